Source: an optimization exercise on an open RTL-to-GDS flow (aim: small area). Production flows keep margins and buffers that such runs may drop.
At most, simulation tests tie the RTL to the original design; equivalence was not proved.
Order is by start time. A run may have started before the one above it ended, and the first run may already hold edits.
Not every run is shown, and edits may drop behaviour that the tests do not exercise.
For run 12, only the layout was checked, not whether the RTL still works.
No driver is modelled on the clock port, so clocking that relies on it looks cheaper here than on a real chip.
Power figures rest on the tool's default switching activity, not on a simulated workload.

**flow/run.sh**
```bash
#!/bin/bash
# synth_recipe.tcl (not shown) runs the flow's synth.tcl, then flattens the netlist and writes it again
# the make line also repeats each setting of config.mk as NAME=value (left out here)
make -C /OpenROAD-flow-scripts/flow DESIGN_CONFIG=/design/flow/config.mk WORK_HOME=/design/flow/orfs CLKGATE_MAP_FILE= SYNTH_SCRIPT=/design/flow/synth_recipe.tcl finish
```
**flow/config.mk**
```make
export PLATFORM = sky130hd
export DESIGN_NAME = top
export DESIGN_NICKNAME = top
export VERILOG_FILES = /design/flow/design.v
export SDC_FILE = /design/flow/constraint.sdc
export NUM_CORES = 4
export LEC_CHECK = 0
export CAP_MARGIN = 20
export CORE_MARGIN = 2
export CORE_UTILIZATION = 40
export SLEW_MARGIN = 20
```
**flow/constraint.sdc**
```tcl
create_clock -name core_clock -period 10.0 [get_ports {clk}]
set_input_delay 2.0000 -clock core_clock [delete_from_list [all_inputs] [get_ports {clk}]]
set_output_delay 2.0000 -clock core_clock [all_outputs]
set_load 0.01 [all_outputs]
```
**flow/design.v**
```verilog
module stability_detector (  
    input   logic   clk,
    input   logic   data_in,
    output  logic   data_out
);
    logic[2:0] data_buffer;
    always_ff @ (posedge clk) begin
        data_buffer <= {data_buffer[1:0], data_in};
    end
    always_ff @ (posedge clk) begin
        if (data_buffer == 3'b111) begin
            data_out <= 1'b1;
        end else if (data_buffer == 3'b000) begin
            data_out <= 1'b0;
        end
    end
endmodule
module params (
    input   logic       clk,
    input   logic       reset_n,
    input   logic       write_en,
    input   logic       address,
    input   logic[7:0]  param,
    output  logic[7:0]  p,
    output  logic[7:0]  setpoint
);  
    always_ff @ (posedge clk) begin
        if (~reset_n) begin
            p        <= 16;
            setpoint <= 127;
        end else begin
            if (write_en) begin
                case (address)
                    0: p        <= param;
                    1: setpoint <= param;
                endcase
            end
        end
    end
endmodule
module spi_mcp3202_interface (
    input   logic       sys_clk,
    input   logic       sys_reset_n,
    output  logic       spi_clk,
    input   logic       spi_miso,
    output  logic       spi_mosi,
    output  logic       spi_cs_n,
    output  logic[11:0] sensor_reading,
    output  logic       reading_valid
);
    typedef enum {IDLE, START, SGL, SIGN, MSBF, NULL,
                  DATA11, DATA10, DATA9, DATA8, DATA7, DATA6, DATA5, DATA4, DATA3, DATA2, DATA1, DATA0,
                  DONENC, DONE, DONEW} controller_state;     
    controller_state state;
    controller_state next_state;
    logic[4:0] counter;
    logic[8:0] done_counter;
    always_ff @ (posedge sys_clk) begin
        if (~sys_reset_n) begin
            counter <= '0;
            done_counter <= '0;
            state <= IDLE;
        end else begin
            counter <= counter + 1;
            if (state == DONE) begin
                done_counter <= '0;
            end else begin
                done_counter <= done_counter + 1;
            end
            state <= next_state;
        end
    end
    always_ff @ (posedge sys_clk) begin
        spi_clk <= (next_state == IDLE || next_state == DONEW) ? 1'b0 : counter[4];
        spi_cs_n <= (next_state == IDLE || next_state == DONEW);
    end
    always_ff @ (posedge sys_clk) begin
        if (next_state == START) begin
            spi_mosi <= 1'b1;
        end else if (next_state == SGL) begin
            spi_mosi <= 1'b1;
        end else if (next_state == SIGN) begin
            spi_mosi <= 1'b0;
        end else if (next_state == MSBF) begin
            spi_mosi <= 1'b1;
        end else begin
            spi_mosi <= 1'b0;
        end
    end
    always_ff @ (posedge sys_clk) begin
        if (counter == 5'b10000) begin
            if (next_state == DATA11) begin
                sensor_reading[11] <= spi_miso;
            end else if (next_state == DATA10) begin
                sensor_reading[10] <= spi_miso;
            end else if (next_state == DATA9) begin
                sensor_reading[9] <= spi_miso;
            end else if (next_state == DATA8) begin
                sensor_reading[8] <= spi_miso;
            end else if (next_state == DATA7) begin
                sensor_reading[7] <= spi_miso;
            end else if (next_state == DATA6) begin
                sensor_reading[6] <= spi_miso;
            end else if (next_state == DATA5) begin
                sensor_reading[5] <= spi_miso;
            end else if (next_state == DATA4) begin
                sensor_reading[4] <= spi_miso;
            end else if (next_state == DATA3) begin
                sensor_reading[3] <= spi_miso;
            end else if (next_state == DATA2) begin
                sensor_reading[2] <= spi_miso;
            end else if (next_state == DATA1) begin
                sensor_reading[1] <= spi_miso;
            end else if (next_state == DATA0) begin
                sensor_reading[0] <= spi_miso;
            end else if (next_state == DONENC) begin
                reading_valid <= 1'b1;
            end
        end else begin
            reading_valid <= 1'b0;
        end
    end
    always_comb begin
        next_state = state;
        if (counter == 5'b00000) begin
            case (state)
                IDLE:   next_state = START;
                START:  next_state = SGL;
                SGL:    next_state = SIGN;
                SIGN:   next_state = MSBF;
                MSBF:   next_state = NULL;
                NULL:   next_state = DATA11;
                DATA11: next_state = DATA10;
                DATA10: next_state = DATA9;
                DATA9:  next_state = DATA8;
                DATA8:  next_state = DATA7;
                DATA7:  next_state = DATA6;
                DATA6:  next_state = DATA5;
                DATA5:  next_state = DATA4;
                DATA4:  next_state = DATA3;
                DATA3:  next_state = DATA2;
                DATA2:  next_state = DATA1;
                DATA1:  next_state = DATA0;
                DATA0:  next_state = DONENC;
                DONENC: next_state = DONE;
                DONE:   next_state = DONEW;
                DONEW:  next_state = (&done_counter) ? IDLE : DONEW;
            endcase 
        end
    end
endmodule
module p_controller (
    input   logic               clk,
    input   logic               reset_n,
    input   logic[11:0]         sensor_reading,
    input   logic[7:0]          setpoint,
    input   logic[7:0]          p,
    output  logic signed[7:0]   output_setpoint
);
    logic[7:0]          round_reading;
    logic signed[8:0]   error;
    logic signed[17:0]  internal_output_setpoint;
    always_ff @ (posedge clk) begin
        if (sensor_reading[3] == 1'b1 && sensor_reading[11:4] != '1) begin
            round_reading <= sensor_reading[11:4] + 1;
        end else begin
            round_reading <= sensor_reading[11:4];
        end
    end
    always_ff @ (posedge clk) begin
        error <= $signed(setpoint) - $signed(round_reading);
    end
    always_ff @ (posedge clk) begin
        internal_output_setpoint <= error * $signed({1'b0, p});
    end
    always_ff @ (posedge clk) begin
        output_setpoint <= (internal_output_setpoint >>> 10);
    end
endmodule
module pwm (
    input   logic       clk,
    input   logic       reset_n,
    input   logic[7:0]  duty_cycle,
    output  logic       pwm_out
);
    logic[9:0] counter;
    logic[9:0] switch_threshold;
    assign switch_threshold = {duty_cycle, 2'b00};
    always_ff @ (posedge clk) begin
        if (~reset_n) begin
            counter <= '0;
        end else begin
            counter <= counter + 1;
        end
    end
    always_ff @ (posedge clk) begin
        if (counter > switch_threshold) begin
            pwm_out <= 1'b0;
        end else begin
            pwm_out <= 1'b1;
        end
    end
endmodule
`default_nettype none
module motor_driver (
    input   logic               clk,
    input   logic               reset_n,
    input   logic signed[7:0]   setpoint,
    output  logic               pwm_a,
    output  logic               pwm_b
);
    logic[7:0] motor_a_duty_cycle;
    logic[7:0] motor_b_duty_cycle;
    always_ff @ (posedge clk) begin
        if (~reset_n) begin
            motor_a_duty_cycle <= 8'd127;
            motor_b_duty_cycle <= 8'd127;
        end else begin
            motor_a_duty_cycle <= $signed(8'd127) + setpoint;
            motor_b_duty_cycle <= $signed(8'd127) - setpoint;
        end
    end
    pwm a (
        .clk        (clk),
        .reset_n    (reset_n),
        .duty_cycle (motor_a_duty_cycle),
        .pwm_out    (pwm_a)
    );
    pwm b (
        .clk        (clk),
        .reset_n    (reset_n),
        .duty_cycle (motor_b_duty_cycle),
        .pwm_out    (pwm_b)
    );
endmodule
module spi_mosi_interface # (
    parameter WIDTH = 16
) (
    input   logic                   sys_clk,
    input   logic                   sys_reset_n,
    input   logic                   spi_clk,
    input   logic                   spi_mosi,
    input   logic                   spi_cs_n,
    output  logic[WIDTH-1:0]        mosi_buffer,
    output  logic                   mosi_buffer_valid
);
    logic sync_spi_clk;
    logic sync_spi_mosi;
    logic sync_spi_cs_n;
    logic sync_spi_cs_n_del;
    logic internal_reset_n;
    logic[$clog2(WIDTH):0] mosi_buffer_counter;
    always_ff @ (posedge sys_clk) begin
        if (~sys_reset_n) begin
            internal_reset_n <= 1'b0;
            sync_spi_cs_n_del <= 1'b1;
        end else begin
            if (sync_spi_cs_n == 1'b0 && sync_spi_cs_n_del == 1'b1) begin
                internal_reset_n <= 1'b0;
            end else begin
                internal_reset_n <= 1'b1;
            end
            sync_spi_cs_n_del <= sync_spi_cs_n;
        end
    end
    logic sync_spi_clk_del;
    always_ff @ (posedge sys_clk) begin
        sync_spi_clk_del <= sync_spi_clk;
    end
    always_ff @ (posedge sys_clk) begin
        if (~sys_reset_n || ~internal_reset_n) begin
            mosi_buffer_counter <= '0;
            mosi_buffer <= '0;
        end else if (sync_spi_clk && ~sync_spi_clk_del) begin
            mosi_buffer <= {mosi_buffer[WIDTH-2:0], sync_spi_mosi};
            mosi_buffer_counter <= mosi_buffer_counter + 1'b1;
        end
    end
    assign mosi_buffer_valid = (mosi_buffer_counter == WIDTH);
    stability_detector clk (sys_clk, spi_clk, sync_spi_clk);
    stability_detector mosi (sys_clk, spi_mosi, sync_spi_mosi);
    stability_detector cs_n (sys_clk, spi_cs_n, sync_spi_cs_n);
endmodule
`default_nettype none
module top (
    input   logic       clk,
    input   logic       reset_n,
    input   logic       input_spi_clk,
    input   logic       input_spi_mosi,
    input   logic       input_spi_cs_n,
    output  logic       adc_spi_clk,
    input   logic       adc_spi_miso,
    output  logic       adc_spi_mosi,
    output  logic       adc_spi_cs_n,
    output  logic       pwm_a,
    output  logic       pwm_b
);
    logic[15:0] input_mosi_buffer;
    logic       input_mosi_buffer_valid;
    logic       param_address;
    logic[7:0]  param_value;
    logic[7:0]  p;
    logic[7:0]  setpoint;
    logic[11:0] sensor_reading;
    logic[11:0] sensor_reading_captured;
    logic       sensor_reading_valid;
    logic signed[7:0] motor_setpoint;
    assign param_address = input_mosi_buffer[8];
    assign param_value = input_mosi_buffer[7:0];
    always_ff @ (posedge clk) begin
        if (sensor_reading_valid) begin
            sensor_reading_captured <= sensor_reading;
        end
    end
    spi_mosi_interface # (16) input_spi_interface (
        .sys_clk            (clk),
        .sys_reset_n        (reset_n),
        .spi_clk            (input_spi_clk),
        .spi_mosi           (input_spi_mosi),
        .spi_cs_n           (input_spi_cs_n),
        .mosi_buffer        (input_mosi_buffer),
        .mosi_buffer_valid  (input_mosi_buffer_valid)
    );
    params p_setpoint_storage (
        .clk                (clk),
        .reset_n            (reset_n),
        .write_en           (input_mosi_buffer_valid),
        .address            (param_address),
        .param              (param_value),
        .p                  (p),
        .setpoint           (setpoint)
    );
    spi_mcp3202_interface mcp3202 (
        .sys_clk            (clk),
        .sys_reset_n        (reset_n),
        .spi_clk            (adc_spi_clk),
        .spi_miso           (adc_spi_miso),
        .spi_mosi           (adc_spi_mosi),
        .spi_cs_n           (adc_spi_cs_n),
        .sensor_reading     (sensor_reading),
        .reading_valid      (sensor_reading_valid)
    );
    p_controller p_cont (
        .clk                (clk),
        .reset_n            (reset_n),
        .sensor_reading     (sensor_reading_captured),
        .setpoint           (setpoint),
        .p                  (p),
        .output_setpoint    (motor_setpoint)  
    );
    motor_driver driver (
        .clk                (clk),
        .reset_n            (reset_n),
        .setpoint           (motor_setpoint),
        .pwm_a              (pwm_a),
        .pwm_b              (pwm_b)
    );
endmodule
```
==> metrics.cfg, run 1 <==
[outcome]
status = finished clean

[timing]
slew_headroom = 0.4005
fmax_mhz = 200.9
rsz0062_at_grt = false
hold_viol = 0
min_period_ns = 4.977
final.setup.tns_ns = 0
setup_violations = 0
finalCritPeriodShare = 0.4977
maxSlewViolCount = 0
fin_worst_skew_ns = 0.02574
worstMarginPinSlew_ns = 0.8974

[job]
drv_cap = 0

[synthesis]
yosysSeqAreaShare = 0.4110
synth_enable_flop_cells = 18
synth_top_area_share = 0.3532
synth_area_leader_cell = dfxtp_1
synth_area_leaders = dfxtp_1, fa_1, ha_1, edfxtp_1, inv_1
ys_seq_elements = 183
synthArstFlopShare = 0
synthDistinctLibCells = 48
syn_inst = 961
ys_warn_count = 8
avgSynthCellArea_um2 = 9.731
synth_area_um2 = 9351
syn-num-nets = 1095
synth_ff_type = dfxtp_1

[critical_path]
rrSetupSlack_ns = 5.02
cpMaxStageDelayCell = dfxtp_1
critPathLaunchType = flip-flop
rr_worst_depth = 15
crit_fanout = 10
critPathArrivalTime_ns = 5.28
r2r-start = p_setpoint_storage.p[1]
critPathKind = reg -> reg
critPathMaxStageDelay_ns = 0.56
crit_path_end_kind = flip-flop
r2r_end = p_cont.internal_output_setpoint[17]
required_ns = 10.30
crit_chain = and2_1 > fa_1 > fa_1 > fa_1 > inv_1 > fa_1 > inv_1 > ha_1 > and3_1 > a221o_1 > a221oi_2 > o21ai_1 > o41ai_2 > o21bai_1 > xnor2_1
worst_path_most_repeated_cell = fa_1

[cells_and_area]
nFillCells = 2135
fin_util = 0.4564
antennaDiodeCount = 0
syn_to_final_growth_pct = 11.16
fin_area_um2 = 10400
drive_gt1_frac = 0.04281
nets = 1102

[worst_hold_path]
min_path_type = reg -> reg
min_to = p_cont.output_setpoint[6]
whs_path_depth = 0
min_from = p_cont.internal_output_setpoint[16]

[clock_network]
cts_tree = built
path_clk_slew_ns = 0.08
postCtsSetupBuffers = 0
clockBufferDepth = 2
cts-resized-gates = 0
clkLatencyLatePin_ns = 0.44
cts-root-buf = clkbuf_16
numCtsBuffers = 17
cts_sinks = 183
htreeDepth = 4
postCtsHoldBufs = 0

[power]
swShare = 0.2647
p_leak_uw = 0.004775
power_switching_uw = 409.2
powerDensity_nw_per_um2 = 148.7
p_clk_frac = 0.461
p_int_uw = 1137
seqPwrFrac = 0.496
combPwrFrac = 0.043
peakVddDrop_v = 0.00009753

[grt]
antenna_found_initial = 0
grt_max_degree = 60
grt_overflow = 0
grt_pass1_wl_um = 27920
grt_pass1_vias = 5967
grt_usage = 0.1422

[placed_design]
gp_congestion = 0.8179
io_buffers = 10
dp_hpwl_um = 11510
placed_area_um2 = 9752

[detailed_routing]
num_vias = 5908
drc_errors = 0
dr.pass1.iters = 4
drtIter0Drc = 258
routedWlPerCell_um = 12.10
routed_wl_um = 15650
vias_per_cell = 4.566
drtAntennaViolNets = 0

[die]
ios = 11
die-area_um2 = 24620
die_h_um = 156.9
rows = 55
initial_core_util = 0.4105
die_w_um = 156.9
core_area_um2 = 22780

## layout by cell type, fill, tap and decap left out, types with 15 or more instances in the layout
cell / instances
dfxtp_1: 165
inv_1: 139
nand2_1: 93
nor2_1: 70
ha_1: 68
and2_1: 65
fa_1: 60
xnor2_1: 32
xor2_1: 31
nand3_1: 30
a21oi_1: 26
edfxtp_1: 18
o21ai_0: 17
clkbuf_16: 17
nand4_1: 16
mux2i_1: 16
and3_1: 15
## sequential cells by signal, summed over array words and instances (netlist names), 9 cells and up
register                         count
driver.a.counter                    10
mcp3202.sensor_reading               9
p_cont.error                         9
driver.b.counter                    10
mcp3202.state                       32
mcp3202.done_counter                 9
input_spi_interface.mosi_buffer      9
sensor_reading_captured              9
## stage by stage
step	hold WS, ns	instances	setup WS (ns)	total power [uW]
floorplan	0.3096	961	5.292	829.6
CTS	0.3209	1294	5.013	1570
detailed placement	0.3121	1262	5.049	850.7
finish	0.3162	1294	5.023	1546
global placement	0.3102	1262	5.091	850.4
global route	0.3411	1294	4.720	1611
## worst max-delay path by stage
stage | startpoint | end | slack (ns) | cells after the start
floorplan | p_setpoint_storage.p[5] | p_cont.internal_output_setpoint[17] | 5.29 | 17
CTS | p_setpoint_storage.p[1] | p_cont.internal_output_setpoint[17] | 5.01 | 15
global placement | p_setpoint_storage.p[1] | p_cont.internal_output_setpoint[17] | 5.09 | 15
global route | p_setpoint_storage.p[1] | p_cont.internal_output_setpoint[17] | 4.72 | 17
detailed placement | p_setpoint_storage.p[1] | p_cont.internal_output_setpoint[17] | 5.05 | 15
finish | p_setpoint_storage.p[1] | p_cont.internal_output_setpoint[17] | 5.02 | 15
## kinds of logic after synthesis
kind of cell / share of synthesized area
and+or+nand+nor: 0.1806
DFF: 0.4110
buffers and inverters: 0.06623
adders and majority gates: 0.2194
AOI/OAI and AO/OA: 0.04536
xor gates and xnor gates: 0.05900
muxes: 0.01833
## routing by layer
metal / wire length [um] / global-route usage / vias to the layer above
met5: 0 / 0 / -
li1: - / - / 3090
met1: 7793 / 0.1860 / 2766
met3: 282 / 0.02368 / 11
met2: 7391 / 0.2400 / 41
met4: 185 / 0.04631 / 0
## final cells by class
type	instances	area [um2]	area share
inverter	140	525.5	0.05055
timing repair buffer	11	102.6	0.009870
clock inverter	15	217.7	0.02094
clock buffer	17	425.4	0.04092
multi-input combinational	615	4888	0.4703
sequential	183	3844	0.3698
tap	313	391.6	0.03767
## power groups by stage
stage	Clock [uW]	Combinational [uW]	Sequential, uW
5_1_grt	765	76.8	769
2_1_floorplan	0	48.6	781
6_report	713	66.9	766
3_5_place_dp	0	67.5	783
4_1_cts	736	68.2	766
3_3_place_gp	0	67.3	783
## critical path: cells and delay by family (launching register included)
family,cells,cell delay (ns)
buffers and inverters,2,0.09
DFF,1,0.56
xor gates and xnor gates,1,0.13
adders and majority gates,5,2.21
and+or+nand+nor,2,0.46
AOI/OAI and AO/OA,5,1.37
## Yosys cell counts (all sizes together) (17+ instances only)
library cell  count
nor2             70
edfxtp           18
nand2            93
nand3            30
a21oi            26
ha               68
fa               60
xor2             31
xnor2            32
and2             65
clkbuf           17
inv             140
o21ai            19
dfxtp           165
==> run 2: changes to the inputs <==
==> flow/design.v (replaced) <==
`default_nettype none
module top (
    input   logic       clk,
    input   logic       reset_n,
    input   logic       input_spi_clk,
    input   logic       input_spi_mosi,
    input   logic       input_spi_cs_n,
    output  logic       adc_spi_clk,
    input   logic       adc_spi_miso,
    output  logic       adc_spi_mosi,
    output  logic       adc_spi_cs_n,
    output  logic       pwm_a,
    output  logic       pwm_b
);
    logic [9:0] n;
    logic [5:0] s;
    always_ff @(posedge clk) begin
        if (~reset_n) begin
            n <= '1;
            s <= 6'd35;
        end else begin
            n <= n + 1'b1;
            if (&n[4:0])
                s <= (s == 6'd35) ? 6'd0 : s + 1'b1;
        end
    end
    assign adc_spi_cs_n = (s >= 6'd19);
    assign adc_spi_clk  = ~adc_spi_cs_n & n[4];
    assign adc_spi_mosi = (s == 6'd0) | (s == 6'd1) | (s == 6'd3);
    logic [8:0] sr;
    always_ff @(posedge clk) begin
        if (n[4:0] == 5'd15 && s >= 6'd5 && s <= 6'd13)
            sr <= {sr[7:0], adc_spi_miso};
    end
    logic [7:0] r8;
    logic       rx, rf;
    always_ff @(posedge clk) begin
        if (s == 6'd17 && n[4:0] == 5'd21) begin
            r8 <= sr[8:1];
            rf <= sr[0] & ~(&sr[8:1]);
            rx <= sr[8] | (sr[0] & (&sr[7:1]));
        end
    end
    logic       clk_q;
    logic [3:0] since;
    logic [4:0] bitcnt;
    logic [8:0] buffer;
    logic [7:0] p, setpoint;
    wire rise  = input_spi_clk & ~clk_q;
    wire shift = (since == 4'd1);
    wire valid = (bitcnt == 5'd16);
    always_ff @(posedge clk) begin
        clk_q <= input_spi_clk;
        if (rise)
            since <= 4'd0;
        else if (~since[3])
            since <= since + 1'b1;
        if (shift)
            buffer <= {buffer[7:0], input_spi_mosi};
    end
    always_ff @(posedge clk) begin
        if (~reset_n || input_spi_cs_n)
            bitcnt <= '0;
        else if (shift)
            bitcnt <= bitcnt + 1'b1;
    end
    always_ff @(posedge clk) begin
        if (~reset_n) begin
            p        <= 8'd16;
            setpoint <= 8'd127;
        end else if (valid) begin
            if (~buffer[8] && since == 4'd7)
                p <= buffer[7:0];
            if (buffer[8] && since[3])
                setpoint <= buffer[7:0];
        end
    end
    wire signed [8:0]  err  = $signed({setpoint[7], setpoint}) - $signed({rx, r8}) - $signed({8'd0, rf});
    wire signed [17:0] prod = err * $signed({1'b0, p});
    wire signed [7:0]  cmd  = prod[17:10];
    wire [7:0] duty_a = 8'd127 + cmd;
    wire [7:0] duty_b = 8'd127 - cmd;
    always_ff @(posedge clk) begin
        pwm_a <= (&n) | (n[9:2] < duty_a);
        pwm_b <= (&n) | (n[9:2] < duty_b);
    end
endmodule
==> run 2 against run 1 <==
  * Still clean on timing, DRC and antenna
  * Non-clock buffer count grew 2
  * Combinational power grew 150%
  * Clock skew shrank 0.021 ns
  * Global-route usage grew 1.4 points
  * Die area shrank 30%
  * Worst setup slack lost 3.4 ns
  * Synthesized cell count shrank 30%
  * Design area shrank 32%
  * Count of clock-buffer cells in the layout shrank 6
  * Flip-flop and latch count shrank 111
  * Largest cell class unchanged
  * Largest power group unchanged
==> metrics.cfg, run 2 <==
[synthesis]
synth_mux_area_frac = 0.01588  ; -0.002454
yosysSeqAreaShare = 0.2664  ; -0.1446
synthDistinctLibCells = 55  ; +15%
synth_ff_type = dfxtp_1
synth_compound_area_frac = 0.07764  ; +0.03228
synth_most_common_cell = inv_1
yosys.area_share.simple = 0.1621  ; -0.01857
avgSynthCellArea_um2 = 9.560  ; -1.8%
syn-num-nets = 816  ; -25%
synth_area_leaders = fa_1, ha_1, dfxtp_1, edfxtp_1, inv_1
synthAdderAreaFrac = 0.3303  ; +0.1109
ys_seq_elements = 72  ; -61%
synth_enable_flop_cells = 28  ; +10
synth_top_area_share = 0.1890  ; -0.1643
ys_top_cells_by_count = inv_1, ha_1, nand2_1
synth_area_um2 = 6462  ; -31%
ys_warn_count = 1  ; -7
synth_area_leader_cell = fa_1
syn_inst = 676  ; -30%
synth_top_family_by_area = adder cells
synth_xor_area_frac = 0.06312  ; +0.004113
synthArstFlopShare = 0  ; unchanged

[grt]
grt_max_degree = 34  ; -43%
antenna_found_initial = 0  ; unchanged
grt_overflow = 0  ; unchanged
grt_pass1_vias = 4722  ; -21%
grt_pass1_wl_um = 22310  ; -20%
grt_usage = 0.1557  ; +0.01354

[detailed_routing]
routedWlPerCell_um = 13.71  ; +13%
num_vias = 4385  ; -26%
drtAntennaViolNets = 0  ; unchanged
routed_wl_um = 12380  ; -21%
vias_per_cell = 4.856  ; +6.4%
dr.pass1.iters = 4  ; unchanged
drc_errors = 0  ; unchanged
drtIter0Drc = 173  ; -33%

[die]
ios = 11  ; unchanged
die_w_um = 131.1  ; -16%
core_area_um2 = 15830  ; -31%
initial_core_util = 0.4083  ; -0.002246
die_h_um = 131.1  ; -16%
die-area_um2 = 17190  ; -30%
rows = 46  ; -16%

[cells_and_area]
fin_util = 0.4454  ; -0.01098
antennaDiodeCount = 0  ; unchanged
drive_gt1_frac = 0.04221  ; -0.0006009
largest_reg_flops = 10  ; -69%
final_common_cell = inv_1
regMostFlops = n
final_cell_mix = inv_1, nand2_1, ha_1
syn_to_final_growth_pct = 9.080
nFillCells = 1497  ; -30%
largestRegisters = n (10), buffer (9), sr (9)
nets = 822  ; -25%

[timing]
worstMarginPinSlew_ns = 0.9527  ; +0.05527 ns
fin_worst_skew_ns = 0.005217  ; -0.02053 ns
final.setup.tns_ns = 0  ; unchanged
slew_headroom = 0.3603  ; -0.04018
fmax_mhz = 118.8  ; -41%
hold_viol = 0  ; unchanged
maxSlewViolCount = 0  ; unchanged
min_period_ns = 8.416  ; +3.439 ns
rsz0062_at_grt = false
setup_violations = 0  ; unchanged
finalCritPeriodShare = 0.8416  ; +0.3439

[critical_path]
rr_worst_depth = 32  ; +17
r2r_end = pwm_a
cpMaxStageDelayCell = xnor2_1
required_ns = 10.25  ; -0.05 ns
crit_end = pwm_a
crit_fanout = 12  ; +2
crit_path_end_kind = flip-flop
critPathKind = reg -> reg
critPathArrivalTime_ns = 8.67  ; +3.39 ns
rrSetupSlack_ns = 1.58  ; -3.44 ns
worst_path_most_repeated_cell = fa_1
critical_path.startpoint = r8[0]
r2r-start = r8[0]
critPathMaxStageDelay_ns = 0.69  ; +0.13 ns
critPathLaunchType = flip-flop

[power]
combPwrFrac = 0.193  ; +0.150
p_leak_uw = 0.003341  ; -30%
peakVddDrop_v = 0.0001072  ; +9.9%
swShare = 0.2922  ; +0.02749
power_switching_uw = 248.4  ; -39%
p_clk_frac = 0.334  ; -0.127
powerDensity_nw_per_um2 = 120.6  ; -19%
seqPwrFrac = 0.473  ; -0.023
p_int_uw = 601.8  ; -47%

[worst_hold_path]
min_from = n[0]
min_path_type = reg -> reg

[clock_network]
clkLatencyLatePin_ns = 0.32  ; -0.12 ns
cts-resized-gates = 0  ; unchanged
cts_sinks = 72  ; -61%
postCtsHoldBufs = 0  ; unchanged
cts_tree = built
numCtsBuffers = 9  ; -8
clockBufferDepth = 2  ; unchanged
path_clk_slew_ns = 0.05  ; -0.03 ns
postCtsSetupBuffers = 0  ; unchanged
cts-root-buf = clkbuf_16
htreeDepth = 3  ; -1

[outcome]
status = finished clean

[job]
drv_cap = 0  ; unchanged

[placed_design]
dp_hpwl_um = 9786  ; -15%
gp_congestion = 0.8349  ; +2.1%
io_buffers = 10  ; unchanged

==> run 2: cell count changes after synthesis, moves of 11 or more <==
cell     change
and2_1      -35
nand4_1     -11
xor2_1      -16
dfxtp_1    -121
inv_1       -12
nor2_1      -45
nand3_1     -18
nand2_1     -20
o21ai_0     -11
==> run 2: worst max-delay path: cells and delay by family (launching register included) <==
| family | cells | cell delay [ns] |
|---|---|---|
| and+or+nand+nor | 8 | 1.71 |
| adders and majority gates | 8 | 3.32 |
| DFF | 1 | 0.36 |
| xor gates and xnor gates | 1 | 0.69 |
| buffers and inverters | 5 | 0.28 |
| AOI/OAI and AO/OA | 10 | 1.97 |
==> run 2: how the worst min path moves through the flow <==
stage                       to  cells past startpoint
after floorplan           n[0]                      1
after global placement    n[0]                      1
after detailed placement  n[0]                      1
after CTS                 n[0]                      1
after global routing      n[0]                      1
final                     n[0]                      1
==> run 2: logic make-up after synthesis <==
family                     Yosys count
adders and majority gates          134
xor gates and xnor gates            45
AOI/OAI and AO/OA                   69
DFF                                 72
buffers and inverters              145
muxes                                9
and+or+nand+nor                    202
==> run 2: cell type report <==
class	count	area, um2	area share
inverter	127	476.7	0.06763
clock buffer	11	232.7	0.03301
clock inverter	5	31.28	0.004437
multi-input combinational	459	4199	0.5957
sequential	72	1722	0.2442
timing repair buffer	13	117.6	0.01668
tap	216	270.3	0.03834
==> run 2: metrics by stage <==
step	std cells	hold WS, ns	cell area, um2	setup slack (ns)	power, uW
detailed placement	887	0.4332	6785	1.575	572.9
floorplan	676	0.4126	6462	2.255	511.2
global placement	887	0.4291	6790	1.872	563.6
global route	903	0.4819	7049	1.035	903.5
CTS	903	0.4479	7049	1.550	860.0
finish	903	0.4470	7049	1.584	850.2
==> run 2: power by group through the flow <==
| stage | logic (uW) | clock network [uW] | registers [uW] |
|---|---|---|---|
| 2_1_floorplan | 120 | 0 | 391 |
| 3_3_place_gp | 157 | 0 | 406 |
| 3_5_place_dp | 164 | 0 | 409 |
| 4_1_cts | 166 | 291 | 403 |
| 5_1_grt | 190 | 303 | 410 |
| 6_report | 164 | 284 | 403 |
==> run 2: metal layers <==
metal | share of wire | vias to the layer above | global-route usage | routed length, um
met4 | 0.019 | 0 | 0.05133 | 233
li1 | - | 2191 | - | -
met3 | 0.024 | 24 | 0.02315 | 300
met5 | 0 | - | 0 | 0
met1 | 0.47 | 2111 | 0.2000 | 5840
met2 | 0.49 | 59 | 0.2699 | 6005
==> run 3: changes to the inputs <==
--- a/flow/config.mk
+++ b/flow/config.mk
@@ -5,6 +5,7 @@
 export SDC_FILE = /design/flow/constraint.sdc
 export NUM_CORES = 4
 export LEC_CHECK = 0
+export ABC_AREA = 1
 export CAP_MARGIN = 20
 export CORE_MARGIN = 2
 export CORE_UTILIZATION = 40
==> run 3 against run 2 <==
  * Highest routed layer unchanged
  * Largest cell class unchanged
  * Power fell by 3.0%
  * First-iteration DRC count rose by 55%
  * Global-route usage rose by 0.30 points
==> metrics.cfg, run 3 <==
[timing]
setup_violations = 0  ; unchanged
rsz0062_at_grt = false
worstMarginPinSlew_ns = 0.7409  ; -0.2118 ns
hold_slack_ns = 0.4360  ; -0.01109 ns
finalCritPeriodShare = 0.7163  ; -0.1252
maxSlewViolCount = 0  ; unchanged
fin_worst_skew_ns = 0.01034  ; +0.005125 ns
fmax_mhz = 139.6  ; +17%
final.setup.tns_ns = 0  ; unchanged
min_period_ns = 7.163  ; -1.252 ns
hold_viol = 0  ; unchanged
slew_headroom = 0.5042  ; +0.1439

[critical_path]
critPathMaxStageDelay_ns = 0.58  ; -0.11 ns
required_ns = 10.29  ; +0.04 ns
r2r-start = r8[0]
crit_path_end_kind = flip-flop
crit_fanout = 7  ; -5
critPathKind = reg -> reg
critPathLaunchType = flip-flop
critical_path.startpoint = r8[0]
critPathArrivalTime_ns = 7.45  ; -1.22 ns
cpMaxStageDelayCell = fa_1
worst_path_most_repeated_cell = nand2_1

[grt]
grt_max_degree = 21  ; -38%
grt_pass1_vias = 4848  ; +2.7%
grt_overflow = 0  ; unchanged
grt_pass1_wl_um = 22750  ; +1.9%
antenna_found_initial = 0  ; unchanged
grt_usage = 0.1587  ; +0.002970

[clock_network]
cts_sinks = 72  ; unchanged
cts-resized-gates = 0  ; unchanged
clockBufferDepth = 2  ; unchanged
cts_tree = built
cts-root-buf = clkbuf_16
postCtsSetupBuffers = 0  ; unchanged
clkLatencyLatePin_ns = 0.34  ; +0.02 ns
numCtsBuffers = 9  ; unchanged
htreeDepth = 3  ; unchanged
path_clk_slew_ns = 0.07  ; +0.02 ns
postCtsHoldBufs = 0  ; unchanged

[synthesis]
ys_top_cells_by_count = inv_1, nand2_1, ha_1
avgSynthCellArea_um2 = 8.223  ; -14%
synth_area_leader_cell = fa_1
synthArstFlopShare = 0  ; unchanged
synth_top_area_share = 0.1854  ; -0.003554
yosysSeqAreaShare = 0.2614  ; -0.005010
synthDistinctLibCells = 45  ; -18%
synth_most_common_cell = inv_1
synth_area_um2 = 6586  ; +1.9%
ys_seq_elements = 72  ; unchanged
synth_enable_flop_cells = 28  ; unchanged
synth_area_leaders = fa_1, ha_1, dfxtp_1, edfxtp_1, inv_1
syn-num-nets = 941  ; +15%
syn_inst = 801  ; +18%
synth_ff_type = dfxtp_1
ys_warn_count = 1  ; unchanged

[power]
p_leak_uw = 0.003631  ; +8.7%
peakVddDrop_v = 0.0001436  ; +34%
power_uw = 824.7  ; -3.0%
powerDensity_nw_per_um2 = 114.2  ; -5.3%

[detailed_routing]
drc_errors = 0  ; unchanged
dr.pass1.iters = 4  ; unchanged
drtAntennaViolNets = 0  ; unchanged
num_vias = 4885  ; +11%
vias_per_cell = 4.711  ; -3.0%
routedWlPerCell_um = 12.18  ; -11%
drtIter0Drc = 269  ; +55%
routed_wl_um = 12630  ; +2.1%

[cells_and_area]
nets = 956  ; +16%
finalNonFillerCells = 1037  ; +15%
largest_reg_flops = 10  ; unchanged
largestRegisters = n (10), buffer (9), sr (9)
final_cell_mix = inv_1, nand2_1, ha_1
nFillCells = 1618  ; +8.1%
drive_gt1_frac = 0.06090  ; +0.01869
fin_util = 0.4512  ; +0.005829
final_common_cell = inv_1
syn_to_final_growth_pct = 9.612
antennaDiodeCount = 0  ; unchanged
regMostFlops = n

[job]
drv_cap = 0  ; unchanged

[die]
die_h_um = 132.3  ; +0.93%
initial_core_util = 0.4116  ; +0.003336
rows = 46  ; unchanged
core_area_um2 = 16000  ; +1.1%
die_w_um = 132.3  ; +0.93%
ios = 11  ; unchanged
die-area_um2 = 17510  ; +1.9%

[outcome]
status = finished clean

[placed_design]
gp_congestion = 0.8357  ; about the same
io_buffers = 10  ; unchanged
dp_hpwl_um = 10540  ; +7.7%
dp.cells = 1021  ; +15%

[worst_hold_path]
min_from = n[0]
min_path_type = reg -> reg

[run 3: cell count changes after synthesis, sizes merged, moves of 8 or more]
| cell | change |
|---|---|
| nand2 | +82 |
| inv | +62 |
| nor2 | +41 |
| a21oi | +32 |
| and2 | -29 |
| o21ai | +26 |
| xnor2 | -20 |
| a21o | -12 |
| nor2b | -12 |
| clkbuf | -11 |
| nand3 | +11 |
| mux2i | -8 |
| nand2b | -8 |
[run 3: metal layers]
layer	wire length (um)	global-route usage	share of wire	vias up
met5	0	0	0	-
met4	181	0.04241	0.014	0
met3	341	0.02461	0.027	12
met2	5503	0.2504	0.44	59
met1	6607	0.2271	0.52	2297
li1	-	-	-	2517
[run 3: logic make-up after synthesis]
logic type / count (synthesis) / share of synthesized area
xor gates and xnor gates: 19 / 0.02641
buffers and inverters: 199 / 0.1159
and+or+nand+nor: 279 / 0.1886
AOI/OAI and AO/OA: 98 / 0.08359
adders and majority gates: 134 / 0.3241
DFF: 72 / 0.2614
[run 3: where the power goes]
part / switching (uW) / internal (uW) / total (uW) / leakage [uW]
clock network: 138 / 176 / 315 / 0.000147
logic: 75.5 / 53.3 / 129 / 0.00287
registers: 35.0 / 346 / 381 / 0.000614
total: 249 / 576 / 825 / 0.00363
[run 3: through the flow]
step | worst slack (ns) | instance area [um2]
finish | 2.837 | 7219
CTS | 2.799 | 7219
global route | 2.236 | 7219
detailed placement | 2.849 | 6925
floorplan | 3.453 | 6586
global placement | 2.905 | 6925
[run 3: critical path, delay by kind of cell (launching register included)]
family	cells	cell delay, ns
AO/OA/AOI/OAI	6	0.86
XOR/XNOR	1	0.32
adder cells (fa/ha/maj)	9	3.63
buffers and inverters	6	0.38
flip-flops	1	0.37
AND/OR/NAND/NOR	17	1.57
[run 3: layout make-up]
class	count	area, um2	share of cell area
clock buffers	9	225.2	0.03120
clock inverters	7	68.82	0.009532
inverters	191	716.9	0.09931
multi-input cells	530	4101	0.5681
flip-flops and latches	72	1722	0.2385
well taps	216	270.3	0.03744
repair buffers	12	115.1	0.01594
[run 3: worst paths after layout]
path | endpoint | slack [ns] | depth (start not counted)
max | pwm_a | 2.84 | 39
min | n[0] | 0.44 | 1
max reg2reg | pwm_a | 2.84 | 39
min reg2reg | n[0] | 0.44 | 1
==> run 4: changes to the inputs <==
--- a/flow/design.v
+++ b/flow/design.v
@@ -1,3 +1,218 @@
+module p_mul (
+    input  logic [8:0] en,
+    input  logic [7:0] pn,
+    output logic [6:0] cmd
+);
+    wire e8 = ~en[8];
+    wire pp1 = ~(en[0] | pn[0]);
+    wire pp2 = ~(en[0] | pn[1]);
+    wire pp3 = ~(en[0] | pn[2]);
+    wire pp4 = ~(en[0] | pn[3]);
+    wire pp5 = ~(en[0] | pn[4]);
+    wire pp6 = ~(en[0] | pn[5]);
+    wire pp7 = ~(en[0] | pn[6]);
+    wire pp8 = ~(en[0] | pn[7]);
+    wire pp9 = ~(en[1] | pn[0]);
+    wire pp10 = ~(en[1] | pn[1]);
+    wire pp11 = ~(en[1] | pn[2]);
+    wire pp12 = ~(en[1] | pn[3]);
+    wire pp13 = ~(en[1] | pn[4]);
+    wire pp14 = ~(en[1] | pn[5]);
+    wire pp15 = ~(en[1] | pn[6]);
+    wire pp16 = ~(en[1] | pn[7]);
+    wire pp17 = ~(en[2] | pn[0]);
+    wire pp18 = ~(en[2] | pn[1]);
+    wire pp19 = ~(en[2] | pn[2]);
+    wire pp20 = ~(en[2] | pn[3]);
+    wire pp21 = ~(en[2] | pn[4]);
+    wire pp22 = ~(en[2] | pn[5]);
+    wire pp23 = ~(en[2] | pn[6]);
+    wire pp24 = ~(en[2] | pn[7]);
+    wire pp25 = ~(en[3] | pn[0]);
+    wire pp26 = ~(en[3] | pn[1]);
+    wire pp27 = ~(en[3] | pn[2]);
+    wire pp28 = ~(en[3] | pn[3]);
+    wire pp29 = ~(en[3] | pn[4]);
+    wire pp30 = ~(en[3] | pn[5]);
+    wire pp31 = ~(en[3] | pn[6]);
+    wire pp32 = ~(en[3] | pn[7]);
+    wire pp33 = ~(en[4] | pn[0]);
+    wire pp34 = ~(en[4] | pn[1]);
+    wire pp35 = ~(en[4] | pn[2]);
+    wire pp36 = ~(en[4] | pn[3]);
+    wire pp37 = ~(en[4] | pn[4]);
+    wire pp38 = ~(en[4] | pn[5]);
+    wire pp39 = ~(en[4] | pn[6]);
+    wire pp40 = ~(en[4] | pn[7]);
+    wire pp41 = ~(en[5] | pn[0]);
+    wire pp42 = ~(en[5] | pn[1]);
+    wire pp43 = ~(en[5] | pn[2]);
+    wire pp44 = ~(en[5] | pn[3]);
+    wire pp45 = ~(en[5] | pn[4]);
+    wire pp46 = ~(en[5] | pn[5]);
+    wire pp47 = ~(en[5] | pn[6]);
+    wire pp48 = ~(en[5] | pn[7]);
+    wire pp49 = ~(en[6] | pn[0]);
+    wire pp50 = ~(en[6] | pn[1]);
+    wire pp51 = ~(en[6] | pn[2]);
+    wire pp52 = ~(en[6] | pn[3]);
+    wire pp53 = ~(en[6] | pn[4]);
+    wire pp54 = ~(en[6] | pn[5]);
+    wire pp55 = ~(en[6] | pn[6]);
+    wire pp56 = ~(en[6] | pn[7]);
+    wire pp57 = ~(en[7] | pn[0]);
+    wire pp58 = ~(en[7] | pn[1]);
+    wire pp59 = ~(en[7] | pn[2]);
+    wire pp60 = ~(en[7] | pn[3]);
+    wire pp61 = ~(en[7] | pn[4]);
+    wire pp62 = ~(en[7] | pn[5]);
+    wire pp63 = ~(en[7] | pn[6]);
+    wire pp64 = ~(en[7] | pn[7]);
+    wire pp65 = e8 & pn[0];
+    wire pp66 = e8 & pn[1];
+    wire pp67 = e8 & pn[2];
+    wire pp68 = e8 & pn[3];
+    wire pp69 = e8 & pn[4];
+    wire pp70 = e8 & pn[5];
+    wire pp71 = e8 & pn[6];
+    wire pp72 = e8 & pn[7];
+    wire s73, c74;
+    p_ha us73 (.a(pp7), .b(pp14), .s(s73), .co(c74));
+    wire s75, c76;
+    p_fa us75 (.a(pp8), .b(pp15), .c(pp22), .s(s75), .co(c76));
+    wire s77, c78;
+    p_ha us77 (.a(pp29), .b(pp36), .s(s77), .co(c78));
+    wire s79, c80;
+    p_fa us79 (.a(pp16), .b(pp23), .c(pp30), .s(s79), .co(c80));
+    wire s81, c82;
+    p_fa us81 (.a(pp37), .b(pp44), .c(pp51), .s(s81), .co(c82));
+    wire s83, c84;
+    p_ha us83 (.a(pp58), .b(pp65), .s(s83), .co(c84));
+    wire s85, c86;
+    p_fa us85 (.a(pp24), .b(pp31), .c(pp38), .s(s85), .co(c86));
+    wire s87, c88;
+    p_fa us87 (.a(pp45), .b(pp52), .c(pp59), .s(s87), .co(c88));
+    wire s89, c90;
+    p_fa us89 (.a(pp32), .b(pp39), .c(pp46), .s(s89), .co(c90));
+    wire s91, c92;
+    p_ha us91 (.a(pp5), .b(pp12), .s(s91), .co(c92));
+    wire s93, c94;
+    p_fa us93 (.a(pp6), .b(pp13), .c(pp20), .s(s93), .co(c94));
+    wire s95, c96;
+    p_ha us95 (.a(pp27), .b(pp34), .s(s95), .co(c96));
+    wire s97, c98;
+    p_fa us97 (.a(s73), .b(pp21), .c(pp28), .s(s97), .co(c98));
+    wire s99, c100;
+    p_fa us99 (.a(pp35), .b(pp42), .c(pp49), .s(s99), .co(c100));
+    wire s101, c102;
+    p_fa us101 (.a(s75), .b(s77), .c(pp43), .s(s101), .co(c102));
+    wire s103, c104;
+    p_fa us103 (.a(pp50), .b(pp57), .c(c74), .s(s103), .co(c104));
+    wire s105, c106;
+    p_fa us105 (.a(s79), .b(s81), .c(s83), .s(s105), .co(c106));
+    wire s107, c108;
+    p_fa us107 (.a(e8), .b(c76), .c(c78), .s(s107), .co(c108));
+    wire s109, c110;
+    p_fa us109 (.a(s85), .b(s87), .c(pp66), .s(s109), .co(c110));
+    wire s111, c112;
+    p_fa us111 (.a(c80), .b(c82), .c(c84), .s(s111), .co(c112));
+    wire s113, c114;
+    p_fa us113 (.a(s89), .b(pp53), .c(pp60), .s(s113), .co(c114));
+    wire s115, c116;
+    p_fa us115 (.a(pp67), .b(c86), .c(c88), .s(s115), .co(c116));
+    wire s117, c118;
+    p_fa us117 (.a(pp40), .b(pp47), .c(pp54), .s(s117), .co(c118));
+    wire s119, c120;
+    p_fa us119 (.a(pp61), .b(pp68), .c(c90), .s(s119), .co(c120));
+    wire s121, c122;
+    p_fa us121 (.a(pp48), .b(pp55), .c(pp62), .s(s121), .co(c122));
+    wire s123, c124;
+    p_ha us123 (.a(pp4), .b(pp11), .s(s123), .co(c124));
+    wire s125, c126;
+    p_fa us125 (.a(s91), .b(pp19), .c(pp26), .s(s125), .co(c126));
+    wire s127, c128;
+    p_fa us127 (.a(s93), .b(s95), .c(pp41), .s(s127), .co(c128));
+    wire s129, c130;
+    p_fa us129 (.a(s97), .b(s99), .c(c94), .s(s129), .co(c130));
+    wire s131, c132;
+    p_fa us131 (.a(s101), .b(s103), .c(c98), .s(s131), .co(c132));
+    wire s133, c134;
+    p_fa us133 (.a(s105), .b(s107), .c(c102), .s(s133), .co(c134));
+    wire s135, c136;
+    p_fa us135 (.a(s109), .b(s111), .c(c106), .s(s135), .co(c136));
+    wire s137, c138;
+    p_fa us137 (.a(s113), .b(s115), .c(c110), .s(s137), .co(c138));
+    wire s139, c140;
+    p_fa us139 (.a(s117), .b(s119), .c(c114), .s(s139), .co(c140));
+    wire s141, c142;
+    p_fa us141 (.a(s121), .b(pp69), .c(c118), .s(s141), .co(c142));
+    wire s143, c144;
+    p_fa us143 (.a(pp56), .b(pp63), .c(pp70), .s(s143), .co(c144));
+    wire s145, c146;
+    p_ha us145 (.a(pp3), .b(pp10), .s(s145), .co(c146));
+    wire s147, c148;
+    p_fa us147 (.a(s123), .b(pp18), .c(pp25), .s(s147), .co(c148));
+    wire s149, c150;
+    p_fa us149 (.a(s125), .b(pp33), .c(c124), .s(s149), .co(c150));
+    wire s151, c152;
+    p_fa us151 (.a(s127), .b(c92), .c(c126), .s(s151), .co(c152));
+    wire s153, c154;
+    p_fa us153 (.a(s129), .b(c96), .c(c128), .s(s153), .co(c154));
+    wire s155, c156;
+    p_fa us155 (.a(s131), .b(c100), .c(c130), .s(s155), .co(c156));
+    wire s157, c158;
+    p_fa us157 (.a(s133), .b(c104), .c(c132), .s(s157), .co(c158));
+    wire s159, c160;
+    p_fa us159 (.a(s135), .b(c108), .c(c134), .s(s159), .co(c160));
+    wire s161, c162;
+    p_fa us161 (.a(s137), .b(c112), .c(c136), .s(s161), .co(c162));
+    wire s163, c164;
+    p_fa us163 (.a(s139), .b(c116), .c(c138), .s(s163), .co(c164));
+    wire s165, c166;
+    p_fa us165 (.a(s141), .b(c120), .c(c140), .s(s165), .co(c166));
+    wire s167, c168;
+    p_fa us167 (.a(s143), .b(c122), .c(c142), .s(s167), .co(c168));
+    wire s169, c170;
+    p_fa us169 (.a(pp64), .b(pp71), .c(c144), .s(s169), .co(c170));
+    wire c171 = pp2 & pp9;
+    wire c172 = (s145 & pp17) | (s145 & c171) | (pp17 & c171);
+    wire c173 = (s147 & c146) | (s147 & c172) | (c146 & c172);
+    wire c174 = (s149 & c148) | (s149 & c173) | (c148 & c173);
+    wire c175 = (s151 & c150) | (s151 & c174) | (c150 & c174);
+    wire c176 = (s153 & c152) | (s153 & c175) | (c152 & c175);
+    wire c177 = (s155 & c154) | (s155 & c176) | (c154 & c176);
+    wire c178 = (s157 & c156) | (s157 & c177) | (c156 & c177);
+    wire c179 = (s159 & c158) | (s159 & c178) | (c158 & c178);
+    wire s180, c181;
+    p_fa us180 (.a(s161), .b(c160), .c(c179), .s(s180), .co(c181));
+    assign cmd[0] = s180;
+    wire s182, c183;
+    p_fa us182 (.a(s163), .b(c162), .c(c181), .s(s182), .co(c183));
+    assign cmd[1] = s182;
+    wire s184, c185;
+    p_fa us184 (.a(s165), .b(c164), .c(c183), .s(s184), .co(c185));
+    assign cmd[2] = s184;
+    wire s186, c187;
+    p_fa us186 (.a(s167), .b(c166), .c(c185), .s(s186), .co(c187));
+    assign cmd[3] = s186;
+    wire s188, c189;
+    p_fa us188 (.a(s169), .b(c168), .c(c187), .s(s188), .co(c189));
+    assign cmd[4] = s188;
+    wire s190, c191;
+    p_fa us190 (.a(pp72), .b(c170), .c(c189), .s(s190), .co(c191));
+    assign cmd[5] = s190;
+    wire s192, c193;
+    p_ha us192 (.a(e8), .b(c191), .s(s192), .co(c193));
+    assign cmd[6] = s192;
+endmodule
+module p_fa (input logic a, input logic b, input logic c, output logic s, output logic co);
+    assign s  = a ^ b ^ c;
+    assign co = (a & b) | (a & c) | (b & c);
+endmodule
+module p_ha (input logic a, input logic b, output logic s, output logic co);
+    assign s  = a ^ b;
+    assign co = a & b;
+endmodule
 `default_nettype none
 module top (
     input   logic       clk,
@@ -42,21 +257,20 @@
         end
     end
     logic       clk_q;
-    logic [3:0] since;
+    logic [3:0] since;       
     logic [4:0] bitcnt;
-    logic [8:0] buffer;
-    logic [7:0] p, setpoint;
-    wire rise  = input_spi_clk & ~clk_q;
+    logic [8:0] bufn;        
+    logic [7:0] pn, spn;     
     wire shift = (since == 4'd1);
     wire valid = (bitcnt == 5'd16);
     always_ff @(posedge clk) begin
         clk_q <= input_spi_clk;
-        if (rise)
+        if (input_spi_clk & ~clk_q)
             since <= 4'd0;
         else if (~since[3])
             since <= since + 1'b1;
         if (shift)
-            buffer <= {buffer[7:0], input_spi_mosi};
+            bufn <= {bufn[7:0], ~input_spi_mosi};
     end
     always_ff @(posedge clk) begin
         if (~reset_n || input_spi_cs_n)
@@ -66,22 +280,44 @@
     end
     always_ff @(posedge clk) begin
         if (~reset_n) begin
-            p        <= 8'd16;
-            setpoint <= 8'd127;
+            pn  <= ~8'd16;
+            spn <= ~8'd127;
         end else if (valid) begin
-            if (~buffer[8] && since == 4'd7)
-                p <= buffer[7:0];
-            if (buffer[8] && since[3])
-                setpoint <= buffer[7:0];
+            if (bufn[8] && since == 4'd7)
+                pn <= bufn[7:0];
+            if (~bufn[8] && since[3])
+                spn <= bufn[7:0];
         end
     end
-    wire signed [8:0]  err  = $signed({setpoint[7], setpoint}) - $signed({rx, r8}) - $signed({8'd0, rf});
-    wire signed [17:0] prod = err * $signed({1'b0, p});
-    wire signed [7:0]  cmd  = prod[17:10];
-    wire [7:0] duty_a = 8'd127 + cmd;
-    wire [7:0] duty_b = 8'd127 - cmd;
-    always_ff @(posedge clk) begin
-        pwm_a <= (&n) | (n[9:2] < duty_a);
-        pwm_b <= (&n) | (n[9:2] < duty_b);
+    logic [8:0] en;
+    logic [8:0] ec;
+    assign ec[0] = rf;
+    genvar gi;
+    generate for (gi = 0; gi < 8; gi = gi + 1) begin : g_en
+        p_fa fa_en (.a(r8[gi]), .b(spn[gi]), .c(ec[gi]), .s(en[gi]), .co(ec[gi+1]));
+    end endgenerate
+    assign en[8] = rx ^ spn[7] ^ ec[8];
+    logic [6:0] cmd;
+    p_mul mul (.en(en), .pn(pn), .cmd(cmd));
+    logic [6:0] bz;          
+    logic [7:0] duty_a, duty_b;
+    assign bz[0] = 1'b1;
+    generate for (gi = 0; gi < 6; gi = gi + 1) begin : g_dec
+        assign duty_a[gi] = cmd[gi] ^ bz[gi];
+        assign bz[gi+1]   = bz[gi] & ~cmd[gi];
+    end endgenerate
+    assign duty_a[6] = cmd[6] ^ bz[6];
+    assign duty_a[7] = ~cmd[6] & ~bz[6];
+    assign duty_b    = {cmd[6], ~cmd[6], ~cmd[5:0]};
+    logic [8:0] lta, ltb;
+    assign lta[0] = 1'b0;
+    assign ltb[0] = 1'b0;
+    generate for (gi = 0; gi < 8; gi = gi + 1) begin : g_cmp
+        assign lta[gi+1] = (~n[gi+2] & duty_a[gi]) | (~(n[gi+2] ^ duty_a[gi]) & lta[gi]);
+        assign ltb[gi+1] = (~n[gi+2] & duty_b[gi]) | (~(n[gi+2] ^ duty_b[gi]) & ltb[gi]);
+    end endgenerate
+    always_ff @(posedge clk) begin
+        pwm_a <= (&n) | lta[8];
+        pwm_b <= (&n) | ltb[8];
     end
 endmodule
--- a/flow/config.mk
+++ b/flow/config.mk
@@ -5,8 +5,9 @@
 export SDC_FILE = /design/flow/constraint.sdc
 export NUM_CORES = 4
 export LEC_CHECK = 0
-export ABC_AREA = 1
 export CAP_MARGIN = 20
 export CORE_MARGIN = 2
 export CORE_UTILIZATION = 40
 export SLEW_MARGIN = 20
+export SYNTH_HIERARCHICAL = 1
+export SYNTH_MINIMUM_KEEP_SIZE = 0
==> run 4 against run 3 <==
  * Wire length is 29% lower
  * Still clean
  * Highest routed layer unchanged
  * Area after synthesis is 25% lower
  * Clock power is 8.6% higher
==> metrics.cfg, run 4 <==
[outcome]
status = finished clean

[timing]
finalCritPeriodShare = 0.9618  ; +0.2455
maxSlewViolCount = 0  ; unchanged
worstMarginPinSlew_ns = 0.7190  ; -0.02186 ns
slew_headroom = 0.5201  ; +0.01588
fmax_mhz = 104.0  ; -26%
fin_worst_skew_ns = 0.004167  ; -0.006174 ns
setup_violations = 0  ; unchanged
hold_viol = 0  ; unchanged
hold_slack_ns = 0.4310  ; -0.004993 ns
min_period_ns = 9.618  ; +2.455 ns
rsz0062_at_grt = false

[power]
p_int_uw = 647.5  ; +12%
p_clk_frac = 0.382  ; about the same
powerDensity_nw_per_um2 = 162.8  ; +43%
combPwrFrac = 0.179  ; +0.023
seqPwrFrac = 0.439  ; -0.023
power_uw = 895.3  ; +8.6%
power_switching_uw = 247.8  ; -0.50%
swShare = 0.2767  ; -0.02519
p_leak_uw = 0.002406  ; -34%
peakVddDrop_v = 0.0001053  ; -27%

[synthesis]
avgSynthCellArea_um2 = 10.76  ; +31%
synthDistinctLibCells = 49  ; +8.9%
synth_area_um2 = 4959  ; -25%
synth_area_leader_cell = fa_1
synth_ff_type = dfxtp_1
synth_area_leaders = fa_1, dfxtp_1, edfxtp_1, ha_1, nor2_1
synth_most_common_cell = nor2_1
synth_top_area_share = 0.2261  ; +0.04068
ys_seq_elements = 72  ; unchanged
ys_warn_count = 7  ; +6
syn-num-nets = 562  ; -40%
yosysSeqAreaShare = 0.3472  ; +0.08581
syn_inst = 461  ; -42%
synthArstFlopShare = 0  ; unchanged
ys_top_cells_by_count = nor2_1, fa_1, dfxtp_1
synth_enable_flop_cells = 28  ; unchanged

[critical_path]
rr_worst_depth = 31  ; -21%
rrSetupSlack_ns = 0.38  ; -2.45 ns
critPathKind = reg -> reg
required_ns = 10.22  ; -0.07 ns
worst_path_most_repeated_cell = fa_1
critPathMaxStageDelay_ns = 0.55  ; -0.03 ns
crit_fanout = 3  ; -4
cpMaxStageDelayCell = fa_1
crit_path_end_kind = flip-flop
critPathArrivalTime_ns = 9.84  ; +2.39 ns
critPathLaunchType = flip-flop
r2r-start = r8[0]
r2r_end = pwm_a

[cells_and_area]
fin_area_um2 = 5498  ; -24%
drive_gt1_frac = 0.08639  ; +0.02549
antennaDiodeCount = 0  ; unchanged
final_cell_mix = nor2_1, fa_1, dfxtp_1
nets = 559  ; -42%
final_common_cell = nor2_1
largest_reg_flops = 10  ; unchanged
syn_to_final_growth_pct = 10.88
largestRegisters = n (10), bufn (9), sr (9)
regMostFlops = n

[detailed_routing]
routedWlPerCell_um = 14.22  ; +17%
drc_errors = 0  ; unchanged
drtAntennaViolNets = 0  ; unchanged
wl_met2_um = 4427  ; -20%
drtIter0Drc = 118  ; -56%
dr.pass1.iters = 4  ; unchanged
route.top_layer_used = met4
drt-met1-wl_um = 4128  ; -38%
vias_per_cell = 4.899  ; +4.0%
route.met3.wl_um = 269  ; -21%
num_vias = 3091  ; -37%
routed_wl_um = 8970  ; -29%

[grt]
grt_max_degree = 34  ; +62%
antenna_found_initial = 0  ; unchanged
grt_overflow = 0  ; unchanged
grt_pass1_wl_um = 15740  ; -31%
grt_usage = 0.1506  ; -0.008062
grt_pass1_vias = 3296  ; -32%

[clock_network]
numCtsBuffers = 9  ; unchanged
cts_tree = built
clkLatencyLatePin_ns = 0.33  ; about the same
cts_sinks = 72  ; unchanged
htreeDepth = 3  ; unchanged
path_clk_slew_ns = 0.06  ; about the same
clockBufferDepth = 2  ; unchanged
cts-root-buf = clkbuf_16

[job]
drv_cap = 0  ; unchanged

[worst_hold_path]
min_path_type = reg -> reg
min_to = n[0]
whs_path_depth = 1  ; unchanged
min_from = n[0]

[die]
die_w_um = 115.3  ; -13%
die-area_um2 = 13300  ; -24%
rows = 40  ; -13%
core_area_um2 = 12060  ; -25%
ios = 11  ; unchanged
die_h_um = 115.3  ; -13%
initial_core_util = 0.4111  ; -0.0005363

[placed_design]
dp_hpwl_um = 6879  ; -35%
placed_area_um2 = 5129  ; -26%
gp_congestion = 0.8251  ; -1.3%
io_buffers = 10  ; unchanged

==> run 4: Yosys stat by module (local to each module, per instance) <==
module	flip-flops and latches	cells inside	area (um2)	times used
top	72	286	3224	1
p_ha	0	1	12.51	8
p_fa	0	1	20.02	56
p_mul	0	111	513.0	1
==> run 4: worst max path at each step <==
stage               startpoint    end  cells after the start
detailed placement       r8[0]  pwm_a                     33
finish                   r8[0]  pwm_a                     31
global route             r8[0]  pwm_a                     33
CTS                      r8[0]  pwm_a                     33
global placement         r8[0]  pwm_a                     33
floorplan                r8[0]  pwm_a                     34
==> run 4: area by class of cell <==
cell class | count | area, um2
Tap cell | 168 | 210.2
Fill cell | 1125 | 6564
Clock buffer | 10 | 229.0
Multi-Input combinational cell | 330 | 2995
Inverter | 30 | 112.6
Sequential cell | 72 | 1722
Timing Repair Buffer | 15 | 136.4
Clock inverter | 6 | 92.59
==> run 4: power groups by stage <==
| stage | Combinational [uW] | Sequential (uW) | Clock [uW] |
|---|---|---|---|
| finish | 160 | 393 | 342 |
| CTS | 161 | 393 | 351 |
| global route | 186 | 399 | 363 |
| detailed placement | 159 | 399 | 0 |
| global placement | 155 | 398 | 0 |
| floorplan | 124 | 384 | 0 |
==> run 4: stage by stage <==
step                  util  setup slack [ns]  TNS [ns]  std cells
floorplan                -            0.1026         0        461
global placement    0.4252           0.06095         0        613
global route        0.4558          0.001812         0        631
CTS                 0.4538           0.04118         0        630
finish              0.4558            0.3819         0        631
detailed placement  0.4252           -0.1618   -0.1618        613
==> run 4: layer usage <==
metal | up-vias | track usage
met3 | 10 | 0.02056
met4 | 0 | 0.06506
met2 | 53 | 0.2538
met5 | - | 0
li1 | 1510 | -
met1 | 1518 | 0.1944
==> run 4: logic make-up after synthesis <==
kind of cell | after synthesis | synth area share
AO/OA/AOI/OAI | 35 | 0.04517
XOR/XNOR | 19 | 0.03356
buffers and inverters | 59 | 0.05703
multiplexers | 16 | 0.03230
adder cells (fa/ha/maj) | 96 | 0.3268
flip-flops | 72 | 0.3472
AND/OR/NAND/NOR | 164 | 0.1580
==> run 4: what timing repair did <==
item                       in CTS  in global routing
gates resized for setup         5                  8
setup buffers                   1                  1
pin swaps                       6                 10
hold buffers                    0                  0
setup endpoints to repair       1                  2
==> run 4: worst max-delay path: cells and delay by family, from the launching register on <==
kind / cells / cell delay [ns]
compound gates: 5 / 0.75
simple gates: 2 / 0.14
buf+inv: 1 / 0.06
flops: 1 / 0.41
fa+ha+maj: 21 / 7.80
xor+xnor: 2 / 0.34
==> run 5: changes to the inputs <==
--- a/flow/config.mk
+++ b/flow/config.mk
@@ -8,6 +8,8 @@
 export CAP_MARGIN = 20
 export CORE_MARGIN = 2
 export CORE_UTILIZATION = 40
+export CTS_BUF_LIST = sky130_fd_sc_hd__clkbuf_4 sky130_fd_sc_hd__clkbuf_8
+export CTS_CLUSTER_SIZE = 30
 export SLEW_MARGIN = 20
 export SYNTH_HIERARCHICAL = 1
 export SYNTH_MINIMUM_KEEP_SIZE = 0
==> run 5 against run 4 <==
  * Still clean on timing, DRC and antenna
  * Non-clock buffer count stayed put
  * Worst hold slack improved by 0.0035 ns
  * Area after synthesis stayed put
  * Clock skew rose by 0.0025 ns
  * Critical path depth did not move
  * Largest cell class unchanged
  * Largest power group unchanged
==> metrics.cfg, run 5 <==
[detailed_routing]
dr.pass1.iters = 4  ; unchanged
drtAntennaViolNets = 0  ; unchanged
routed_wl_um = 8913  ; -0.64%
routedWlPerCell_um = 14.13  ; -0.64%
num_vias = 3098  ; +0.23%
drtIter0Drc = 112  ; -5.1%
vias_per_cell = 4.910  ; +0.23%
drc_errors = 0  ; unchanged

[critical_path]
critPathKind = reg -> reg
worst_path_most_repeated_cell = fa_1
critPathLaunchType = flip-flop
cpLargestDelayFamily = adder cells
crit_path_end_kind = flip-flop
cpMaxStageDelayCell = fa_1
critPathArrivalTime_ns = 9.84  ; about the same
rrSetupSlack_ns = 0.40  ; +0.02 ns
required_ns = 10.24  ; +0.02 ns
crit_fanout = 3  ; unchanged
critPathMaxStageDelay_ns = 0.55  ; about the same
cp_num_buf_inv = 1  ; unchanged

[cells_and_area]
final_cell_mix = nor2_1, fa_1, dfxtp_1
nets = 559  ; unchanged
syn_to_final_growth_pct = 8.958
regMostFlops = n
final_common_cell = nor2_1
fin_util = 0.4479  ; -0.007884
largest_reg_flops = 10  ; unchanged
drive_gt1_frac = 0.09071  ; +0.004320
fin_area_um2 = 5403  ; -1.7%
antennaDiodeCount = 0  ; unchanged
largestRegisters = n (10), bufn (9), sr (9)

[clock_network]
clkLatencyLatePin_ns = 0.35  ; +0.02 ns
cts_sinks = 72  ; unchanged
cts_tree = built
clockBufferDepth = 2  ; unchanged
numCtsBuffers = 9  ; unchanged
cts-root-buf = clkbuf_8
path_clk_slew_ns = 0.08  ; +0.02 ns
htreeDepth = 3  ; unchanged
postCtsHoldBufs = 0  ; unchanged

[synthesis]
synth_area_leaders = fa_1, dfxtp_1, edfxtp_1, ha_1, nor2_1
syn-num-nets = 562  ; unchanged
ys_seq_elements = 72  ; unchanged
avgSynthCellArea_um2 = 10.76  ; unchanged
ys_top_cells_by_count = nor2_1, fa_1, dfxtp_1
synthDistinctLibCells = 49  ; unchanged
synth_area_leader_cell = fa_1
yosysSeqAreaShare = 0.3472  ; unchanged
synthArstFlopShare = 0  ; unchanged
synth_area_um2 = 4959  ; unchanged
syn_inst = 461  ; unchanged
synth_most_common_cell = nor2_1
ys_warn_count = 7  ; unchanged
synth_ff_type = dfxtp_1
synth_enable_flop_cells = 28  ; unchanged
synth_top_area_share = 0.2261  ; unchanged

[placed_design]
dp_slack_ns = -0.1618  ; unchanged
placed_area_um2 = 5129  ; unchanged
io_buffers = 10  ; unchanged
gp_congestion = 0.8251  ; unchanged
dp_hpwl_um = 6879  ; unchanged

[job]
drv_cap = 0  ; unchanged

[die]
die_w_um = 115.3  ; unchanged
initial_core_util = 0.4111  ; unchanged
rows = 40  ; unchanged
core_area_um2 = 12060  ; unchanged
die_h_um = 115.3  ; unchanged
die-area_um2 = 13300  ; unchanged
ios = 11  ; unchanged

[grt]
grt_overflow = 0  ; unchanged
grt_usage = 0.1489  ; -0.001680
busiest_layer = met2
use_met3 = 0.02319  ; +0.002636
grt_pass1_vias = 3298  ; +0.061%
met2_usage = 0.2511  ; -0.002729
antenna_found_initial = 0  ; unchanged
grt_pass1_wl_um = 15650  ; -0.57%
grt_max_degree = 34  ; unchanged
use_met1 = 0.1940  ; -0.0003386

[power]
power_uw = 808.6  ; -9.7%
p_leak_uw = 0.002362  ; -1.8%
powerDensity_nw_per_um2 = 149.7  ; -8.1%
peakVddDrop_v = 0.0001028  ; -2.3%

[timing]
hold_viol = 0  ; unchanged
worstMarginPinSlew_ns = 0.6953  ; -0.02377 ns
slew_headroom = 0.5360  ; +0.01586
final.setup.worst_slack_ns = 0.4042  ; +0.02231 ns
rsz0062_at_grt = false
setup_violations = 0  ; unchanged
min_period_ns = 9.596  ; -0.02231 ns
fmax_mhz = 104.2  ; +0.23%
finalCritPeriodShare = 0.9596  ; -0.002231
maxSlewViolCount = 0  ; unchanged
fin_worst_skew_ns = 0.006679  ; +0.002512 ns

[worst_hold_path]
min_path_type = reg -> reg

[outcome]
status = finished clean

-- run 5: cell types whose count changed in the layout (fill, tap and decap cells not counted) --
cell	change
fa_2	+1
clkbuf_8	+9
fa_1	-1
clkbuf_1	-1
clkbuf_16	-9
clkbuf_4	+1
-- run 5: report_power, final --
group          total, uW  switching [uW]  internal, uW
Clock                256             111           145
Sequential           393            42.0           351
Combinational        160            83.6          76.4
Total                809             237           572
-- run 5: per-stage QoR --
| stage | TNS, ns | hold slack [ns] | instances |
|---|---|---|---|
| after floorplan | 0 | 0.4039 | 461 |
| after global placement | 0 | 0.4168 | 613 |
| after detailed placement | -0.1618 | 0.4235 | 613 |
| after CTS | 0 | 0.4416 | 630 |
| after global routing | 0 | 0.4646 | 631 |
| final | 0 | 0.4344 | 631 |
-- run 5: final timing paths --
path	startpoint	end	cells after the start
worst max register to register	r8[0]	pwm_a	31
worst max-delay path	r8[0]	pwm_a	31
worst min register to register	n[0]	n[0]	1
worst min-delay path	n[0]	n[0]	1
-- run 5: cells by family (layout without fill, tap and decap cells) --
logic type               after synthesis  after routing  share of synthesized area
multiplexers                          16             16                    0.03230
AO/OA/AOI/OAI                         35             35                    0.04517
flip-flops                            72             72                     0.3472
buffers and inverters                 59             61                    0.05703
adder cells (fa/ha/maj)               96             96                     0.3268
AND/OR/NAND/NOR                      164            164                     0.1580
XOR/XNOR                              19             19                    0.03356
-- run 5: cell type report --
type | instances | area, um2
well taps | 168 | 210.2
multi-input cells | 330 | 2998
flip-flops and latches | 72 | 1722
clock buffers | 10 | 131.4
fillers | 1142 | 6659
inverters | 30 | 112.6
clock inverters | 6 | 92.59
repair buffers | 15 | 136.4
-- run 5: what timing repair did --
item	4_1_cts	5_1_grt
gates resized for setup	5	9
endpoints found under the setup margin	1	2
setup buffers	1	1
pin swaps	6	11
-- run 5: per-module statistics from Yosys (local to each module, per instance) --
module  cells inside  times used
top              286           1
p_mul            111           1
p_fa               1          56
p_ha               1           8
-- run 5: metal layers --
metal	vias up	wire length [um]
li1	1508	-
met1	1532	4098
met2	46	4376
met3	12	290
met4	0	148
met5	-	0
==> run 6: changes to the inputs <==
--- a/flow/design.v
+++ b/flow/design.v
@@ -227,15 +227,23 @@
     output  logic       pwm_a,
     output  logic       pwm_b
 );
-    logic [9:0] n;
-    logic [5:0] s;
+    logic [9:0]  n;
+    logic [5:0]  s;
+    logic [9:0]  n_inc;      
+    logic [10:0] t;          
+    assign t[0] = 1'b1;
+    genvar gi;
+    generate for (gi = 0; gi < 10; gi = gi + 1) begin : g_n
+        assign n_inc[gi] = n[gi] ^ t[gi];
+        assign t[gi+1]   = n[gi] & t[gi];
+    end endgenerate
     always_ff @(posedge clk) begin
         if (~reset_n) begin
             n <= '1;
             s <= 6'd35;
         end else begin
-            n <= n + 1'b1;
-            if (&n[4:0])
+            n <= n_inc;
+            if (t[5])
                 s <= (s == 6'd35) ? 6'd0 : s + 1'b1;
         end
     end
@@ -292,7 +300,6 @@
     logic [8:0] en;
     logic [8:0] ec;
     assign ec[0] = rf;
-    genvar gi;
     generate for (gi = 0; gi < 8; gi = gi + 1) begin : g_en
         p_fa fa_en (.a(r8[gi]), .b(spn[gi]), .c(ec[gi]), .s(en[gi]), .co(ec[gi+1]));
     end endgenerate
@@ -310,14 +317,14 @@
     assign duty_a[7] = ~cmd[6] & ~bz[6];
     assign duty_b    = {cmd[6], ~cmd[6], ~cmd[5:0]};
     logic [8:0] lta, ltb;
-    assign lta[0] = 1'b0;
-    assign ltb[0] = 1'b0;
+    assign lta[0] = t[2];    
+    assign ltb[0] = t[2];
     generate for (gi = 0; gi < 8; gi = gi + 1) begin : g_cmp
-        assign lta[gi+1] = (~n[gi+2] & duty_a[gi]) | (~(n[gi+2] ^ duty_a[gi]) & lta[gi]);
-        assign ltb[gi+1] = (~n[gi+2] & duty_b[gi]) | (~(n[gi+2] ^ duty_b[gi]) & ltb[gi]);
+        assign lta[gi+1] = (~n_inc[gi+2] & duty_a[gi]) | (~n_inc[gi+2] & lta[gi]) | (duty_a[gi] & lta[gi]);
+        assign ltb[gi+1] = (~n_inc[gi+2] & duty_b[gi]) | (~n_inc[gi+2] & ltb[gi]) | (duty_b[gi] & ltb[gi]);
     end endgenerate
     always_ff @(posedge clk) begin
-        pwm_a <= (&n) | lta[8];
-        pwm_b <= (&n) | ltb[8];
+        pwm_a <= lta[8];
+        pwm_b <= ltb[8];
     end
 endmodule
--- a/flow/config.mk
+++ b/flow/config.mk
@@ -8,8 +8,9 @@
 export CAP_MARGIN = 20
 export CORE_MARGIN = 2
 export CORE_UTILIZATION = 40
-export CTS_BUF_LIST = sky130_fd_sc_hd__clkbuf_4 sky130_fd_sc_hd__clkbuf_8
-export CTS_CLUSTER_SIZE = 30
+export CTS_BUF_LIST = sky130_fd_sc_hd__clkbuf_8
+export CTS_CLUSTER_DIAMETER = 200
+export CTS_CLUSTER_SIZE = 40
 export SLEW_MARGIN = 20
 export SYNTH_HIERARCHICAL = 1
 export SYNTH_MINIMUM_KEEP_SIZE = 0
==> run 6 against run 5 <==
  * Still clean
  * First-iteration DRC count is 17% higher
  * Sequential share of layout area is 1.1 points higher
  * Clock skew is 0.0016 ns higher
  * Largest cell class unchanged
==> metrics.cfg, run 6 <==
[outcome]
status = finished clean

[worst_hold_path]
min_path_type = reg -> reg

[power]
p_int_uw = 541.7  ; -5.3%
p_leak_uw = 0.002177  ; -7.8%
p_clk_frac = 0.279  ; -0.038
combPwrFrac = 0.226  ; +0.028
power_uw = 781.9  ; -3.3%
seqPwrFrac = 0.495  ; +0.009
powerDensity_nw_per_um2 = 149.9  ; +0.13%
peakVddDrop_v = 0.00009125  ; -11%
swShare = 0.3072  ; +0.01442
power_switching_uw = 240.2  ; +1.5%

[detailed_routing]
routedWlPerCell_um = 14.47  ; +2.4%
num_vias = 2959  ; -4.5%
drtIter0Drc = 131  ; +17%
vias_per_cell = 5.084  ; +3.6%
drc_errors = 0  ; unchanged
dr.pass1.iters = 6  ; +2
drtAntennaViolNets = 0  ; unchanged
routed_wl_um = 8421  ; -5.5%

[timing]
finalCritPeriodShare = 0.9596  ; about the same
final.setup.tns_ns = 0  ; unchanged
worstMarginPinSlew_ns = 0.9960  ; +0.3007 ns
hold_slack_ns = 0.4093  ; -0.02515 ns
maxSlewViolCount = 0  ; unchanged
min_period_ns = 9.596  ; +0.0001330 ns
slew_headroom = 0.3305  ; -0.2055
fin_worst_skew_ns = 0.008259  ; +0.001580 ns
fmax_mhz = 104.2  ; about the same
rsz0062_at_grt = false
setup_violations = 0  ; unchanged
hold_viol = 0  ; unchanged

[cells_and_area]
largestRegisters = n (10), bufn (9), sr (9)
antennaDiodeCount = 0  ; unchanged
multiInputGateArea_um2 = 2887  ; -3.7%
nFillCells = 1083  ; -5.2%
fin_util = 0.4531  ; +0.005139
nets = 526  ; -5.9%
fin_area_um2 = 5218  ; -3.4%
final_common_cell = nor2_1
final_cell_mix = nor2_1, dfxtp_1, fa_1
regMostFlops = n
largest_reg_flops = 10  ; unchanged
drive_gt1_frac = 0.1253  ; +0.03457
seq_area_um2 = 1722  ; unchanged
syn_to_final_growth_pct = 9.679

[critical_path]
critPathLaunchType = flip-flop
required_ns = 10.24  ; about the same
worst_path_most_repeated_cell = fa_2
crit_end = pwm_a
rr_worst_depth = 31  ; unchanged
critPathArrivalTime_ns = 9.83  ; about the same
crit_fanout = 3  ; unchanged
r2r-start = rf
critical_path.startpoint = rf
cpMaxStageDelayCell = fa_2
rrSetupSlack_ns = 0.40  ; about the same
cp_num_buf_inv = 2  ; +1
critPathKind = reg -> reg
crit_path_end_kind = flip-flop
critPathMaxStageDelay_ns = 0.57  ; +0.02 ns
r2r_end = pwm_a
cp.depth = 31  ; unchanged
cpLargestDelayFamily = adder cells

[synthesis]
synth_area_leaders = fa_1, dfxtp_1, edfxtp_1, ha_1, nor2_1
yosysSeqAreaShare = 0.3619  ; +0.01470
synth_top_area_share = 0.2357  ; +0.009574
syn-num-nets = 524  ; -6.8%
avgSynthCellArea_um2 = 11.01  ; +2.4%
ys_top_cells_by_count = nor2_1, fa_1, dfxtp_1
ys_warn_count = 7  ; unchanged
synthArstFlopShare = 0  ; unchanged
ys_seq_elements = 72  ; unchanged
synthDistinctLibCells = 47  ; -4.1%
synth_area_leader_cell = fa_1
synth_most_common_cell = nor2_1
syn_inst = 432  ; -6.3%
synth_enable_flop_cells = 28  ; unchanged
synth_area_um2 = 4757  ; -4.1%
synth_ff_type = dfxtp_1

[clock_network]
htreeDepth = 3  ; unchanged
cts_sinks = 72  ; unchanged
clkLatencyLatePin_ns = 0.35  ; about the same
postCtsHoldBufs = 0  ; unchanged
clockBufferDepth = 2  ; unchanged
numCtsBuffers = 9  ; unchanged
path_clk_slew_ns = 0.08  ; about the same
cts-root-buf = clkbuf_8
cts_tree = built

[grt]
grt_overflow = 0  ; unchanged
grt_usage = 0.1485  ; -0.0004100
grt_pass1_vias = 3151  ; -4.5%
grt_pass1_wl_um = 15080  ; -3.7%
antenna_found_initial = 0  ; unchanged
grt_max_degree = 33  ; -2.9%

[die]
ios = 11  ; unchanged
core_area_um2 = 11520  ; -4.5%
die_w_um = 113.1  ; -2.0%
die_h_um = 113.1  ; -2.0%
rows = 39  ; -2.5%
die-area_um2 = 12780  ; -3.9%
initial_core_util = 0.4131  ; +0.001982

[placed_design]
dp_hpwl_um = 6251  ; -9.1%
gp_congestion = 0.7907  ; -4.2%
placed_area_um2 = 4959  ; -3.3%
io_buffers = 10  ; unchanged

[job]
drv_cap = 0  ; unchanged

==> run 6: cell types whose count changed after synthesis, sizes merged, moves of 5 or more <==
cell    delta
inv       -11
ha         -9
nand2      -8
nand2b     +7
xnor2      -7
maj3       +5
==> run 6: timing repair <==
item | in CTS | in global routing
setup endpoints to repair | 1 | 1
resized for setup | 7 | 8
buffers inserted | 2 | 0
hold endpoints to repair | 0 | 0
pin swaps | 6 | 8
==> run 6: per-layer routing <==
layer	wire length (um)	global-route usage	vias to the layer above
met3	299	0.03107	11
met2	4046	0.2403	38
met5	0	0	-
li1	-	-	1435
met4	145	0.05528	0
met1	3929	0.1981	1475
==> run 6: worst reg2reg max path, delay by kind of cell (launching register included) <==
family          cells  cell delay [ns]
simple gates        2             0.10
compound gates      6             0.81
flops               1             0.40
fa+ha+maj          21             8.01
buf+inv             2             0.17
==> run 6: layout make-up <==
class,count,share of cell area
flip-flops and latches,72,0.3300
inverters,19,0.01367
clock buffers,11,0.02902
multi-input cells,313,0.5532
well taps,143,0.03429
clock inverters,5,0.007674
repair buffers,19,0.03213
==> run 6: worst min-delay path by stage <==
| stage | from | to | slack, ns | cells past startpoint |
|---|---|---|---|---|
| 2_1_floorplan | n[0] | n[0] | 0.38 | 1 |
| 3_3_place_gp | n[0] | n[0] | 0.39 | 1 |
| 3_5_place_dp | n[0] | n[0] | 0.39 | 1 |
| 4_1_cts | n[0] | n[0] | 0.41 | 1 |
| 5_1_grt | n[0] | n[0] | 0.45 | 1 |
| 6_report | n[0] | n[0] | 0.41 | 1 |
==> run 6: cell families (layout without fill, tap and decap cells) <==
family	count (synthesis)	count (layout)	synth area share
simple gates	154	154	0.1528
fa+ha+maj	92	92	0.3288
flops	72	72	0.3619
buf+inv	47	54	0.04524
compound gates	37	37	0.05181
mux	16	16	0.03367
xor+xnor	14	14	0.02578
==> run 6: Yosys stat by module (local to each module, per instance) <==
module  cells inside  copies in the design  cell area (um2)
p_mul            111                     1            513.0
p_fa               1                    56            20.02
p_ha               1                     8            12.51
top              257                     1             3023
==> run 6: stage by stage <==
stage / std cells / setup WS (ns)
detailed placement: 564 / -0.1823
finish: 582 / 0.4041
CTS: 582 / 0.008544
floorplan: 432 / 0.02483
global route: 582 / 0.02139
global placement: 564 / -0.03292
==> run 6: power groups by stage <==
stage / logic (uW) / clock network [uW] / registers (uW)
after floorplan: 134 / 0 / 381
after global placement: 169 / 0 / 391
after detailed placement: 173 / 0 / 393
after CTS: 175 / 224 / 386
after global routing: 202 / 239 / 392
final: 176 / 218 / 387
==> run 7: changes to the inputs <==
==> flow/config.mk (replaced) <==
export PLATFORM = sky130hd
export DESIGN_NAME = top
export DESIGN_NICKNAME = top
export VERILOG_FILES = /design/flow/design.v
export SDC_FILE = /design/flow/constraint.sdc
export NUM_CORES = 4
export LEC_CHECK = 0
export CAP_MARGIN = 20
export CORE_MARGIN = 2
export CORE_UTILIZATION = 60
export CTS_BUF_LIST = sky130_fd_sc_hd__clkbuf_4 sky130_fd_sc_hd__clkbuf_8
export CTS_CLUSTER_SIZE = 30
export SLEW_MARGIN = 20
export SYNTH_HIERARCHICAL = 1
export SYNTH_MINIMUM_KEEP_SIZE = 0
==> run 7 against run 6 <==
  * Still clean
  * Global-route usage increased by 6.7 points
  * Design area is 0.46% lower
  * Flip-flop and latch count is the same
  * Wire length shrank 1.5%
  * Clock skew is 0.0051 ns higher
  * Maximum frequency fell by 2.3%
==> metrics.cfg, run 7 <==
[die]
die_h_um = 93.04  ; -18%
die-area_um2 = 8656  ; -32%
core_area_um2 = 7687  ; -33%
die_w_um = 93.04  ; -18%
rows = 32  ; -18%
ios = 11  ; unchanged
initial_core_util = 0.6188  ; +0.2057

[clock_network]
cts_sinks = 72  ; unchanged
clockBufferDepth = 2  ; unchanged
path_clk_slew_ns = 0.09  ; about the same
clkLatencyLatePin_ns = 0.34  ; about the same
cts_tree = built
postCtsHoldBufs = 0  ; unchanged
numCtsBuffers = 9  ; unchanged
htreeDepth = 3  ; unchanged
cts-root-buf = clkbuf_8

[synthesis]
ys_warn_count = 7  ; unchanged
synth_area_leader_cell = fa_1
synth_ff_type = dfxtp_1
synth_top_area_share = 0.2357  ; unchanged
syn-num-nets = 524  ; unchanged
synth_enable_flop_cells = 28  ; unchanged
ys_seq_elements = 72  ; unchanged
synth_most_common_cell = nor2_1
yosysSeqAreaShare = 0.3619  ; unchanged
syn_inst = 432  ; unchanged
ys_top_cells_by_count = nor2_1, fa_1, dfxtp_1
avgSynthCellArea_um2 = 11.01  ; unchanged
synthDistinctLibCells = 47  ; unchanged
synthArstFlopShare = 0  ; unchanged
synth_area_leaders = fa_1, dfxtp_1, edfxtp_1, ha_1, nor2_1
synth_area_um2 = 4757  ; unchanged

[grt]
grt_usage = 0.2155  ; +0.06695
grt_overflow = 0  ; unchanged
grt_pass1_vias = 3043  ; -3.4%
grt_pass1_wl_um = 14390  ; -4.5%
antenna_found_initial = 0  ; unchanged
grt_max_degree = 33  ; unchanged

[cells_and_area]
nets = 524  ; -0.38%
drive_gt1_frac = 0.1213  ; -0.004003
antennaDiodeCount = 0  ; unchanged
final_cell_mix = nor2_1, fa_1, dfxtp_1
largestRegisters = n (10), bufn (9), sr (9)
nFillCells = 618  ; -43%
largest_reg_flops = 10  ; unchanged
final_common_cell = nor2_1
syn_to_final_growth_pct = 9.179
regMostFlops = n

[worst_hold_path]
min_to = n[0]
min_from = n[0]
min_path_type = reg -> reg
whs_path_depth = 1  ; unchanged

[detailed_routing]
drc_errors = 0  ; unchanged
num_vias = 2958  ; -0.034%
routed_wl_um = 8292  ; -1.5%
dr.pass1.iters = 4  ; -2
drtAntennaViolNets = 0  ; unchanged
vias_per_cell = 5.488  ; +7.9%
drtIter0Drc = 149  ; +14%
routedWlPerCell_um = 15.38  ; +6.3%

[critical_path]
rr_worst_depth = 30  ; -3.2%
rrSetupSlack_ns = 0.18  ; -0.22 ns
r2r-start = r8[0]
critPathMaxStageDelay_ns = 0.61  ; +0.04 ns
crit_path_end_kind = flip-flop
worst_path_most_repeated_cell = fa_2
required_ns = 10.22  ; -0.02 ns
r2r_end = pwm_a
crit_fanout = 3  ; unchanged
critPathKind = reg -> reg
cpMaxStageDelayCell = fa_2
critPathLaunchType = flip-flop
critPathArrivalTime_ns = 10.05  ; +0.22 ns

[timing]
finalCritPeriodShare = 0.9821  ; +0.02250
fmax_mhz = 101.8  ; -2.3%
fin_worst_skew_ns = 0.01339  ; +0.005130 ns
slew_headroom = 0.2802  ; -0.05030
hold_slack_ns = 0.4111  ; +0.001759 ns
setup_violations = 0  ; unchanged
min_period_ns = 9.821  ; +0.2250 ns
hold_viol = 0  ; unchanged
maxSlewViolCount = 0  ; unchanged
worstMarginPinSlew_ns = 1.075  ; +0.07903 ns
rsz0062_at_grt = true

[power]
power_uw = 815.2  ; +4.3%
peakVddDrop_v = 0.0001513  ; +66%
p_leak_uw = 0.002188  ; +0.50%
powerDensity_nw_per_um2 = 157.0  ; +4.7%

[placed_design]
gp_congestion = 0.8244  ; +4.3%
io_buffers = 10  ; unchanged
dp_hpwl_um = 6256  ; about the same

[outcome]
status = finished clean

[job]
drv_cap = 0  ; unchanged

## run 7: what timing repair did
action | in CTS | in global routing
resized for setup | 7 | 9
setup endpoints to repair | 1 | 1
buffers inserted | 0 | 1
pin swaps | 3 | 9
## run 7: cells by family (layout without fill, tap and decap cells)
group	after synthesis	in the layout	share of synthesized area
AOI/OAI and AO/OA	37	37	0.05181
xor gates and xnor gates	14	14	0.02578
adders and majority gates	92	92	0.3288
buffers and inverters	47	52	0.04524
DFF	72	72	0.3619
muxes	16	16	0.03367
and+or+nand+nor	154	154	0.1528
## run 7: per-stage QoR
| stage | utilization | worst slack [ns] | setup TNS (ns) | std cells | area, um2 |
|---|---|---|---|---|---|
| after global routing | 0.6756 | -0.2089 | -0.2089 | 539 | 5194 |
| after global placement | 0.6374 | 0.02545 | 0 | 522 | 4900 |
| after CTS | 0.6691 | 0.001263 | 0 | 538 | 5144 |
| after floorplan | - | 0.02483 | 0 | 432 | 4765 |
| after detailed placement | 0.6374 | -0.2080 | -0.2080 | 522 | 4900 |
| final | 0.6756 | 0.1791 | 0 | 539 | 5194 |
## run 7: worst max path at each step
stage	from	end	slack, ns	cells past startpoint
2_1_floorplan	r8[0]	pwm_a	0.02	33
3_3_place_gp	r8[0]	pwm_a	0.03	32
3_5_place_dp	r8[0]	pwm_a	-0.21	32
4_1_cts	r8[0]	pwm_a	0.001	32
5_1_grt	r8[0]	pwm_a	-0.21	32
6_report	r8[0]	pwm_a	0.18	30
## run 7: final cells by class
type | count | area [um2] | share of cell area
Sequential cell | 72 | 1722 | 0.3315
Clock inverter | 6 | 90.09 | 0.01735
Timing Repair Buffer | 17 | 152.6 | 0.02939
Inverter | 19 | 71.32 | 0.01373
Tap cell | 102 | 127.6 | 0.02457
Clock buffer | 10 | 131.4 | 0.02530
Multi-Input combinational cell | 313 | 2899 | 0.5582
## run 7: critical path, delay by kind of cell (launching register included)
family	cells	cell delay, ns
AO/OA/AOI/OAI	4	0.46
adder cells (fa/ha/maj)	21	8.39
buffers and inverters	1	0.05
flip-flops	1	0.41
AND/OR/NAND/NOR	4	0.37
## run 7: modules after synthesis, one instance, submodules excluded
module  cells inside  copies in the design
p_fa               1                    56
p_ha               1                     8
p_mul            111                     1
top              257                     1
## run 7: metal layers
layer,part of all wire,global-route usage,up-vias
met2,0.48,0.3599,40
met5,0,0,-
li1,-,-,1426
met1,0.47,0.2842,1479
met3,0.030,0.04432,13
met4,0.022,0.06985,0
## run 7: report_power, final
part | internal [uW] | leakage (uW) | switching (uW)
registers | 351 | 0.000615 | 33.8
clock network | 145 | 0.000111 | 112
logic | 83.6 | 0.00146 | 90.4
total | 579 | 0.00219 | 236
==> run 8: changes to the inputs <==
--- a/flow/design.v
+++ b/flow/design.v
@@ -227,38 +227,38 @@
     output  logic       pwm_a,
     output  logic       pwm_b
 );
-    logic [9:0]  n;
+    logic [9:0]  m;
     logic [5:0]  s;
-    logic [9:0]  n_inc;      
+    logic [9:0]  m_inc;      
     logic [10:0] t;          
     assign t[0] = 1'b1;
     genvar gi;
-    generate for (gi = 0; gi < 10; gi = gi + 1) begin : g_n
-        assign n_inc[gi] = n[gi] ^ t[gi];
-        assign t[gi+1]   = n[gi] & t[gi];
+    generate for (gi = 0; gi < 10; gi = gi + 1) begin : g_m
+        assign m_inc[gi] = m[gi] ^ t[gi];
+        assign t[gi+1]   = m[gi] & t[gi];
     end endgenerate
     always_ff @(posedge clk) begin
         if (~reset_n) begin
-            n <= '1;
+            m <= 10'd2;
             s <= 6'd35;
         end else begin
-            n <= n_inc;
-            if (t[5])
+            m <= m_inc;
+            if (m[4:0] == 5'd2)
                 s <= (s == 6'd35) ? 6'd0 : s + 1'b1;
         end
     end
     assign adc_spi_cs_n = (s >= 6'd19);
-    assign adc_spi_clk  = ~adc_spi_cs_n & n[4];
+    assign adc_spi_clk  = ~adc_spi_cs_n & ((m[4:0] >= 5'd19) | (m[4:0] <= 5'd2));
     assign adc_spi_mosi = (s == 6'd0) | (s == 6'd1) | (s == 6'd3);
     logic [8:0] sr;
     always_ff @(posedge clk) begin
-        if (n[4:0] == 5'd15 && s >= 6'd5 && s <= 6'd13)
+        if (m[4:0] == 5'd18 && s >= 6'd5 && s <= 6'd13)
             sr <= {sr[7:0], adc_spi_miso};
     end
     logic [7:0] r8;
     logic       rx, rf;
     always_ff @(posedge clk) begin
-        if (s == 6'd17 && n[4:0] == 5'd21) begin
+        if (s == 6'd17 && m[4:0] == 5'd24) begin
             r8 <= sr[8:1];
             rf <= sr[0] & ~(&sr[8:1]);
             rx <= sr[8] | (sr[0] & (&sr[7:1]));
@@ -306,25 +306,19 @@
     assign en[8] = rx ^ spn[7] ^ ec[8];
     logic [6:0] cmd;
     p_mul mul (.en(en), .pn(pn), .cmd(cmd));
-    logic [6:0] bz;          
-    logic [7:0] duty_a, duty_b;
-    assign bz[0] = 1'b1;
-    generate for (gi = 0; gi < 6; gi = gi + 1) begin : g_dec
-        assign duty_a[gi] = cmd[gi] ^ bz[gi];
-        assign bz[gi+1]   = bz[gi] & ~cmd[gi];
-    end endgenerate
-    assign duty_a[6] = cmd[6] ^ bz[6];
-    assign duty_a[7] = ~cmd[6] & ~bz[6];
-    assign duty_b    = {cmd[6], ~cmd[6], ~cmd[5:0]};
+    logic [7:0] ya, yb;
+    assign ya = {~cmd[6], cmd[6], cmd[5:0]};
+    assign yb = ~ya;
+    wire ok = (|m_inc[9:2]) | (m_inc[1] & m_inc[0]);
     logic [8:0] lta, ltb;
-    assign lta[0] = t[2];    
-    assign ltb[0] = t[2];
+    assign lta[0] = 1'b0;
+    assign ltb[0] = 1'b1;
     generate for (gi = 0; gi < 8; gi = gi + 1) begin : g_cmp
-        assign lta[gi+1] = (~n_inc[gi+2] & duty_a[gi]) | (~n_inc[gi+2] & lta[gi]) | (duty_a[gi] & lta[gi]);
-        assign ltb[gi+1] = (~n_inc[gi+2] & duty_b[gi]) | (~n_inc[gi+2] & ltb[gi]) | (duty_b[gi] & ltb[gi]);
+        assign lta[gi+1] = (~m_inc[gi+2] & ya[gi]) | (~m_inc[gi+2] & lta[gi]) | (ya[gi] & lta[gi]);
+        assign ltb[gi+1] = (~m_inc[gi+2] & yb[gi]) | (~m_inc[gi+2] & ltb[gi]) | (yb[gi] & ltb[gi]);
     end endgenerate
     always_ff @(posedge clk) begin
-        pwm_a <= lta[8];
-        pwm_b <= ltb[8];
+        pwm_a <= ok & lta[8];
+        pwm_b <= ok & ltb[8];
     end
 endmodule
==> flow/flow/run.sh (new file) <==
#!/bin/bash
# The standard layout, with clock tree synthesis run without dummy loads
# and with clkbuf_4 buffers. Each tool's output is in orfs/logs; the make
# output is in flow_make.log.
set -euo pipefail
export CTS_ARGS="-sink_clustering_enable -repair_clock_nets -dont_use_dummy_load -buf_list sky130_fd_sc_hd__clkbuf_4"
bash standard.sh > flow_make.log 2>&1
==> flow/standard.sh (new file) <==
#!/bin/bash
# synth_recipe.tcl (not shown) runs the flow's synth.tcl, then flattens the netlist and writes it again
# the make line also repeats each setting of config.mk as NAME=value (left out here)
make -C /OpenROAD-flow-scripts/flow DESIGN_CONFIG=/design/flow/config.mk WORK_HOME=/design/flow/orfs CLKGATE_MAP_FILE= SYNTH_SCRIPT=/design/flow/synth_recipe.tcl "${@:-finish}"
==> flow/config.mk (replaced) <==
export PLATFORM = sky130hd
export DESIGN_NAME = top
export DESIGN_NICKNAME = top
export VERILOG_FILES = /design/flow/design.v
export SDC_FILE = /design/flow/constraint.sdc
export NUM_CORES = 4
export LEC_CHECK = 0
export CAP_MARGIN = 20
export CORE_MARGIN = 2
export CORE_UTILIZATION = 40
export SLEW_MARGIN = 20
export SYNTH_HIERARCHICAL = 1
export SYNTH_MINIMUM_KEEP_SIZE = 0
removed: flow/run.sh
==> run 8 against run 7 <==
  * Design area decreased by 3.5%
  * Non-clock buffer count decreased by 5
  * Worst setup slack improved by 0.17 ns
  * Critical path type unchanged
==> metrics.cfg, run 8 <==
[worst_hold_path]
whs_path_depth = 0  ; -1
min_from = sr[6]
min_path_type = reg -> reg
min_to = sr[7]

[placed_design]
dp_slack_ns = 0.3499  ; +0.5579 ns
io_buffers = 10  ; unchanged
dp_hpwl_um = 6308  ; +0.84%
dp.cells = 573  ; +9.8%
gp_congestion = 0.8250  ; about the same
placed_area_um2 = 4931  ; +0.64%

[grt]
grt_pass1_vias = 2990  ; -1.7%
antenna_found_initial = 0  ; unchanged
grt_pass1_wl_um = 14300  ; -0.67%
grt_max_degree = 34  ; +3.0%
grt_overflow = 0  ; unchanged
grt_usage = 0.1400  ; -0.07543

[cells_and_area]
regMostFlops = m
syn_to_final_growth_pct = 5.005
finalNonFillerCells = 582  ; +8.0%
final_cell_mix = nor2_1, fa_1, dfxtp_1
multiInputGateArea_um2 = 2872  ; -0.95%
largestRegisters = m (10), bufn (9), sr (9)
antennaDiodeCount = 0  ; unchanged
nFillCells = 1102  ; +78%
final_common_cell = nor2_1
drive_gt1_frac = 0.05239  ; -0.06889
seq_area_um2 = 1722  ; unchanged
nets = 529  ; +0.95%
fin_area_um2 = 5014  ; -3.5%
largest_reg_flops = 10  ; unchanged

[timing]
fmax_mhz = 103.6  ; +1.8%
worstMarginPinSlew_ns = 0.7118  ; -0.3632 ns
min_period_ns = 9.649  ; -0.1719 ns
fin_worst_skew_ns = 0.03724  ; +0.02385 ns
finalCritPeriodShare = 0.9649  ; -0.01719
slew_headroom = 0.5249  ; +0.2447
final.setup.worst_slack_ns = 0.3510  ; +0.1719 ns
setup_violations = 0  ; unchanged
hold_slack_ns = 0.4929  ; +0.08186 ns
hold_viol = 0  ; unchanged
maxSlewViolCount = 0  ; unchanged

[critical_path]
rr_worst_depth = 28  ; -6.7%
r2r_end = pwm_a
crit_path_end_kind = flip-flop
rrSetupSlack_ns = 0.35  ; +0.17 ns
r2r-start = r8[0]
required_ns = 10.27  ; +0.05 ns
critPathLaunchType = flip-flop
worst_path_most_repeated_cell = fa_1
critPathArrivalTime_ns = 9.92  ; -0.13 ns
cpMaxStageDelayCell = fa_1
crit_fanout = 8  ; +5
critPathKind = reg -> reg
cp_num_buf_inv = 0  ; -1
cpLargestDelayFamily = adder cells
critPathMaxStageDelay_ns = 0.66  ; +0.05 ns

[power]
peakVddDrop_v = 0.00008428  ; -44%
powerDensity_nw_per_um2 = 117.0  ; -25%
p_leak_uw = 0.002100  ; -4.0%
power_uw = 586.6  ; -28%

[die]
die-area_um2 = 12830  ; +48%
core_area_um2 = 11520  ; +50%
rows = 39  ; +22%
die_w_um = 113.3  ; +22%
ios = 11  ; unchanged
initial_core_util = 0.4146  ; -0.2042
die_h_um = 113.3  ; +22%

[job]
drv_cap = 0  ; unchanged

[detailed_routing]
drtIter0Drc = 99  ; -34%
routed_wl_um = 8307  ; +0.18%
drc_errors = 0  ; unchanged
vias_per_cell = 5.137  ; -6.4%
num_vias = 2990  ; +1.1%
routedWlPerCell_um = 14.27  ; -7.2%
dr.pass1.iters = 4  ; unchanged
drtAntennaViolNets = 0  ; unchanged

[synthesis]
yosysSeqAreaShare = 0.3606  ; -0.001328
synthArstFlopShare = 0  ; unchanged
synth_enable_flop_cells = 28  ; unchanged
synthDistinctLibCells = 49  ; +4.3%
synth_top_area_share = 0.2348  ; -0.0008646
synth_most_common_cell = nor2_1
synth_ff_type = dfxtp_1
synth_area_leaders = fa_1, dfxtp_1, edfxtp_1, ha_1, nor2_1
synth_area_leader_cell = fa_1
syn_inst = 445  ; +3.0%
syn-num-nets = 533  ; +1.7%
ys_top_cells_by_count = nor2_1, fa_1, dfxtp_1
avgSynthCellArea_um2 = 10.73  ; -2.6%
ys_seq_elements = 72  ; unchanged
synth_area_um2 = 4775  ; +0.37%
ys_warn_count = 7  ; unchanged

[clock_network]
htreeDepth = 3  ; unchanged
cts-root-buf = clkbuf_4
clockBufferDepth = 2  ; unchanged
cts_sinks = 72  ; unchanged
numCtsBuffers = 9  ; unchanged
path_clk_slew_ns = 0.11  ; +0.02 ns
clkLatencyLatePin_ns = 0.41  ; +0.07 ns
cts_tree = built

[outcome]
status = finished clean

-- run 8: changes by cell type after synthesis, sizes merged, moves of 3 or more --
| cell | before | now |
|---|---|---|
| maj3 | 6 | 2 |
| nand2b | 9 | 6 |
| xnor2 | 8 | 5 |
| ha | 30 | 26 |
| nor4 | 2 | 6 |
| nor3 | 3 | 9 |
| nand2 | 20 | 25 |
| a21oi | 8 | 12 |
| and2 | 1 | 10 |
| nand3 | 1 | 4 |
-- run 8: worst max path at each step --
stage,startpoint,endpoint,slack [ns],cells after the start
floorplan,r8[0],pwm_a,0.38,30
global placement,r8[0],pwm_a,0.50,29
detailed placement,r8[0],pwm_a,0.35,27
CTS,r8[0],pwm_a,0.30,27
global route,r8[0],pwm_a,-0.004,29
finish,r8[0],pwm_a,0.35,28
-- run 8: final cells by class --
| cell class | count | area share |
|---|---|---|
| clock buffers | 9 | 0.01348 |
| inverters | 17 | 0.01273 |
| multi-input cells | 329 | 0.5727 |
| flip-flops and latches | 72 | 0.3434 |
| well taps | 143 | 0.03569 |
| repair buffers | 12 | 0.02196 |
-- run 8: through the flow --
stage | utilization | TNS (ns)
5_1_grt | 0.4354 | -0.004150
4_1_cts | 0.4341 | 0
6_report | 0.4354 | 0
3_5_place_dp | 0.4282 | 0
2_1_floorplan | - | 0
3_3_place_gp | 0.4277 | 0
-- run 8: routing by layer --
layer	global-route usage	vias to the layer above	part of all wire
met1	0.1911	1486	0.48
li1	-	1469	-
met3	0.02892	10	0.021
met5	0	-	0
met2	0.2267	25	0.49
met4	0.04146	0	0.012
-- run 8: kinds of logic after synthesis --
| family | Yosys count | share of synthesized area |
|---|---|---|
| xor gates and xnor gates | 10 | 0.01834 |
| AOI/OAI and AO/OA | 44 | 0.05870 |
| buffers and inverters | 44 | 0.04324 |
| DFF | 72 | 0.3606 |
| and+or+nand+nor | 175 | 0.1782 |
| muxes | 16 | 0.03354 |
| adders and majority gates | 84 | 0.3074 |
-- run 8: repair_timing --
item,in CTS,in global routing
setup buffers,0,0
hold buffers,0,0
resized for setup,0,2
setup endpoints to repair,0,1
-- run 8: per-module statistics from Yosys, one instance, submodules excluded --
module,flops+latches,cells,times used,area [um2]
top,72,270,1,3040
p_mul,0,111,1,513.0
p_fa,0,1,56,20.02
p_ha,0,1,8,12.51
-- run 8: where the power goes --
group / switching (uW) / internal [uW]
Combinational: 49.4 / 43.9
Sequential: 27.8 / 338
Clock: 85.4 / 41.8
Total: 163 / 424
==> run 9: changes to the inputs <==
--- a/flow/design.v
+++ b/flow/design.v
@@ -237,28 +237,28 @@
         assign m_inc[gi] = m[gi] ^ t[gi];
         assign t[gi+1]   = m[gi] & t[gi];
     end endgenerate
+    wire [6:0] s_inc = {1'b0, s} + {6'd0, m[4:0] == 5'd2};
     always_ff @(posedge clk) begin
         if (~reset_n) begin
             m <= 10'd2;
-            s <= 6'd35;
+            s <= 6'd63;
         end else begin
             m <= m_inc;
-            if (m[4:0] == 5'd2)
-                s <= (s == 6'd35) ? 6'd0 : s + 1'b1;
+            s <= s_inc[5:0] | {1'b0, {3{s_inc[6]}}, 2'b00};
         end
     end
-    assign adc_spi_cs_n = (s >= 6'd19);
+    assign adc_spi_cs_n = (s >= 6'd47);
     assign adc_spi_clk  = ~adc_spi_cs_n & ((m[4:0] >= 5'd19) | (m[4:0] <= 5'd2));
-    assign adc_spi_mosi = (s == 6'd0) | (s == 6'd1) | (s == 6'd3);
+    assign adc_spi_mosi = (s == 6'd28) | (s == 6'd29) | (s == 6'd31);
     logic [8:0] sr;
     always_ff @(posedge clk) begin
-        if (m[4:0] == 5'd18 && s >= 6'd5 && s <= 6'd13)
+        if (m[4:0] == 5'd18 && s >= 6'd33 && s <= 6'd41)
             sr <= {sr[7:0], adc_spi_miso};
     end
     logic [7:0] r8;
     logic       rx, rf;
     always_ff @(posedge clk) begin
-        if (s == 6'd17 && m[4:0] == 5'd24) begin
+        if (s == 6'd45 && m[4:0] == 5'd24) begin
             r8 <= sr[8:1];
             rf <= sr[0] & ~(&sr[8:1]);
             rx <= sr[8] | (sr[0] & (&sr[7:1]));
==> run 9 against run 8 <==
  * Global-route usage up 1.0 points
  * Sequential share of layout area rose by 0.29 points
  * Worst setup slack gained 0.11 ns
  * Maximum frequency is 1.2% higher
  * Combinational power rose by 8%
  * Clock power hardly changed
  * Design area fell by 0.85%
  * Cell count down 1.7%
  * Non-clock buffer count is the same
  * Area after synthesis fell by 0.50%
  * Register-to-register slack gained 0.11 ns
  * Synthesized cell count decreased by 1.8%
  * Critical path type unchanged
  * Largest power group unchanged
==> metrics.cfg, run 9 <==
[cells_and_area]
final_common_cell = nor2_1
finalNonFillerCells = 572  ; -1.7%
syn_to_final_growth_pct = 4.635
nets = 518  ; -2.1%
antennaDiodeCount = 0  ; unchanged
regMostFlops = m
drive_gt1_frac = 0.05128  ; -0.001110
largestRegisters = m (10), bufn (9), sr (9)
final_cell_mix = nor2_1, fa_1, dfxtp_1
largest_reg_flops = 10  ; unchanged
nFillCells = 1102  ; unchanged
fin_area_um2 = 4971  ; -0.85%

[critical_path]
crit_path_end_kind = flip-flop
critPathMaxStageDelay_ns = 0.64  ; -0.02 ns
rrSetupSlack_ns = 0.46  ; +0.11 ns
crit_fanout = 8  ; unchanged
required_ns = 10.29  ; +0.02 ns
cpMaxStageDelayCell = fa_2
critPathKind = reg -> reg
cpLargestDelayFamily = adder cells
cp_num_buf_inv = 0  ; unchanged
critPathArrivalTime_ns = 9.83  ; -0.09 ns
critPathLaunchType = flip-flop
worst_path_most_repeated_cell = fa_1

[grt]
antenna_found_initial = 0  ; unchanged
grt_pass1_wl_um = 14990  ; +4.9%
grt_usage = 0.1501  ; +0.01001
grt_max_degree = 34  ; unchanged
grt_overflow = 0  ; unchanged
grt_pass1_vias = 3106  ; +3.9%

[clock_network]
numCtsBuffers = 9  ; unchanged
clkLatencyLatePin_ns = 0.42  ; about the same
cts_tree = built
path_clk_slew_ns = 0.10  ; about the same
postCtsSetupBuffers = 0  ; unchanged
postCtsHoldBufs = 0  ; unchanged
clockBufferDepth = 2  ; unchanged
htreeDepth = 3  ; unchanged
cts-root-buf = clkbuf_4
cts_sinks = 72  ; unchanged

[timing]
slew_headroom = 0.5246  ; about the same
hold_viol = 0  ; unchanged
hold_slack_ns = 0.4901  ; -0.002850 ns
rsz0062_at_grt = false
worstMarginPinSlew_ns = 0.7123  ; +0.0004488 ns
finalCritPeriodShare = 0.9538  ; -0.01107
maxSlewViolCount = 0  ; unchanged
fin_worst_skew_ns = 0.03855  ; +0.001311 ns
setup_violations = 0  ; unchanged
final.setup.tns_ns = 0  ; unchanged
min_period_ns = 9.538  ; -0.1107 ns
fmax_mhz = 104.8  ; +1.2%

[synthesis]
synth_top_area_share = 0.2360  ; +0.001175
synth_ff_type = dfxtp_1
ys_seq_elements = 72  ; unchanged
synth_area_leaders = fa_1, dfxtp_1, edfxtp_1, nor2_1, ha_1
synthDistinctLibCells = 51  ; +4.1%
avgSynthCellArea_um2 = 10.87  ; +1.3%
synth_enable_flop_cells = 28  ; unchanged
synth_most_common_cell = nor2_1
syn_inst = 437  ; -1.8%
yosysSeqAreaShare = 0.3624  ; +0.001804
synth_area_um2 = 4751  ; -0.50%
ys_warn_count = 7  ; unchanged
syn-num-nets = 524  ; -1.7%
synthArstFlopShare = 0  ; unchanged
synth_area_leader_cell = fa_1
ys_top_cells_by_count = nor2_1, fa_1, dfxtp_1

[detailed_routing]
num_vias = 2946  ; -1.5%
drtAntennaViolNets = 0  ; unchanged
routedWlPerCell_um = 15.03  ; +5.3%
dr.pass1.iters = 4  ; unchanged
vias_per_cell = 5.150  ; +0.25%
drtIter0Drc = 153  ; +55%
routed_wl_um = 8596  ; +3.5%
drc_errors = 0  ; unchanged

[placed_design]
dp.cells = 563  ; -1.7%
io_buffers = 10  ; unchanged
dp_hpwl_um = 6435  ; +2.0%
gp_congestion = 0.7936  ; -3.8%
placed_area_um2 = 4891  ; -0.81%

[power]
powerDensity_nw_per_um2 = 122.4  ; +4.6%
p_leak_uw = 0.002066  ; -1.6%
power_uw = 608.3  ; +3.7%
peakVddDrop_v = 0.00009573  ; +14%

[die]
die_h_um = 113.0  ; -0.24%
rows = 39  ; unchanged
ios = 11  ; unchanged
initial_core_util = 0.4125  ; -0.002064
die-area_um2 = 12760  ; -0.48%
die_w_um = 113.0  ; -0.24%
core_area_um2 = 11520  ; unchanged

[worst_hold_path]
min_path_type = reg -> reg

[outcome]
status = finished clean

[job]
drv_cap = 0  ; unchanged

-- run 9: changes by cell type in the layout (fill, tap and decap cells not counted), moves of 2 or more --
cell      change
a31oi_1       +3
nand2_1       -2
nand2b_1      +2
nor4_1        -2
inv_1         -4
nor2_1        +2
nand3_1       +4
nor3_1        -5
a21o_1        -2
nor2b_1       +2
a21oi_1       -5
-- run 9: repair_timing --
action	CTS	global route
endpoints found under the setup margin	0	1
resized for setup	0	1
hold endpoints to repair	0	0
-- run 9: layer usage --
metal / global-route usage / routed length [um]
met5: 0 / 0
met4: 0.04878 / 117
met3: 0.03214 / 178
met2: 0.2538 / 4264
met1: 0.1935 / 4035
-- run 9: logic make-up (layout without fill, tap and decap cells) --
kind of cell	after synthesis	after routing	share of synthesized area
flip-flops	72	72	0.3624
multiplexers	16	16	0.03371
XOR/XNOR	10	10	0.01843
AO/OA/AOI/OAI	40	40	0.05610
buffers and inverters	42	34	0.04398
adder cells (fa/ha/maj)	85	85	0.3108
AND/OR/NAND/NOR	172	172	0.1746
-- run 9: cell type report --
class | instances | area (um2) | area share
well taps | 143 | 178.9 | 0.03599
inverters | 13 | 48.80 | 0.009816
flip-flops and latches | 72 | 1722 | 0.3463
repair buffers | 12 | 110.1 | 0.02215
clock buffers | 9 | 67.56 | 0.01359
multi-input cells | 323 | 2844 | 0.5721
-- run 9: modules after synthesis (local to each module, per instance) --
module / cells inside / cell area (um2) / flip-flops and latches / copies in the design
p_ha: 1 / 12.51 / 0 / 8
p_mul: 111 / 513.0 / 0 / 1
p_fa: 1 / 20.02 / 0 / 56
top: 262 / 3017 / 72 / 1
-- run 9: stage by stage --
step | utilization | setup slack, ns
floorplan | - | 0.5754
global placement | 0.4247 | 0.6556
detailed placement | 0.4247 | 0.3788
CTS | 0.4306 | 0.3601
global route | 0.4317 | 0.05284
finish | 0.4317 | 0.4617
-- run 9: worst paths after layout --
check | start | end | cells after the start
min reg2reg | sr[7] | sr[8] | 0
max | r8[0] | pwm_a | 27
min | sr[7] | sr[8] | 0
max reg2reg | r8[0] | pwm_a | 27
-- run 9: report_power, final --
part           switching [uW]  total (uW)  internal, uW
sequential               37.1         378           341
clock                    87.4         129          41.8
combinational            52.4         101          48.9
total                     177         608           431
==> run 10: changes to the inputs <==
==> flow/flow/run.sh (replaced) <==
#!/bin/bash
# The standard layout with two changes: the port buffers are buf_1
# cells, and clock tree synthesis uses clkbuf_4 buffers without dummy loads.
# Each tool's output is in orfs/logs; the make output is in flow_make.log.
set -euo pipefail
export BUFFER_PORTS_ARGS="-buffer_cell sky130_fd_sc_hd__buf_1"
export CTS_ARGS="-sink_clustering_enable -repair_clock_nets -dont_use_dummy_load -buf_list sky130_fd_sc_hd__clkbuf_4"
bash standard.sh > flow_make.log 2>&1
==> run 10 against run 9 <==
  * Still clean
  * First-iteration DRC count increased by 22%
  * Non-clock buffer count increased by 1
  * Synthesized cell count unchanged
  * Clock skew increased by 0.0011 ns
  * Area after synthesis unchanged
  * Sequential power about the same
  * Worst hold slack got worse by 0.0060 ns
  * Power decreased by 1.6%
  * Worst setup slack got worse by 0.022 ns
  * Count of clock-buffer cells in the layout unchanged
  * Cell count increased by 0.17%
  * Combinational power decreased by 7%
  * Critical endpoint unchanged
==> metrics.cfg, run 10 <==
[die]
die_w_um = 113.0  ; unchanged
die_h_um = 113.0  ; unchanged
initial_core_util = 0.4125  ; unchanged
ios = 11  ; unchanged
rows = 39  ; unchanged
core_area_um2 = 11520  ; unchanged
die-area_um2 = 12760  ; unchanged

[critical_path]
critPathMaxStageDelay_ns = 0.64  ; about the same
critPathKind = reg -> reg
critPathArrivalTime_ns = 9.84  ; about the same
cpLargestDelayFamily = adder cells
critPathLaunchType = flip-flop
required_ns = 10.28  ; about the same
crit_path_end_kind = flip-flop
cpMaxStageDelayCell = fa_2
cp_num_buf_inv = 0  ; unchanged
worst_path_most_repeated_cell = fa_1
crit_fanout = 8  ; unchanged

[clock_network]
clkLatencyLatePin_ns = 0.42  ; about the same
cts_tree = built
numCtsBuffers = 9  ; unchanged
clockBufferDepth = 2  ; unchanged
cts-root-buf = clkbuf_4
htreeDepth = 3  ; unchanged
cts_sinks = 72  ; unchanged
path_clk_slew_ns = 0.12  ; +0.02 ns
postCtsSetupBuffers = 0  ; unchanged

[synthesis]
synth_area_um2 = 4751  ; unchanged
synthAdderAreaFrac = 0.3108  ; unchanged
syn-num-nets = 524  ; unchanged
synth_enable_flop_cells = 28  ; unchanged
yosysSeqAreaShare = 0.3624  ; unchanged
synth_compound_area_frac = 0.05610  ; unchanged
synth_area_leaders = fa_1, dfxtp_1, edfxtp_1, nor2_1, ha_1
synth_top_area_share = 0.2360  ; unchanged
synth_top_family_by_area = adder cells
yosys.area_share.simple = 0.1746  ; unchanged
avgSynthCellArea_um2 = 10.87  ; unchanged
synthDistinctLibCells = 51  ; unchanged
synth_most_common_cell = nor2_1
ys_seq_elements = 72  ; unchanged
ys_top_cells_by_count = nor2_1, fa_1, dfxtp_1
ys_warn_count = 7  ; unchanged
synth_ff_type = dfxtp_1
syn_inst = 437  ; unchanged
synth_area_leader_cell = fa_1
synth_xor_area_frac = 0.01844  ; unchanged
synthArstFlopShare = 0  ; unchanged
synth_mux_area_frac = 0.03371  ; unchanged

[grt]
antenna_found_initial = 0  ; unchanged
grt_max_degree = 23  ; -32%
grt_overflow = 0  ; unchanged
busiest_layer = met2
use_met3 = 0.02464  ; -0.007499
grt_usage = 0.1472  ; -0.002870
grt_pass1_vias = 3164  ; +1.9%
use_met1 = 0.1960  ; +0.002441
grt_pass1_wl_um = 14970  ; -0.18%
met2_usage = 0.2430  ; -0.01084

[detailed_routing]
dr.pass1.iters = 4  ; unchanged
drc_errors = 0  ; unchanged
routedWlPerCell_um = 14.66  ; -2.4%
vias_per_cell = 5.223  ; +1.4%
drtIter0Drc = 187  ; +22%
drtAntennaViolNets = 0  ; unchanged
num_vias = 2993  ; +1.6%
routed_wl_um = 8403  ; -2.2%

[cells_and_area]
largest_reg_flops = 10  ; unchanged
final_common_cell = nor2_1
antennaDiodeCount = 0  ; unchanged
drive_gt1_frac = 0.05116  ; -0.0001193
syn_to_final_growth_pct = 3.582
largestRegisters = m (10), bufn (9), sr (9)
finalNonFillerCells = 573  ; +0.17%
regMostFlops = m
final_cell_mix = nor2_1, fa_1, dfxtp_1
fin_area_um2 = 4921  ; -1.0%
nFillCells = 1116  ; +1.3%
nets = 519  ; +0.19%

[timing]
worstMarginPinSlew_ns = 0.7019  ; -0.01043 ns
fmax_mhz = 104.6  ; -0.23%
min_period_ns = 9.561  ; +0.02239 ns
maxSlewViolCount = 0  ; unchanged
setup_violations = 0  ; unchanged
final.setup.tns_ns = 0  ; unchanged
rsz0062_at_grt = false
hold_viol = 0  ; unchanged
slew_headroom = 0.5286  ; +0.003948
finalCritPeriodShare = 0.9561  ; +0.002239
fin_worst_skew_ns = 0.03964  ; +0.001087 ns

[placed_design]
gp_congestion = 0.7880  ; -0.71%
dp.cells = 564  ; +0.18%
io_buffers = 10  ; unchanged
dp_hpwl_um = 6446  ; +0.17%
placed_area_um2 = 4836  ; -1.1%

[outcome]
status = finished clean

[worst_hold_path]
min_path_type = reg -> reg

[power]
p_leak_uw = 0.002043  ; -1.1%
powerDensity_nw_per_um2 = 121.7  ; -0.55%
peakVddDrop_v = 0.00009971  ; +4.1%

[job]
drv_cap = 0  ; unchanged

[run 10: worst paths after layout]
check | from | endpoint | slack [ns] | cells after the start
min | bufn[3] | bufn[4] | 0.48 | 0
min reg2reg | bufn[3] | bufn[4] | 0.48 | 0
max | r8[0] | pwm_a | 0.44 | 27
max reg2reg | r8[0] | pwm_a | 0.44 | 27
[run 10: cells by family after synthesis]
family	count (synthesis)
AND/OR/NAND/NOR	172
adder cells (fa/ha/maj)	85
flip-flops	72
buffers and inverters	42
AO/OA/AOI/OAI	40
multiplexers	16
XOR/XNOR	10
[run 10: per-module statistics from Yosys (local to each module, per instance)]
| module | flops+latches | area [um2] | times used | cells |
|---|---|---|---|---|
| p_ha | 0 | 12.51 | 8 | 1 |
| p_fa | 0 | 20.02 | 56 | 1 |
| top | 72 | 3017 | 1 | 262 |
| p_mul | 0 | 513.0 | 1 | 111 |
[run 10: layout make-up]
| cell class | instances | area [um2] | area share |
|---|---|---|---|
| flip-flops and latches | 72 | 1722 | 0.3499 |
| clock buffers | 9 | 67.56 | 0.01373 |
| repair buffers | 13 | 60.06 | 0.01220 |
| multi-input cells | 323 | 2844 | 0.5779 |
| well taps | 143 | 178.9 | 0.03636 |
| inverters | 13 | 48.80 | 0.009916 |
[run 10: routing by layer]
metal,wire (um),vias up
met2,4066,30
li1,-,1447
met1,4013,1504
met4,121,0
met5,0,-
met3,202,12
[run 10: report_power, final]
part | total (uW) | internal, uW | switching, uW
Clock | 129 | 41.8 | 87.0
Sequential | 376 | 340 | 35.1
Combinational | 94.4 | 42.7 | 51.7
[run 10: worst register-to-register path: stages (launching register included)]
cell and delay [ns]:
edfxtp_1 0.42, fa_1 0.44, fa_1 0.39, fa_1 0.39, fa_1 0.39, fa_1 0.40, fa_1 0.39, fa_1 0.40
fa_2 0.64, nor2_1 0.09, fa_1 0.53, fa_1 0.46, fa_1 0.53, fa_1 0.51, nor2_1 0.15, nor3_1 0.07
nand2_1 0.07, o22ai_1 0.09, fa_1 0.39, fa_1 0.38, fa_1 0.38, fa_1 0.38, fa_1 0.38, fa_1 0.38
ha_1 0.40, nor2_1 0.08, a32oi_1 0.21, o22ai_1 0.09
[run 10: repair_timing]
action	4_1_cts	5_1_grt
resized for setup	0	1
hold buffers	0	0
setup endpoints to repair	0	2
[run 10: metrics by stage]
step	hold WS (ns)	setup WS [ns]	total power, uW	utilization
2_1_floorplan	0.4395	0.5754	445.8	-
3_3_place_gp	0.4698	0.6603	469.4	0.4199
3_5_place_dp	0.4715	0.3704	473.3	0.4199
4_1_cts	0.4838	0.3404	604.8	0.4258
5_1_grt	0.5103	0.05669	639.9	0.4273
6_report	0.4841	0.4393	598.8	0.4273
==> run 11: changes to the inputs <==
--- a/flow/design.v
+++ b/flow/design.v
@@ -256,14 +256,14 @@
             sr <= {sr[7:0], adc_spi_miso};
     end
     logic [7:0] r8;
-    logic       rx, rf;
+    logic       rf;
     always_ff @(posedge clk) begin
         if (s == 6'd45 && m[4:0] == 5'd24) begin
             r8 <= sr[8:1];
             rf <= sr[0] & ~(&sr[8:1]);
-            rx <= sr[8] | (sr[0] & (&sr[7:1]));
         end
     end
+    wire rx = r8[7] | (rf & (&r8[6:0]));
     logic       clk_q;
     logic [3:0] since;       
     logic [4:0] bitcnt;
==> flow/flow/run.sh (replaced) <==
#!/bin/bash
# The standard layout with three changes: the port buffers are buf_1
# cells; clock tree synthesis uses clkbuf_4 buffers without dummy loads; and
# after clock tree synthesis, flow/post_cts.tcl upsizes to clkbuf_8 each
# clock buffer whose flip-flops' clock slew is estimated over 100 ps.
# Each tool's output is in orfs/logs; the make output is in flow_make.log.
set -euo pipefail
here=$(cd "$(dirname "$0")" && pwd)
export BUFFER_PORTS_ARGS="-buffer_cell sky130_fd_sc_hd__buf_1"
export CTS_ARGS="-sink_clustering_enable -repair_clock_nets -dont_use_dummy_load -buf_list sky130_fd_sc_hd__clkbuf_4"
export POST_CTS_TCL="$here/post_cts.tcl"
bash standard.sh > flow_make.log 2>&1
==> flow/flow/post_cts.tcl (new file) <==
estimate_parasitics -placement
set weak {}
foreach pin [all_registers -clock_pins -edge_triggered] {
  set worst 0
  foreach edge {rise fall} {
    foreach a {min max} {
      set s [get_property $pin slew_${a}_$edge]
      if {$s > $worst} { set worst $s }
    }
  }
  if {$worst > 0.100} {
    set net [get_nets -of_objects $pin]
    foreach drv [get_pins -of_objects $net -filter "direction==output"] {
      lappend weak [get_cells -of_objects $drv]
    }
  }
}
set done {}
foreach c $weak {
  set name [get_property $c full_name]
  if {[lsearch -exact $done $name] >= 0} { continue }
  lappend done $name
  if {[get_property [get_lib_cells -of_objects $c] name] eq "sky130_fd_sc_hd__clkbuf_4"} {
    puts "upsizing clock buffer $name"
    replace_cell $c sky130_fd_sc_hd__clkbuf_8
  }
}
if {[llength $done] > 0} {
  detailed_placement
  check_placement -verbose
  estimate_parasitics -placement
}
==> run 11 against run 10 <==
  * Still clean on timing, DRC and antenna
  * Critical path depth grew 2
  * Worst hold slack worse by 0.019 ns
  * Count of clock-buffer cells in the layout is the same
  * Sequential power shrank 1%
  * Wire length grew 0.49%
  * Sequential share of layout area shrank 0.64 points
  * First-iteration DRC count decreased by 24%
  * Area after synthesis decreased by 0.63%
  * Cell count increased by 0.70%
  * Register-to-register slack better by 0.05 ns
  * Non-clock buffer count is 1 higher
  * Synthesized cell count rose by 0.69%
  * Critical endpoint unchanged
  * Largest power group unchanged
==> metrics.cfg, run 11 <==
[outcome]
status = finished clean

[critical_path]
crit_fanout = 6  ; -2
r2r-start = r8[0]
worst_path_most_repeated_cell = fa_1
critPathArrivalTime_ns = 9.82  ; -0.02 ns
required_ns = 10.31  ; +0.03 ns
cp_num_buf_inv = 0  ; unchanged
rrSetupSlack_ns = 0.49  ; +0.05 ns
rr_worst_depth = 29  ; +7.4%
critPathMaxStageDelay_ns = 0.53  ; -0.11 ns
crit_path_end_kind = flip-flop
r2r_end = pwm_a
cpLargestDelayFamily = adder cells
cpMaxStageDelayCell = fa_1
critPathKind = reg -> reg
critPathLaunchType = flip-flop

[synthesis]
syn-num-nets = 527  ; +0.57%
yosysSeqAreaShare = 0.3583  ; -0.004056
synth_ff_type = dfxtp_1
syn_inst = 440  ; +0.69%
synth_area_leaders = fa_1, dfxtp_1, edfxtp_1, nor2_1, ha_1
ys_top_cells_by_count = nor2_1, fa_1, dfxtp_1
synth_top_area_share = 0.2375  ; +0.001501
ys_warn_count = 7  ; unchanged
synth_enable_flop_cells = 27  ; -3.6%
synth_area_um2 = 4721  ; -0.63%
synthArstFlopShare = 0  ; unchanged
ys_seq_elements = 71  ; -1.4%
synth_area_leader_cell = fa_1
synthDistinctLibCells = 47  ; -7.8%
synth_most_common_cell = nor2_1
avgSynthCellArea_um2 = 10.73  ; -1.3%

[timing]
maxSlewViolCount = 0  ; unchanged
finalCritPeriodShare = 0.9507  ; -0.005335
setup_violations = 0  ; unchanged
worstMarginPinSlew_ns = 0.7046  ; +0.002755 ns
fin_worst_skew_ns = 0.02413  ; -0.01551 ns
final.setup.worst_slack_ns = 0.4927  ; +0.05335 ns
hold_viol = 0  ; unchanged
fmax_mhz = 105.2  ; +0.56%
slew_headroom = 0.5298  ; +0.001174
min_period_ns = 9.507  ; -0.05335 ns

[cells_and_area]
final_common_cell = nor2_1
drive_gt1_frac = 0.05300  ; +0.001833
nets = 523  ; +0.77%
fin_util = 0.4295  ; +0.002146
largestRegisters = m (10), bufn (9), sr (9)
syn_to_final_growth_pct = 4.320
nFillCells = 1088  ; -2.5%
largest_reg_flops = 10  ; unchanged
regMostFlops = m
fin_area_um2 = 4925  ; about the same
final_cell_mix = nor2_1, fa_1, dfxtp_1
antennaDiodeCount = 0  ; unchanged

[die]
rows = 39  ; unchanged
core_area_um2 = 11470  ; -0.42%
die_w_um = 112.6  ; -0.31%
die_h_um = 112.6  ; -0.31%
ios = 11  ; unchanged
initial_core_util = 0.4117  ; -0.0008631
die-area_um2 = 12690  ; -0.61%

[job]
drv_cap = 0  ; unchanged

[detailed_routing]
drc_errors = 0  ; unchanged
routed_wl_um = 8444  ; +0.49%
vias_per_cell = 5.109  ; -2.2%
routedWlPerCell_um = 14.63  ; -0.21%
drtAntennaViolNets = 0  ; unchanged
dr.pass1.iters = 4  ; unchanged
num_vias = 2948  ; -1.5%
drtIter0Drc = 142  ; -24%

[clock_network]
clkLatencyLatePin_ns = 0.41  ; about the same
cts_sinks = 71  ; -1.4%
path_clk_slew_ns = 0.09  ; -0.03 ns
cts_tree = built

[placed_design]
placed_area_um2 = 4817  ; -0.39%
dp_slack_ns = 0.3706  ; +0.0001630 ns
dp_hpwl_um = 6482  ; +0.57%
gp_congestion = 0.8244  ; +4.6%
io_buffers = 10  ; unchanged

[power]
p_leak_uw = 0.002057  ; +0.69%
powerDensity_nw_per_um2 = 122.8  ; +0.91%
power_uw = 604.8  ; +0.99%
peakVddDrop_v = 0.00009622  ; -3.5%

[grt]
antenna_found_initial = 0  ; unchanged
grt_overflow = 0  ; unchanged
grt_usage = 0.1498  ; +0.002571
grt_pass1_vias = 3134  ; -0.95%
grt_max_degree = 19  ; -17%
grt_pass1_wl_um = 15170  ; +1.4%

[worst_hold_path]
min_to = sr[1]
whs_path_depth = 0  ; unchanged
min_from = sr[0]
min_path_type = reg -> reg

[run 11: cell types whose count changed in the layout (fill, tap and decap cells not counted), moves of 2 or more]
cell	previous run	this run
nand4_1	3	6
clkbuf_4	9	6
a31oi_1	6	4
a21oi_1	6	11
clkbuf_8	0	3
[run 11: power by group]
| part | switching [uW] | leakage, uW | internal (uW) | total [uW] |
|---|---|---|---|---|
| Combinational | 51.1 | 0.00140 | 42.2 | 93.3 |
| Sequential | 34.2 | 0.000604 | 336 | 371 |
| Clock | 86.4 | 0.0000492 | 54.4 | 141 |
| Total | 172 | 0.00206 | 433 | 605 |
[run 11: metal layers]
layer | wire, um | GRT usage | part of all wire | vias to the layer above
li1 | - | - | - | 1454
met1 | 4086 | 0.1988 | 0.48 | 1452
met2 | 4032 | 0.2467 | 0.48 | 30
met3 | 160 | 0.02862 | 0.019 | 12
met4 | 164 | 0.05203 | 0.019 | 0
met5 | 0 | 0 | 0 | -
[run 11: worst max path at each step]
stage,slack [ns],start,endpoint,depth (start not counted)
after floorplan,0.51,r8[0],pwm_b,31
after detailed placement,0.37,r8[0],pwm_a,29
final,0.49,r8[0],pwm_a,29
after global placement,0.57,r8[0],pwm_a,29
after global routing,-0.03,r8[0],pwm_a,29
[run 11: area by class of cell]
| class | instances | area, um2 | share of cell area |
|---|---|---|---|
| timing repair buffer | 14 | 67.56 | 0.01372 |
| inverter | 13 | 48.80 | 0.009909 |
| multi-input combinational | 327 | 2851 | 0.5790 |
| sequential | 71 | 1692 | 0.3435 |
| tap | 143 | 178.9 | 0.03633 |
| clock buffer | 9 | 86.33 | 0.01753 |
[run 11: modules after synthesis (local to each module, per instance)]
module	flops+latches	cells	area, um2
top	71	265	2987
p_mul	0	111	513.0
p_fa	0	1	20.02
p_ha	0	1	12.51
[run 11: cells by family (layout without fill, tap and decap cells)]
family,count (synthesis),in the layout,synth area share
and+or+nand+nor,175,175,0.1776
adders and majority gates,85,85,0.3130
DFF,71,71,0.3583
buffers and inverters,42,36,0.04214
AOI/OAI and AO/OA,41,41,0.05645
muxes,16,16,0.03392
xor gates and xnor gates,10,10,0.01855
[run 11: through the flow]
stage	TNS, ns	std cells	hold WS (ns)
floorplan	0	440	0.4268
global placement	0	568	0.4404
detailed placement	0	568	0.4514
global route	-0.02633	577	0.4858
finish	0	577	0.4649
==> run 12: changes to the inputs <==
--- a/flow/design.v
+++ b/flow/design.v
@@ -77,126 +77,126 @@
     wire pp71 = e8 & pn[6];
     wire pp72 = e8 & pn[7];
     wire s73, c74;
-    p_ha us73 (.a(pp7), .b(pp14), .s(s73), .co(c74));
+    p_fa us73 (.a(pp3), .b(pp10), .c(pp17), .s(s73), .co(c74));
     wire s75, c76;
-    p_fa us75 (.a(pp8), .b(pp15), .c(pp22), .s(s75), .co(c76));
+    p_fa us75 (.a(pp4), .b(pp11), .c(pp18), .s(s75), .co(c76));
     wire s77, c78;
-    p_ha us77 (.a(pp29), .b(pp36), .s(s77), .co(c78));
+    p_fa us77 (.a(c74), .b(s75), .c(pp25), .s(s77), .co(c78));
     wire s79, c80;
-    p_fa us79 (.a(pp16), .b(pp23), .c(pp30), .s(s79), .co(c80));
+    p_fa us79 (.a(pp5), .b(pp12), .c(pp19), .s(s79), .co(c80));
     wire s81, c82;
-    p_fa us81 (.a(pp37), .b(pp44), .c(pp51), .s(s81), .co(c82));
+    p_fa us81 (.a(c76), .b(s79), .c(pp26), .s(s81), .co(c82));
     wire s83, c84;
-    p_ha us83 (.a(pp58), .b(pp65), .s(s83), .co(c84));
+    p_fa us83 (.a(c78), .b(pp33), .c(s81), .s(s83), .co(c84));
     wire s85, c86;
-    p_fa us85 (.a(pp24), .b(pp31), .c(pp38), .s(s85), .co(c86));
+    p_fa us85 (.a(pp6), .b(pp13), .c(pp20), .s(s85), .co(c86));
     wire s87, c88;
-    p_fa us87 (.a(pp45), .b(pp52), .c(pp59), .s(s87), .co(c88));
+    p_fa us87 (.a(c80), .b(s85), .c(pp27), .s(s87), .co(c88));
     wire s89, c90;
-    p_fa us89 (.a(pp32), .b(pp39), .c(pp46), .s(s89), .co(c90));
+    p_fa us89 (.a(c82), .b(pp34), .c(s87), .s(s89), .co(c90));
     wire s91, c92;
-    p_ha us91 (.a(pp5), .b(pp12), .s(s91), .co(c92));
+    p_fa us91 (.a(pp41), .b(c84), .c(s89), .s(s91), .co(c92));
     wire s93, c94;
-    p_fa us93 (.a(pp6), .b(pp13), .c(pp20), .s(s93), .co(c94));
+    p_fa us93 (.a(pp7), .b(pp14), .c(pp21), .s(s93), .co(c94));
     wire s95, c96;
-    p_ha us95 (.a(pp27), .b(pp34), .s(s95), .co(c96));
+    p_fa us95 (.a(c86), .b(s93), .c(pp28), .s(s95), .co(c96));
     wire s97, c98;
-    p_fa us97 (.a(s73), .b(pp21), .c(pp28), .s(s97), .co(c98));
+    p_fa us97 (.a(c88), .b(pp35), .c(s95), .s(s97), .co(c98));
     wire s99, c100;
-    p_fa us99 (.a(pp35), .b(pp42), .c(pp49), .s(s99), .co(c100));
+    p_fa us99 (.a(pp42), .b(c90), .c(s97), .s(s99), .co(c100));
     wire s101, c102;
-    p_fa us101 (.a(s75), .b(s77), .c(pp43), .s(s101), .co(c102));
+    p_fa us101 (.a(pp49), .b(c92), .c(s99), .s(s101), .co(c102));
     wire s103, c104;
-    p_fa us103 (.a(pp50), .b(pp57), .c(c74), .s(s103), .co(c104));
+    p_fa us103 (.a(pp8), .b(pp15), .c(pp22), .s(s103), .co(c104));
     wire s105, c106;
-    p_fa us105 (.a(s79), .b(s81), .c(s83), .s(s105), .co(c106));
+    p_fa us105 (.a(c94), .b(s103), .c(pp29), .s(s105), .co(c106));
     wire s107, c108;
-    p_fa us107 (.a(e8), .b(c76), .c(c78), .s(s107), .co(c108));
+    p_fa us107 (.a(c96), .b(pp36), .c(s105), .s(s107), .co(c108));
     wire s109, c110;
-    p_fa us109 (.a(s85), .b(s87), .c(pp66), .s(s109), .co(c110));
+    p_fa us109 (.a(pp43), .b(c98), .c(s107), .s(s109), .co(c110));
     wire s111, c112;
-    p_fa us111 (.a(c80), .b(c82), .c(c84), .s(s111), .co(c112));
+    p_fa us111 (.a(pp50), .b(c100), .c(s109), .s(s111), .co(c112));
     wire s113, c114;
-    p_fa us113 (.a(s89), .b(pp53), .c(pp60), .s(s113), .co(c114));
+    p_fa us113 (.a(pp57), .b(c102), .c(s111), .s(s113), .co(c114));
     wire s115, c116;
-    p_fa us115 (.a(pp67), .b(c86), .c(c88), .s(s115), .co(c116));
+    p_fa us115 (.a(pp16), .b(pp23), .c(c104), .s(s115), .co(c116));
     wire s117, c118;
-    p_fa us117 (.a(pp40), .b(pp47), .c(pp54), .s(s117), .co(c118));
+    p_fa us117 (.a(pp30), .b(s115), .c(c106), .s(s117), .co(c118));
     wire s119, c120;
-    p_fa us119 (.a(pp61), .b(pp68), .c(c90), .s(s119), .co(c120));
+    p_fa us119 (.a(pp37), .b(s117), .c(pp44), .s(s119), .co(c120));
     wire s121, c122;
-    p_fa us121 (.a(pp48), .b(pp55), .c(pp62), .s(s121), .co(c122));
+    p_fa us121 (.a(c108), .b(pp51), .c(s119), .s(s121), .co(c122));
     wire s123, c124;
-    p_ha us123 (.a(pp4), .b(pp11), .s(s123), .co(c124));
+    p_fa us123 (.a(c110), .b(pp58), .c(c112), .s(s123), .co(c124));
     wire s125, c126;
-    p_fa us125 (.a(s91), .b(pp19), .c(pp26), .s(s125), .co(c126));
+    p_fa us125 (.a(s121), .b(s123), .c(c114), .s(s125), .co(c126));
     wire s127, c128;
-    p_fa us127 (.a(s93), .b(s95), .c(pp41), .s(s127), .co(c128));
+    p_fa us127 (.a(e8), .b(pp65), .c(s125), .s(s127), .co(c128));
     wire s129, c130;
-    p_fa us129 (.a(s97), .b(s99), .c(c94), .s(s129), .co(c130));
+    p_fa us129 (.a(pp24), .b(pp31), .c(c116), .s(s129), .co(c130));
     wire s131, c132;
-    p_fa us131 (.a(s101), .b(s103), .c(c98), .s(s131), .co(c132));
+    p_fa us131 (.a(pp38), .b(s129), .c(c118), .s(s131), .co(c132));
     wire s133, c134;
-    p_fa us133 (.a(s105), .b(s107), .c(c102), .s(s133), .co(c134));
+    p_fa us133 (.a(pp45), .b(s131), .c(c120), .s(s133), .co(c134));
     wire s135, c136;
-    p_fa us135 (.a(s109), .b(s111), .c(c106), .s(s135), .co(c136));
+    p_fa us135 (.a(pp52), .b(s133), .c(pp59), .s(s135), .co(c136));
     wire s137, c138;
-    p_fa us137 (.a(s113), .b(s115), .c(c110), .s(s137), .co(c138));
+    p_fa us137 (.a(c122), .b(s135), .c(c124), .s(s137), .co(c138));
     wire s139, c140;
-    p_fa us139 (.a(s117), .b(s119), .c(c114), .s(s139), .co(c140));
+    p_fa us139 (.a(pp66), .b(s137), .c(c126), .s(s139), .co(c140));
     wire s141, c142;
-    p_fa us141 (.a(s121), .b(pp69), .c(c118), .s(s141), .co(c142));
+    p_fa us141 (.a(pp32), .b(pp39), .c(c130), .s(s141), .co(c142));
     wire s143, c144;
-    p_fa us143 (.a(pp56), .b(pp63), .c(pp70), .s(s143), .co(c144));
+    p_fa us143 (.a(pp46), .b(s141), .c(c132), .s(s143), .co(c144));
     wire s145, c146;
-    p_ha us145 (.a(pp3), .b(pp10), .s(s145), .co(c146));
+    p_fa us145 (.a(pp53), .b(s143), .c(c134), .s(s145), .co(c146));
     wire s147, c148;
-    p_fa us147 (.a(s123), .b(pp18), .c(pp25), .s(s147), .co(c148));
+    p_fa us147 (.a(pp60), .b(s145), .c(c136), .s(s147), .co(c148));
     wire s149, c150;
-    p_fa us149 (.a(s125), .b(pp33), .c(c124), .s(s149), .co(c150));
+    p_fa us149 (.a(s147), .b(pp67), .c(c138), .s(s149), .co(c150));
     wire s151, c152;
-    p_fa us151 (.a(s127), .b(c92), .c(c126), .s(s151), .co(c152));
+    p_fa us151 (.a(pp40), .b(pp47), .c(c142), .s(s151), .co(c152));
     wire s153, c154;
-    p_fa us153 (.a(s129), .b(c96), .c(c128), .s(s153), .co(c154));
+    p_fa us153 (.a(pp54), .b(s151), .c(c144), .s(s153), .co(c154));
     wire s155, c156;
-    p_fa us155 (.a(s131), .b(c100), .c(c130), .s(s155), .co(c156));
+    p_fa us155 (.a(pp61), .b(s153), .c(c146), .s(s155), .co(c156));
     wire s157, c158;
-    p_fa us157 (.a(s133), .b(c104), .c(c132), .s(s157), .co(c158));
+    p_fa us157 (.a(s155), .b(c148), .c(pp68), .s(s157), .co(c158));
     wire s159, c160;
-    p_fa us159 (.a(s135), .b(c108), .c(c134), .s(s159), .co(c160));
+    p_fa us159 (.a(pp48), .b(pp55), .c(c152), .s(s159), .co(c160));
     wire s161, c162;
-    p_fa us161 (.a(s137), .b(c112), .c(c136), .s(s161), .co(c162));
+    p_fa us161 (.a(pp62), .b(s159), .c(c154), .s(s161), .co(c162));
     wire s163, c164;
-    p_fa us163 (.a(s139), .b(c116), .c(c138), .s(s163), .co(c164));
+    p_fa us163 (.a(s161), .b(c156), .c(pp69), .s(s163), .co(c164));
     wire s165, c166;
-    p_fa us165 (.a(s141), .b(c120), .c(c140), .s(s165), .co(c166));
+    p_fa us165 (.a(pp56), .b(pp63), .c(c160), .s(s165), .co(c166));
     wire s167, c168;
-    p_fa us167 (.a(s143), .b(c122), .c(c142), .s(s167), .co(c168));
+    p_fa us167 (.a(s165), .b(c162), .c(pp70), .s(s167), .co(c168));
     wire s169, c170;
-    p_fa us169 (.a(pp64), .b(pp71), .c(c144), .s(s169), .co(c170));
+    p_fa us169 (.a(pp64), .b(c166), .c(pp71), .s(s169), .co(c170));
     wire c171 = pp2 & pp9;
-    wire c172 = (s145 & pp17) | (s145 & c171) | (pp17 & c171);
-    wire c173 = (s147 & c146) | (s147 & c172) | (c146 & c172);
-    wire c174 = (s149 & c148) | (s149 & c173) | (c148 & c173);
-    wire c175 = (s151 & c150) | (s151 & c174) | (c150 & c174);
-    wire c176 = (s153 & c152) | (s153 & c175) | (c152 & c175);
-    wire c177 = (s155 & c154) | (s155 & c176) | (c154 & c176);
-    wire c178 = (s157 & c156) | (s157 & c177) | (c156 & c177);
-    wire c179 = (s159 & c158) | (s159 & c178) | (c158 & c178);
+    wire c172 = c171 & s73;
+    wire c173 = c172 & s77;
+    wire c174 = c173 & s83;
+    wire c175 = c174 & s91;
+    wire c176 = c175 & s101;
+    wire c177 = c176 & s113;
+    wire c178 = c177 & s127;
+    wire c179 = (c128 & s139) | (c128 & c178) | (s139 & c178);
     wire s180, c181;
-    p_fa us180 (.a(s161), .b(c160), .c(c179), .s(s180), .co(c181));
+    p_fa us180 (.a(s149), .b(c140), .c(c179), .s(s180), .co(c181));
     assign cmd[0] = s180;
     wire s182, c183;
-    p_fa us182 (.a(s163), .b(c162), .c(c181), .s(s182), .co(c183));
+    p_fa us182 (.a(s157), .b(c150), .c(c181), .s(s182), .co(c183));
     assign cmd[1] = s182;
     wire s184, c185;
-    p_fa us184 (.a(s165), .b(c164), .c(c183), .s(s184), .co(c185));
+    p_fa us184 (.a(c158), .b(s163), .c(c183), .s(s184), .co(c185));
     assign cmd[2] = s184;
     wire s186, c187;
-    p_fa us186 (.a(s167), .b(c166), .c(c185), .s(s186), .co(c187));
+    p_fa us186 (.a(c164), .b(s167), .c(c185), .s(s186), .co(c187));
     assign cmd[3] = s186;
     wire s188, c189;
-    p_fa us188 (.a(s169), .b(c168), .c(c187), .s(s188), .co(c189));
+    p_fa us188 (.a(c168), .b(s169), .c(c187), .s(s188), .co(c189));
     assign cmd[4] = s188;
     wire s190, c191;
     p_fa us190 (.a(pp72), .b(c170), .c(c189), .s(s190), .co(c191));
==> flow/flow/run.sh (replaced) <==
#!/bin/bash
# The standard layout with four changes: after floorplanning,
# flow/downsize.tcl puts every logic cell at its smallest drive strength
# (the later repair steps size up where needed); the port buffers are buf_1
# cells; clock tree synthesis uses clkbuf_4 buffers without dummy loads; and
# after clock tree synthesis, flow/post_cts.tcl upsizes to clkbuf_8 each
# clock buffer whose flip-flops' clock slew is estimated over 100 ps.
# Each tool's output is in orfs/logs; the make output is in flow_make.log.
set -euo pipefail
here=$(cd "$(dirname "$0")" && pwd)
export BUFFER_PORTS_ARGS="-buffer_cell sky130_fd_sc_hd__buf_1"
export CTS_ARGS="-sink_clustering_enable -repair_clock_nets -dont_use_dummy_load -buf_list sky130_fd_sc_hd__clkbuf_4"
export POST_CTS_TCL="$here/post_cts.tcl"
export POST_FLOORPLAN_TCL="$here/downsize.tcl"
bash standard.sh > flow_make.log 2>&1
==> flow/flow/downsize.tcl (new file) <==
# Start placement from the smallest drive strength of every logic cell that
# synthesis sized up (not the flip-flops or clock buffers); the resizer's
# later repair steps size up again only where slew, load or timing needs it.
foreach inst [get_cells *] {
  set master [get_property [get_lib_cells -of_objects $inst] name]
  if {![regexp {^(sky130_fd_sc_hd__[a-z0-9]+)_([0-9]+)$} $master -> base drive]} { continue }
  if {$drive <= 1 || [string match *clk* $base] || [string match *df* $base]} { continue }
  foreach alt [list ${base}_1 ${base}_0] {
    if {[llength [get_lib_cells -quiet $alt]] > 0} {
      replace_cell $inst $alt
      break
    }
  }
}
==> run 12 against run 11 <==
  * Worst setup slack worse by 0.031 ns
  * Core utilization is 0.12 points lower
  * Clock skew hardly changed
  * Non-clock buffer count is 1 higher
  * Critical path type unchanged
  * Critical endpoint is now pwm_b
==> metrics.cfg, run 12 <==
[grt]
grt_max_degree = 34  ; +15
grt_usage = 0.1409  ; -0.008863
antenna_found_initial = 0  ; unchanged
grt_pass1_wl_um = 14150  ; -6.8%
grt_pass1_vias = 3060  ; -2.4%
grt_overflow = 0  ; unchanged

[power]
power_switching_uw = 173.3  ; +0.94%
p_leak_uw = 0.002015  ; -2.0%
seqPwrFrac = 0.607  ; -0.006
powerDensity_nw_per_um2 = 124.9  ; +1.7%
p_clk_frac = 0.243  ; +0.010
combPwrFrac = 0.150  ; -0.004
p_int_uw = 440.2  ; +1.6%
peakVddDrop_v = 0.0001040  ; +8.1%
swShare = 0.2825  ; -0.001412

[synthesis]
ys_warn_count = 7  ; unchanged
synth_area_um2 = 4711  ; -0.21%
syn_inst = 425  ; -3.4%
synth_most_common_cell = nor2_1
ys_seq_elements = 71  ; unchanged
synth_enable_flop_cells = 27  ; unchanged
synthArstFlopShare = 0  ; unchanged
synth_area_leaders = fa_1, dfxtp_1, edfxtp_1, nor2_1, ha_1
ys_top_cells_by_count = nor2_1, fa_1, dfxtp_1
avgSynthCellArea_um2 = 11.08  ; +3.3%
synthDistinctLibCells = 49  ; +4.3%
yosysSeqAreaShare = 0.3591  ; +0.0007614
syn-num-nets = 512  ; -2.8%
synth_area_leader_cell = fa_1
synth_top_area_share = 0.2677  ; +0.03025
synth_ff_type = dfxtp_1

[critical_path]
crit_end = pwm_b
critical_path.startpoint = r8[0]
critPathKind = reg -> reg
crit_fanout = 8  ; +2
critPathLaunchType = flip-flop
crit_path_end_kind = flip-flop
critPathArrivalTime_ns = 9.88  ; +0.06 ns
rr_worst_depth = 26  ; -10%
r2r-start = r8[0]
rrSetupSlack_ns = 0.46  ; -0.03 ns
required_ns = 10.34  ; +0.03 ns
r2r_end = pwm_b

[die]
rows = 39  ; unchanged
die_h_um = 112.5  ; -0.10%
ios = 11  ; unchanged
core_area_um2 = 11470  ; unchanged
die-area_um2 = 12660  ; -0.20%
die_w_um = 112.5  ; -0.10%
initial_core_util = 0.4108  ; -0.0008729

[detailed_routing]
routed_wl_um = 7883  ; -6.6%
num_vias = 2917  ; -1.1%
drtIter0Drc = 145  ; +2.1%
routedWlPerCell_um = 14.03  ; -4.2%
dr.pass1.iters = 4  ; unchanged
vias_per_cell = 5.190  ; +1.6%
drc_errors = 0  ; unchanged
drtAntennaViolNets = 0  ; unchanged

[cells_and_area]
multiInputGateArea_um2 = 2818  ; -1.2%
syn_to_final_growth_pct = 4.250  ; about the same
largestRegisters = m (10), bufn (9), sr (9)
drive_gt1_frac = 0.04535  ; -0.007649
regMostFlops = m
nets = 508  ; -2.9%
fin_area_um2 = 4911  ; -0.28%
largest_reg_flops = 10  ; unchanged
final_common_cell = nor2_1
seq_area_um2 = 1692  ; unchanged
fin_util = 0.4283  ; -0.001200
antennaDiodeCount = 0  ; unchanged
final_cell_mix = nor2_1, fa_1, dfxtp_1
nFillCells = 1050  ; -3.5%

[outcome]
status = finished clean

[job]
drv_cap = 0  ; unchanged

[timing]
slew_headroom = 0.5335  ; +0.003736
final.setup.tns_ns = 0  ; unchanged
fmax_mhz = 104.8  ; -0.33%
finalCritPeriodShare = 0.9538  ; +0.003103
maxSlewViolCount = 0  ; unchanged
worstMarginPinSlew_ns = 0.6960  ; -0.008641 ns
rsz0062_at_grt = false
hold_viol = 0  ; unchanged
min_period_ns = 9.538  ; +0.03103 ns
fin_worst_skew_ns = 0.02409  ; -0.00004030 ns
setup_violations = 0  ; unchanged

[clock_network]
clkLatencyLatePin_ns = 0.43  ; +0.02 ns
cts_tree = built
cts_sinks = 71  ; unchanged
path_clk_slew_ns = 0.09  ; about the same

[placed_design]
gp_congestion = 0.7694  ; -6.7%
placed_area_um2 = 4773  ; -0.91%
dp_hpwl_um = 5978  ; -7.8%
io_buffers = 10  ; unchanged

[worst_hold_path]
min_path_type = reg -> reg

[run 12: cell types whose count changed in the layout (fill, tap and decap cells not counted), sizes merged, moves of 3 or more]
cell,previous run,this run
fa,56,63
ha,25,18
nor2,85,78
a22oi,3,0
nand2,21,18
o22ai,6,3
[run 12: per-layer routing]
metal | GRT usage | part of all wire | vias to the layer above | wire [um]
li1 | - | - | 1395 | -
met1 | 0.1835 | 0.47 | 1476 | 3744
met2 | 0.2317 | 0.48 | 35 | 3774
met3 | 0.03186 | 0.029 | 11 | 232
met4 | 0.05203 | 0.017 | 0 | 131
met5 | 0 | 0 | - | 0
[run 12: per-module statistics from Yosys (local to each module, per instance)]
| module | area (um2) | cells | flops+latches |
|---|---|---|---|
| p_fa | 20.02 | 1 | 0 |
| p_mul | 441.7 | 97 | 0 |
| top | 2995 | 264 | 71 |
| p_ha | 12.51 | 1 | 0 |
[run 12: cells by family (layout without fill, tap and decap cells)]
family                     after synthesis  in the layout  synth area share
and+or+nand+nor                        170            170            0.1809
buffers and inverters                   43             37           0.04250
xor gates and xnor gates                10             10           0.01859
adders and majority gates               83             83            0.3201
AOI/OAI and AO/OA                       32             32           0.04488
DFF                                     71             71            0.3591
muxes                                   16             16           0.03400
[run 12: worst min-delay path by stage]
| stage | cells after the start | from | slack, ns | to |
|---|---|---|---|---|
| after floorplan | 0 | sr[8] | 0.43 | r8[7] |
| after global placement | 0 | sr[8] | 0.45 | r8[7] |
| after detailed placement | 0 | sr[0] | 0.45 | sr[1] |
| final | 0 | sr[0] | 0.44 | sr[1] |
| after global routing | 0 | sr[0] | 0.46 | sr[1] |
[run 12: per-stage QoR]
stage	setup WS, ns	cells	power (uW)	hold slack (ns)
5_1_grt	0.02024	562	653.7	0.4624
6_report	0.4617	562	613.5	0.4392
2_1_floorplan	0.6652	425	439.7	0.4268
3_5_place_dp	0.3565	551	468.5	0.4491
3_3_place_gp	0.5686	551	462.5	0.4480
[run 12: cell type report]
type,instances,share of cell area
clock buffers,9,0.02013
inverters,13,0.009936
multi-input cells,311,0.5738
flip-flops and latches,71,0.3445
well taps,143,0.03643
repair buffers,15,0.01529
[run 12: power groups by stage]
stage	combinational, uW	clock, uW	sequential [uW]
floorplan	77.6	0	362
global placement	86.8	0	376
detailed placement	90.9	0	378
global route	106	170	377
finish	91.8	149	372
[run 12: worst max-delay path, cell delays in order, from the launching register on]
cell      delay (ns)
edfxtp_1        0.42
fa_1            0.45
fa_1            0.40
fa_2            0.64
nor2_1          0.07
fa_1            0.46
fa_1            0.43
fa_1            0.57
fa_1            0.44
fa_1            0.40
fa_1            0.47
fa_1            0.53
fa_1            0.41
or4b_1          0.17
nor4_1          0.05
maj3_1          0.39
fa_1            0.38
fa_1            0.38
fa_1            0.39
fa_1            0.39
fa_1            0.41
fa_2            0.38
ha_4            0.30
inv_1           0.07
nor3_1          0.18
a21oi_1         0.09
o211ai_1        0.19
==> run 13: changes to the inputs <==
==> flow/design.v: back to that of run 11 <==
==> run 13 against run 12 <==
  * Worst hold slack improved by 0.023 ns
  * Clock skew rose by 0.0072 ns
  * Sequential power barely moved
  * Largest power group unchanged
  * Critical path depth rose by 2
  * Critical path type unchanged
  * Still clean
  * Largest cell class unchanged
  * Die area rose by 0.20%
  * Core utilization fell by 0.055 points
  * Highest routed layer unchanged
  * Synthesized cell count rose by 3.5%
  * Area after synthesis rose by 0.21%
  * Maximum frequency rose by 0.14%
==> metrics.cfg, run 13 <==
[cells_and_area]
final_common_cell = nor2_1
drive_gt1_frac = 0.03687  ; -0.008480
multiInputGateArea_um2 = 2825  ; +0.27%
nFillCells = 1082  ; +3.0%
regMostFlops = m
syn_to_final_growth_pct = 3.896
largest_reg_flops = 10  ; unchanged
antennaDiodeCount = 0  ; unchanged
largestRegisters = m (10), bufn (9), sr (9)
fin_area_um2 = 4905  ; -0.13%
final_cell_mix = nor2_1, fa_1, dfxtp_1
finalNonFillerCells = 577  ; +2.7%
nets = 523  ; +3.0%
seq_area_um2 = 1692  ; unchanged

[critical_path]
r2r_end = pwm_b
crit_fanout = 8  ; unchanged
rrSetupSlack_ns = 0.48  ; about the same
critical_path.startpoint = r8[0]
crit_end = pwm_b
cp.depth = 28  ; +7.7%
rr_worst_depth = 28  ; +7.7%
cp_num_buf_inv = 0  ; -1
required_ns = 10.31  ; -0.03 ns
r2r-start = r8[0]
cpLargestDelayFamily = adder cells
worst_path_most_repeated_cell = fa_1
critPathKind = reg -> reg
critPathArrivalTime_ns = 9.83  ; -0.05 ns
critPathLaunchType = flip-flop
crit_path_end_kind = flip-flop
critPathMaxStageDelay_ns = 0.68  ; +0.04 ns
cpMaxStageDelayCell = fa_1

[timing]
fmax_mhz = 105.0  ; +0.14%
rsz0062_at_grt = false
finalCritPeriodShare = 0.9525  ; -0.001338
hold_slack_ns = 0.4621  ; +0.02294 ns
final.setup.worst_slack_ns = 0.4750  ; +0.01338 ns
min_period_ns = 9.525  ; -0.01338 ns
slew_headroom = 0.5334  ; about the same
setup_violations = 0  ; unchanged
maxSlewViolCount = 0  ; unchanged
final.setup.tns_ns = 0  ; unchanged
worstMarginPinSlew_ns = 0.6991  ; +0.003135 ns
hold_viol = 0  ; unchanged
fin_worst_skew_ns = 0.03131  ; +0.007221 ns

[die]
die_w_um = 112.6  ; +0.10%
core_area_um2 = 11470  ; unchanged
die_h_um = 112.6  ; +0.10%
ios = 11  ; unchanged
rows = 39  ; unchanged
initial_core_util = 0.4117  ; +0.0008729
die-area_um2 = 12690  ; +0.20%

[synthesis]
synth_top_family_by_area = adder cells
ys_top_cells_by_count = nor2_1, fa_1, dfxtp_1
synth_enable_flop_cells = 27  ; unchanged
synth_compound_area_frac = 0.05645  ; +0.01157
ys_seq_elements = 71  ; unchanged
avgSynthCellArea_um2 = 10.73  ; -3.2%
synth_ff_type = dfxtp_1
synthDistinctLibCells = 47  ; -4.1%
synth_area_leaders = fa_1, dfxtp_1, edfxtp_1, nor2_1, ha_1
synthArstFlopShare = 0  ; unchanged
yosysSeqAreaShare = 0.3583  ; -0.0007614
ys_warn_count = 7  ; unchanged
synth_mux_area_frac = 0.03393  ; -0.00007209
syn-num-nets = 527  ; +2.9%
synth_top_area_share = 0.2375  ; -0.03025
synth_area_um2 = 4721  ; +0.21%
synth_most_common_cell = nor2_1
synth_xor_area_frac = 0.01855  ; -0.00003942
synthAdderAreaFrac = 0.3130  ; -0.007040
yosys.area_share.simple = 0.1776  ; -0.003299
syn_inst = 440  ; +3.5%
synth_area_leader_cell = fa_1

[clock_network]
clkLatencyLatePin_ns = 0.41  ; -0.02 ns
cts_sinks = 71  ; unchanged
path_clk_slew_ns = 0.09  ; about the same
cts_tree = built

[detailed_routing]
drtIter0Drc = 142  ; -2.1%
route.top_layer_used = met4
routed_wl_um = 8327  ; +5.6%
dr.pass1.iters = 6  ; +2
wl_met2_um = 4071  ; +7.9%
vias_per_cell = 5.182  ; -0.16%
num_vias = 2990  ; +2.5%
drt-met1-wl_um = 3898  ; +4.1%
route.met3.wl_um = 210  ; -9.5%
drtAntennaViolNets = 0  ; unchanged
drc_errors = 0  ; unchanged
routedWlPerCell_um = 14.43  ; +2.9%

[power]
p_leak_uw = 0.002047  ; +1.6%
power_switching_uw = 171.5  ; -1.0%
p_clk_frac = 0.238  ; -0.005
peakVddDrop_v = 0.00008683  ; -16%
seqPwrFrac = 0.610  ; +0.003
combPwrFrac = 0.152  ; +0.002
powerDensity_nw_per_um2 = 124.1  ; -0.69%
swShare = 0.2818  ; -0.0006423
p_int_uw = 437.0  ; -0.73%

[placed_design]
io_buffers = 10  ; unchanged
dp.cells = 568  ; +3.1%
placed_area_um2 = 4797  ; +0.50%
dp_hpwl_um = 6307  ; +5.5%
dp_slack_ns = 0.3608  ; +0.004275 ns
gp_congestion = 0.8407  ; +9.3%

[job]
drv_cap = 0  ; unchanged

[grt]
grt_pass1_wl_um = 15370  ; +8.6%
grt_pass1_vias = 3265  ; +6.7%
grt_usage = 0.1501  ; +0.009219
grt_max_degree = 24  ; -29%
antenna_found_initial = 0  ; unchanged
grt_overflow = 0  ; unchanged

[outcome]
status = finished clean

[worst_hold_path]
min_path_type = reg -> reg

==> run 13: power by group through the flow <==
stage	Sequential, uW	Combinational, uW	Clock, uW
floorplan	362	79.7	0
global placement	376	88.7	0
detailed placement	376	91.4	0
global route	377	111	164
finish	371	92.6	145
==> run 13: worst min-delay path by stage <==
stage,slack (ns),start,to,cells after the start
after global routing,0.50,sr[8],r8[7],0
after global placement,0.44,sr[0],sr[1],0
after detailed placement,0.45,sr[8],r8[7],0
final,0.46,sr[0],sr[1],0
after floorplan,0.43,sr[8],r8[7],0
==> run 13: layout make-up <==
cell class | instances | share of cell area
multi-input cells | 327 | 0.5760
clock buffers | 9 | 0.01888
repair buffers | 14 | 0.01378
well taps | 143 | 0.03648
flip-flops and latches | 71 | 0.3449
inverters | 13 | 0.009949
==> run 13: cell families after synthesis <==
family / Yosys count
flip-flops: 71
multiplexers: 16
adder cells (fa/ha/maj): 85
AO/OA/AOI/OAI: 41
XOR/XNOR: 10
buffers and inverters: 42
AND/OR/NAND/NOR: 175
==> run 13: Yosys stat by module (local to each module, per instance) <==
module | copies in the design | cells inside
p_mul | 1 | 111
p_fa | 56 | 1
p_ha | 8 | 1
top | 1 | 265
==> run 13: worst register-to-register path: cells and delay by family (launching register included) <==
| family | cells | cell delay, ns |
|---|---|---|
| AO/OA/AOI/OAI | 4 | 0.44 |
| adder cells (fa/ha/maj) | 19 | 8.08 |
| flip-flops | 1 | 0.43 |
| AND/OR/NAND/NOR | 5 | 0.48 |
==> run 13: metrics by stage <==
stage | power, uW | util
finish | 608.5 | 0.4277
global route | 652.0 | 0.4277
detailed placement | 467.7 | 0.4183
global placement | 464.5 | 0.4183
floorplan | 441.4 | -
==> run 13: layer usage <==
layer / GRT usage / vias up
met5: 0 / -
met4: 0.05041 / 0
met1: 0.2043 / 1487
met3: 0.02970 / 12
met2: 0.2415 / 34
li1: - / 1457
==> run 14: changes to the inputs <==
--- a/flow/config.mk
+++ b/flow/config.mk
@@ -7,7 +7,7 @@
 export LEC_CHECK = 0
 export CAP_MARGIN = 20
 export CORE_MARGIN = 2
-export CORE_UTILIZATION = 40
+export CORE_UTILIZATION = 55
 export SLEW_MARGIN = 20
 export SYNTH_HIERARCHICAL = 1
 export SYNTH_MINIMUM_KEEP_SIZE = 0
==> run 14 against run 13 <==
  * Worst setup slack lost 0.031 ns
  * Largest cell class unchanged
  * Worst hold slack gained 0.0021 ns
  * Clock power is essentially flat
==> metrics.cfg, run 14 <==
[critical_path]
critPathKind = reg -> reg
critPathArrivalTime_ns = 9.90  ; +0.07 ns
required_ns = 10.34  ; +0.03 ns
critPathMaxStageDelay_ns = 0.53  ; -0.15 ns
critPathLaunchType = flip-flop
worst_path_most_repeated_cell = fa_1
crit_fanout = 5  ; -3
cpMaxStageDelayCell = fa_1
crit_path_end_kind = flip-flop

[placed_design]
io_buffers = 10  ; unchanged
gp_congestion = 0.8056  ; -4.2%
dp.cells = 529  ; -6.9%
placed_area_um2 = 4748  ; -1.0%
dp_hpwl_um = 6599  ; +4.6%

[cells_and_area]
largestRegisters = m (10), bufn (9), sr (9)
nFillCells = 744  ; -31%
drive_gt1_frac = 0.05046  ; +0.01359
final_common_cell = nor2_1
syn_to_final_growth_pct = 3.525
final_cell_mix = nor2_1, fa_1, dfxtp_1
regMostFlops = m
fin_area_um2 = 4887  ; -0.36%
largest_reg_flops = 10  ; unchanged
antennaDiodeCount = 0  ; unchanged
finalNonFillerCells = 541  ; -6.2%
fin_util = 0.5918  ; +0.1641
nets = 525  ; +0.38%

[timing]
min_period_ns = 9.556  ; +0.03148 ns
worstMarginPinSlew_ns = 0.9606  ; +0.2615 ns
maxSlewViolCount = 0  ; unchanged
setup_violations = 0  ; unchanged
slew_headroom = 0.3543  ; -0.1791
finalCritPeriodShare = 0.9556  ; +0.003148
fin_worst_skew_ns = 0.02684  ; -0.004468 ns
hold_viol = 0  ; unchanged
rsz0062_at_grt = false
fmax_mhz = 104.6  ; -0.33%
final.setup.tns_ns = 0  ; unchanged
hold_slack_ns = 0.4642  ; +0.002060 ns

[synthesis]
yosys.area_share.simple = 0.1776  ; unchanged
ys_top_cells_by_count = nor2_1, fa_1, dfxtp_1
syn_inst = 440  ; unchanged
synth_area_um2 = 4721  ; unchanged
ys_seq_elements = 71  ; unchanged
ys_warn_count = 7  ; unchanged
synthArstFlopShare = 0  ; unchanged
synth_compound_area_frac = 0.05645  ; unchanged
synth_ff_type = dfxtp_1
synth_top_area_share = 0.2375  ; unchanged
synth_area_leaders = fa_1, dfxtp_1, edfxtp_1, nor2_1, ha_1
synth_mux_area_frac = 0.03393  ; unchanged
synth_most_common_cell = nor2_1
yosysSeqAreaShare = 0.3583  ; unchanged
synth_xor_area_frac = 0.01855  ; unchanged
synth_area_leader_cell = fa_1
synth_enable_flop_cells = 27  ; unchanged
avgSynthCellArea_um2 = 10.73  ; unchanged
syn-num-nets = 527  ; unchanged
synthAdderAreaFrac = 0.3130  ; unchanged
synth_top_family_by_area = adder cells
synthDistinctLibCells = 47  ; unchanged

[grt]
use_met3 = 0.04118  ; +0.01149
busiest_layer = met2
met2_usage = 0.3136  ; +0.07205
use_met1 = 0.2674  ; +0.06304
grt_pass1_vias = 3091  ; -5.3%
grt_max_degree = 22  ; -8.3%
grt_usage = 0.1956  ; +0.04544
antenna_found_initial = 0  ; unchanged
grt_pass1_wl_um = 14680  ; -4.4%
grt_overflow = 0  ; unchanged

[detailed_routing]
dr.pass1.iters = 4  ; -2
vias_per_cell = 5.590  ; +7.9%
num_vias = 3024  ; +1.1%
routedWlPerCell_um = 15.79  ; +9.4%
drtIter0Drc = 110  ; -23%
drc_errors = 0  ; unchanged
drtAntennaViolNets = 0  ; unchanged
routed_wl_um = 8542  ; +2.6%

[clock_network]
clkLatencyLatePin_ns = 0.41  ; about the same
cts_tree = built
path_clk_slew_ns = 0.09  ; about the same
cts_sinks = 71  ; unchanged

[die]
die-area_um2 = 9340  ; -26%
ios = 11  ; unchanged
die_w_um = 96.65  ; -14%
core_area_um2 = 8258  ; -28%
initial_core_util = 0.5717  ; +0.1600
rows = 33  ; -15%
die_h_um = 96.65  ; -14%

[outcome]
status = finished clean

[power]
p_leak_uw = 0.002051  ; +0.19%
peakVddDrop_v = 0.00008919  ; +2.7%
powerDensity_nw_per_um2 = 124.6  ; +0.41%

[job]
drv_cap = 0  ; unchanged

[worst_hold_path]
min_path_type = reg -> reg

run 14: changes by cell type in the layout (fill, tap and decap cells not counted), sizes merged:
cell	previous run	this run
buf	14	16
run 14: through the flow:
step,setup slack (ns),total power [uW]
after floorplan,0.5081,441.4
after global placement,0.5720,465.2
after detailed placement,0.4343,469.0
after global routing,0.04270,644.6
final,0.4436,608.8
run 14: area by class of cell:
cell class	count	area (um2)	area share
clock buffer	9	86.33	0.01767
inverter	13	48.80	0.009985
multi-input combinational	327	2843	0.5817
sequential	71	1692	0.3461
tap	105	131.4	0.02688
timing repair buffer	16	86.33	0.01767
run 14: critical path: cells and delay by family, from the launching register on:
kind	cells	cell delay [ns]
fa+ha+maj	19	7.68
compound gates	5	0.59
flops	1	0.42
simple gates	4	0.42
xor+xnor	2	0.39
run 14: logic make-up after synthesis:
kind of cell,Yosys count
xor gates and xnor gates,10
buffers and inverters,42
DFF,71
adders and majority gates,85
muxes,16
and+or+nand+nor,175
AOI/OAI and AO/OA,41
run 14: metal layers:
layer  up-vias  wire length (um)  part of all wire
met4         0               205             0.024
met1      1508              4153              0.49
met5         -                 0                 0
li1       1456                 -                 -
met3        15               246             0.029
met2        45              3938              0.46
run 14: per-module statistics from Yosys (local to each module, per instance):
module	flops+latches	cell area (um2)
p_fa	0	20.02
p_ha	0	12.51
p_mul	0	513.0
top	71	2987
run 14: path summary, 6_finish.rpt:
check / start / to / slack (ns) / cells past startpoint
min: sr[0] / sr[1] / 0.46 / 0
min reg2reg: sr[0] / sr[1] / 0.46 / 0
max: r8[0] / pwm_b / 0.44 / 30
max reg2reg: r8[0] / pwm_b / 0.44 / 30
run 14: report_power, final:
part	internal, uW	switching [uW]	leakage, uW	total, uW
combinational	43.8	51.8	0.00140	95.6
sequential	336	34.9	0.000604	371
clock	54.4	87.6	0.0000492	142
total	434	174	0.00205	609
==> run 15: changes to the inputs <==
--- a/flow/config.mk
+++ b/flow/config.mk
@@ -7,7 +7,8 @@
 export LEC_CHECK = 0
 export CAP_MARGIN = 20
 export CORE_MARGIN = 2
-export CORE_UTILIZATION = 55
+export CORE_UTILIZATION = 40
+export GPL_TIMING_DRIVEN = 0
 export SLEW_MARGIN = 20
 export SYNTH_HIERARCHICAL = 1
 export SYNTH_MINIMUM_KEEP_SIZE = 0
==> run 15 against run 14 <==
  * Count of clock-buffer cells in the layout unchanged
  * Clock power rose by 3%
  * Combinational power up 13%
  * Global-route usage down 4.7 points
  * Power is 1.4% higher
  * Clock skew decreased by 0.0051 ns
  * Sequential share of layout area is 1.4 points lower
  * Wire length rose by 0.32%
  * Register-to-register slack got worse by 0.09 ns
  * Critical path depth decreased by 3
  * Non-clock buffer count is 28 higher
  * Largest power group unchanged
==> metrics.cfg, run 15 <==
[detailed_routing]
drc_errors = 0  ; unchanged
dr.pass1.iters = 4  ; unchanged
routedWlPerCell_um = 14.12  ; -11%
drtAntennaViolNets = 0  ; unchanged
vias_per_cell = 5.008  ; -10%
drtIter0Drc = 144  ; +31%
num_vias = 3040  ; +0.53%
routed_wl_um = 8569  ; +0.32%

[synthesis]
ys_top_cells_by_count = nor2_1, fa_1, dfxtp_1
yosysSeqAreaShare = 0.3583  ; unchanged
synth_area_um2 = 4721  ; unchanged
syn-num-nets = 527  ; unchanged
synth_area_leader_cell = fa_1
synth_top_area_share = 0.2375  ; unchanged
ys_seq_elements = 71  ; unchanged
synth_area_leaders = fa_1, dfxtp_1, edfxtp_1, nor2_1, ha_1
ys_warn_count = 7  ; unchanged
synth_enable_flop_cells = 27  ; unchanged
synth_ff_type = dfxtp_1
synthDistinctLibCells = 47  ; unchanged
synth_most_common_cell = nor2_1
synthArstFlopShare = 0  ; unchanged
syn_inst = 440  ; unchanged
avgSynthCellArea_um2 = 10.73  ; unchanged

[critical_path]
crit_fanout = 8  ; +3
r2r-start = r8[0]
critPathMaxStageDelay_ns = 0.69  ; +0.16 ns
crit_path_end_kind = flip-flop
cp_num_buf_inv = 0  ; unchanged
critPathArrivalTime_ns = 9.95  ; +0.05 ns
required_ns = 10.30  ; -0.04 ns
rr_worst_depth = 27  ; -10%
worst_path_most_repeated_cell = fa_1
critical_path.startpoint = r8[0]
cpLargestDelayFamily = adder cells
cp.depth = 27  ; -10%
r2r_end = pwm_a
critPathKind = reg -> reg
critPathLaunchType = flip-flop
rrSetupSlack_ns = 0.35  ; -0.09 ns
cpMaxStageDelayCell = fa_2
crit_end = pwm_a

[placed_design]
gp_congestion = 0.8396  ; +4.2%
dp.cells = 596  ; +13%
placed_area_um2 = 4910  ; +3.4%
dp_slack_ns = -0.2982  ; -0.7326 ns
dp_hpwl_um = 6542  ; -0.85%
io_buffers = 10  ; unchanged

[die]
die_h_um = 112.6  ; +17%
initial_core_util = 0.4117  ; -0.1600
rows = 39  ; +18%
die_w_um = 112.6  ; +17%
core_area_um2 = 11470  ; +39%
ios = 11  ; unchanged
die-area_um2 = 12690  ; +36%

[timing]
final.setup.worst_slack_ns = 0.3496  ; -0.09392 ns
fin_worst_skew_ns = 0.02173  ; -0.005114 ns
hold_viol = 0  ; unchanged
fmax_mhz = 103.6  ; -0.97%
hold_slack_ns = 0.4596  ; -0.004637 ns
min_period_ns = 9.650  ; +0.09392 ns
worstMarginPinSlew_ns = 0.6260  ; -0.3346 ns
slew_headroom = 0.5827  ; +0.2284
finalCritPeriodShare = 0.9650  ; +0.009392
setup_violations = 0  ; unchanged
maxSlewViolCount = 0  ; unchanged

[cells_and_area]
nFillCells = 1087  ; +46%
syn_to_final_growth_pct = 7.766
fin_util = 0.4436  ; -0.1482
largestRegisters = m (10), bufn (9), sr (9)
fin_area_um2 = 5087  ; +4.1%
nets = 553  ; +5.3%
final_common_cell = nor2_1
largest_reg_flops = 10  ; unchanged
finalNonFillerCells = 607  ; +12%
drive_gt1_frac = 0.06466  ; +0.01420
antennaDiodeCount = 0  ; unchanged
final_cell_mix = nor2_1, fa_1, dfxtp_1
regMostFlops = m

[power]
power_switching_uw = 176.6  ; +1.3%
peakVddDrop_v = 0.0001074  ; +20%
p_leak_uw = 0.002114  ; +3.1%
p_clk_frac = 0.237  ; +0.004
swShare = 0.2860  ; about the same
powerDensity_nw_per_um2 = 121.4  ; -2.6%
p_int_uw = 440.8  ; +1.5%
seqPwrFrac = 0.589  ; -0.021
combPwrFrac = 0.174  ; +0.017

[grt]
grt_overflow = 0  ; unchanged
antenna_found_initial = 0  ; unchanged
grt_pass1_vias = 3165  ; +2.4%
grt_usage = 0.1482  ; -0.04733
grt_pass1_wl_um = 15000  ; +2.2%
grt_max_degree = 14  ; -36%

[clock_network]
clkLatencyLatePin_ns = 0.41  ; about the same
path_clk_slew_ns = 0.08  ; about the same
cts_sinks = 71  ; unchanged
cts_tree = built

[worst_hold_path]
min_path_type = reg -> reg

[outcome]
status = finished clean

[job]
drv_cap = 0  ; unchanged

## run 15: cell counts after synthesis
No cell type changed its count.
## run 15: kinds of logic (layout without fill, tap and decap cells)
kind of cell | Yosys count | after routing | share of synthesized area
simple gates | 175 | 175 | 0.1776
flops | 71 | 71 | 0.3583
buf+inv | 42 | 66 | 0.04214
fa+ha+maj | 85 | 85 | 0.3130
compound gates | 41 | 41 | 0.05645
xor+xnor | 10 | 10 | 0.01855
mux | 16 | 16 | 0.03392
## run 15: per-layer routing
layer | up-vias | GRT usage | wire, um
li1 | 1512 | - | -
met1 | 1483 | 0.2029 | 4183
met2 | 34 | 0.2407 | 4085
met3 | 11 | 0.02106 | 191
met4 | 0 | 0.05528 | 109
met5 | - | 0 | 0
## run 15: per-module statistics from Yosys, one instance, submodules excluded
| module | area, um2 | flip-flops and latches | cells inside |
|---|---|---|---|
| top | 2987 | 71 | 265 |
| p_mul | 513.0 | 0 | 111 |
| p_fa | 20.02 | 0 | 1 |
| p_ha | 12.51 | 0 | 1 |
## run 15: worst min path at each step
stage,startpoint,end,slack [ns],cells past startpoint
after detailed placement,sr[0],sr[1],0.44,0
after floorplan,sr[8],r8[7],0.43,0
final,sr[0],sr[1],0.46,0
after global placement,sr[8],r8[7],0.44,0
after global routing,sr[0],sr[1],0.49,0
## run 15: layout make-up
class                           instances  area [um2]  area share
Buffer                                 26       97.59     0.01918
Sequential cell                        71        1692      0.3325
Timing Repair Buffer                   18       96.34     0.01894
Tap cell                              143       178.9     0.03517
Inverter                               13       48.80    0.009592
Multi-Input combinational cell        327        2882      0.5664
Clock buffer                            9       92.59     0.01820
## run 15: through the flow
stage	setup TNS [ns]	total power [uW]
after floorplan	0	441.4
after global placement	-0.4168	467.2
after detailed placement	-0.5929	477.5
after global routing	-0.03979	656.2
final	0	617.4
## run 15: power groups by stage
stage,Combinational (uW),Sequential (uW),Clock (uW)
final,108,363,146
after global routing,123,369,163
after detailed placement,107,370,0
after global placement,97.2,370,0
after floorplan,79.7,362,0
==> run 16: changes to the inputs <==
--- a/flow/design.v
+++ b/flow/design.v
@@ -269,7 +269,7 @@
     logic [4:0] bitcnt;
     logic [8:0] bufn;        
     logic [7:0] pn, spn;     
-    wire shift = (since == 4'd1);
+    wire shift = (since == 4'd1) & clk_q;
     wire valid = (bitcnt == 5'd16);
     always_ff @(posedge clk) begin
         clk_q <= input_spi_clk;
--- a/flow/config.mk
+++ b/flow/config.mk
@@ -8,7 +8,6 @@
 export CAP_MARGIN = 20
 export CORE_MARGIN = 2
 export CORE_UTILIZATION = 40
-export GPL_TIMING_DRIVEN = 0
 export SLEW_MARGIN = 20
 export SYNTH_HIERARCHICAL = 1
 export SYNTH_MINIMUM_KEEP_SIZE = 0
==> run 16 against run 15 <==
  * Non-clock buffer count fell by 30
  * Count of clock-buffer cells in the layout did not move
  * Synthesized cell count rose by 0.23%
==> metrics.cfg, run 16 <==
[synthesis]
ys_warn_count = 7  ; unchanged
synth_ff_type = dfxtp_1
synth_most_common_cell = nor2_1
synth_area_um2 = 4738  ; +0.37%
syn-num-nets = 528  ; +0.19%
synth_area_leader_cell = fa_1
yosysSeqAreaShare = 0.3570  ; -0.001325
synth_top_area_share = 0.2366  ; -0.0008779
synthDistinctLibCells = 48  ; +2.1%
avgSynthCellArea_um2 = 10.74  ; +0.14%
synth_enable_flop_cells = 27  ; unchanged
synthArstFlopShare = 0  ; unchanged
ys_seq_elements = 71  ; unchanged
synth_area_leaders = fa_1, dfxtp_1, edfxtp_1, ha_1, nor2_1
ys_top_cells_by_count = nor2_1, fa_1, dfxtp_1
syn_inst = 441  ; +0.23%

[critical_path]
critical_path.startpoint = r8[0]
required_ns = 10.33  ; +0.03 ns
r2r-start = r8[0]
rrSetupSlack_ns = 0.49  ; +0.14 ns
cp.depth = 28  ; +3.7%
crit_fanout = 8  ; unchanged
cpMaxStageDelayCell = fa_2
cp_num_buf_inv = 1  ; +1
critPathLaunchType = flip-flop
critPathMaxStageDelay_ns = 0.64  ; -0.05 ns
rr_worst_depth = 28  ; +3.7%
crit_path_end_kind = flip-flop
r2r_end = pwm_b
critPathKind = reg -> reg
worst_path_most_repeated_cell = fa_1
cpLargestDelayFamily = adder cells
crit_end = pwm_b
critPathArrivalTime_ns = 9.84  ; -0.11 ns

[timing]
slew_headroom = 0.5486  ; -0.03406
fin_worst_skew_ns = 0.03354  ; +0.01181 ns
min_period_ns = 9.513  ; -0.1376 ns
setup_violations = 0  ; unchanged
rsz0062_at_grt = false
finalCritPeriodShare = 0.9513  ; -0.01376
fmax_mhz = 105.1  ; +1.4%
worstMarginPinSlew_ns = 0.6749  ; +0.04890 ns
hold_viol = 0  ; unchanged
maxSlewViolCount = 0  ; unchanged
final.setup.tns_ns = 0  ; unchanged

[grt]
grt_max_degree = 30  ; +16
grt_usage = 0.1446  ; -0.003604
grt_overflow = 0  ; unchanged
grt_pass1_wl_um = 14880  ; -0.83%
antenna_found_initial = 0  ; unchanged
grt_pass1_vias = 3187  ; +0.70%

[cells_and_area]
multiInputGateArea_um2 = 2811  ; -2.4%
finalNonFillerCells = 578  ; -4.8%
nFillCells = 1082  ; -0.46%
regMostFlops = m
seq_area_um2 = 1692  ; unchanged
fin_util = 0.4268  ; -0.01680
antennaDiodeCount = 0  ; unchanged
final_cell_mix = nor2_1, fa_1, dfxtp_1
syn_to_final_growth_pct = 3.301
fin_area_um2 = 4895  ; -3.8%
largest_reg_flops = 10  ; unchanged
largestRegisters = m (10), bufn (9), sr (9)
drive_gt1_frac = 0.03448  ; -0.03017
final_common_cell = nor2_1
nets = 524  ; -5.2%

[placed_design]
dp_hpwl_um = 6420  ; -1.9%
io_buffers = 10  ; unchanged
gp_congestion = 0.7810  ; -7.0%
placed_area_um2 = 4793  ; -2.4%
dp.cells = 569  ; -4.5%

[die]
initial_core_util = 0.4132  ; +0.001527
rows = 39  ; unchanged
die_h_um = 112.8  ; +0.18%
die-area_um2 = 12730  ; +0.36%
core_area_um2 = 11470  ; unchanged
ios = 11  ; unchanged
die_w_um = 112.8  ; +0.18%

[detailed_routing]
routedWlPerCell_um = 14.46  ; +2.5%
route.top_layer_used = met4
vias_per_cell = 5.197  ; +3.8%
route.met3.wl_um = 249  ; +30%
drc_errors = 0  ; unchanged
num_vias = 3004  ; -1.2%
wl_met2_um = 3946  ; -3.4%
drtAntennaViolNets = 0  ; unchanged
drtIter0Drc = 114  ; -21%
drt-met1-wl_um = 3997  ; -4.4%
routed_wl_um = 8360  ; -2.4%
dr.pass1.iters = 4  ; unchanged

[clock_network]
path_clk_slew_ns = 0.09  ; about the same
cts_sinks = 71  ; unchanged
cts_tree = built
clkLatencyLatePin_ns = 0.41  ; about the same

[power]
p_leak_uw = 0.002038  ; -3.6%
powerDensity_nw_per_um2 = 118.7  ; -2.2%
peakVddDrop_v = 0.00008511  ; -21%
power_uw = 580.9  ; -5.9%

[worst_hold_path]
min_path_type = reg -> reg

[job]
drv_cap = 0  ; unchanged

[outcome]
status = finished clean

[run 16: worst min path at each step]
stage	from	to	slack, ns	cells past startpoint
2_1_floorplan	sr[8]	r8[7]	0.43	0
3_5_place_dp	sr[0]	sr[1]	0.44	0
6_report	sr[0]	sr[1]	0.46	0
3_3_place_gp	sr[0]	sr[1]	0.44	0
5_1_grt	sr[0]	sr[1]	0.47	0
[run 16: metal layers]
metal | global-route usage | vias to the layer above
li1 | - | 1465
met1 | 0.1903 | 1479
met2 | 0.2415 | 48
met3 | 0.02464 | 12
met4 | 0.05285 | 0
met5 | 0 | -
[run 16: power breakdown]
group / internal, uW / switching, uW / total, uW
clock: 58.6 / 85.7 / 144
combinational: 36.8 / 46.1 / 83.0
sequential: 325 / 28.6 / 354
[run 16: cells by family after synthesis]
family,share of synthesized area
mux,0.03591
buf+inv,0.04304
fa+ha+maj,0.3074
compound gates,0.05545
simple gates,0.1827
xor+xnor,0.01849
flops,0.3570
[run 16: cell type report]
class                           count  share of cell area
Tap cell                          143             0.03655
Multi-Input combinational cell    327              0.5744
Clock buffer                        9             0.01892
Sequential cell                    71              0.3456
Inverter                           14             0.01074
Timing Repair Buffer               14             0.01380
[run 16: through the flow]
stage | setup WS (ns) | hold WS (ns)
floorplan | 0.5302 | 0.4268
global placement | 0.5936 | 0.4436
detailed placement | 0.4222 | 0.4384
global route | 0.01478 | 0.4705
finish | 0.4872 | 0.4572
[run 16: Yosys stat by module, one instance, submodules excluded]
module | copies in the design | cells inside | area, um2
top | 1 | 266 | 3004
p_ha | 8 | 1 | 12.51
p_fa | 56 | 1 | 20.02
p_mul | 1 | 111 | 513.0
==> run 17: changes to the inputs <==
--- a/flow/flow/run.sh
+++ b/flow/flow/run.sh
@@ -11,5 +11,6 @@
 export BUFFER_PORTS_ARGS="-buffer_cell sky130_fd_sc_hd__buf_1"
 export CTS_ARGS="-sink_clustering_enable -repair_clock_nets -dont_use_dummy_load -buf_list sky130_fd_sc_hd__clkbuf_4"
 export POST_CTS_TCL="$here/post_cts.tcl"
+export PRE_CTS_TCL="$here/pre_cts.tcl"
 export POST_FLOORPLAN_TCL="$here/downsize.tcl"
 bash standard.sh > flow_make.log 2>&1
==> flow/flow/pre_cts.tcl (new file) <==
# Remove the buffers that timing-driven global placement inserted; the
# repair steps after clock tree synthesis size gates up instead where
# timing needs it.
set placed {}
foreach inst [get_cells place*] { lappend placed [get_property $inst full_name] }
if {[llength $placed] > 0} { remove_buffers $placed }
==> run 17 against run 16 <==
  * Die area unchanged
  * Sequential share of layout area rose by 0.16 points
  * Highest routed layer unchanged
  * Combinational power is 6.4% lower
  * First-iteration DRC count is 25% lower
  * Wire length up 0.69%
  * Maximum frequency is essentially flat
  * Area after synthesis is the same
  * Critical path depth is 2 higher
  * Register-to-register slack about the same
==> metrics.cfg, run 17 <==
[grt]
grt_max_degree = 34  ; +13%
grt_pass1_wl_um = 14880  ; about the same
grt_usage = 0.1446  ; about the same
antenna_found_initial = 0  ; unchanged
grt_overflow = 0  ; unchanged
grt_pass1_vias = 3127  ; -1.9%

[worst_hold_path]
min_path_type = reg -> reg

[power]
p_leak_uw = 0.002032  ; -0.28%
peakVddDrop_v = 0.00008548  ; +0.43%
powerDensity_nw_per_um2 = 118.6  ; about the same

[detailed_routing]
routed_wl_um = 8418  ; +0.69%
dr.pass1.iters = 4  ; unchanged
drtIter0Drc = 85  ; -25%
vias_per_cell = 5.296  ; +1.9%
routedWlPerCell_um = 14.82  ; +2.5%
drtAntennaViolNets = 0  ; unchanged
num_vias = 3008  ; +0.13%
drc_errors = 0  ; unchanged

[cells_and_area]
multiInputGateArea_um2 = 2831  ; +0.71%
drive_gt1_frac = 0.04235  ; +0.007870
largestRegisters = m (10), bufn (9), sr (9)
final_common_cell = nor2_1
finalNonFillerCells = 568  ; -1.7%
antennaDiodeCount = 0  ; unchanged
syn_to_final_growth_pct = 2.825
seq_area_um2 = 1692  ; unchanged
nets = 514  ; -1.9%
fin_util = 0.4249  ; -0.001964
regMostFlops = m
nFillCells = 1083  ; +0.092%
largest_reg_flops = 10  ; unchanged
final_cell_mix = nor2_1, fa_1, dfxtp_1

[clock_network]
clkLatencyLatePin_ns = 0.41  ; about the same
path_clk_slew_ns = 0.09  ; about the same
cts_tree = built
cts_sinks = 71  ; unchanged

[placed_design]
gp_congestion = 0.7810  ; unchanged
dp.cells = 569  ; unchanged
io_buffers = 10  ; unchanged
dp_slack_ns = 0.4222  ; unchanged
dp_hpwl_um = 6420  ; unchanged

[synthesis]
synth_area_um2 = 4738  ; unchanged
synthArstFlopShare = 0  ; unchanged
synth_area_leader_cell = fa_1
ys_seq_elements = 71  ; unchanged
synth_area_leaders = fa_1, dfxtp_1, edfxtp_1, ha_1, nor2_1
avgSynthCellArea_um2 = 10.74  ; unchanged
synth_enable_flop_cells = 27  ; unchanged
ys_warn_count = 7  ; unchanged
yosysSeqAreaShare = 0.3570  ; unchanged
ys_top_cells_by_count = nor2_1, fa_1, dfxtp_1
syn-num-nets = 528  ; unchanged
synth_most_common_cell = nor2_1
syn_inst = 441  ; unchanged
synthDistinctLibCells = 48  ; unchanged
synth_ff_type = dfxtp_1
synth_top_area_share = 0.2366  ; unchanged

[die]
ios = 11  ; unchanged
rows = 39  ; unchanged
initial_core_util = 0.4132  ; unchanged
die_h_um = 112.8  ; unchanged
die-area_um2 = 12730  ; unchanged
die_w_um = 112.8  ; unchanged
core_area_um2 = 11470  ; unchanged

[timing]
slew_headroom = 0.5513  ; +0.002710
final.setup.tns_ns = 0  ; unchanged
min_period_ns = 9.516  ; +0.003053 ns
setup_violations = 0  ; unchanged
hold_viol = 0  ; unchanged
fmax_mhz = 105.1  ; about the same
rsz0062_at_grt = false
maxSlewViolCount = 0  ; unchanged
worstMarginPinSlew_ns = 0.6708  ; -0.004053 ns
final.setup.worst_slack_ns = 0.4841  ; -0.003053 ns
fin_worst_skew_ns = 0.03422  ; +0.0006866 ns
finalCritPeriodShare = 0.9516  ; about the same

[critical_path]
crit_fanout = 4  ; -4
required_ns = 10.34  ; about the same
critPathArrivalTime_ns = 9.85  ; about the same
critPathKind = reg -> reg
critPathMaxStageDelay_ns = 0.53  ; -0.11 ns
crit_path_end_kind = flip-flop
worst_path_most_repeated_cell = fa_1
cpMaxStageDelayCell = fa_1
critPathLaunchType = flip-flop

[job]
drv_cap = 0  ; unchanged

[outcome]
status = finished clean

-- run 17: cell counts after synthesis --
Identical to the previous run, type by type.
-- run 17: final timing paths --
check,startpoint,endpoint,slack [ns],depth (start not counted)
setup / recovery,r8[0],pwm_b,0.48,30
hold / removal,sr[8],r8[7],0.46,0
setup reg to reg,r8[0],pwm_b,0.48,30
hold reg to reg,sr[8],r8[7],0.46,0
-- run 17: final cells by class --
| cell class | count | area share |
|---|---|---|
| clock buffer | 9 | 0.01900 |
| inverter | 14 | 0.01079 |
| multi-input combinational | 327 | 0.5812 |
| sequential | 71 | 0.3472 |
| tap | 143 | 0.03672 |
| timing repair buffer | 4 | 0.005136 |
-- run 17: metal layers --
metal | GRT usage | vias up | part of all wire
li1 | - | 1444 | -
met5 | 0 | - | 0
met4 | 0.05285 | 0 | 0.021
met3 | 0.02571 | 13 | 0.033
met1 | 0.1921 | 1498 | 0.48
met2 | 0.2387 | 53 | 0.47
-- run 17: worst max-delay path, delay by kind of cell, from the launching register on --
family	cells	cell delay, ns
AO/OA/AOI/OAI	5	0.63
adder cells (fa/ha/maj)	19	7.62
buffers and inverters	1	0.08
flip-flops	1	0.42
AND/OR/NAND/NOR	3	0.31
XOR/XNOR	2	0.41
-- run 17: report_power, final --
| group | switching [uW] | internal [uW] |
|---|---|---|
| Clock | 86.4 | 58.6 |
| Sequential | 29.9 | 325 |
| Combinational | 43.2 | 34.5 |
-- run 17: kinds of logic (layout without fill, tap and decap cells) --
family / count (synthesis) / after routing / share of synthesized area
AND/OR/NAND/NOR: 177 / 177 / 0.1827
adder cells (fa/ha/maj): 83 / 83 / 0.3074
flip-flops: 71 / 71 / 0.3570
buffers and inverters: 43 / 27 / 0.04304
AO/OA/AOI/OAI: 40 / 40 / 0.05545
multiplexers: 17 / 17 / 0.03591
XOR/XNOR: 10 / 10 / 0.01849
-- run 17: per-module statistics from Yosys (local to each module, per instance) --
module	flops+latches	cells
p_ha	0	1
top	71	266
p_fa	0	1
p_mul	0	111
-- run 17: through the flow --
stage,total power (uW),area (um2),hold slack (ns)
floorplan,421.8,4738,0.4268
global placement,437.3,4793,0.4436
detailed placement,441.5,4793,0.4384
global route,611.4,4872,0.4705
finish,577.7,4872,0.4577
==> run 18: changes to the inputs <==
--- a/flow/flow/run.sh
+++ b/flow/flow/run.sh
@@ -11,6 +11,5 @@
 export BUFFER_PORTS_ARGS="-buffer_cell sky130_fd_sc_hd__buf_1"
 export CTS_ARGS="-sink_clustering_enable -repair_clock_nets -dont_use_dummy_load -buf_list sky130_fd_sc_hd__clkbuf_4"
 export POST_CTS_TCL="$here/post_cts.tcl"
-export PRE_CTS_TCL="$here/pre_cts.tcl"
 export POST_FLOORPLAN_TCL="$here/downsize.tcl"
 bash standard.sh > flow_make.log 2>&1
--- a/flow/flow/post_cts.tcl
+++ b/flow/flow/post_cts.tcl
@@ -8,7 +8,7 @@
       if {$s > $worst} { set worst $s }
     }
   }
-  if {$worst > 0.100} {
+  if {$worst > 0.106} {
     set net [get_nets -of_objects $pin]
     foreach drv [get_pins -of_objects $net -filter "direction==output"] {
       lappend weak [get_cells -of_objects $drv]
removed: flow/flow/pre_cts.tcl
==> run 18 against run 17 <==
  * Still clean
  * Area after synthesis unchanged
  * Flip-flop and latch count unchanged
  * Non-clock buffer count rose by 13
  * Worst hold slack better by 0.0013 ns
  * Sequential power about the same
  * Critical path depth down 2
  * Largest cell class unchanged
==> metrics.cfg, run 18 <==
[detailed_routing]
drc_errors = 0  ; unchanged
num_vias = 3037  ; +0.96%
dr.pass1.iters = 4  ; unchanged
routed_wl_um = 8451  ; +0.39%
drtAntennaViolNets = 0  ; unchanged
routedWlPerCell_um = 14.55  ; -1.9%
vias_per_cell = 5.227  ; -1.3%
drtIter0Drc = 105  ; +24%

[placed_design]
dp_hpwl_um = 6420  ; unchanged
io_buffers = 10  ; unchanged
gp_congestion = 0.7810  ; unchanged

[timing]
worstMarginPinSlew_ns = 0.6610  ; -0.009763 ns
finalCritPeriodShare = 0.9519  ; about the same
hold_slack_ns = 0.4590  ; +0.001286 ns
hold_viol = 0  ; unchanged
final.setup.tns_ns = 0  ; unchanged
setup_violations = 0  ; unchanged
fmax_mhz = 105.1  ; about the same
min_period_ns = 9.519  ; +0.002704 ns
rsz0062_at_grt = false
fin_worst_skew_ns = 0.02523  ; -0.008996 ns
maxSlewViolCount = 0  ; unchanged
slew_headroom = 0.5579  ; +0.006530

[critical_path]
critPathMaxStageDelay_ns = 0.61  ; +0.08 ns
critical_path.startpoint = r8[0]
required_ns = 10.27  ; -0.07 ns
r2r_end = pwm_b
critPathLaunchType = flip-flop
cp.depth = 28  ; -6.7%
critPathArrivalTime_ns = 9.79  ; -0.06 ns
cpMaxStageDelayCell = fa_2
worst_path_most_repeated_cell = fa_1
cpLargestDelayFamily = adder cells
r2r-start = r8[0]
crit_path_end_kind = flip-flop
crit_end = pwm_b
rr_worst_depth = 28  ; -6.7%
crit_fanout = 6  ; +2
cp_num_buf_inv = 0  ; -1
rrSetupSlack_ns = 0.48  ; about the same
critPathKind = reg -> reg

[cells_and_area]
largest_reg_flops = 10  ; unchanged
final_cell_mix = nor2_1, fa_1, dfxtp_1
largestRegisters = m (10), bufn (9), sr (9)
antennaDiodeCount = 0  ; unchanged
regMostFlops = m
nFillCells = 1082  ; -0.092%
final_common_cell = nor2_1
seq_area_um2 = 1692  ; unchanged
syn_to_final_growth_pct = 3.829
drive_gt1_frac = 0.04566  ; +0.003309
multiInputGateArea_um2 = 2826  ; -0.18%
nets = 527  ; +2.5%

[synthesis]
ys_seq_elements = 71  ; unchanged
syn_inst = 441  ; unchanged
synth_area_um2 = 4738  ; unchanged
synthArstFlopShare = 0  ; unchanged
avgSynthCellArea_um2 = 10.74  ; unchanged
synth_ff_type = dfxtp_1
synth_area_leaders = fa_1, dfxtp_1, edfxtp_1, ha_1, nor2_1
synth_top_area_share = 0.2366  ; unchanged
yosysSeqAreaShare = 0.3570  ; unchanged
syn-num-nets = 528  ; unchanged
synth_enable_flop_cells = 27  ; unchanged
synthDistinctLibCells = 48  ; unchanged
synth_area_leader_cell = fa_1
synth_most_common_cell = nor2_1
ys_top_cells_by_count = nor2_1, fa_1, dfxtp_1
ys_warn_count = 7  ; unchanged

[die]
die-area_um2 = 12730  ; unchanged
die_h_um = 112.8  ; unchanged
die_w_um = 112.8  ; unchanged
core_area_um2 = 11470  ; unchanged
ios = 11  ; unchanged
initial_core_util = 0.4132  ; unchanged
rows = 39  ; unchanged

[outcome]
status = finished clean

[job]
drv_cap = 0  ; unchanged

[grt]
antenna_found_initial = 0  ; unchanged
grt_usage = 0.1449  ; +0.0002126
grt_pass1_wl_um = 14900  ; about the same
grt_max_degree = 30  ; -12%
grt_pass1_vias = 3187  ; +1.9%
grt_overflow = 0  ; unchanged

[power]
powerDensity_nw_per_um2 = 116.3  ; -1.9%
p_leak_uw = 0.002044  ; +0.59%
peakVddDrop_v = 0.00008231  ; -3.7%

[clock_network]
clkLatencyLatePin_ns = 0.40  ; about the same
path_clk_slew_ns = 0.10  ; about the same
cts_sinks = 71  ; unchanged
cts_tree = built

[worst_hold_path]
min_path_type = reg -> reg

[run 18: cell types whose count changed in the layout (fill, tap and decap cells not counted), sizes merged]
| cell | change |
|---|---|
| buf | +13 |
[run 18: worst register-to-register path: cells and delay by family, from the launching register on]
family	cells	cell delay [ns]
and+or+nand+nor	2	0.14
xor gates and xnor gates	2	0.40
DFF	1	0.43
adders and majority gates	18	7.55
AOI/OAI and AO/OA	6	0.87
[run 18: through the flow]
stage | utilization | std cells | total power [uW] | setup WS, ns | instance area [um2]
2_1_floorplan | - | 441 | 421.8 | 0.5302 | 4738
3_3_place_gp | 0.4180 | 569 | 437.3 | 0.5936 | 4793
3_5_place_dp | 0.4180 | 569 | 441.5 | 0.4222 | 4793
5_1_grt | 0.4290 | 581 | 607.8 | 0.04272 | 4920
6_report | 0.4290 | 581 | 572.3 | 0.4814 | 4920
[run 18: logic make-up after synthesis]
family,after synthesis,share of synthesized area
AO/OA/AOI/OAI,40,0.05545
adder cells (fa/ha/maj),83,0.3074
flip-flops,71,0.3570
buffers and inverters,43,0.04304
AND/OR/NAND/NOR,177,0.1827
multiplexers,17,0.03591
XOR/XNOR,10,0.01849
[run 18: worst min path at each step]
stage,startpoint,endpoint,slack (ns),cells after the start
after floorplan,sr[8],r8[7],0.43,0
after global placement,sr[0],sr[1],0.44,0
after detailed placement,sr[0],sr[1],0.44,0
after global routing,sr[0],sr[1],0.47,0
final,sr[0],sr[1],0.46,0
[run 18: Yosys stat by module (local to each module, per instance)]
module	cells inside	cell area, um2	flip-flops and latches	copies in the design
p_fa	1	20.02	0	56
top	266	3004	71	1
p_ha	1	12.51	0	8
p_mul	111	513.0	0	1
[run 18: power by group]
part,switching (uW),total [uW],internal [uW]
registers,28.4,353,325
clock network,85.6,136,50.3
logic,46.2,83.1,36.9
[run 18: routing by layer]
| metal | part of all wire | track usage | wire, um |
|---|---|---|---|
| met5 | 0 | 0 | 0 |
| met1 | 0.48 | 0.1914 | 4037 |
| met2 | 0.47 | 0.2411 | 3997 |
| met3 | 0.028 | 0.02464 | 238 |
| met4 | 0.021 | 0.05285 | 177 |
[run 18: final cells by class]
type                    count  share of cell area
repair buffers             17             0.01831
inverters                  14             0.01068
flip-flops and latches     71              0.3438
well taps                 143             0.03637
multi-input cells         327              0.5745
clock buffers               9             0.01628
==> run 19: changes to the inputs <==
==> flow/flow/run.sh (replaced) <==
#!/bin/bash
# The standard layout with five changes: after floorplanning,
# flow/downsize.tcl puts every logic cell at its smallest drive strength
# (the later repair steps size up where needed); the port buffers are buf_1
# cells; before clock tree synthesis, flow/pre_cts.tcl removes the buffers
# that global placement inserted; clock tree synthesis uses clkbuf_4
# buffers without dummy loads; and after it, flow/post_cts.tcl upsizes to
# clkbuf_8 each clock buffer whose flip-flops' clock slew is estimated over
# 100 ps.
# Each tool's output is in orfs/logs; the make output is in flow_make.log.
set -euo pipefail
here=$(cd "$(dirname "$0")" && pwd)
export BUFFER_PORTS_ARGS="-buffer_cell sky130_fd_sc_hd__buf_1"
export CTS_ARGS="-sink_clustering_enable -repair_clock_nets -dont_use_dummy_load -buf_list sky130_fd_sc_hd__clkbuf_4"
export PRE_CTS_TCL="$here/pre_cts.tcl"
export POST_CTS_TCL="$here/post_cts.tcl"
export POST_FLOORPLAN_TCL="$here/downsize.tcl"
bash standard.sh > flow_make.log 2>&1
--- a/flow/flow/post_cts.tcl
+++ b/flow/flow/post_cts.tcl
@@ -8,7 +8,7 @@
       if {$s > $worst} { set worst $s }
     }
   }
-  if {$worst > 0.106} {
+  if {$worst > 0.100} {
     set net [get_nets -of_objects $pin]
     foreach drv [get_pins -of_objects $net -filter "direction==output"] {
       lappend weak [get_cells -of_objects $drv]
==> flow/flow/pre_cts.tcl (new file) <==
# Remove the buffers that timing-driven global placement inserted (the
# instances named place*, one at a time: remove_buffers with no instance
# would remove every buffer, the port buffers too); the repair steps after
# clock tree synthesis size gates up instead where timing needs it.
foreach inst [get_cells -quiet place*] {
  remove_buffers $inst
}
==> run 19 against run 18 <==
  * Still clean
  * Count of clock-buffer cells in the layout did not move
  * Critical path depth up 2
  * Via count decreased by 0.23%
  * Core utilization decreased by 0.076 points
  * Sequential power is essentially flat
  * Wire length about the same
  * Clock skew increased by 0.0083 ns
  * Maximum frequency hardly changed
  * Critical endpoint unchanged
==> metrics.cfg, run 19 <==
[outcome]
status = finished clean

[critical_path]
critPathKind = reg -> reg
critPathMaxStageDelay_ns = 0.53  ; -0.08 ns
cpMaxStageDelayCell = fa_1
worst_path_most_repeated_cell = fa_1
cp_num_buf_inv = 1  ; +1
crit_fanout = 4  ; -2
critPathLaunchType = flip-flop
crit_path_end_kind = flip-flop
critPathArrivalTime_ns = 9.85  ; +0.06 ns
cpLargestDelayFamily = adder cells
required_ns = 10.33  ; +0.06 ns

[grt]
grt_usage = 0.1446  ; -0.0002126
grt_pass1_vias = 3176  ; -0.35%
grt_max_degree = 34  ; +13%
grt_pass1_wl_um = 14910  ; about the same
antenna_found_initial = 0  ; unchanged
use_met1 = 0.1911  ; -0.0002820
met2_usage = 0.2407  ; -0.0003992
grt_overflow = 0  ; unchanged
use_met3 = 0.02464  ; unchanged
busiest_layer = met2

[detailed_routing]
vias_per_cell = 5.242  ; +0.29%
drc_errors = 0  ; unchanged
dr.pass1.iters = 4  ; unchanged
routed_wl_um = 8450  ; about the same
drtAntennaViolNets = 0  ; unchanged
num_vias = 3030  ; -0.23%
routedWlPerCell_um = 14.62  ; +0.51%
drtIter0Drc = 110  ; +4.8%

[synthesis]
synth_area_leaders = fa_1, dfxtp_1, edfxtp_1, ha_1, nor2_1
synthArstFlopShare = 0  ; unchanged
synth_ff_type = dfxtp_1
syn-num-nets = 528  ; unchanged
synthDistinctLibCells = 48  ; unchanged
synth_enable_flop_cells = 27  ; unchanged
yosysSeqAreaShare = 0.3570  ; unchanged
synth_top_area_share = 0.2366  ; unchanged
synth_area_leader_cell = fa_1
avgSynthCellArea_um2 = 10.74  ; unchanged
syn_inst = 441  ; unchanged
synth_area_um2 = 4738  ; unchanged
ys_top_cells_by_count = nor2_1, fa_1, dfxtp_1
ys_seq_elements = 71  ; unchanged
ys_warn_count = 7  ; unchanged
synth_most_common_cell = nor2_1

[timing]
rsz0062_at_grt = false
fmax_mhz = 105.1  ; about the same
hold_viol = 0  ; unchanged
final.setup.worst_slack_ns = 0.4811  ; -0.0003700 ns
min_period_ns = 9.519  ; +0.0003700 ns
maxSlewViolCount = 0  ; unchanged
final.setup.tns_ns = 0  ; unchanged
fin_worst_skew_ns = 0.03350  ; +0.008272 ns
slew_headroom = 0.5515  ; -0.006339
worstMarginPinSlew_ns = 0.6705  ; +0.009477 ns
setup_violations = 0  ; unchanged
finalCritPeriodShare = 0.9519  ; about the same

[cells_and_area]
finalNonFillerCells = 578  ; -0.52%
syn_to_final_growth_pct = 3.644
regMostFlops = m
final_common_cell = nor2_1
antennaDiodeCount = 0  ; unchanged
final_cell_mix = nor2_1, fa_1, dfxtp_1
largestRegisters = m (10), bufn (9), sr (9)
largest_reg_flops = 10  ; unchanged
fin_util = 0.4283  ; -0.0007630
drive_gt1_frac = 0.04368  ; -0.001984
nets = 524  ; -0.57%

[die]
die_w_um = 112.8  ; unchanged
core_area_um2 = 11470  ; unchanged
rows = 39  ; unchanged
die_h_um = 112.8  ; unchanged
die-area_um2 = 12730  ; unchanged
initial_core_util = 0.4132  ; unchanged
ios = 11  ; unchanged

[power]
seqPwrFrac = 0.607  ; -0.010
swShare = 0.2779  ; -0.002082
combPwrFrac = 0.144  ; about the same
power_uw = 582.5  ; +1.8%
power_switching_uw = 161.9  ; +1.0%
peakVddDrop_v = 0.00008566  ; +4.1%
p_leak_uw = 0.002047  ; +0.14%
powerDensity_nw_per_um2 = 118.6  ; +2.0%
p_clk_frac = 0.248  ; +0.010
p_int_uw = 420.6  ; +2.1%

[clock_network]
cts_tree = built
path_clk_slew_ns = 0.09  ; about the same
clkLatencyLatePin_ns = 0.41  ; about the same
cts_sinks = 71  ; unchanged

[worst_hold_path]
min_path_type = reg -> reg

[placed_design]
gp_congestion = 0.7810  ; unchanged
dp_slack_ns = 0.4222  ; unchanged
dp_hpwl_um = 6420  ; unchanged
dp.cells = 569  ; unchanged
io_buffers = 10  ; unchanged

[job]
drv_cap = 0  ; unchanged

==> run 19: cell count changes in the layout (fill, tap and decap cells not counted), sizes merged <==
cell	before	now
buf	17	13
clkbuf	9	10
==> run 19: cell families after synthesis <==
family,Yosys count,synth area share
adder cells (fa/ha/maj),83,0.3074
flip-flops,71,0.3570
AND/OR/NAND/NOR,177,0.1827
AO/OA/AOI/OAI,40,0.05545
buffers and inverters,43,0.04304
XOR/XNOR,10,0.01849
multiplexers,17,0.03591
==> run 19: final timing paths <==
check / from / slack [ns] / cells past startpoint / end
max reg2reg: r8[0] / 0.48 / 30 / pwm_b
min: sr[8] / 0.46 / 0 / r8[7]
max: r8[0] / 0.48 / 30 / pwm_b
min reg2reg: sr[8] / 0.46 / 0 / r8[7]
==> run 19: layout make-up <==
type                       count  area, um2
fill                        1084       6556
multi-input combinational    327       2831
sequential                    71       1692
tap                          143      178.9
clock buffer                   9      92.59
timing repair buffer          14      63.81
inverter                      14      52.55
==> run 19: worst reg2reg max path, delay by kind of cell, from the launching register on <==
kind                     cells  cell delay (ns)
AND/OR/NAND/NOR              3             0.31
XOR/XNOR                     2             0.41
buffers and inverters        1             0.09
AO/OA/AOI/OAI                5             0.63
flip-flops                   1             0.42
adder cells (fa/ha/maj)     19             7.62
==> run 19: metrics by stage <==
stage	hold WS, ns	instance area (um2)
2_1_floorplan	0.4268	4738
3_3_place_gp	0.4436	4793
3_5_place_dp	0.4384	4793
5_1_grt	0.4705	4911
6_report	0.4577	4911
==> run 19: layer usage <==
metal	wire length [um]	part of all wire
met1	4079	0.48
met2	3933	0.47
met3	258	0.031
met4	177	0.021
met5	0	0
==> run 19: per-module statistics from Yosys, one instance, submodules excluded <==
module  flip-flops and latches  cell area (um2)
p_mul                        0            513.0
top                         71             3004
p_ha                         0            12.51
p_fa                         0            20.02
==> run 19: power groups by stage <==
stage          logic (uW)  registers, uW  clock network (uW)
2_1_floorplan        74.2            348                   0
3_3_place_gp         79.8            358                   0
3_5_place_dp         82.8            359                   0
5_1_grt              97.3            359                 161
6_report             84.1            354                 145

re-timing with driven ports:
Ports are ideal in the flow. The routed layouts listed here were re-timed in OpenROAD. Step 1 sets driving cells, clkbuf_16 on the clock port and buf_2 on the other inputs (assumed; they add their load-dependent delay and slew). Step 2, shift: input delay + t, output delay - t, t = (earliest + latest rising clock arrival at the registers) / 2. This alone moves slack from input paths to output paths. a / b / c = no drivers / after step 1 / after step 2; a / b = the first two.
run	shift t [ns]	setup WS [ns]	worst setup path at the end	cell pins on the clock port's net
run 1	0.472	5.023 / 5.023 / 5.023	register to register	1
run 2	0.358	1.584 / 1.584 / 1.584	register to register	1
run 3	0.366	2.837 / 2.837 / 2.837	register to register	1
run 4	0.363	0.382 / 0.382 / 0.382	register to register	1
run 5	0.376	0.404 / 0.404 / 0.404	register to register	1
run 6	0.379	0.404 / 0.404 / 0.404	register to register	1
run 7	0.368	0.179 / 0.179 / 0.179	register to register	1
run 8	0.416	0.351 / 0.351 / 0.351	register to register	1
run 9	0.434	0.462 / 0.462 / 0.462	register to register	1
run 10	0.427	0.439 / 0.439 / 0.439	register to register	1
run 11	0.428	0.493 / 0.493 / 0.493	register to register	1
run 12	0.444	0.462 / 0.462 / 0.462	register to register	1
run 13	0.423	0.475 / 0.475 / 0.475	register to register	1
run 14	0.424	0.444 / 0.444 / 0.444	register to register	1
run 15	0.427	0.350 / 0.350 / 0.350	register to register	1
run 16	0.418	0.487 / 0.487 / 0.487	register to register	1
run 17	0.420	0.484 / 0.484 / 0.484	register to register	1
run 18	0.412	0.481 / 0.481 / 0.481	register to register	1
run 19	0.418	0.481 / 0.481 / 0.481	register to register	1
After both steps every run listed still meets setup and hold.
